This is an optimization exercise on Yosys and OpenROAD, whose aim is small area, a short achievable clock period and few clock cycles, not a production implementation. Only simulation tests tie the RTL to the original design; equivalence was not proved. The runs stand in the order in which they began. Some may have run side by side, so a run need not build on the results above it, and the first need not be the original design. Some runs may be left out. An edit can pass the tests and still lose a function that they never use. Power and IR drop assume default switching activity.

### design/flow/design.v
module IF(clk,reset,intterupt,stall,flush,exception,
    PCSrcID,branchaddrID,jumpaddrID,instructionIF,
    PCIF,PCplus4IF,instructionID,imem_data,PC);
    input clk,reset,intterupt,stall,flush,exception;
    input [2:0] PCSrcID;
    input [31:0] branchaddrID,jumpaddrID;
    input [31:0] instructionID; 
    output [31:0] instructionIF;
    output [31:0] PCplus4IF,PCIF;
    input [31:0] imem_data; 
    output reg [31:0] PC;
    wire [31:0] PCnext;
    assign PCIF=flush? PC-32'd4:PC;
    assign PCplus4IF=(stall)?PC:PC+32'd4;
    assign PCnext=
        (PCSrcID==3)? 32'h80000004:
        (PCSrcID==4)? 32'h80000008:
        (stall)? PC:
        (PCSrcID==1)? branchaddrID:
        (PCSrcID==2)? jumpaddrID:
        (PCSrcID==0)? PCplus4IF:32'd0;
    always @(posedge clk or posedge reset) 
    begin
        if (reset) begin
            PC<=0;
        end
        else begin
            PC<=PCnext;
        end
    end
    wire [31:0] instructionPC;
    assign instructionPC=imem_data;
    assign instructionIF=flush? 32'b0: stall? instructionID: instructionPC;
endmodule
module IF_ID(clk,reset,intterupt,PCIF,PCplus4IF,instructionIF,PCID,PCplus4ID,instructionID);
    input clk,reset,intterupt;
    input [31:0] PCplus4IF,PCIF;
    input [31:0] instructionIF;
    output reg [31:0] PCplus4ID,PCID;
    output reg [31:0] instructionID;
    always @(posedge clk or posedge reset)
    begin
        if (reset)
        begin
            PCplus4ID<=0;
            PCID<=0;
            instructionID<=0;
        end
        else begin
            PCplus4ID<=PCplus4IF;
            PCID<=PCIF;
            instructionID<=instructionIF;
        end
    end
endmodule
module Control(OpCode,Funct,stall,intterupt,exception,
	BranchID,JumpID,JRID,RegWriteID,RegDstID,MemReadID,MemWriteID,MemtoRegID,ALUSrcID,ExtOpID,ALUOpID);
	input [5:0] OpCode;
	input [5:0] Funct;
	input stall,intterupt,exception;
	output BranchID,JumpID,RegWriteID,MemReadID,MemWriteID,ALUSrcID,ExtOpID,JRID;
	output [1:0] RegDstID,MemtoRegID;
	output [3:0] ALUOpID;
	assign ALUOpID[2:0] = 
		(OpCode == 6'h00)? 3'b010: 
		(OpCode == 6'h04)? 3'b001: 
		(OpCode == 6'h0c)? 3'b100: 
		(OpCode == 6'h0d)? 3'b011: 
		(OpCode == 6'h0f)? 3'b110: 
		(OpCode == 6'h0a || OpCode == 6'h0b)? 3'b101:3'b000; 
	assign ALUOpID[3] = OpCode[0];
	assign BranchID=
		(OpCode == 6'h04 || OpCode==6'h05 || OpCode==6'h06 || OpCode==6'h07)? 1:0;
	assign JumpID=
		(OpCode==6'h02 || OpCode==6'h03 || (OpCode==6'h00 & Funct==6'h08) || (OpCode==6'h00 & Funct==6'h09))?1:0; 
	assign JRID=
		(OpCode==6'h00 & (Funct==6'h08 | Funct==6'h09));
	assign RegWriteID=
		(intterupt | exception)? 1:
		(stall)? 0:
		(OpCode == 6'h2b || OpCode == 6'h04 || OpCode == 6'h05 || OpCode==6'h06 || OpCode==6'h07 ||
		 OpCode == 6'h02 || (OpCode == 6'h00 & Funct == 6'h08))? 0:1; 
	assign RegDstID=
		(intterupt | exception)? 2'b11:
		(OpCode == 6'h23 || OpCode == 6'h0f || OpCode == 6'h08 || OpCode == 6'h09 || OpCode == 6'h0c || OpCode == 6'h0b || OpCode == 6'h0a || OpCode==6'h0d)? 2'b00:
		(OpCode == 6'h03 || (OpCode==6'h00 & Funct==6'h09))? 2'b10:2'b01;
	assign MemReadID=
		(stall)? 0:
		(OpCode == 6'h23)? 1:0;
	assign MemWriteID=
		(stall | intterupt)? 0:
		(OpCode == 6'h2b)? 1:0;
	assign MemtoRegID=
		intterupt? 2'b11:
		(OpCode == 6'h23)? 2'b01:
		(exception || OpCode == 6'h03 || (OpCode == 6'h00 & Funct == 6'h09))? 2'b10:2'b00;
	assign ALUSrcID=
		(OpCode == 6'h23 || OpCode == 6'h2b || OpCode == 6'h0f || OpCode == 6'h08 || OpCode == 6'h09 || OpCode == 6'h0c || OpCode == 6'h0a || OpCode == 6'h0b || OpCode==6'h0d)? 1:0;
	assign ExtOpID=
		(OpCode == 6'h0c || OpCode==6'h0d)? 0:1;
endmodule
module Compare(forwardout1ID,forwardout2ID,OpCode,compare);
    input [31:0] forwardout1ID,forwardout2ID;
    input [5:0] OpCode;
    output compare;
    wire [31:0] diff;
    assign diff=forwardout1ID-forwardout2ID;
    assign compare=
        (OpCode==6'h4 & diff==0) | (OpCode==6'h5 & diff!=0) | (OpCode==6'h6 & $signed(forwardout1ID)<=0) | (OpCode==6'h7 & $signed(forwardout1ID)>0);
endmodule
module RegisterFile(reset,clk,RegWriteWB,readaddr1,readaddr2,regwriteaddrWB,regwritedataWB,
	readdata1,readdata2);
	input reset,clk;
	input RegWriteWB;
	input [4:0] readaddr1,readaddr2,regwriteaddrWB;
	input [31:0] regwritedataWB;
	output [31:0] readdata1,readdata2;
	reg [31:0] RF_data[31:1];
	assign readdata1 = (readaddr1 == 5'b00000)? 32'h00000000: RF_data[readaddr1];
	assign readdata2 = (readaddr2 == 5'b00000)? 32'h00000000: RF_data[readaddr2];
	integer i;
	always @(posedge reset or posedge clk)
		if (reset)
			for (i = 1; i < 32; i = i + 1)
				RF_data[i] <= 32'h00000000;
		else if (RegWriteWB && (regwriteaddrWB != 5'b00000))
			RF_data[regwriteaddrWB] <= regwritedataWB;
endmodule
module DataForward(clk,reset,intterupt,
    readdata1,readdata2,
    regwritedataWB,ALUoutMEM,
    regwriteaddrWB,regwriteaddrMEM,rsaddr,rtaddr,
    RegWriteWB,RegWriteMEM,
    forwardout1,forwardout2);
    input clk,reset,intterupt;
    input [31:0] readdata1,readdata2,regwritedataWB,ALUoutMEM;
    input [4:0] regwriteaddrWB,regwriteaddrMEM,rsaddr,rtaddr;
    input RegWriteWB,RegWriteMEM;
    output [31:0] forwardout1,forwardout2;
    wire [1:0] Forward1,Forward2; 
    assign Forward1=(RegWriteMEM & (regwriteaddrMEM!=0) & (regwriteaddrMEM==rsaddr))? 2'b01:
        (RegWriteWB & (regwriteaddrWB!=0) & (regwriteaddrWB==rsaddr))? 2'b10:2'b00;
    assign Forward2=(RegWriteMEM & (regwriteaddrMEM!=0) & (regwriteaddrMEM==rtaddr))? 2'b01:
        (RegWriteWB & (regwriteaddrWB!=0) & (regwriteaddrWB==rtaddr))? 2'b10:2'b00;
    assign forwardout1=(Forward1==2'b01)? ALUoutMEM:(Forward1==2'b10)? regwritedataWB:readdata1;
    assign forwardout2=(Forward2==2'b01)? ALUoutMEM:(Forward2==2'b10)? regwritedataWB:readdata2;
endmodule
module ID(clk,reset,intterupt,stall,exception,instructionID,PCplus4ID,PCID,regwriteaddrWB,regwritedataWB,RegWriteWB,RegWriteMEM,
    ALUoutMEM,regwriteaddrMEM,readdata1ID,readdata2ID,extenddataID,rdaddrID,rtaddrID,rsaddrID,branchaddrID,jumpaddrID,
    JumpID,JRID,PCSrcID,RegWriteID,ExtOpID,MemReadID,MemWriteID,ALUSrcID,MemtoRegID,BranchID,RegDstID,ALUOpID,FunctID,shamtID);
    input clk,reset,intterupt,stall;
    input [31:0] instructionID,PCplus4ID,PCID;
    input [4:0] regwriteaddrWB,regwriteaddrMEM;
    input [31:0] regwritedataWB,ALUoutMEM;
    input RegWriteWB,RegWriteMEM;
    output exception;
    output [31:0] readdata1ID;
    output [31:0] readdata2ID;
    output [31:0] extenddataID;
    output [31:0] branchaddrID,jumpaddrID;
    output [4:0] rdaddrID,rtaddrID,rsaddrID,shamtID;
    output RegWriteID,ExtOpID,MemReadID,MemWriteID,ALUSrcID,BranchID,JumpID,JRID;
    output [1:0] RegDstID,MemtoRegID;
    output [3:0] ALUOpID;
    output [5:0] FunctID;
    output [2:0] PCSrcID;
    assign exception=(instructionID[31:26]==6'h3f);
    Control Control(.OpCode(instructionID[31:26]),.Funct(instructionID[5:0]),.stall(stall),.intterupt(intterupt),.exception(exception),
		.BranchID(BranchID),.RegWriteID(RegWriteID),.RegDstID(RegDstID),.JumpID(JumpID),.JRID(JRID), 
		.MemReadID(MemReadID),.MemWriteID(MemWriteID),.MemtoRegID(MemtoRegID),
		.ALUSrcID(ALUSrcID),.ExtOpID(ExtOpID),.ALUOpID(ALUOpID));
    wire [31:0] regreaddata1,regreaddata2;
    RegisterFile RegisterFile(.reset(reset),.clk(clk),.RegWriteWB(RegWriteWB),
        .readaddr1(instructionID[25:21]),.readaddr2(instructionID[20:16]),.regwriteaddrWB(regwriteaddrWB),.regwritedataWB(regwritedataWB),
	    .readdata1(regreaddata1),.readdata2(regreaddata2));
    assign extenddataID={ExtOpID? {16{instructionID[15]}}:16'h0000, instructionID[15:0]};
    assign rdaddrID=instructionID[15:11];
    assign rtaddrID=instructionID[20:16];
    assign rsaddrID=instructionID[25:21];
    assign shamtID=instructionID[10:6];
    assign FunctID=instructionID[5:0];
    wire forwardWB_ID1,forwardWB_ID2;
    assign forwardWB_ID1=RegWriteWB & (regwriteaddrWB!=0) & (regwriteaddrWB==instructionID[25:21]);
    assign forwardWB_ID2=RegWriteWB & (regwriteaddrWB!=0) & (regwriteaddrWB==instructionID[20:16]);
    assign readdata1ID=forwardWB_ID1? regwritedataWB:regreaddata1;
    assign readdata2ID=forwardWB_ID2? regwritedataWB:regreaddata2; 
    wire compare;
    wire [31:0] forwardout1ID,forwardout2ID;
    Compare Compare(.forwardout1ID(forwardout1ID),.forwardout2ID(forwardout2ID),.OpCode(instructionID[31:26]),.compare(compare));
    assign PCSrcID=(intterupt)? 3'd3: (exception & PCID[31]==0)? 3'd4: (BranchID & compare)? 3'd1:(JumpID)?3'd2:3'd0;
    assign branchaddrID=PCplus4ID+{extenddataID[29:0],2'b00};
    DataForward DataForwardID(.clk(clk),.reset(reset),.intterupt(intterupt),
      .readdata1(readdata1ID),.readdata2(readdata2ID),.regwritedataWB(regwritedataWB),.ALUoutMEM(ALUoutMEM), 
      .regwriteaddrWB(regwriteaddrWB),.regwriteaddrMEM(regwriteaddrMEM),.rsaddr(rsaddrID),.rtaddr(rtaddrID),
      .RegWriteWB(RegWriteWB),.RegWriteMEM(RegWriteMEM), 
      .forwardout1(forwardout1ID),.forwardout2(forwardout2ID)); 
    assign jumpaddrID=JRID?forwardout1ID:{PCplus4ID[31:28],instructionID[25:0],2'b00};
endmodule
module StallFlush(clk,reset,intterupt,
    MemReadEX,rtaddrEX,rtaddrID,rsaddrID,PCSrcID,BranchID,JRID,regwriteaddrEX,
    MemReadMEM,regwriteaddrMEM,MemtoRegMEM,RegWriteEX,
    stall,flush);
    input clk,reset,intterupt;
    input MemReadEX,BranchID,JRID,MemReadMEM,RegWriteEX;
    input [4:0] regwriteaddrEX,rtaddrEX,rsaddrID,rtaddrID,regwriteaddrMEM;
    input [2:0] PCSrcID;
    input [1:0] MemtoRegMEM;
    output stall,flush;
    assign stall=(MemReadEX & (rtaddrEX!=0) & ((rtaddrEX==rsaddrID) | (rtaddrEX==rtaddrID))) 
    | (BranchID & RegWriteEX & (regwriteaddrEX!=0) & (regwriteaddrEX==rsaddrID | regwriteaddrEX==rtaddrID)) 
    | (BranchID & MemReadMEM & (regwriteaddrMEM!=0) & ((regwriteaddrMEM==rsaddrID) | (regwriteaddrMEM==rtaddrID))) 
    | (BranchID & (MemtoRegMEM==2'b10) & (rsaddrID==5'b11111 | rtaddrID==5'b11111)) 
    | (BranchID & (MemtoRegMEM==2'b11) & (rsaddrID==5'b11010 | rtaddrID==5'b11010)) 
    | (JRID & RegWriteEX & (regwriteaddrEX!=0) & (regwriteaddrEX==rsaddrID)) 
    | (JRID & MemReadMEM & (regwriteaddrMEM!=0) & (regwriteaddrMEM==rsaddrID)) 
    | (JRID & (MemtoRegMEM==2'b10) & rsaddrID==5'b11111) 
    | (JRID & (MemtoRegMEM==2'b11) & rsaddrID==5'b11010); 
    assign flush=(stall!=1) & (PCSrcID!=0);
endmodule
module ID_EX(clk,reset,intterupt,
    PCplus4ID,readdata1ID,readdata2ID,extenddataID,rdaddrID,rtaddrID,rsaddrID,
    RegWriteID,ExtOpID,MemReadID,MemWriteID,FunctID,shamtID,PCID,
    ALUSrcID,MemtoRegID,RegDstID,ALUOpID,
    PCplus4EX,readdata1EX,readdata2EX,extenddataEX,rdaddrEX,rtaddrEX,rsaddrEX,
    RegWriteEX,ExtOpEX,MemReadEX,MemWriteEX,FunctEX,shamtEX,PCEX,
    ALUSrcEX,MemtoRegEX,RegDstEX,ALUOpEX);
    input clk,reset,intterupt;
    input [31:0] PCplus4ID,readdata1ID,readdata2ID,extenddataID,PCID;
    input [4:0] rdaddrID,rtaddrID,rsaddrID,shamtID;
    input RegWriteID,ExtOpID,MemReadID,MemWriteID,ALUSrcID;
    input [1:0] RegDstID,MemtoRegID;
    input [3:0] ALUOpID;
    input [5:0] FunctID;
    output reg [31:0] PCplus4EX,readdata1EX,readdata2EX,extenddataEX,PCEX;
    output reg [4:0] rdaddrEX,rtaddrEX,rsaddrEX,shamtEX;
    output reg RegWriteEX,ExtOpEX,MemReadEX,MemWriteEX,ALUSrcEX;
    output reg [1:0] RegDstEX,MemtoRegEX;
    output reg [3:0] ALUOpEX;
    output reg [5:0] FunctEX;
    always @(posedge clk or posedge reset)
    begin
        if(reset) begin
            PCplus4EX<=0;
            PCEX<=0;
            readdata1EX<=0;
            readdata2EX<=0;
            extenddataEX<=0;
            rdaddrEX<=0;
            rtaddrEX<=0;
            rsaddrEX<=0;
            shamtEX<=0;
            RegWriteEX<=0;
            ExtOpEX<=0;
            MemReadEX<=0;
            MemWriteEX<=0;
            ALUSrcEX<=0;
            MemtoRegEX<=0;
            RegDstEX<=0;
            ALUOpEX<=0;
            FunctEX<=0;
        end
        else begin
            PCplus4EX<=PCplus4ID;
            PCEX<=PCID;
            readdata1EX<=readdata1ID;
            readdata2EX<=readdata2ID;
            extenddataEX<=extenddataID;
            rdaddrEX<=rdaddrID;
            rtaddrEX<=rtaddrID;
            rsaddrEX<=rsaddrID;
            shamtEX<=shamtID;
            RegWriteEX<=RegWriteID;
            ExtOpEX<=ExtOpID;
            MemReadEX<=MemReadID;
            MemWriteEX<=MemWriteID;
            ALUSrcEX<=ALUSrcID;
            MemtoRegEX<=MemtoRegID;
            RegDstEX<=RegDstID;
            ALUOpEX<=ALUOpID;
            FunctEX<=FunctID;
        end
    end
endmodule
module ALUControl(ALUOp, Funct, ALUCt, Sign);
	input [3:0] ALUOp;
	input [5:0] Funct;
	output reg [4:0] ALUCt;
	output Sign;
	parameter aluAND = 5'b00000;
	parameter aluOR  = 5'b00001;
	parameter aluADD = 5'b00010;
	parameter aluSUB = 5'b00110;
	parameter aluSLT = 5'b00111;
	parameter aluNOR = 5'b01100;
	parameter aluXOR = 5'b01101;
	parameter aluSLL = 5'b10000;
	parameter aluSRL = 5'b11000;
	parameter aluSRA = 5'b11001;
	parameter aluLU  = 5'b11010;
	assign Sign = (ALUOp[2:0] == 3'b010)? ~Funct[0]: ~ALUOp[3];
	reg [4:0] aluFunct;
	always @(*)
		case (Funct)
			6'b00_0000: aluFunct <= aluSLL;
			6'b00_0010: aluFunct <= aluSRL;
			6'b00_0011: aluFunct <= aluSRA;
			6'b10_0000: aluFunct <= aluADD;
			6'b10_0001: aluFunct <= aluADD;
			6'b10_0010: aluFunct <= aluSUB;
			6'b10_0011: aluFunct <= aluSUB;
			6'b10_0100: aluFunct <= aluAND;
			6'b10_0101: aluFunct <= aluOR;
			6'b10_0110: aluFunct <= aluXOR;
			6'b10_0111: aluFunct <= aluNOR;
			6'b10_1010: aluFunct <= aluSLT;
			6'b10_1011: aluFunct <= aluSLT;
			default: aluFunct <= aluADD;
		endcase
	always @(*)
		case (ALUOp[2:0])
			3'b000: ALUCt <= aluADD;
			3'b001: ALUCt <= aluSUB;
			3'b100: ALUCt <= aluAND;
			3'b011: ALUCt <= aluOR;
			3'b101: ALUCt <= aluSLT;
			3'b110: ALUCt <= aluLU;
			3'b010: ALUCt <= aluFunct;
			default: ALUCt <= aluADD;
		endcase
endmodule
module ALU(in1, in2, ALUCt, Sign, out, zero,shamt);
	input [31:0] in1, in2;
	input [4:0] ALUCt,shamt;
	input Sign;
	output reg [31:0] out;
	output zero;
	assign zero = (out == 0);
	wire ss;
	assign ss = {in1[31], in2[31]};
	wire lt_31;
	assign lt_31 = (in1[30:0] < in2[30:0]);
	wire lt_signed;
	assign lt_signed = (in1[31] ^ in2[31])? 
		((ss == 2'b01)? 0: 1): lt_31;
	always @(*)
		case (ALUCt)
			5'b00000: out <= in1 & in2;
			5'b00001: out <= in1 | in2;
			5'b00010: out <= in1 + in2;
			5'b00110: out <= in1 - in2;
			5'b00111: out <= {31'h00000000, Sign? lt_signed: (in1 < in2)};
			5'b01100: out <= ~(in1 | in2);
			5'b01101: out <= in1 ^ in2;
			5'b10000: out <= (in2 << shamt);
			5'b11000: out <= (in2 >> shamt);
			5'b11001: out <= ({{32{in2[31]}}, in2} >> shamt);
			5'b11010: out <= {in2[15:0],16'b0};
			default: out <= 32'h00000000;
		endcase
endmodule
module EX(clk,reset,intterupt,
    readdata1EX,readdata2EX,extenddataEX,rdaddrEX,rtaddrEX,rsaddrEX,shamtEX,
    regwritedataWB,ALUoutMEM,regwriteaddrWB,regwriteaddrMEM,RegWriteWB,RegWriteMEM,
    ALUSrcEX,ALUOpEX,RegDstEX,FunctEX,
    ALUequalEX,ALUoutEX,memwritedataEX,regwriteaddrEX);
    input clk,reset,intterupt;
    input [31:0] readdata1EX,readdata2EX,extenddataEX;
    input [31:0] regwritedataWB,ALUoutMEM;
    input [4:0] rdaddrEX,rtaddrEX,rsaddrEX;
    input [4:0] regwriteaddrMEM,regwriteaddrWB;
    input [4:0] shamtEX;
    input ALUSrcEX;
    input RegWriteMEM,RegWriteWB;
    input [1:0] RegDstEX;
    input [3:0] ALUOpEX;
    input [5:0] FunctEX;
    output ALUequalEX;
    output [31:0] ALUoutEX,memwritedataEX;
    output [4:0] regwriteaddrEX;
    wire [4:0] ALUCt;
    wire Sign;
    ALUControl ALUControl(.ALUOp(ALUOpEX),.Funct(FunctEX),.ALUCt(ALUCt),.Sign(Sign));
    wire [31:0] forwardout1EX,forwardout2EX;
    DataForward DataForwardEX(.clk(clk),.reset(reset),.intterupt(intterupt),
        .readdata1(readdata1EX),.readdata2(readdata2EX),.regwritedataWB(regwritedataWB),.ALUoutMEM(ALUoutMEM), 
        .regwriteaddrWB(regwriteaddrWB),.regwriteaddrMEM(regwriteaddrMEM),.rsaddr(rsaddrEX),.rtaddr(rtaddrEX),
        .RegWriteWB(RegWriteWB),.RegWriteMEM(RegWriteMEM), 
        .forwardout1(forwardout1EX),.forwardout2(forwardout2EX)); 
    wire [31:0] ALUin2;
    assign ALUin2=ALUSrcEX?extenddataEX:forwardout2EX;
    ALU ALU(.in1(forwardout1EX),.in2(ALUin2),.ALUCt(ALUCt),.Sign(Sign),.shamt(shamtEX),
        .out(ALUoutEX),.zero(ALUequalEX));
    assign memwritedataEX=forwardout2EX;
    assign regwriteaddrEX=(RegDstEX==2'b00)? rtaddrEX:(RegDstEX==2'b01)? rdaddrEX:(RegDstEX==2'b10)? 5'b11111:5'b11010;
endmodule
module EX_MEM(clk,reset,intterupt,
    ALUequalEX,MemWriteEX,MemReadEX,MemtoRegEX,RegWriteEX,
    ALUoutEX,memwritedataEX,regwriteaddrEX,PCplus4EX,PCEX,
    ALUequalMEM,MemWriteMEM,MemReadMEM,MemtoRegMEM,RegWriteMEM,
    ALUoutMEM,memwritedataMEM,regwriteaddrMEM,PCplus4MEM,PCMEM);
    input clk,reset,intterupt;
    input ALUequalEX,MemWriteEX,MemReadEX,RegWriteEX;
    input [1:0] MemtoRegEX; 
    input [31:0] ALUoutEX,memwritedataEX,PCplus4EX,PCEX;
    input [4:0] regwriteaddrEX;
    output reg ALUequalMEM,MemWriteMEM,MemReadMEM,RegWriteMEM;
    output reg [1:0] MemtoRegMEM;
    output reg [31:0] ALUoutMEM,memwritedataMEM,PCplus4MEM,PCMEM;
    output reg [4:0] regwriteaddrMEM;
    always @(posedge clk or posedge reset)
    begin
        if(reset) begin
            ALUequalMEM<=0;
            MemWriteMEM<=0;
            MemReadMEM<=0;
            MemtoRegMEM<=0;
            RegWriteMEM<=0;
            ALUoutMEM<=0;
            memwritedataMEM<=0;
            regwriteaddrMEM<=0;
            PCplus4MEM<=0;
            PCMEM<=0;
        end
        else begin
            ALUequalMEM<=ALUequalEX;
            MemWriteMEM<=MemWriteEX;
            MemReadMEM<=MemReadEX;
            MemtoRegMEM<=MemtoRegEX;
            RegWriteMEM<=RegWriteEX;
            ALUoutMEM<=ALUoutEX;
            memwritedataMEM<=memwritedataEX;
            regwriteaddrMEM<=regwriteaddrEX;
            PCplus4MEM<=PCplus4EX;
            PCMEM<=PCEX;
        end
    end
endmodule
module MEM(clk,reset,
    memaddrMEM,memwritedataMEM,
    ALUequalMEM,MemWriteMEM,MemReadMEM,
    memreaddataMEM,
    dmem_addr,dmem_wdata,dmem_we,dmem_re,dmem_rdata);
    input clk,reset;
    input [31:0] memaddrMEM,memwritedataMEM;
    input ALUequalMEM,MemWriteMEM,MemReadMEM;
    output [31:0] memreaddataMEM;
    output [31:0] dmem_addr,dmem_wdata;
    output dmem_we,dmem_re;
    input [31:0] dmem_rdata;
    assign dmem_addr=memaddrMEM;
    assign dmem_wdata=memwritedataMEM;
    assign dmem_we=MemWriteMEM;
    assign dmem_re=MemReadMEM;
    assign memreaddataMEM=MemReadMEM? dmem_rdata:32'h00000000;
endmodule
module MEM_WB(clk,reset,intterupt,
    ALUoutMEM,memreaddataMEM,regwriteaddrMEM,MemtoRegMEM,RegWriteMEM,PCplus4MEM,PCMEM,
    ALUoutWB,memreaddataWB,regwriteaddrWB,MemtoRegWB,RegWriteWB,PCplus4WB,PCWB);
    input clk,reset,intterupt;
    input [31:0] ALUoutMEM,memreaddataMEM,PCplus4MEM,PCMEM;
    input [4:0] regwriteaddrMEM;
    input [1:0] MemtoRegMEM;
    input RegWriteMEM;
    output reg [31:0] ALUoutWB,memreaddataWB,PCplus4WB,PCWB;
    output reg [4:0] regwriteaddrWB;
    output reg [1:0] MemtoRegWB;
    output reg RegWriteWB;
    always @(posedge clk or posedge reset)
    begin
        if(reset) begin
            ALUoutWB<=0;
            memreaddataWB<=0;
            regwriteaddrWB<=0;
            MemtoRegWB<=0;
            RegWriteWB<=0;
            PCplus4WB<=0;
            PCWB<=0;
        end
        else begin
            ALUoutWB<=ALUoutMEM;
            memreaddataWB<=memreaddataMEM;
            regwriteaddrWB<=regwriteaddrMEM;
            MemtoRegWB<=MemtoRegMEM;
            RegWriteWB<=RegWriteMEM;
            PCplus4WB<=PCplus4MEM;
            PCWB<=PCMEM;
        end
    end
endmodule
module WB(clk,reset,intterupt,
    memreaddataWB,ALUoutWB,PCplus4WB,PCWB,MemtoRegWB,regwritedataWB);
    input clk,reset,intterupt;
    input [31:0] memreaddataWB,ALUoutWB,PCplus4WB,PCWB;
    input [1:0] MemtoRegWB;
    output [31:0] regwritedataWB;
    assign regwritedataWB=(MemtoRegWB==2'b01)? memreaddataWB:(MemtoRegWB==2'b00)? ALUoutWB:(MemtoRegWB==2'b10)?PCplus4WB:PCWB;
endmodule
module CPU(reset, clk, imem_addr, imem_data, dmem_addr, dmem_wdata, dmem_we, dmem_re, dmem_rdata);
	input reset, clk; 
    output [31:0] imem_addr; 
    input [31:0] imem_data; 
    output [31:0] dmem_addr,dmem_wdata; 
    output dmem_we,dmem_re; 
    input [31:0] dmem_rdata; 
    wire stall,flush; 
    wire intterupt,exception;
    assign intterupt=1'b0; 
    wire [2:0] PCSrcID; 
    wire [31:0] jumpaddrID; 
    wire [31:0] branchaddrID; 
    wire [31:0] instructionIF,instructionID; 
    wire [31:0] PCplus4IF,PCIF; 
    IF IF(.clk(clk),.reset(reset),.intterupt(intterupt),.stall(stall),.flush(flush),.exception(exception),
        .PCSrcID(PCSrcID), 
        .branchaddrID(branchaddrID),.instructionID(instructionID),.jumpaddrID(jumpaddrID), 
        .imem_data(imem_data),.PC(imem_addr),
        .instructionIF(instructionIF),.PCplus4IF(PCplus4IF),.PCIF(PCIF)); 
    wire [31:0] PCplus4ID,PCID;
    IF_ID IF_ID(.clk(clk),.reset(reset),.intterupt(intterupt),
        .PCIF(PCIF),.PCplus4IF(PCplus4IF),.instructionIF(instructionIF), 
        .PCID(PCID),.PCplus4ID(PCplus4ID),.instructionID(instructionID)); 
    wire [4:0] regwriteaddrWB,regwriteaddrMEM; 
    wire [31:0] regwritedataWB,ALUoutMEM; 
    wire RegWriteWB,RegWriteMEM; 
    wire [31:0] readdata1ID;
    wire [31:0] readdata2ID; 
    wire [31:0] extenddataID; 
    wire [4:0] rdaddrID,rsaddrID,rtaddrID; 
    wire [4:0] shamtID;
    wire RegWriteID,ExtOpID,MemReadID,MemWriteID,ALUSrcID,BranchID,JumpID,JRID;
    wire [1:0] RegDstID,MemtoRegID;
    wire [3:0] ALUOpID;
    wire [5:0] FunctID; 
    ID ID(.clk(clk),.reset(reset),.intterupt(intterupt),.stall(stall),.exception(exception),
        .instructionID(instructionID),.PCplus4ID(PCplus4ID),.PCID(PCID),
        .regwriteaddrWB(regwriteaddrWB),.regwritedataWB(regwritedataWB),.RegWriteWB(RegWriteWB),
        .regwriteaddrMEM(regwriteaddrMEM),.ALUoutMEM(ALUoutMEM),.RegWriteMEM(RegWriteMEM), 
        .readdata1ID(readdata1ID),.readdata2ID(readdata2ID),.extenddataID(extenddataID),
        .rdaddrID(rdaddrID),.rtaddrID(rtaddrID),.rsaddrID(rsaddrID),.branchaddrID(branchaddrID),.jumpaddrID(jumpaddrID), 
        .RegWriteID(RegWriteID),.ExtOpID(ExtOpID),.MemReadID(MemReadID),.PCSrcID(PCSrcID),.shamtID(shamtID),
        .MemWriteID(MemWriteID),.ALUSrcID(ALUSrcID),.MemtoRegID(MemtoRegID),.JumpID(JumpID),.JRID(JRID),
        .BranchID(BranchID),.RegDstID(RegDstID),.ALUOpID(ALUOpID),.FunctID(FunctID)); 
    wire [31:0] PCplus4EX,PCEX;
    wire [31:0] readdata1EX;
    wire [31:0] readdata2EX; 
    wire [31:0] extenddataEX; 
    wire [4:0] rdaddrEX,rtaddrEX,rsaddrEX; 
    wire [4:0] shamtEX;
    wire RegWriteEX,ExtOpEX,MemReadEX,MemWriteEX,ALUSrcEX;
    wire [1:0] RegDstEX,MemtoRegEX;
    wire [3:0] ALUOpEX;
    wire [5:0] FunctEX; 
    wire [4:0] regwriteaddrEX;
    wire MemReadMEM;
    wire [1:0] MemtoRegMEM;
    StallFlush StallFlush(.clk(clk),.reset(reset),.intterupt(intterupt),
        .regwriteaddrEX(regwriteaddrEX),.BranchID(BranchID),.RegWriteEX(RegWriteEX),.JRID(JRID),
        .MemReadEX(MemReadEX),.rtaddrEX(rtaddrEX),.rtaddrID(rtaddrID),.rsaddrID(rsaddrID),.PCSrcID(PCSrcID),
        .MemReadMEM(MemReadMEM),.MemtoRegMEM(MemtoRegMEM),.regwriteaddrMEM(regwriteaddrMEM), 
        .stall(stall),.flush(flush)); 
    ID_EX ID_EX(.clk(clk),.reset(reset),.intterupt(intterupt),
        .readdata1ID(readdata1ID),.readdata2ID(readdata2ID),.extenddataID(extenddataID),.PCplus4ID(PCplus4ID),
        .rdaddrID(rdaddrID),.rtaddrID(rtaddrID),.rsaddrID(rsaddrID),.shamtID(shamtID),.PCID(PCID),
        .RegWriteID(RegWriteID),.ExtOpID(ExtOpID),.MemReadID(MemReadID),
        .MemWriteID(MemWriteID),.ALUSrcID(ALUSrcID),.MemtoRegID(MemtoRegID),
        .RegDstID(RegDstID),.ALUOpID(ALUOpID),.FunctID(FunctID),
        .readdata1EX(readdata1EX),.readdata2EX(readdata2EX),.extenddataEX(extenddataEX),.PCplus4EX(PCplus4EX),
        .rdaddrEX(rdaddrEX),.rtaddrEX(rtaddrEX),.rsaddrEX(rsaddrEX),.shamtEX(shamtEX),.PCEX(PCEX),
        .RegWriteEX(RegWriteEX),.ExtOpEX(ExtOpEX),.MemReadEX(MemReadEX),
        .MemWriteEX(MemWriteEX),.ALUSrcEX(ALUSrcEX),.MemtoRegEX(MemtoRegEX),
        .RegDstEX(RegDstEX),.ALUOpEX(ALUOpEX),.FunctEX(FunctEX));
    wire [31:0] ALUoutEX;
    wire [31:0] memwritedataEX;
    wire ALUequalEX;
    EX EX(.clk(clk),.reset(reset),.intterupt(intterupt),
        .readdata1EX(readdata1EX),.readdata2EX(readdata2EX),.extenddataEX(extenddataEX),
        .rdaddrEX(rdaddrEX),.rtaddrEX(rtaddrEX),.rsaddrEX(rsaddrEX),.shamtEX(shamtEX),
        .regwritedataWB(regwritedataWB),.ALUoutMEM(ALUoutMEM),.regwriteaddrWB(regwriteaddrWB),.regwriteaddrMEM(regwriteaddrMEM), 
        .RegWriteWB(RegWriteWB),.RegWriteMEM(RegWriteMEM),
        .ALUSrcEX(ALUSrcEX),.ALUOpEX(ALUOpEX),.RegDstEX(RegDstEX),.FunctEX(FunctEX), 
        .ALUequalEX(ALUequalEX), 
        .ALUoutEX(ALUoutEX),.memwritedataEX(memwritedataEX),.regwriteaddrEX(regwriteaddrEX)); 
    wire [31:0] memwritedataMEM;
    wire [31:0] PCplus4MEM,PCMEM;
    wire ALUequalMEM,MemWriteMEM; 
    EX_MEM EX_MEM(.clk(clk),.reset(reset),.intterupt(intterupt),
        .ALUequalEX(ALUequalEX),.MemWriteEX(MemWriteEX),.MemReadEX(MemReadEX),.MemtoRegEX(MemtoRegEX),.RegWriteEX(RegWriteEX),
        .ALUoutEX(ALUoutEX),.memwritedataEX(memwritedataEX),.regwriteaddrEX(regwriteaddrEX),.PCplus4EX(PCplus4EX),.PCEX(PCEX),
        .ALUequalMEM(ALUequalMEM),.MemWriteMEM(MemWriteMEM),.MemReadMEM(MemReadMEM),.MemtoRegMEM(MemtoRegMEM),.RegWriteMEM(RegWriteMEM),
        .ALUoutMEM(ALUoutMEM),.memwritedataMEM(memwritedataMEM),.regwriteaddrMEM(regwriteaddrMEM),.PCplus4MEM(PCplus4MEM),.PCMEM(PCMEM));
    wire [31:0] memreaddataMEM;
    MEM MEM(.clk(clk),.reset(reset),
        .memaddrMEM(ALUoutMEM),.memwritedataMEM(memwritedataMEM), 
        .ALUequalMEM(ALUequalMEM),.MemWriteMEM(MemWriteMEM),.MemReadMEM(MemReadMEM), 
        .memreaddataMEM(memreaddataMEM), 
        .dmem_addr(dmem_addr),.dmem_wdata(dmem_wdata),.dmem_we(dmem_we),.dmem_re(dmem_re),.dmem_rdata(dmem_rdata)); 
    wire [31:0] ALUoutWB;
    wire [31:0] memreaddataWB;
    wire [31:0] PCplus4WB,PCWB;
    wire [1:0] MemtoRegWB;
    MEM_WB MEM_WB(.clk(clk),.reset(reset),.intterupt(intterupt),
        .ALUoutMEM(ALUoutMEM),.memreaddataMEM(memreaddataMEM),.regwriteaddrMEM(regwriteaddrMEM),
        .MemtoRegMEM(MemtoRegMEM),.RegWriteMEM(RegWriteMEM),.PCplus4MEM(PCplus4MEM),.PCMEM(PCMEM),
        .ALUoutWB(ALUoutWB),.memreaddataWB(memreaddataWB),.regwriteaddrWB(regwriteaddrWB),
        .MemtoRegWB(MemtoRegWB),.RegWriteWB(RegWriteWB),.PCplus4WB(PCplus4WB),.PCWB(PCWB));
    WB WB(.clk(clk),.reset(reset),.intterupt(intterupt),
        .PCWB(PCWB),.PCplus4WB(PCplus4WB),.memreaddataWB(memreaddataWB),.ALUoutWB(ALUoutWB),.MemtoRegWB(MemtoRegWB), 
        .regwritedataWB(regwritedataWB)); 
endmodule
### design/flow/config.mk
export PLATFORM = sky130hd
export DESIGN_NAME = CPU
export DESIGN_NICKNAME = CPU
export VERILOG_FILES = /design/flow/design.v
export SDC_FILE = /design/flow/constraint.sdc
export NUM_CORES = 4
export LEC_CHECK = 0
export CAP_MARGIN = 20
export CORE_MARGIN = 2
export CORE_UTILIZATION = 30
export SLEW_MARGIN = 20
### design/flow/run.sh
#!/bin/bash
# synth_recipe.tcl (not shown) runs the flow's synth.tcl, then flattens the netlist and writes it again
# the make line also repeats each setting of config.mk as NAME=value (left out here)
make -C /OpenROAD-flow-scripts/flow DESIGN_CONFIG=/design/flow/config.mk WORK_HOME=/design/flow/orfs CLKGATE_MAP_FILE= SYNTH_SCRIPT=/design/flow/synth_recipe.tcl finish
### design/flow/constraint.sdc
create_clock -name core_clock -period 11.0 [get_ports {clk}]
set_input_delay 2.2000 -clock core_clock [delete_from_list [all_inputs] [get_ports {clk}]]
set_output_delay 2.2000 -clock core_clock [all_outputs]
set_load 0.01 [all_outputs]
==> impl_metrics.toml, run 1 <==
[routing]
vias = 81300
wl_per_cell_um = 37.8
routed_wl_um = 482000
drc = 0
dr.pass1.iters = 11
detail-route-antenna-nets = 0
vias_per_cell = 6.37
drt_iter0_drc = 13600

[logic_synthesis]
synth-seq-cells = 1553
async_flop_share = 1.00
synth_cells = 9099
syn_area_mm2 = 0.0822
synth_flop_cell = "dfrtp_1"
ys_warn_count = 9
synth.avg_cell_area_um2 = 9.03
synth_edf_count = 0
synth_cell_types = 93
yosysSeqAreaShare = 0.473
ys_top_cells_by_area = "dfrtp_1, o21ai_0, nand2_1"
yosysTopAreaCellShare = 0.473
yosys.area.top_type = "dfrtp_1"

[global_route]
grt_pass1_wl_um = 656000
antenna_found_initial = 35
grt_pass1_vias = 76600
grt_max_degree = 163
grtUsageTotal = 0.337
grt_remaining_overflow = 0

[power]
ir_drop_uv = 180
cellPowerDensity_mw_per_mm2 = 380
leakage_nw = 41.3
fin_total_pwr_mw = 36.4

[final_layout]
layout_commonest_cell = "dfrtp_1"
final_util = 0.351
fillers = 27500
nNetsFinal = 9253
layout.cells.non_filler = 12800
drive_gt1_frac = 0.110
area_growth_pct = 16.5
layout_common_cells = "dfrtp_1, nand2_1, o21ai_0"

[setup_path]
worstSetupEndpointType = "flip-flop"
critical_path.most_common_cell = "buf_4"
cp.buffers_inverters = 5
cp.arrival_ps = 10440
cp_top_family = "simple AND/OR/NAND/NOR gates"
rr_endpoint = "IF_ID.instructionID[22]"
r2r_slack_ps = 1340
path_cells = "buf_4 > and3b_2 > buf_4 > and3_1 > a2111oi_0 > nand3_1 > nor3_1 > buf_4 > o31ai_1 > ha_1 > nor4_1 > a22oi_1 > buf_4 > a221o_1 > a21boi_0 > o22ai_1 > a2111oi_0 > o2111ai_1 > or3b_2 > a32o_1 > or2_2 > nor3_4 > buf_4 > a22o_1"
critPathCapture = "IF_ID.instructionID[22]"
path_max_fanout = 24
startpoint_type = "flip-flop"
r2r_start = "IF_ID.instructionID[23]"
worst_path_max_delay_cell = "nor3_1"
cp.depth = 24
r2r_cells = 24
slowest_delay_ps = 1030
worstSetupStartpoint = "IF_ID.instructionID[23]"
required_ps = 11780
crit_type = "reg2reg"

[floorplan]
io_pins = 164
die_w_um = 527
chipHeight_um = 527
rows = 192
core-area_mm2 = 0.273
die-area_mm2 = 0.278
start_util = 0.301

[timing]
period_share = 0.878
period_minus_slack_ps = 9660
fin_tns_setup_ps = 0
slew_headroom = 0.103
slew_viol_final = 0
rsz0062_at_grt = "false"
fin_hold_ws_ps = 332
setup_viol = 0
fmax_ghz = 0.104
hold_viol = 0
fin_skew_ps = 82.6
tightest_slew_ps = 1350

[clock_tree]
ctsHoldBuffers = 0
cts_setup_buffers = 0
cts-buffers-inserted = 186
clk_latency_ps = 930
h-tree-depth = 4
cts.sinks = 1553
cts_root_buffer = "clkbuf_16"
clk_path_buf_depth = 4
post_cts_resized = 0
clkTransAtPathRegs_ps = 60
cts_tree = "yes"

[placed_design]
hpwlAfterDp_um = 337000
place.gp.congestion = 1.07
io_buffers = 163
place_inst = 12400

[hold_path]
min_path_type = "reg2reg"
min_path_cells = 0

[outcome]
status = "no timing/DRC/antenna violations"

[run]
drv_cap = 0
==> cell type report <==
| class | instances | area (µm²) | share of cell area |
|---|---|---|---|
| flip-flops and latches | 1553 | 38900 | 0.406 |
| diodes | 20 | 50.0 | 0.000523 |
| clock buffers | 244 | 5240 | 0.0547 |
| well taps | 3589 | 4490 | 0.0469 |
| repair buffers | 535 | 4740 | 0.0495 |
| inverters | 168 | 634 | 0.00662 |
| clock inverters | 87 | 1050 | 0.0109 |
| multi-input cells | 6580 | 40700 | 0.425 |
==> where the power goes <==
part | internal, mW | total, mW | leakage, nW | switching (mW)
Sequential | 8.02 | 11.0 | 20.1 | 2.97
Combinational | 5.68 | 18.9 | 18.1 | 13.2
Clock | 3.81 | 6.51 | 3.09 | 2.71
==> metrics by stage <==
step	area, µm²	setup WS (ps)
2_1_floorplan	82200	-12710
3_3_place_gp	89200	1630
3_5_place_dp	89300	1840
4_1_cts	95600	1760
5_1_grt	95700	1130
6_report	95800	1340
==> sequential cells by signal (all words and copies together), names as in the netlist, 4 cells and up <==
signal	cells
ID.RegisterFile.RF_data	992
ID_EX.FunctEX	5
ID_EX.rtaddrEX	5
IF_ID.instructionID	32
ID_EX.PCEX	30
EX_MEM.PCMEM	32
MEM_WB.memreaddataWB	32
MEM_WB.PCWB	32
ID_EX.readdata2EX	32
ID_EX.readdata1EX	32
EX_MEM.memwritedataMEM	32
MEM_WB.PCplus4WB	30
ID_EX.PCplus4EX	32
ID_EX.ALUOpEX	4
EX_MEM.PCplus4MEM	30
EX_MEM.ALUoutMEM	32
EX_MEM.regwriteaddrMEM	5
ID_EX.rsaddrEX	5
ID_EX.extenddataEX	12
MEM_WB.regwriteaddrWB	5
MEM_WB.ALUoutWB	32
IF_ID.PCplus4ID	32
IF_ID.PCID	30
IF.PC	32
==> worst reg2reg max path, cell delays in order, from the launching register on <==
cell	delay [ps]
dfrtp_2	490
buf_4	380
and3b_2	650
buf_4	400
and3_1	200
a2111oi_0	790
nand3_1	150
nor3_1	1030
buf_4	260
o31ai_1	190
ha_1	310
nor4_1	350
a22oi_1	130
buf_4	190
a221o_1	340
a21boi_0	260
o22ai_1	110
a2111oi_0	570
o2111ai_1	290
or3b_2	550
a32o_1	380
or2_2	630
nor3_4	370
buf_4	360
a22o_1	200
==> worst min-delay path by stage <==
stage	slack, ps	from	end
after detailed placement	330	ID_EX.PCEX[15]	EX_MEM.PCMEM[15]
after floorplan	330	ID_EX.MemWriteEX	EX_MEM.MemWriteMEM
after global placement	330	EX_MEM.PCMEM[14]	MEM_WB.PCWB[14]
final	330	EX_MEM.PCMEM[9]	MEM_WB.PCWB[9]
after CTS	340	EX_MEM.PCMEM[9]	MEM_WB.PCWB[9]
after global routing	350	EX_MEM.PCplus4MEM[4]	MEM_WB.PCplus4WB[4]
==> kinds of logic after synthesis <==
logic type	after synthesis	synth area share
adder cells (fa/ha/maj)	163	0.0251
buffers and inverters	966	0.0450
flip-flops	1553	0.473
AND/OR/NAND/NOR	2924	0.165
XOR/XNOR	183	0.0195
multiplexers	338	0.0442
AO/OA/AOI/OAI	2972	0.228
==> synth_stat cells (all sizes together) (20+ instances only) <==
cell / instances
o211ai: 53
o21a: 40
xor2: 79
mux2: 68
o22ai: 20
xnor2: 104
o31ai: 32
nand2b: 51
nor2: 350
nand2: 1446
a31oi: 47
o21ai: 1345
a221oi: 113
nand4: 174
nor2b: 32
clkbuf: 693
a21o: 24
a2111oi: 78
dfrtp: 1553
buf: 105
and3: 196
nand3: 304
a22o: 123
a211oi: 41
a21oi: 352
or3: 28
nor3: 98
or4: 28
nor4: 61
inv: 166
ha: 160
a22oi: 491
nand3b: 23
and2: 51
mux2i: 257
a222oi: 33
==> layer usage <==
layer,up-vias,routed length (µm),track usage
met1,40700,195000,0.448
met5,-,224,0.00208
met3,1645,57500,0.109
met2,6054,194000,0.470
met4,19,36200,0.204
li1,32900,-,-
Testbench counts, summed over its fixed seeds: cycles 103,966.
==> run 2: changes to the inputs <==
==> design/flow/design.v (replaced) <==
module CPU(reset, clk, imem_addr, imem_data, dmem_addr, dmem_wdata, dmem_we, dmem_re, dmem_rdata);
  input reset, clk;
  output [31:0] imem_addr;
  input [31:0] imem_data;
  output [31:0] dmem_addr, dmem_wdata;
  output dmem_we, dmem_re;
  input [31:0] dmem_rdata;
  localparam ALU_ADD = 4'd0, ALU_SUB = 4'd1, ALU_AND = 4'd2, ALU_OR = 4'd3,
             ALU_XOR = 4'd4, ALU_NOR = 4'd5, ALU_SLT = 4'd6, ALU_SLTU = 4'd7,
             ALU_SLL = 4'd8, ALU_SRL = 4'd9, ALU_SRA = 4'd10, ALU_LUI = 4'd11,
             ALU_LINK = 4'd12;
  reg [31:0] pc;
  reg [31:0] e_a, e_b, e_x;
  reg [15:0] e_imm;
  reg        e_fa, e_fb;
  reg [4:0]  e_dst;
  reg        e_ld, e_st, e_br, e_jr, e_pred;
  reg [1:0]  e_bop;
  reg [3:0]  e_alu;
  reg        e_isimm, e_sext;
  reg [31:0] m_res, m_sd;
  reg [4:0]  m_dst;
  reg        m_ld, m_st;
  reg [31:0] rf [0:31];
  reg [31:1] rv;
  wire [31:0] rvz = {rv, 1'b0};
  wire [31:0] ins = imem_data;
  wire [5:0] op = ins[31:26];
  wire [5:0] fn = ins[5:0];
  wire [4:0] rs = ins[25:21], rt = ins[20:16], rd = ins[15:11];
  wire rtype = (op == 6'h00);
  wire r_sh  = rtype & (fn == 6'h00 | fn == 6'h02 | fn == 6'h03);
  wire r_alu = rtype & (fn[5:4] == 2'b10);
  wire r_jr  = rtype & (fn == 6'h08);
  wire r_jalr = rtype & (fn == 6'h09);
  wire i_alu = (op[5:3] == 3'b001);
  wire i_lui = (op == 6'h0f);
  wire f_ld  = (op == 6'h23);
  wire f_st  = (op == 6'h2b);
  wire f_br  = (op[5:2] == 4'b0001);
  wire f_j   = (op[5:1] == 5'b00001);
  wire f_jal = (op == 6'h03);
  wire f_trap = (op == 6'h3f);
  wire uses_rs = ~(f_j | f_trap | i_lui | r_sh);
  wire uses_rt = rtype | f_st | (op[5:1] == 5'b00010);
  reg [4:0] f_dst;
  always @* begin
    if (r_sh | r_alu) f_dst = rd;
    else if (i_alu | f_ld) f_dst = rt;
    else if (f_jal | r_jalr) f_dst = 5'd31;
    else if (f_trap) f_dst = 5'd26;
    else f_dst = 5'd0;
  end
  reg [3:0] f_alu;
  always @* begin
    f_alu = ALU_ADD;
    if (rtype) begin
      case (fn)
        6'h00: f_alu = ALU_SLL;
        6'h02: f_alu = ALU_SRL;
        6'h03: f_alu = ALU_SRA;
        6'h22, 6'h23: f_alu = ALU_SUB;
        6'h24: f_alu = ALU_AND;
        6'h25: f_alu = ALU_OR;
        6'h26: f_alu = ALU_XOR;
        6'h27: f_alu = ALU_NOR;
        6'h2a: f_alu = ALU_SLT;
        6'h2b: f_alu = ALU_SLTU;
        6'h09: f_alu = ALU_LINK;
        default: f_alu = ALU_ADD;
      endcase
    end else begin
      case (op)
        6'h0a: f_alu = ALU_SLT;
        6'h0b: f_alu = ALU_SLTU;
        6'h0c: f_alu = ALU_AND;
        6'h0d: f_alu = ALU_OR;
        6'h0e: f_alu = ALU_XOR;
        6'h0f: f_alu = ALU_LUI;
        6'h03, 6'h3f: f_alu = ALU_LINK;
        default: f_alu = ALU_ADD;
      endcase
    end
  end
  wire [31:0] m_wdata = m_ld ? dmem_rdata : m_res;
  wire [31:0] rf_a = rvz[rs] ? rf[rs] : 32'd0;
  wire [31:0] rf_b = rvz[rt] ? rf[rt] : 32'd0;
  wire [31:0] f_a = (m_dst != 5'd0 && m_dst == rs) ? m_wdata : rf_a;
  wire [31:0] f_b = (m_dst != 5'd0 && m_dst == rt) ? m_wdata : rf_b;
  wire [31:0] pc4 = pc + 32'd4;
  wire [31:0] btarget = pc4 + {{14{ins[15]}}, ins[15:0], 2'b00};
  wire f_pred = f_br & ins[15];
  wire [31:0] a = e_fa ? m_res : e_a;
  wire [31:0] b = e_fb ? m_res : e_b;
  wire [31:0] immx = {e_sext ? {16{e_imm[15]}} : 16'd0, e_imm};
  wire [31:0] bi = e_isimm ? immx : b;
  wire [31:0] sum = a + bi;
  wire [31:0] dif = a - bi;
  wire lt_s = (a[31] ^ bi[31]) ? a[31] : dif[31];
  wire lt_u = (a < bi);
  reg [31:0] res;
  always @* begin
    case (e_alu)
      ALU_ADD:  res = sum;
      ALU_SUB:  res = dif;
      ALU_AND:  res = a & bi;
      ALU_OR:   res = a | bi;
      ALU_XOR:  res = a ^ bi;
      ALU_NOR:  res = ~(a | bi);
      ALU_SLT:  res = {31'd0, lt_s};
      ALU_SLTU: res = {31'd0, lt_u};
      ALU_SLL:  res = bi << e_imm[10:6];
      ALU_SRL:  res = bi >> e_imm[10:6];
      ALU_SRA:  res = $signed(bi) >>> e_imm[10:6];
      ALU_LUI:  res = {e_imm, 16'd0};
      default:  res = e_x;
    endcase
  end
  wire a_zero = (a == 32'd0);
  reg cond;
  always @* begin
    case (e_bop)
      2'd0: cond = (a == b);
      2'd1: cond = (a != b);
      2'd2: cond = a[31] | a_zero;
      default: cond = ~a[31] & ~a_zero;
    endcase
  end
  wire e_redirect = e_jr | (e_br & (cond != e_pred));
  wire [31:0] e_target = e_jr ? a : e_x;
  wire stall = e_ld & (e_dst != 5'd0) &
               ((uses_rs & (rs == e_dst)) | (uses_rt & (rt == e_dst)));
  wire kill = e_redirect | stall;
  reg [31:0] npc;
  always @* begin
    if (e_redirect) npc = e_target;
    else if (stall) npc = pc;
    else if (f_j) npc = {pc4[31:28], ins[25:0], 2'b00};
    else if (f_trap & ~pc[31]) npc = 32'h80000008;
    else if (f_pred) npc = btarget;
    else npc = pc4;
  end
  always @(posedge clk or posedge reset)
    if (reset) pc <= 32'd0;
    else pc <= npc;
  always @(posedge clk or posedge reset)
    if (reset) begin
      e_dst <= 5'd0; e_ld <= 1'b0; e_st <= 1'b0; e_br <= 1'b0; e_jr <= 1'b0;
    end else if (kill) begin
      e_dst <= 5'd0; e_ld <= 1'b0; e_st <= 1'b0; e_br <= 1'b0; e_jr <= 1'b0;
    end else begin
      e_dst <= f_dst; e_ld <= f_ld; e_st <= f_st; e_br <= f_br; e_jr <= r_jr | r_jalr;
    end
  always @(posedge clk) begin
    e_a <= f_a;
    e_b <= f_b;
    e_fa <= (e_dst != 5'd0) && (e_dst == rs);
    e_fb <= (e_dst != 5'd0) && (e_dst == rt);
    e_imm <= ins[15:0];
    e_x <= (f_br & ~ins[15]) ? btarget : pc4;
    e_pred <= f_pred;
    e_bop <= op[1:0];
    e_alu <= f_alu;
    e_isimm <= i_alu | f_ld | f_st;
    e_sext <= ~(op == 6'h0c | op == 6'h0d | op == 6'h0e);
  end
  always @(posedge clk or posedge reset)
    if (reset) begin
      m_dst <= 5'd0; m_ld <= 1'b0; m_st <= 1'b0;
    end else begin
      m_dst <= e_dst; m_ld <= e_ld; m_st <= e_st;
    end
  always @(posedge clk) begin
    m_res <= res;
    m_sd <= b;
  end
  assign dmem_addr = m_res;
  assign dmem_wdata = m_sd;
  assign dmem_we = m_st;
  assign dmem_re = m_ld;
  always @(posedge clk or posedge reset)
    if (reset) rv <= 31'd0;
    else if (m_dst != 5'd0) rv[m_dst] <= 1'b1;
  always @(posedge clk)
    if (m_dst != 5'd0) rf[m_dst] <= m_wdata;
  assign imem_addr = pc;
endmodule
==> run 2 against run 1 <==
Maximum frequency rose by 59%. Synthesized cell count fell by 46%. Die area fell by 15%. Routed wire length fell by 46%. Design area fell by 16%. Clock-buffer cell count fell by 52. Non-clock buffer count fell by 234. Total power fell by 60%. Sequential power fell by 43%. Critical endpoint is now m_res[31]. Highest routed layer unchanged.
==> impl_metrics.toml, run 2 <==
[setup_path]
cp_top_family = "compound AO/OA/AOI/OAI gates"
slowest_delay_ps = 670
worst_path_max_delay_cell = "mux2i_2"
worstSetupEndpointType = "flip-flop"
rr_endpoint = "m_res[31]"
path_cells = "buf_4 > inv_2 > buf_4 > mux2i_2 > ha_1 > inv_1 > a21oi_1 > o2111ai_1 > a311oi_2 > o21bai_2 > a21oi_2 > o2111a_1 > nor2b_1 > nor2_1 > o21bai_1 > fa_1 > o22ai_1 > a211oi_1 > a21oi_1 > nor2b_1 > nor3_1 > a21oi_1"
crit_type = "reg2reg"
r2r_cells = 22
cp.arrival_ps = 6790
r2r_start = "e_isimm"
cp.depth = 22
path_max_fanout = 35
critPathCapture = "m_res[31]"
worstSetupStartpoint = "e_isimm"
critical_path.most_common_cell = "a21oi_1"
r2r_slack_ps = 4920
startpoint_type = "flip-flop"
required_ps = 11720
cp.buffers_inverters = 4

[logic_synthesis]
yosysTopAreaCellShare = 0.440
synth_flop_cell = "edfxtp_1"
synth_xor_area_frac = 0.0187
ys_top_cells_by_area = "edfxtp_1, mux4_2, dfxtp_1"
synth_common_cells = "edfxtp_1, mux4_2, nor2_1"
synth_simple_gate_area_frac = 0.0578
yosysSeqAreaShare = 0.522
yosys.area.top_type = "edfxtp_1"
synth_cells = 4873
synth_compound_area_frac = 0.0887
synth_edf_count = 1024
ys_warn_count = 1
synth_cell_types = 103
syn_area_mm2 = 0.0699
async_flop_share = 0.0612
synth.avg_cell_area_um2 = 14.3
muxShareOfSynthArea = 0.257
synth_top_family_by_area = "multiplexers"
synthAdderAreaFrac = 0.0262
synth-seq-cells = 1290
synth_most_common_cell = "edfxtp_1"

[hold_path]
min_path_type = "reg2reg"
hp-start = "e_st"

[final_layout]
final_util = 0.345
largest-register = "rf"
drive_gt1_frac = 0.231
area_growth_pct = 14.5
finalInstanceArea_mm2 = 0.0800
layout_commonest_cell = "edfxtp_1"
largest_register_ffs = 1024
layout_common_cells = "edfxtp_1, mux4_2, nand2_1"
nNetsFinal = 5206

[power]
ir_drop_uv = 136
seq_power_share = 0.438
p_comb_frac = 0.234
p_int_mw = 9.79
pwr-share-clk = 0.328
switchingPower_mw = 4.58
p_sw_frac = 0.319
leakage_nw = 27.1
cellPowerDensity_mw_per_mm2 = 180
fin_total_pwr_mw = 14.4

[routing]
drc = 0
vias_per_cell = 5.98
detail-route-antenna-nets = 0
vias = 48800
routed_wl_um = 260000
drt_iter0_drc = 6884
dr.pass1.iters = 9
wl_per_cell_um = 31.8

[outcome]
status = "no timing/DRC/antenna violations"

[timing]
rsz0062_at_grt = "false"
setup_viol = 0
slew_headroom = 0.222
fin_hold_ws_ps = 394
tightest_slew_ps = 1160
fin_skew_ps = 45.3
hold_viol = 0
slew_viol_final = 0
period_share = 0.552
period_minus_slack_ps = 6080
fin_tns_setup_ps = 0
fmax_ghz = 0.165

[floorplan]
core-area_mm2 = 0.232
chipHeight_um = 487
rows = 177
die_w_um = 487
io_pins = 164
die-area_mm2 = 0.237
start_util = 0.301

[clock_tree]
h-tree-depth = 4
clk_latency_ps = 800
cts-buffers-inserted = 138
clkTransAtPathRegs_ps = 60
post_cts_resized = 0
clk_path_buf_depth = 3
cts.sinks = 1290
ctsHoldBuffers = 0
cts_setup_buffers = 0
cts_tree = "yes"
cts_root_buffer = "clkbuf_16"

[global_route]
grt_pass1_vias = 47400
grt_remaining_overflow = 0
antenna_found_initial = 10
grtUsageTotal = 0.215
grt_max_degree = 120
grt_pass1_wl_um = 364000

[run]
drv_cap = 0

[placed_design]
hpwlAfterDp_um = 169000
place.gp.congestion = 0.977
io_buffers = 163
placed_area_mm2 = 0.0754
==> run 2: cell types whose count changed after synthesis, moves of 245 or more <==
cell / before / now
a22oi_1: 491 / 27
clkbuf_1: 693 / 235
dfrtp_1: 1553 / 79
edfxtp_1: 0 / 1024
mux4_2: 13 / 672
nand2_1: 1446 / 263
nand3_1: 304 / 59
o21ai_0: 1332 / 216
==> run 2: per-layer routing <==
layer	global-route usage	vias to the layer above	share of wire
li1	-	19800	-
met1	0.273	25300	0.37
met2	0.333	3105	0.46
met3	0.0548	603	0.11
met4	0.119	6	0.064
met5	0.00327	-	0.00051
==> run 2: final cells by class <==
class / count / area, µm²
antenna: 3 / 7.51
clock inverter: 61 / 752
tap: 3043 / 3810
clock buffer: 192 / 3810
multi-input combinational: 3093 / 31700
timing repair buffer: 301 / 2740
fill: 22100 / 152000
inverter: 172 / 647
sequential: 1290 / 36500
==> run 2: logic make-up (layout without fill, tap and decap cells) <==
| family | Yosys count | after routing |
|---|---|---|
| multiplexers | 935 | 935 |
| flip-flops | 1290 | 1290 |
| other | 1 | 35 |
| AO/OA/AOI/OAI | 962 | 962 |
| XOR/XNOR | 149 | 149 |
| AND/OR/NAND/NOR | 871 | 871 |
| buffers and inverters | 521 | 726 |
| adder cells (fa/ha/maj) | 144 | 144 |
==> run 2: worst min-delay path by stage <==
stage	to	slack, ps	cells past startpoint
final	m_st	390	0
after global routing	m_st	390	0
after CTS	m_st	390	0
after detailed placement	m_st	350	0
after global placement	m_st	380	0
after floorplan	m_st	330	0
==> run 2: power by group through the flow <==
stage                     Combinational, mW  Sequential, mW  Clock (mW)
after detailed placement               3.29            6.36           0
after global placement                 3.26            6.35           0
after CTS                              3.31            6.26        4.78
after floorplan                        2.06            6.14           0
final                                  3.36            6.28        4.72
after global routing                   3.60            6.29        4.97
==> run 2: through the flow <==
stage / std cells / setup slack (ps)
after floorplan: 4904 / 6200
after global placement: 7898 / 4790
after detailed placement: 7898 / 4820
after CTS: 8151 / 5100
after global routing: 8154 / 4740
final: 8155 / 4920
Testbench counts for the RTL of run 2, summed over its fixed seeds: cycles 94,728.
==> run 3: changes to the inputs <==
==> design/flow/design.v (replaced) <==
module CPU(reset, clk, imem_addr, imem_data, dmem_addr, dmem_wdata, dmem_we, dmem_re, dmem_rdata);
  input reset, clk;
  output [31:0] imem_addr;
  input [31:0] imem_data;
  output [31:0] dmem_addr, dmem_wdata;
  output dmem_we, dmem_re;
  input [31:0] dmem_rdata;
  reg [31:0] pc;
  reg [31:0] e_a, e_b, e_x, e_i;
  reg        e_fa, e_fb;
  reg [4:0]  e_dst;
  reg        e_ld, e_st, e_br, e_jr, e_pred;
  reg [1:0]  e_bop;
  reg        e_bi;
  reg        e_sub, e_uns;
  reg [1:0]  e_lop;
  reg        e_left, e_arith;
  reg        e_rsum, e_rlog, e_rslt, e_rsh, e_rb;
  reg [31:0] m_res, m_sd;
  reg [4:0]  m_dst;
  reg        m_ld, m_st;
  reg [31:0] rf [1:31];
  reg [31:1] rv;
  wire [31:0] ins = imem_data;
  wire [5:0] op = ins[31:26];
  wire [5:0] fn = ins[5:0];
  wire [4:0] rs = ins[25:21], rt = ins[20:16], rd = ins[15:11];
  wire rtype  = (op == 6'h00);
  wire r_sh   = rtype & (fn == 6'h00 | fn == 6'h02 | fn == 6'h03);
  wire r_alu  = rtype & (fn[5:4] == 2'b10);
  wire r_jr   = rtype & (fn == 6'h08);
  wire r_jalr = rtype & (fn == 6'h09);
  wire i_alu  = (op[5:3] == 3'b001);
  wire i_lui  = (op == 6'h0f);
  wire i_zx   = (op == 6'h0c) | (op == 6'h0d) | (op == 6'h0e);
  wire f_ld   = (op == 6'h23);
  wire f_st   = (op == 6'h2b);
  wire f_br   = (op[5:2] == 4'b0001);
  wire f_j    = (op[5:1] == 5'b00001);
  wire f_jal  = (op == 6'h03);
  wire f_trap = (op == 6'h3f);
  wire f_jr   = r_jr | r_jalr;
  wire f_link = f_jal | r_jalr | f_trap;
  wire f_imm  = i_alu | f_ld | f_st;
  wire uses_rs = ~(f_j | f_trap | i_lui | r_sh);
  wire uses_rt = rtype | f_st | (op[5:1] == 5'b00010);
  reg [4:0] f_dst;
  always @* begin
    if (r_sh | r_alu) f_dst = rd;
    else if (i_alu | f_ld) f_dst = rt;
    else if (f_jal | r_jalr) f_dst = 5'd31;
    else if (f_trap) f_dst = 5'd26;
    else f_dst = 5'd0;
  end
  wire f_slt  = (rtype & (fn == 6'h2a | fn == 6'h2b)) | (op == 6'h0a) | (op == 6'h0b);
  wire f_uns  = rtype ? fn[0] : op[0];
  wire f_sub  = (rtype & (fn == 6'h22 | fn == 6'h23)) | f_slt;
  wire f_log  = (rtype & (fn[5:2] == 4'b1001)) | i_zx;
  wire [1:0] f_lop = rtype ? fn[1:0] : op[1:0];
  wire f_rb   = i_lui | f_link;
  wire f_rsum = ~(f_slt | f_log | r_sh | f_rb);
  wire [31:0] m_wdata = m_ld ? dmem_rdata : m_res;
  wire [31:0] rvz = {rv, 1'b0};
  wire [31:0] rf_a = rvz[rs] ? rf[rs] : 32'd0;
  wire [31:0] rf_b = rvz[rt] ? rf[rt] : 32'd0;
  wire mw_rs = (m_dst != 5'd0) && (m_dst == rs);
  wire mw_rt = (m_dst != 5'd0) && (m_dst == rt);
  wire ew_rs = (e_dst != 5'd0) && (e_dst == rs);
  wire ew_rt = (e_dst != 5'd0) && (e_dst == rt);
  wire [31:0] f_a = mw_rs ? m_wdata : rf_a;
  wire [31:0] f_b = mw_rt ? m_wdata : rf_b;
  wire [31:0] pc4 = pc + 32'd4;
  wire [6:0] lo = {1'b0, pc4[7:2]} + {1'b0, ins[5:0]};
  wire [31:0] btarget = {pc4[31:8], lo[5:0], pc4[1:0]};
  wire f_pred = f_br & (ins[15:6] == 10'h3ff) & lo[6];
  wire [31:0] immx = i_lui ? {ins[15:0], 16'd0} : {i_zx ? 16'd0 : {16{ins[15]}}, ins[15:0]};
  wire [31:0] f_i = (f_link ? pc4 : immx) ^ {32{f_sub}};
  wire [31:0] a  = e_fa ? m_res : e_a;
  wire [31:0] b  = e_fb ? m_res : e_b;
  wire [31:0] subm = {32{e_sub}};
  wire [31:0] bx = e_bi ? e_i : e_fb ? (m_res ^ subm) : (e_b ^ subm);
  wire [31:0] bi = bx;
  wire [32:0] sum = {1'b0, a} + {1'b0, bx} + {32'd0, e_sub};
  wire lt = e_uns ? ~sum[32] : ((a[31] == bx[31]) ? a[31] : sum[31]);
  reg [31:0] lres;
  always @* begin
    case (e_lop)
      2'd0: lres = a & bi;
      2'd1: lres = a | bi;
      2'd2: lres = a ^ bi;
      default: lres = ~(a | bi);
    endcase
  end
  reg [31:0] sin, shres;
  wire [31:0] srout;
  integer j;
  always @* for (j = 0; j < 32; j = j + 1) sin[j] = e_left ? b[31-j] : b[j];
  wire [63:0] sext = {{32{e_arith & b[31]}}, sin};
  assign srout = sext >> e_i[10:6];
  always @* for (j = 0; j < 32; j = j + 1) shres[j] = e_left ? srout[31-j] : srout[j];
  wire [31:0] res = ({32{e_rsum}} & sum[31:0]) | ({32{e_rlog}} & lres) |
                    ({32{e_rsh}} & shres) | ({32{e_rb}} & bi) | {31'd0, e_rslt & lt};
  wire a_zero = (a == 32'd0);
  reg cond;
  always @* begin
    case (e_bop)
      2'd0: cond = (a == b);
      2'd1: cond = (a != b);
      2'd2: cond = a[31] | a_zero;
      default: cond = ~a[31] & ~a_zero;
    endcase
  end
  wire e_redirect = e_jr | (e_br & (cond != e_pred));
  wire [31:0] e_btarget = e_x + {e_i[29:0], 2'b00};
  wire [31:0] e_target = e_jr ? a : e_pred ? e_x : e_btarget;
  wire stall = e_ld & (e_dst != 5'd0) &
               ((uses_rs & (rs == e_dst)) | (uses_rt & (rt == e_dst)));
  wire kill = e_redirect | stall;
  wire f_jrnow = f_jr & mw_rs & ~ew_rs;
  wire [31:0] jtarget = m_wdata;
  reg [31:0] fpc;
  always @* begin
    if (f_jrnow) fpc = jtarget;
    else if (f_j) fpc = {pc4[31:28], ins[25:0], 2'b00};
    else if (f_trap & ~pc[31]) fpc = 32'h80000008;
    else if (f_pred) fpc = btarget;
    else fpc = pc4;
  end
  wire [31:0] npc = e_redirect ? e_target : stall ? pc : fpc;
  always @(posedge clk or posedge reset)
    if (reset) pc <= 32'd0;
    else pc <= npc;
  always @(posedge clk or posedge reset)
    if (reset) begin
      e_dst <= 5'd0; e_ld <= 1'b0; e_st <= 1'b0; e_br <= 1'b0; e_jr <= 1'b0;
    end else if (kill) begin
      e_dst <= 5'd0; e_ld <= 1'b0; e_st <= 1'b0; e_br <= 1'b0; e_jr <= 1'b0;
    end else begin
      e_dst <= f_dst; e_ld <= f_ld; e_st <= f_st; e_br <= f_br; e_jr <= f_jr & ~f_jrnow;
    end
  always @(posedge clk) begin
    e_a <= f_a;
    e_b <= f_b;
    e_x <= pc4;
    e_fa <= ew_rs;
    e_fb <= ew_rt;
    e_pred <= f_pred;
    e_bop <= op[1:0];
    e_bi <= f_imm | f_link;
    e_i <= f_i;
    e_sub <= f_sub;
    e_uns <= f_uns;
    e_lop <= f_lop;
    e_left <= ~fn[1];
    e_arith <= fn[0];
    e_rsum <= f_rsum;
    e_rlog <= f_log;
    e_rslt <= f_slt;
    e_rsh <= r_sh;
    e_rb <= f_rb;
  end
  always @(posedge clk or posedge reset)
    if (reset) begin
      m_dst <= 5'd0; m_ld <= 1'b0; m_st <= 1'b0;
    end else begin
      m_dst <= e_dst; m_ld <= e_ld; m_st <= e_st;
    end
  always @(posedge clk) begin
    m_res <= res;
    m_sd <= b;
  end
  assign dmem_addr = m_res;
  assign dmem_wdata = m_sd;
  assign dmem_we = m_st;
  assign dmem_re = m_ld;
  assign imem_addr = pc;
  always @(posedge clk or posedge reset)
    if (reset) rv <= 31'd0;
    else if (m_dst != 5'd0) rv[m_dst] <= 1'b1;
  always @(posedge clk)
    if (m_dst != 5'd0) rf[m_dst] <= m_wdata;
endmodule
==> design/flow/flow/run.sh (new file) <==
#!/bin/bash
# The standard layout, with plain buffers (not delay cells) on the ports,
# timing repair aimed below the clock period (worst paths only), and larger
# clock-tree sink clusters. make's output goes to make.log; each ORFS step
# writes its own log under orfs/logs.
set -euo pipefail
bash standard.sh \
  "BUFFER_PORTS_ARGS=-buffer_cell sky130_fd_sc_hd__buf_2" \
  SETUP_SLACK_MARGIN=7.3 \
  TNS_END_PERCENT=5 \
  finish > make.log 2>&1
==> design/flow/standard.sh (new file) <==
#!/bin/bash
# synth_recipe.tcl (not shown) runs the flow's synth.tcl, then flattens the netlist and writes it again
# the make line also repeats each setting of config.mk as NAME=value (left out here)
make -C /OpenROAD-flow-scripts/flow DESIGN_CONFIG=/design/flow/config.mk WORK_HOME=/design/flow/orfs CLKGATE_MAP_FILE= SYNTH_SCRIPT=/design/flow/synth_recipe.tcl "${@:-finish}"
--- a/design/flow/config.mk
+++ b/design/flow/config.mk
@@ -8,4 +8,6 @@
 export CAP_MARGIN = 20
 export CORE_MARGIN = 2
-export CORE_UTILIZATION = 30
+export CORE_UTILIZATION = 40
+export CTS_CLUSTER_DIAMETER = 60
+export CTS_CLUSTER_SIZE = 20
 export SLEW_MARGIN = 20
removed: design/flow/run.sh
==> run 3 against run 2 <==
Still clean. Setup slack better by 1800 ps. Design area down 2.1%. Register-to-register slack better by 1800 ps. Area after synthesis down 1.8%. Non-clock buffer count up 89. Clock power down 13%. Critical path depth down 11. Critical endpoint is now pc[25]. Largest power group unchanged. Highest routed layer unchanged.
==> impl_metrics.toml, run 3 <==
[final_layout]
diodes = 0
finalInstanceArea_mm2 = 0.0783
drive_gt1_frac = 0.295
nNetsFinal = 5166
layout_common_cells = "edfxtp_1, mux4_2, nand2_1"
area_growth_pct = 14.1
largest_register_ffs = 992
final_util = 0.461
largest-register = "rf"
layout_commonest_cell = "edfxtp_1"

[power]
leakage_nw = 27.1
p_sw_frac = 0.332
p_int_mw = 9.01
pwr-share-clk = 0.304
p_comb_frac = 0.239
switchingPower_mw = 4.47
seq_power_share = 0.457
cellPowerDensity_mw_per_mm2 = 172
ir_drop_uv = 138

[placed_design]
hpwlAfterDp_um = 155000
placed_area_mm2 = 0.0721
io_buffers = 163
place.gp.congestion = 0.992
pre_cts_slack_ps = 4150

[logic_synthesis]
synth_cells = 4847
synth_top_family_by_area = "multiplexers"
ys_top_cells_by_area = "edfxtp_1, mux4_2, dfxtp_1"
ys_warn_count = 1
muxShareOfSynthArea = 0.260
yosysSeqAreaShare = 0.524
synth_simple_gate_area_frac = 0.0524
synthAdderAreaFrac = 0.0216
synth.avg_cell_area_um2 = 14.2
synth_most_common_cell = "edfxtp_1"
synth_edf_count = 992
synth_compound_area_frac = 0.0872
synth_flop_cell = "edfxtp_1"
async_flop_share = 0.0618
synth_common_cells = "edfxtp_1, mux4_2, nand2_1"
synth_cell_types = 91
yosys.area.top_type = "edfxtp_1"
synth_xor_area_frac = 0.0230
synth-seq-cells = 1279
syn_area_mm2 = 0.0686
yosysTopAreaCellShare = 0.434

[routing]
drt_iter0_drc = 6709
routed_wl_um = 256000
dr.pass1.iters = 7
wl_per_cell_um = 35.1
vias_per_cell = 6.65
vias = 48500
drc = 0
detail-route-antenna-nets = 0

[floorplan]
rows = 151
io_pins = 164
chipHeight_um = 418
die_w_um = 418
die-area_mm2 = 0.175
core-area_mm2 = 0.170
start_util = 0.404

[timing]
rsz0062_at_grt = "true"
tightest_slew_ps = 1290
setup_viol = 0
period_minus_slack_ps = 4250
finalWorstSetupSlack_ps = 6750
hold_viol = 0
fmax_ghz = 0.235
slew_headroom = 0.114
fin_tns_setup_ps = 0
fin_hold_ws_ps = 341
slew_viol_final = 0
fin_skew_ps = 70.0
period_share = 0.387

[global_route]
antenna_found_initial = 5
grt_pass1_wl_um = 354000
grt_pass1_vias = 46400
grt_max_degree = 85
grt_remaining_overflow = 0
grtUsageTotal = 0.286

[setup_path]
worst_path_max_delay_cell = "or4_4"
required_ps = 11660
r2r_start = "e_fb"
rr_endpoint = "m_res[25]"
cp.arrival_ps = 4920
path_cells = "buf_8 > nor2_4 > nand3_2 > or4_4 > nor3b_4 > or3b_4 > and2_4 > a221o_1 > mux2_4 > mux2i_1 > mux2i_1"
r2r_cells = 14
cp.buffers_inverters = 1
cp_top_family = "simple AND/OR/NAND/NOR gates"
slowest_delay_ps = 560
worstSetupEndpointType = "flip-flop"
startpoint_type = "input port"
critical_path.most_common_cell = "mux2i_1"
r2r_slack_ps = 6770
crit_type = "in2reg"
path_max_fanout = 5

[clock_tree]
cts.sinks = 1279
clk_latency_ps = 810
cts_root_buffer = "clkbuf_16"
cts_tree = "yes"
clkTransAtPathRegs_ps = 80
clk_path_buf_depth = 3
cts-buffers-inserted = 105
h-tree-depth = 3

[run]
drv_cap = 0

[hold_path]
hp-start = "e_st"
hold_end = "m_st"
min_path_type = "reg2reg"
min_path_cells = 0

[outcome]
status = "no timing/DRC/antenna violations"
run 3: cell count changes after synthesis, sizes merged, moves of 24 or more:
| cell | before | now |
|---|---|---|
| a21o | 45 | 19 |
| edfxtp | 1024 | 992 |
| o211ai | 45 | 21 |
| mux2 | 44 | 80 |
| mux2i | 219 | 272 |
| ha | 140 | 112 |
| xnor2 | 98 | 135 |
| inv | 170 | 195 |
| mux4 | 672 | 630 |
run 3: power by group through the flow:
| stage | sequential, mW | clock [mW] | combinational [mW] |
|---|---|---|---|
| after floorplan | 6.04 | 0 | 1.96 |
| after global placement | 6.22 | 0 | 2.98 |
| after detailed placement | 6.23 | 0 | 3.01 |
| after CTS | 6.12 | 4.15 | 3.14 |
| after global routing | 6.15 | 4.32 | 3.45 |
| final | 6.16 | 4.10 | 3.22 |
run 3: metrics by stage:
| step | power, mW | std cells |
|---|---|---|
| 2_1_floorplan | 8.01 | 4847 |
| 3_3_place_gp | 9.21 | 6996 |
| 3_5_place_dp | 9.24 | 6997 |
| 4_1_cts | 13.4 | 7268 |
| 5_1_grt | 13.9 | 7294 |
| 6_report | 13.5 | 7294 |
run 3: worst max-delay path by stage:
stage                        startpoint  endpoint  slack, ps  cells after the start
after floorplan           imem_data[29]    pc[25]       6200                     13
after global placement    imem_data[16]   e_b[10]       4120                      8
after detailed placement  imem_data[16]    e_b[4]       4150                      8
after CTS                 imem_data[30]    pc[25]       6850                     11
after global routing      imem_data[31]    pc[25]       6680                     11
final                     imem_data[31]    pc[25]       6750                     11
run 3: routing by layer:
layer  wire length [µm]  vias to the layer above  track usage
li1                   -                    19600            -
met2             119000                     3170        0.456
met1              92200                    25000        0.362
met5                 26                        -            0
met3              25200                      734       0.0519
met4              19600                        4        0.182
run 3: kinds of logic (layout without fill, tap and decap cells):
family,count (synthesis),count (layout)
flops,1279,1279
mux,982,982
compound gates,936,936
simple gates,796,798
buf+inv,558,785
xor+xnor,180,180
fa+ha+maj,116,116
run 3: layout make-up:
| cell class | instances | area, µm² |
|---|---|---|
| clock buffer | 119 | 2690 |
| clock inverter | 80 | 1060 |
| fill | 14600 | 91600 |
| inverter | 196 | 738 |
| multi-input combinational | 3012 | 31500 |
| sequential | 1279 | 36000 |
| tap | 2218 | 2780 |
| timing repair buffer | 390 | 3540 |
run 3: repair_timing:
| item | 4_1_cts | 5_1_grt |
|---|---|---|
| setup buffers | 55 | 21 |
| gates resized for setup | 231 | 70 |
| pin swaps | 35 | 14 |
| endpoints found under the hold margin | 0 | 0 |
| setup endpoints to repair | 249 | 244 |
| gates cloned | 17 | 4 |
| hold buffers | 0 | 0 |
Testbench counts for the RTL of run 3, summed over its fixed seeds: cycles 94,493.
==> run 4: changes to the inputs <==
--- a/design/flow/design.v
+++ b/design/flow/design.v
@@ -12,10 +12,10 @@
   reg        e_ld, e_st, e_br, e_jr, e_pred;
   reg [1:0]  e_bop;
-  reg        e_bi;
+  reg        e_bi, e_const;
   reg        e_sub, e_uns;
   reg [1:0]  e_lop;
   reg        e_left, e_arith;
   reg        e_rsum, e_rlog, e_rslt, e_rsh, e_rb;
-  reg [31:0] m_res, m_sd;
+  reg [31:0] m_res, m_sd, m_addr;
   reg [4:0]  m_dst;
   reg        m_ld, m_st;
@@ -75,5 +75,5 @@
   wire f_pred = f_br & (ins[15:6] == 10'h3ff) & lo[6];
   wire [31:0] immx = i_lui ? {ins[15:0], 16'd0} : {i_zx ? 16'd0 : {16{ins[15]}}, ins[15:0]};
-  wire [31:0] f_i = (f_link ? pc4 : immx) ^ {32{f_sub}};
+  wire [31:0] f_i = f_link ? pc4 : (immx ^ {32{op[5:1] == 5'b00101}});
   wire [31:0] a  = e_fa ? m_res : e_a;
   wire [31:0] b  = e_fb ? m_res : e_b;
@@ -117,15 +117,18 @@
                ((uses_rs & (rs == e_dst)) | (uses_rt & (rt == e_dst)));
   wire kill = e_redirect | stall;
-  wire f_jrnow = f_jr & mw_rs & ~ew_rs;
-  wire [31:0] jtarget = m_wdata;
-  reg [31:0] fpc;
-  always @* begin
-    if (f_jrnow) fpc = jtarget;
-    else if (f_j) fpc = {pc4[31:28], ins[25:0], 2'b00};
-    else if (f_trap & ~pc[31]) fpc = 32'h80000008;
-    else if (f_pred) fpc = btarget;
-    else fpc = pc4;
-  end
-  wire [31:0] npc = e_redirect ? e_target : stall ? pc : fpc;
+  wire f_jrnow = f_jr & (ew_rs ? e_const : mw_rs);
+  wire [31:0] jtarget = ew_rs ? e_i : m_wdata;
+  wire f_go   = ~e_redirect & ~stall;
+  wire f_tv   = f_trap & ~pc[31];
+  wire s_stay = ~e_redirect & stall;
+  wire s_jr   = f_go & f_jrnow;
+  wire s_j    = f_go & f_j;
+  wire s_trap = f_go & f_tv;
+  wire s_pred = f_go & f_pred;
+  wire s_seq  = f_go & ~(f_jrnow | f_j | f_tv | f_pred);
+  wire [31:0] npc = ({32{e_redirect}} & e_target) | ({32{s_stay}} & pc) |
+                    ({32{s_jr}} & jtarget) | ({32{s_j}} & {pc4[31:28], ins[25:0], 2'b00}) |
+                    ({32{s_trap}} & 32'h80000008) | ({32{s_pred}} & btarget) |
+                    ({32{s_seq}} & pc4);
   always @(posedge clk or posedge reset)
     if (reset) pc <= 32'd0;
@@ -148,4 +151,5 @@
     e_bop <= op[1:0];
     e_bi <= f_imm | f_link;
+    e_const <= (rs == 5'd0) & ((op == 6'h0d) | (op == 6'h09) | (op == 6'h08)) | i_lui;
     e_i <= f_i;
     e_sub <= f_sub;
@@ -170,5 +174,7 @@
     m_sd <= b;
   end
-  assign dmem_addr = m_res;
+  always @(posedge clk)
+    if (e_ld | e_st) m_addr <= res;
+  assign dmem_addr = m_addr;
   assign dmem_wdata = m_sd;
   assign dmem_we = m_st;
==> run 4 against run 3 <==
First-iteration DRC count up 17%. Design area up 1.2%. Synthesized cell count up 0.50%. Largest power group unchanged. Highest routed layer unchanged. Largest cell class unchanged. Hold slack better by 130 ps. Maximum frequency down 2.4%. Routed wire length up 0.15%. Core utilization up 0.11 points. Via count down 0.88%.
==> impl_metrics.toml, run 4 <==
[timing]
fmax_ghz = 0.229
setup_viol = 0
hold_viol = 0
tightest_slew_ps = 1170
fin_skew_ps = 55.2
fin_tns_setup_ps = 0
finalWorstSetupSlack_ps = 6640
rsz0062_at_grt = "true"
slew_headroom = 0.201
period_share = 0.396
period_minus_slack_ps = 4360
slew_viol_final = 0

[routing]
vias = 48100
routed_wl_um = 256000
drt_iter0_drc = 7817
drc = 0
vias_per_cell = 6.46
wl_per_cell_um = 34.4
detail-route-antenna-nets = 0
dr.pass1.iters = 7

[global_route]
antenna_found_initial = 14
grtUsageTotal = 0.289
grt_pass1_wl_um = 357000
grt_remaining_overflow = 0
grt_pass1_vias = 46400
grt_max_degree = 133

[logic_synthesis]
ys_warn_count = 1
synth_most_common_cell = "edfxtp_1"
synth_common_cells = "edfxtp_1, mux4_2, nand2_1"
synth.avg_cell_area_um2 = 14.2
synth_flop_cell = "edfxtp_1"
synth_cell_types = 83
yosysTopAreaCellShare = 0.446
syn_area_mm2 = 0.0690
synth_edf_count = 1024
synth_cells = 4871
synth-seq-cells = 1312
async_flop_share = 0.0602
yosys.area.top_type = "edfxtp_1"
ys_top_cells_by_area = "edfxtp_1, mux4_2, dfxtp_1"
yosysSeqAreaShare = 0.535

[setup_path]
crit_type = "reg2reg"
path_cells = "buf_12 > buf_4 > mux2i_2 > inv_1 > ha_1 > inv_1 > o21bai_1 > a22o_1 > a311o_1 > a221o_1 > a311oi_2 > o21ai_1 > a21oi_2 > xnor2_1 > a221o_1"
startpoint_type = "flip-flop"
cp.arrival_ps = 4880
required_ps = 11520
worstSetupEndpointType = "flip-flop"
r2r_slack_ps = 6640
worst_path_max_delay_cell = "mux2i_2"
path_max_fanout = 12
slowest_delay_ps = 450

[power]
ir_drop_uv = 137
cellPowerDensity_mw_per_mm2 = 172
leakage_nw = 27.9

[floorplan]
io_pins = 164
rows = 152
die-area_mm2 = 0.176
core-area_mm2 = 0.172
start_util = 0.402
die_w_um = 419
chipHeight_um = 419

[clock_tree]
cts-buffers-inserted = 111
cts_root_buffer = "clkbuf_16"
clk_latency_ps = 780
clk_path_buf_depth = 3
ctsHoldBuffers = 0
cts_tree = "yes"
cts.sinks = 1312
clkTransAtPathRegs_ps = 70
h-tree-depth = 3

[placed_design]
place.gp.congestion = 0.972
place_inst = 7117
pre_cts_slack_ps = 4570
hpwlAfterDp_um = 154000
io_buffers = 163

[final_layout]
nNetsFinal = 5207
layout_common_cells = "edfxtp_1, mux4_2, nand2_1"
layout_commonest_cell = "edfxtp_1"
drive_gt1_frac = 0.282
largest-register = "rf"
area_growth_pct = 14.9
layout.cells.non_filler = 7443
largest_register_ffs = 992

[hold_path]
min_path_type = "reg2reg"

[run]
drv_cap = 0

[outcome]
status = "no timing/DRC/antenna violations"
==> run 4: cell count changes after synthesis, sizes merged, moves of 10 or more <==
cell	before	now
nand2	275	340
mux2	80	45
edfxtp	992	1024
xor2	45	77
o21ai	274	253
a221oi	39	19
o221ai	22	5
a221o	29	14
buf	127	113
xnor2	135	121
nand2b	21	34
inv	195	205
mux4	630	620
==> run 4: final cells by class <==
cell class	count	area, µm²
antenna	12	30.0
fill	15000	92300
multi-input combinational	3012	31100
tap	2310	2890
clock inverter	78	1030
clock buffer	131	2960
timing repair buffer	382	3580
inverter	206	779
sequential	1312	36900
==> run 4: worst max-delay path: cells and delay by family, from the launching register on <==
family,cells,cell delay (ps)
buf+inv,4,740
xor+xnor,1,80
compound gates,8,2010
fa+ha+maj,1,370
flops,1,420
mux,1,450
==> run 4: path summary, 6_finish.rpt <==
kind                           from  cells past startpoint          to
min in group asynchronous     reset                      2       rv[7]
max                            e_fa                     15  m_addr[28]
max reg2reg                    e_fa                     15  m_addr[28]
max in group asynchronous     reset                      3        m_ld
min                        e_dst[3]                      0    m_dst[3]
min reg2reg                e_dst[3]                      0    m_dst[3]
==> run 4: routing by layer <==
layer | up-vias | part of all wire | GRT usage
met1 | 24700 | 0.37 | 0.364
met4 | 6 | 0.071 | 0.179
met5 | - | 0.00014 | 0
met3 | 713 | 0.10 | 0.0684
li1 | 19500 | - | -
met2 | 3118 | 0.46 | 0.450
==> run 4: kinds of logic (layout without fill, tap and decap cells) <==
kind of cell,after synthesis,in the layout,synth area share
other cells,0,12,0
flops,1312,1312,0.535
fa+ha+maj,116,116,0.0215
simple gates,875,878,0.0564
mux,945,948,0.251
xor+xnor,198,198,0.0251
buf+inv,553,797,0.0319
compound gates,872,872,0.0792
==> run 4: power breakdown <==
part           switching (mW)  internal, mW
combinational            1.96          1.14
sequential              0.370          5.86
clock                    2.10          2.24
==> run 4: stage by stage <==
stage                     total power, mW  hold slack, ps  utilization  cell area (µm²)
after floorplan                      8.04             346            -            69500
after global placement               9.16             455        0.423            72600
after detailed placement             9.19             444        0.423            72600
after CTS                            13.6             471        0.460            79000
after global routing                 14.1             484        0.462            79200
final                                13.7             469        0.462            79300
==> run 4: timing repair <==
action | 4_1_cts | 5_1_grt
resized for setup | 245 | 28
gates cloned | 31 | 0
endpoints found under the setup margin | 213 | 226
buffers inserted | 64 | 9
pin swaps | 37 | 13
Testbench counts for the RTL of run 4, summed over its fixed seeds: cycles 92,959.
==> run 5: changes to the inputs <==
--- a/design/flow/design.v
+++ b/design/flow/design.v
@@ -62,6 +62,14 @@
   wire [31:0] m_wdata = m_ld ? dmem_rdata : m_res;
   wire [31:0] rvz = {rv, 1'b0};
-  wire [31:0] rf_a = rvz[rs] ? rf[rs] : 32'd0;
-  wire [31:0] rf_b = rvz[rt] ? rf[rt] : 32'd0;
+  reg [31:0] rf_a, rf_b;
+  integer k;
+  always @* begin
+    rf_a = 32'd0;
+    rf_b = 32'd0;
+    for (k = 1; k < 32; k = k + 1) begin
+      rf_a = rf_a | ({32{rvz[k] & (rs == k)}} & rf[k]);
+      rf_b = rf_b | ({32{rvz[k] & (rt == k)}} & rf[k]);
+    end
+  end
   wire mw_rs = (m_dst != 5'd0) && (m_dst == rs);
   wire mw_rt = (m_dst != 5'd0) && (m_dst == rt);
--- a/design/flow/config.mk
+++ b/design/flow/config.mk
@@ -7,4 +7,6 @@
 export LEC_CHECK = 0
 export CAP_MARGIN = 20
+export CELL_PAD_IN_SITES_DETAIL_PLACEMENT = 2
+export CELL_PAD_IN_SITES_GLOBAL_PLACEMENT = 2
 export CORE_MARGIN = 2
 export CORE_UTILIZATION = 40
==> run 5 against run 4 <==
Global-route usage up 16 points. Synthesized cell count up 10%. Still clean. Critical path type is now in2reg. Setup slack worse by 190 ps. Largest cell class unchanged.
==> impl_metrics.toml, run 5 <==
[power]
cellPowerDensity_mw_per_mm2 = 169
ir_drop_uv = 179
leakage_nw = 27.1

[logic_synthesis]
yosysTopAreaCellShare = 0.478
yosys.area.top_type = "edfxtp_1"
async_flop_share = 0.0602
ys_top_cells_by_area = "edfxtp_1, dfxtp_1, a22oi_1"
synth-seq-cells = 1312
synth_compound_area_frac = 0.201
muxShareOfSynthArea = 0.0515
syn_area_mm2 = 0.0643
synth.avg_cell_area_um2 = 12.0
synth_cells = 5371
synth_most_common_cell = "edfxtp_1"
synthAdderAreaFrac = 0.0230
synth_common_cells = "edfxtp_1, a22oi_1, clkbuf_1"
synth_xor_area_frac = 0.0268
yosysSeqAreaShare = 0.574
synth_flop_cell = "edfxtp_1"
synth_top_family_by_area = "compound AO/OA/AOI/OAI gates"
synth_simple_gate_area_frac = 0.0877
synth_edf_count = 1024
synth_cell_types = 92
ys_warn_count = 1

[clock_tree]
h-tree-depth = 4
cts.sinks = 1312
clk_latency_ps = 840
clkTransAtPathRegs_ps = 70
ctsHoldBuffers = 0
clk_path_buf_depth = 3
cts_root_buffer = "clkbuf_16"
cts-buffers-inserted = 130
cts_tree = "yes"

[timing]
period_share = 0.413
slew_headroom = 0.183
fin_tns_setup_ps = 0
setup_viol = 0
fin_skew_ps = 65.1
hold_viol = 0
slew_viol_final = 0
fmax_ghz = 0.220
tightest_slew_ps = 1230
rsz0062_at_grt = "true"
period_minus_slack_ps = 4540

[floorplan]
die_w_um = 405
core-area_mm2 = 0.160
chipHeight_um = 405
io_pins = 164
die-area_mm2 = 0.164
rows = 147
start_util = 0.402

[placed_design]
place.gp.congestion = 0.942
place_inst = 7431
hpwlAfterDp_um = 232000
io_buffers = 163

[setup_path]
cp.arrival_ps = 5270
r2r_slack_ps = 6580
path_max_fanout = 24
required_ps = 11730
worstSetupEndpointType = "flip-flop"
crit_type = "in2reg"
startpoint_type = "input port"
r2r_cells = 17

[outcome]
status = "no timing/DRC/antenna violations"

[global_route]
grt_pass1_vias = 57500
grtUsageMet3 = 0.123
grt_remaining_overflow = 0
global_route.peak_usage_layer = "met2"
grt_max_degree = 65
grtUsageTotal = 0.452
grt_util_met1 = 0.543
grt_pass1_wl_um = 505000
antenna_found_initial = 21
use_met2 = 0.693

[routing]
detail-route-antenna-nets = 0
routed_wl_um = 384000
vias_per_cell = 7.45
drc = 0
drt_iter0_drc = 9968
dr.pass1.iters = 8
wl_per_cell_um = 49.0
vias = 58300

[hold_path]
min_path_cells = 0
min_path_type = "reg2reg"

[final_layout]
layout_common_cells = "edfxtp_1, a22oi_1, a221oi_1"
layout_commonest_cell = "edfxtp_1"
drive_gt1_frac = 0.209
largest_register_ffs = 992
layout.cells.non_filler = 7832
nNetsFinal = 5732
largest-register = "rf"
fillers = 15600
area_growth_pct = 17.9

[run]
drv_cap = 0
-- run 5: cell type report --
| class | instances | area, µm² | area share |
|---|---|---|---|
| Sequential cell | 1312 | 37000 | 0.487 |
| Multi-Input combinational cell | 3472 | 27000 | 0.356 |
| Timing Repair Buffer | 476 | 4150 | 0.0548 |
| Clock buffer | 151 | 3470 | 0.0457 |
| Tap cell | 2160 | 2700 | 0.0356 |
| Clock inverter | 84 | 902 | 0.0119 |
| Inverter | 158 | 607 | 0.00800 |
| Antenna cell | 19 | 47.5 | 0.000627 |
-- run 5: kinds of logic (layout without fill, tap and decap cells) --
logic type,Yosys count,after routing
simple gates,1166,1168
flops,1312,1312
mux,268,268
buf+inv,590,869
fa+ha+maj,116,116
other cells,0,19
compound gates,1722,1723
xor+xnor,197,197
-- run 5: worst paths after layout --
kind,end,from
min in group asynchronous,rv[25],reset
min,m_st,e_st
max reg2reg,m_addr[25],e_fb
max,e_b[24],imem_data[20]
max in group asynchronous,e_jr,reset
min reg2reg,m_st,e_st
-- run 5: repair_timing --
item | 4_1_cts | 5_1_grt
setup buffers | 41 | 88
cloned | 9 | 9
hold endpoints to repair | 0 | 0
pin swaps | 28 | 51
endpoints found under the setup margin | 259 | 259
resized for setup | 202 | 287
-- run 5: report_power, final --
part / internal (mW) / leakage, nW / total, mW / switching (mW)
Clock: 2.46 / 2.11 / 4.75 / 2.29
Combinational: 0.715 / 12.6 / 2.13 / 1.41
Sequential: 5.66 / 12.4 / 5.98 / 0.324
-- run 5: per-stage QoR --
step | setup WS [ps] | utilization | hold WS [ps] | total power, mW | instance area [µm²]
CTS | 6570 | 0.460 | 406 | 12.8 | 73700
global route | 6520 | 0.473 | 417 | 13.2 | 75800
floorplan | 6460 | - | 346 | 7.13 | 64500
global placement | 4880 | 0.423 | 380 | 8.00 | 67800
finish | 6460 | 0.474 | 394 | 12.9 | 75900
detailed placement | 4790 | 0.424 | 390 | 8.05 | 67900
-- run 5: layer usage --
metal,share of wire,vias to the layer above
met3,0.12,1593
met4,0.093,4
met1,0.35,29900
met5,0.000070,-
li1,-,21800
met2,0.44,5106
-- run 5: worst max-delay path, stage by stage --
cell and delay (ps):
clkbuf_4 240, nor3b_1 580, and3_2 620, buf_4 760, a22o_1 270, a221oi_1 60, nand4_1 200, nor3_4 110
a21oi_1 190
Testbench counts for the RTL of run 5, summed over its fixed seeds: cycles 92,959.
==> run 6: changes to the inputs <==
--- a/design/flow/design.v
+++ b/design/flow/design.v
@@ -17,5 +17,5 @@
   reg        e_left, e_arith;
   reg        e_rsum, e_rlog, e_rslt, e_rsh, e_rb;
-  reg [31:0] m_res, m_sd, m_addr;
+  reg [31:0] m_res, m_sd;
   reg [4:0]  m_dst;
   reg        m_ld, m_st;
@@ -62,14 +62,6 @@
   wire [31:0] m_wdata = m_ld ? dmem_rdata : m_res;
   wire [31:0] rvz = {rv, 1'b0};
-  reg [31:0] rf_a, rf_b;
-  integer k;
-  always @* begin
-    rf_a = 32'd0;
-    rf_b = 32'd0;
-    for (k = 1; k < 32; k = k + 1) begin
-      rf_a = rf_a | ({32{rvz[k] & (rs == k)}} & rf[k]);
-      rf_b = rf_b | ({32{rvz[k] & (rt == k)}} & rf[k]);
-    end
-  end
+  wire [31:0] rf_a = rvz[rs] ? rf[rs] : 32'd0;
+  wire [31:0] rf_b = rvz[rt] ? rf[rt] : 32'd0;
   wire mw_rs = (m_dst != 5'd0) && (m_dst == rs);
   wire mw_rt = (m_dst != 5'd0) && (m_dst == rt);
@@ -182,7 +174,5 @@
     m_sd <= b;
   end
-  always @(posedge clk)
-    if (e_ld | e_st) m_addr <= res;
-  assign dmem_addr = m_addr;
+  assign dmem_addr = m_res;
   assign dmem_wdata = m_sd;
   assign dmem_we = m_st;
--- a/design/flow/config.mk
+++ b/design/flow/config.mk
@@ -7,6 +7,4 @@
 export LEC_CHECK = 0
 export CAP_MARGIN = 20
-export CELL_PAD_IN_SITES_DETAIL_PLACEMENT = 2
-export CELL_PAD_IN_SITES_GLOBAL_PLACEMENT = 2
 export CORE_MARGIN = 2
 export CORE_UTILIZATION = 40
==> run 6 against run 5 <==
Die area grew 5.9%. First-iteration DRC count decreased by 32%. Hold slack lost 30 ps. Global-route usage down 16 points. Combinational power rose by 45%. Still clean. Clock skew is 5.6 ps lower. Register-to-register slack improved by 410 ps. Sequential share of layout area shrank 2.7 points. Non-clock buffer count down 86. Clock power down 11%. Routed wire length down 33%.
==> impl_metrics.toml, run 6 <==
[timing]
fin_skew_ps = 59.5
period_minus_slack_ps = 4120
period_share = 0.374
tightest_slew_ps = 1220
fmax_ghz = 0.243
fin_tns_setup_ps = 0
rsz0062_at_grt = "true"
setup_viol = 0
hold_viol = 0
slew_viol_final = 0
slew_headroom = 0.171

[setup_path]
cp.arrival_ps = 4700
crit_type = "in2reg"
r2r_start = "e_fb"
startpoint_type = "input port"
r2r_slack_ps = 6990
rr_endpoint = "m_res[19]"
required_ps = 11590
path_max_fanout = 49
r2r_cells = 14
worstSetupEndpointType = "flip-flop"

[clock_tree]
ctsHoldBuffers = 0
clk_latency_ps = 790
cts-buffers-inserted = 108
clkTransAtPathRegs_ps = 70
cts_root_buffer = "clkbuf_16"
clk_path_buf_depth = 3
cts.sinks = 1280
h-tree-depth = 3
cts_tree = "yes"

[floorplan]
die-area_mm2 = 0.174
io_pins = 164
core-area_mm2 = 0.169
rows = 151
start_util = 0.402
die_w_um = 417
chipHeight_um = 417

[hold_path]
hold_end = "m_st"
hp-start = "e_st"
min_path_type = "reg2reg"
min_path_cells = 0

[placed_design]
place.gp.congestion = 0.992
place_inst = 6954
io_buffers = 163
placed_area_mm2 = 0.0718
hpwlAfterDp_um = 157000

[logic_synthesis]
synth_xor_area_frac = 0.0257
yosys.area.top_type = "edfxtp_1"
synth-seq-cells = 1280
synth_cell_types = 85
synth_cells = 4797
synth_compound_area_frac = 0.0814
ys_top_cells_by_area = "edfxtp_1, mux4_2, dfxtp_1"
synth_flop_cell = "edfxtp_1"
synthAdderAreaFrac = 0.0217
syn_area_mm2 = 0.0681
synth_simple_gate_area_frac = 0.0537
yosysTopAreaCellShare = 0.437
synth_top_family_by_area = "multiplexers"
ys_warn_count = 1
async_flop_share = 0.0617
synth.avg_cell_area_um2 = 14.2
synth_most_common_cell = "edfxtp_1"
synth_common_cells = "edfxtp_1, mux4_2, nand2_1"
muxShareOfSynthArea = 0.259
yosysSeqAreaShare = 0.528
synth_edf_count = 992

[routing]
dr.pass1.iters = 9
wl_per_cell_um = 35.3
vias = 48000
drc = 0
routed_wl_um = 257000
vias_per_cell = 6.59
drt_iter0_drc = 6772
detail-route-antenna-nets = 0

[final_layout]
layout.cells.non_filler = 7276
area_growth_pct = 14.9
layout_common_cells = "edfxtp_1, mux4_2, nand2_1"
largest_register_ffs = 992
layout_commonest_cell = "edfxtp_1"
finalInstanceArea_mm2 = 0.0783
nNetsFinal = 5139
drive_gt1_frac = 0.294
largest-register = "rf"

[global_route]
antenna_found_initial = 15
grtUsageTotal = 0.292
grt_pass1_wl_um = 360000
grt_pass1_vias = 46500
grt_remaining_overflow = 0
grt_max_degree = 140

[power]
leakage_nw = 27.6
ir_drop_uv = 144
cellPowerDensity_mw_per_mm2 = 172

[outcome]
status = "no timing/DRC/antenna violations"

[run]
drv_cap = 0
## run 6: how the worst max path moves through the flow
stage / from / end / slack [ps] / cells past startpoint
detailed placement: imem_data[21] / e_a[7] / 4810 / 7
CTS: e_fb / m_res[26] / 6990 / 18
floorplan: imem_data[1] / pc[4] / 6470 / 13
global placement: imem_data[24] / pc[24] / 4860 / 11
global route: imem_data[0] / pc[4] / 6880 / 16
finish: imem_data[18] / e_b[22] / 6880 / 6
## run 6: where the power goes
part           leakage [nW]  total (mW)  internal, mW  switching (mW)
sequential             11.8        6.16          5.71           0.446
combinational          13.9        3.09          1.14            1.95
clock                  1.89        4.23          2.13            2.10
## run 6: stage by stage
step	util	worst slack [ps]	power, mW	hold slack, ps
6_report	0.462	6880	13.5	363
5_1_grt	0.462	6880	13.9	372
3_5_place_dp	0.424	4810	9.07	357
4_1_cts	0.460	6990	13.4	364
2_1_floorplan	-	6470	7.83	331
3_3_place_gp	0.424	4860	9.05	366
## run 6: layout make-up
class,count,area (µm²)
clock buffer,115,2790
sequential,1280,36000
inverter,210,817
antenna,7,17.5
clock inverter,89,1140
multi-input combinational,2967,31200
timing repair buffer,390,3490
tap,2218,2780
fill,14700,91000
## run 6: logic make-up (layout without fill, tap and decap cells)
group	Yosys count	after routing
XOR/XNOR	199	199
multiplexers	970	970
adder cells (fa/ha/maj)	116	116
AND/OR/NAND/NOR	812	812
buffers and inverters	550	804
AO/OA/AOI/OAI	870	870
flip-flops	1280	1280
other	0	7
## run 6: metal layers
metal | global-route usage | routed length, µm | vias up
met1 | 0.376 | 95200 | 24700
met5 | 0 | 45 | -
li1 | - | - | 19400
met4 | 0.173 | 18000 | 6
met3 | 0.0592 | 25300 | 715
met2 | 0.459 | 118000 | 3159
## run 6: worst max-delay path, cell delays in order
cell and delay (ps):
buf_6 290, buf_4 680, mux4_2 410, mux4_2 470, mux2i_1 410, o22ai_1 120
## run 6: what timing repair did
item / in CTS / in global routing
setup buffers: 72 / 19
gates cloned: 19 / 1
resized for setup: 241 / 64
pin swaps: 47 / 40
setup endpoints to repair: 246 / 242
Testbench counts for the RTL of run 6, summed over its fixed seeds: cycles 92,959.
==> run 7: changes to the inputs <==
--- a/design/flow/design.v
+++ b/design/flow/design.v
@@ -62,6 +62,14 @@
   wire [31:0] m_wdata = m_ld ? dmem_rdata : m_res;
   wire [31:0] rvz = {rv, 1'b0};
-  wire [31:0] rf_a = rvz[rs] ? rf[rs] : 32'd0;
-  wire [31:0] rf_b = rvz[rt] ? rf[rt] : 32'd0;
+  reg [31:0] rf_a, rf_b;
+  integer k;
+  always @* begin
+    rf_a = 32'd0;
+    rf_b = 32'd0;
+    for (k = 1; k < 32; k = k + 1) begin
+      rf_a = rf_a | ({32{rvz[k] & (rs == k)}} & rf[k]);
+      rf_b = rf_b | ({32{rvz[k] & (rt == k)}} & rf[k]);
+    end
+  end
   wire mw_rs = (m_dst != 5'd0) && (m_dst == rs);
   wire mw_rt = (m_dst != 5'd0) && (m_dst == rt);
--- a/design/flow/config.mk
+++ b/design/flow/config.mk
@@ -7,4 +7,6 @@
 export LEC_CHECK = 0
 export CAP_MARGIN = 20
+export CELL_PAD_IN_SITES_DETAIL_PLACEMENT = 2
+export CELL_PAD_IN_SITES_GLOBAL_PLACEMENT = 2
 export CORE_MARGIN = 2
 export CORE_UTILIZATION = 40
==> run 7 against run 6 <==
Still clean. Total power decreased by 2.9%. Hold slack lost 14 ps. Area after synthesis shrank 6.7%. Via count increased by 24%. Register-to-register slack got worse by 70 ps. Cell count up 8.0%. Sequential power is 4.2% lower. Non-clock buffer count rose by 165. Design area shrank 1.5%. Critical endpoint is now e_b[24].
==> impl_metrics.toml, run 7 <==
[clock_tree]
h-tree-depth = 4
ctsHoldBuffers = 0
clk_latency_ps = 860
cts_tree = "yes"
clkTransAtPathRegs_ps = 70
cts_root_buffer = "clkbuf_16"
cts-buffers-inserted = 130
cts.sinks = 1280
clk_path_buf_depth = 3

[setup_path]
crit_type = "in2reg"
worstSetupEndpointType = "flip-flop"
path_max_fanout = 18
startpoint_type = "input port"
required_ps = 11660
cp.arrival_ps = 4790

[floorplan]
start_util = 0.402
io_pins = 164
core-area_mm2 = 0.158
die-area_mm2 = 0.162
chipHeight_um = 403
die_w_um = 403
rows = 146

[logic_synthesis]
synth_most_common_cell = "edfxtp_1"
ys_top_cells_by_area = "edfxtp_1, dfxtp_1, a22oi_1"
synth_cells = 5417
ys_warn_count = 1
synth.avg_cell_area_um2 = 11.7
async_flop_share = 0.0617
yosysTopAreaCellShare = 0.468
synth_simple_gate_area_frac = 0.0913
synth_common_cells = "edfxtp_1, a22oi_1, clkbuf_1"
synth_flop_cell = "edfxtp_1"
synth_xor_area_frac = 0.0280
synth_edf_count = 992
muxShareOfSynthArea = 0.0492
synth_cell_types = 85
synthAdderAreaFrac = 0.0233
yosys.area.top_type = "edfxtp_1"
yosysSeqAreaShare = 0.565
synth_top_family_by_area = "compound AO/OA/AOI/OAI gates"
synth_compound_area_frac = 0.206
syn_area_mm2 = 0.0636
synth-seq-cells = 1280

[placed_design]
pre_cts_slack_ps = 5140
place.gp.congestion = 0.928
io_buffers = 163
place_inst = 7404
hpwlAfterDp_um = 236000
placed_area_mm2 = 0.0672

[final_layout]
nNetsFinal = 5853
area_growth_pct = 21.3
layout_common_cells = "edfxtp_1, a22oi_1, nand2_1"
final_util = 0.487
layout.cells.non_filler = 7860
drive_gt1_frac = 0.231
seq_area_mm2 = 0.0360
layout_commonest_cell = "edfxtp_1"
multiInputGateArea_mm2 = 0.0278
finalInstanceArea_mm2 = 0.0771
fillers = 15400
largest_register_ffs = 992
largest-register = "rf"

[timing]
slew_viol_final = 0
period_minus_slack_ps = 4130
period_share = 0.375
hold_viol = 0
fmax_ghz = 0.242
fin_hold_ws_ps = 349
finalWorstSetupSlack_ps = 6870
rsz0062_at_grt = "true"
fin_tns_setup_ps = 0
slew_headroom = 0.198
tightest_slew_ps = 1200
fin_skew_ps = 78.7
setup_viol = 0

[global_route]
grt_pass1_wl_um = 509000
grt_max_degree = 79
grt_pass1_vias = 58300
grt_remaining_overflow = 0
grtUsageTotal = 0.458
antenna_found_initial = 32

[routing]
vias_per_cell = 7.60
detail-route-antenna-nets = 0
dr.pass1.iters = 9
routed_wl_um = 391000
vias = 59700
drc = 0
drt_iter0_drc = 11000
wl_per_cell_um = 49.7

[power]
cellPowerDensity_mw_per_mm2 = 170
ir_drop_uv = 176
fin_total_pwr_mw = 13.1
leakage_nw = 27.3

[run]
drv_cap = 0

[outcome]
status = "no timing/DRC/antenna violations"

[hold_path]
min_path_type = "reg2reg"
[run 7: final timing paths]
kind	startpoint	to	slack (ps)	cells after the start
worst max-delay path	imem_data[16]	e_b[24]	6870	11
worst min register to register	e_st	m_st	350	0
worst min-delay path	e_st	m_st	350	0
min in group asynchronous	reset	rv[24]	1480	2
worst max register to register	m_res[15]	m_res[0]	6920	14
max in group asynchronous	reset	m_ld	8270	3
[run 7: logic make-up after synthesis]
| group | Yosys count |
|---|---|
| AOI/OAI and AO/OA | 1756 |
| xor gates and xnor gates | 203 |
| adders and majority gates | 116 |
| buffers and inverters | 609 |
| DFF | 1280 |
| muxes | 253 |
| and+or+nand+nor | 1200 |
[run 7: metal layers]
metal | vias to the layer above | track usage | share of wire | routed length [µm]
met1 | 30300 | 0.549 | 0.34 | 134000
met4 | 26 | 0.346 | 0.097 | 38100
met5 | - | 0 | 0.00057 | 221
met2 | 5586 | 0.699 | 0.43 | 170000
met3 | 1784 | 0.131 | 0.13 | 49400
li1 | 22100 | - | - | -
[run 7: cell type report]
type / count / area share
Sequential cell: 1280 / 0.467
Multi-Input combinational cell: 3533 / 0.361
Inverter: 171 / 0.00857
Tap cell: 2072 / 0.0336
Clock buffer: 146 / 0.0440
Timing Repair Buffer: 555 / 0.0708
Clock inverter: 93 / 0.0147
Antenna cell: 10 / 0.000325
[run 7: power by group]
group | leakage [nW] | total (mW) | switching [mW] | internal, mW
logic | 13.5 | 2.36 | 1.56 | 0.795
clock network | 2.18 | 4.82 | 2.31 | 2.51
registers | 11.6 | 5.90 | 0.359 | 5.55
[run 7: critical path, cell delays in order]
cell,delay (ps)
buf_12,120
buf_4,140
nor3b_2,190
and3_2,240
buf_8,220
buf_12,260
a22o_1,250
a221oi_1,370
nand4_1,240
nor3_4,340
a21oi_1,120
[run 7: repair_timing]
item,CTS,global route
pin swaps,72,92
buffers inserted,56,123
cloned,14,13
setup endpoints to repair,256,251
resized for setup,367,333
Testbench counts for the RTL of run 7, summed over its fixed seeds: cycles 92,959.
==> run 8: changes to the inputs <==
--- a/design/flow/design.v
+++ b/design/flow/design.v
@@ -62,14 +62,6 @@
   wire [31:0] m_wdata = m_ld ? dmem_rdata : m_res;
   wire [31:0] rvz = {rv, 1'b0};
-  reg [31:0] rf_a, rf_b;
-  integer k;
-  always @* begin
-    rf_a = 32'd0;
-    rf_b = 32'd0;
-    for (k = 1; k < 32; k = k + 1) begin
-      rf_a = rf_a | ({32{rvz[k] & (rs == k)}} & rf[k]);
-      rf_b = rf_b | ({32{rvz[k] & (rt == k)}} & rf[k]);
-    end
-  end
+  wire [31:0] rf_a = rvz[rs] ? rf[rs] : 32'd0;
+  wire [31:0] rf_b = rvz[rt] ? rf[rt] : 32'd0;
   wire mw_rs = (m_dst != 5'd0) && (m_dst == rs);
   wire mw_rt = (m_dst != 5'd0) && (m_dst == rt);
--- a/design/flow/config.mk
+++ b/design/flow/config.mk
@@ -7,8 +7,6 @@
 export LEC_CHECK = 0
 export CAP_MARGIN = 20
-export CELL_PAD_IN_SITES_DETAIL_PLACEMENT = 2
-export CELL_PAD_IN_SITES_GLOBAL_PLACEMENT = 2
 export CORE_MARGIN = 2
-export CORE_UTILIZATION = 40
+export CORE_UTILIZATION = 50
 export CTS_CLUSTER_DIAMETER = 60
 export CTS_CLUSTER_SIZE = 20
==> run 8 against run 7 <==
Sequential share of layout area down 0.92 points. Clock power down 11%. Total power up 3.3%. First-iteration DRC count down 38%. Non-clock buffer count down 118. Design area up 2.0%. Hold slack better by 31 ps. Die area down 14%. Synthesized cell count down 11%. Clock skew down 40 ps. Maximum frequency up 0.29%.
==> impl_metrics.toml, run 8 <==
[hold_path]
hp-start = "e_ld"
hold_end = "m_ld"
min_path_cells = 0
min_path_type = "reg2reg"

[floorplan]
rows = 135
die-area_mm2 = 0.139
io_pins = 164
start_util = 0.504
core-area_mm2 = 0.135
die_w_um = 373
chipHeight_um = 373

[timing]
slew_viol_final = 0
fmax_ghz = 0.243
fin_skew_ps = 38.8
slew_headroom = 0.189
setup_viol = 0
tightest_slew_ps = 1190
fin_tns_setup_ps = 0
period_minus_slack_ps = 4120
hold_viol = 0
rsz0062_at_grt = "true"
period_share = 0.374

[power]
ir_drop_uv = 150
leakage_nw = 28.1
cellPowerDensity_mw_per_mm2 = 172

[clock_tree]
clk_latency_ps = 780
clkTransAtPathRegs_ps = 70
cts_root_buffer = "clkbuf_16"
clk_path_buf_depth = 3
cts-buffers-inserted = 111
cts.sinks = 1280
cts_tree = "yes"
ctsHoldBuffers = 0
h-tree-depth = 3

[routing]
routed_wl_um = 259000
drt_iter0_drc = 6786
detail-route-antenna-nets = 0
vias_per_cell = 7.00
dr.pass1.iters = 9
vias = 48200
drc = 0
wl_per_cell_um = 37.5

[setup_path]
startpoint_type = "input port"
r2r_cells = 12
r2r_start = "m_res[5]"
required_ps = 11640
r2r_slack_ps = 6930
path_max_fanout = 48
worstSetupStartpoint = "imem_data[17]"
cp.arrival_ps = 4760
crit_type = "in2reg"
worstSetupEndpointType = "flip-flop"
rr_endpoint = "pc[7]"

[global_route]
grtUsageTotal = 0.368
grt_max_degree = 85
grt_pass1_wl_um = 359000
grt_pass1_vias = 46500
antenna_found_initial = 17
grt_remaining_overflow = 0

[logic_synthesis]
synth-seq-cells = 1280
synth_simple_gate_area_frac = 0.0537
synth.avg_cell_area_um2 = 14.2
synth_top_family_by_area = "multiplexers"
yosysSeqAreaShare = 0.528
syn_area_mm2 = 0.0681
synth_common_cells = "edfxtp_1, mux4_2, nand2_1"
synth_edf_count = 992
synth_flop_cell = "edfxtp_1"
synthAdderAreaFrac = 0.0217
synth_cell_types = 85
yosys.area.top_type = "edfxtp_1"
ys_warn_count = 1
synth_most_common_cell = "edfxtp_1"
muxShareOfSynthArea = 0.259
synth_xor_area_frac = 0.0257
ys_top_cells_by_area = "edfxtp_1, mux4_2, dfxtp_1"
yosysTopAreaCellShare = 0.437
async_flop_share = 0.0617
synth_compound_area_frac = 0.0814
synth_cells = 4797

[final_layout]
nNetsFinal = 5189
finalInstanceArea_mm2 = 0.0786
final_util = 0.581
drive_gt1_frac = 0.302
layout_common_cells = "edfxtp_1, mux4_2, nand2_1"
layout_commonest_cell = "edfxtp_1"
largest_register_ffs = 992
area_growth_pct = 15.4
largest-register = "rf"

[placed_design]
placed_area_mm2 = 0.0712
hpwlAfterDp_um = 155000
place.gp.congestion = 1.01
io_buffers = 163

[outcome]
status = "no timing/DRC/antenna violations"

[run]
drv_cap = 0
run 8: area by class of cell:
| type | instances | area, µm² |
|---|---|---|
| Tap cell | 1781 | 2230 |
| Fill cell | 10600 | 56700 |
| Clock inverter | 89 | 1110 |
| Sequential cell | 1280 | 36000 |
| Timing Repair Buffer | 437 | 4350 |
| Antenna cell | 4 | 10.0 |
| Inverter | 210 | 822 |
| Multi-Input combinational cell | 2967 | 31300 |
| Clock buffer | 121 | 2870 |
run 8: metrics by stage:
| step | hold slack, ps | setup WS (ps) | power [mW] | cells |
|---|---|---|---|---|
| 4_1_cts | 384 | 6980 | 13.4 | 6834 |
| 2_1_floorplan | 331 | 6470 | 7.83 | 4797 |
| 3_5_place_dp | 364 | 4060 | 9.01 | 6524 |
| 3_3_place_gp | 364 | 4090 | 8.99 | 6523 |
| 5_1_grt | 381 | 6870 | 13.9 | 6885 |
| 6_report | 380 | 6880 | 13.5 | 6889 |
run 8: timing repair:
action | 4_1_cts | 5_1_grt
pin swaps | 40 | 37
setup buffers | 68 | 50
setup endpoints to repair | 231 | 234
endpoints found under the hold margin | 0 | 0
resized for setup | 261 | 81
cloned | 32 | 1
run 8: how the worst max path moves through the flow:
stage | depth (start not counted) | endpoint | slack [ps]
final | 6 | e_b[27] | 6880
after global routing | 14 | pc[3] | 6870
after CTS | 19 | m_res[26] | 6980
after detailed placement | 8 | e_a[21] | 4060
after global placement | 8 | e_a[23] | 4090
after floorplan | 13 | pc[4] | 6470
run 8: kinds of logic after synthesis:
logic type               after synthesis
XOR/XNOR                             199
flip-flops                          1280
AND/OR/NAND/NOR                      812
adder cells (fa/ha/maj)              116
AO/OA/AOI/OAI                        870
multiplexers                         970
buffers and inverters                550
run 8: worst max-delay path: stages:
cell,delay (ps)
clkbuf_16,270
buf_4,690
mux4_2,420
mux4_2,500
mux2i_1,380
o22ai_1,120
run 8: layer usage:
| layer | vias up | wire length (µm) | global-route usage |
|---|---|---|---|
| met2 | 3057 | 118000 | 0.567 |
| met3 | 773 | 26000 | 0.0824 |
| li1 | 19500 | - | - |
| met4 | 30 | 19700 | 0.236 |
| met1 | 24900 | 94800 | 0.475 |
| met5 | - | 211 | 0 |
run 8: where the power goes:
part | total (mW) | internal (mW) | switching, mW
combinational | 3.08 | 1.16 | 1.92
sequential | 6.12 | 5.71 | 0.413
clock | 4.31 | 2.18 | 2.13
total | 13.5 | 9.05 | 4.47
Testbench counts for the RTL of run 8, summed over its fixed seeds: cycles 92,959.
==> run 9: changes to the inputs <==
--- a/design/flow/design.v
+++ b/design/flow/design.v
@@ -62,6 +62,14 @@
   wire [31:0] m_wdata = m_ld ? dmem_rdata : m_res;
   wire [31:0] rvz = {rv, 1'b0};
-  wire [31:0] rf_a = rvz[rs] ? rf[rs] : 32'd0;
-  wire [31:0] rf_b = rvz[rt] ? rf[rt] : 32'd0;
+  reg [31:0] rf_a, rf_b;
+  integer k;
+  always @* begin
+    rf_a = 32'd0;
+    rf_b = 32'd0;
+    for (k = 1; k < 32; k = k + 1) begin
+      rf_a = rf_a | ({32{rvz[k] & (rs == k)}} & rf[k]);
+      rf_b = rf_b | ({32{rvz[k] & (rt == k)}} & rf[k]);
+    end
+  end
   wire mw_rs = (m_dst != 5'd0) && (m_dst == rs);
   wire mw_rt = (m_dst != 5'd0) && (m_dst == rt);
@@ -73,5 +81,6 @@
   wire [6:0] lo = {1'b0, pc4[7:2]} + {1'b0, ins[5:0]};
   wire [31:0] btarget = {pc4[31:8], lo[5:0], pc4[1:0]};
-  wire f_pred = f_br & (ins[15:6] == 10'h3ff) & lo[6];
+  wire f_pred = f_br & (ins[15:6] == 10'h3ff) & lo[6] |
+                (op == 6'h05) & (ins[15:6] == 10'h000) & ~lo[6];
   wire [31:0] immx = i_lui ? {ins[15:0], 16'd0} : {i_zx ? 16'd0 : {16{ins[15]}}, ins[15:0]};
   wire [31:0] f_i = f_link ? pc4 : (immx ^ {32{op[5:1] == 5'b00101}});
--- a/design/flow/config.mk
+++ b/design/flow/config.mk
@@ -7,6 +7,8 @@
 export LEC_CHECK = 0
 export CAP_MARGIN = 20
+export CELL_PAD_IN_SITES_DETAIL_PLACEMENT = 2
+export CELL_PAD_IN_SITES_GLOBAL_PLACEMENT = 2
 export CORE_MARGIN = 2
-export CORE_UTILIZATION = 50
+export CORE_UTILIZATION = 40
 export CTS_CLUSTER_DIAMETER = 60
 export CTS_CLUSTER_SIZE = 20
==> run 9 against run 8 <==
Core utilization shrank 10 points. Critical path depth rose by 3. Sequential cell count unchanged. Via count rose by 23%. First-iteration DRC count is 59% higher. Design area decreased by 4.2%. Clock power grew 13%. Setup slack got worse by 240 ps. Synthesized cell count increased by 12%. Cell count grew 13%. Combinational power down 26%. Critical path type unchanged.
==> impl_metrics.toml, run 9 <==
[routing]
detail-route-antenna-nets = 0
drc = 0
drt_iter0_drc = 10800
dr.pass1.iters = 13
vias = 59200
vias_per_cell = 7.64
wl_per_cell_um = 49.5
routed_wl_um = 384000

[logic_synthesis]
synth_cell_types = 92
yosysSeqAreaShare = 0.567
yosysTopAreaCellShare = 0.470
ys_top_cells_by_area = "edfxtp_1, dfxtp_1, a221oi_1"
synth.avg_cell_area_um2 = 11.8
syn_area_mm2 = 0.0634
synth-seq-cells = 1280
synth_most_common_cell = "edfxtp_1"
yosys.area.top_type = "edfxtp_1"
async_flop_share = 0.0617
synth_flop_cell = "edfxtp_1"
synth_edf_count = 992
synth_cells = 5354
ys_warn_count = 1
synth_common_cells = "edfxtp_1, clkbuf_1, nand2_1"

[setup_path]
startpoint_type = "input port"
required_ps = 11730
cp.arrival_ps = 5090
worstSetupEndpointType = "flip-flop"
crit_type = "in2reg"
path_max_fanout = 19

[placed_design]
place.gp.congestion = 0.950
io_buffers = 163
placed_area_mm2 = 0.0670
hpwlAfterDp_um = 233000

[outcome]
status = "no timing/DRC/antenna violations"

[final_layout]
drive_gt1_frac = 0.223
area_growth_pct = 18.8
finalInstanceArea_mm2 = 0.0754
largest-register = "rf"
final_util = 0.477
largest_register_ffs = 992
nNetsFinal = 5745
layout_common_cells = "edfxtp_1, nand2_1, a221oi_1, a22o_1, a22oi_1"
layout_commonest_cell = "edfxtp_1"

[floorplan]
io_pins = 164
die_w_um = 402
start_util = 0.401
die-area_mm2 = 0.162
rows = 146
chipHeight_um = 402
core-area_mm2 = 0.158

[timing]
slew_headroom = 0.167
slew_viol_final = 0
fin_hold_ws_ps = 361
hold_viol = 0
fmax_ghz = 0.230
fin_tns_setup_ps = 0
fin_skew_ps = 51.3
rsz0062_at_grt = "true"
tightest_slew_ps = 1250
period_share = 0.396
setup_viol = 0
period_minus_slack_ps = 4360

[clock_tree]
h-tree-depth = 4
cts_tree = "yes"
cts-buffers-inserted = 130
clk_latency_ps = 820
cts.sinks = 1280
clk_path_buf_depth = 3
clkTransAtPathRegs_ps = 80
cts_root_buffer = "clkbuf_16"

[power]
ir_drop_uv = 172
p_sw_frac = 0.319
fin_total_pwr_mw = 13.0
pwr-share-clk = 0.373
seq_power_share = 0.452
leakage_nw = 26.8
cellPowerDensity_mw_per_mm2 = 172
p_int_mw = 8.85
switchingPower_mw = 4.15
p_comb_frac = 0.175

[global_route]
grt_pass1_wl_um = 508000
grt_pass1_vias = 58000
grt_remaining_overflow = 0
grtUsageTotal = 0.457
grt_max_degree = 65
antenna_found_initial = 29

[hold_path]
min_path_type = "reg2reg"

[run]
drv_cap = 0
[run 9: metrics by stage]
stage               setup WS (ps)  std cells
floorplan                    6620       5354
global placement             5180       7330
detailed placement           5180       7330
CTS                          6820       7651
global route                 6740       7740
finish                       6640       7755
[run 9: final cells by class]
class	count	area (µm²)
fillers	15500	82700
clock buffers	138	3320
diodes	16	40.0
repair buffers	507	4230
multi-input cells	3476	27200
well taps	2072	2590
flip-flops and latches	1280	36000
inverters	168	669
clock inverters	98	1250
[run 9: kinds of logic (layout without fill, tap and decap cells)]
family | after synthesis | after routing | share of synthesized area
compound gates | 1697 | 1698 | 0.202
flops | 1280 | 1280 | 0.567
simple gates | 1176 | 1182 | 0.0901
buf+inv | 605 | 911 | 0.0369
mux | 270 | 270 | 0.0519
xor+xnor | 210 | 210 | 0.0290
fa+ha+maj | 116 | 116 | 0.0234
other cells | 0 | 16 | 0
[run 9: power groups by stage]
stage | clock (mW) | combinational [mW] | sequential (mW)
2_1_floorplan | 0 | 1.25 | 5.81
4_1_cts | 4.86 | 2.13 | 5.85
5_1_grt | 5.03 | 2.41 | 5.89
6_report | 4.85 | 2.27 | 5.88
3_5_place_dp | 0 | 2.05 | 5.95
3_3_place_gp | 0 | 2.00 | 5.95
[run 9: final timing paths]
kind | endpoint | depth (start not counted) | slack (ps) | from
worst max-delay path | e_b[3] | 9 | 6640 | imem_data[17]
worst min-delay path | m_st | 0 | 360 | e_st
worst max register to register | m_res[0] | 22 | 6880 | e_fb
worst min register to register | m_st | 0 | 360 | e_st
max in group asynchronous | m_dst[0] | 3 | 8340 | reset
min in group asynchronous | pc[15] | 2 | 1350 | reset
[run 9: critical path: stages]
cell and delay [ps]:
buf_2 250, and2_1 380, and3_2 1000, buf_4 520, a22o_1 200, a221oi_1 50
nand4_1 140, nor3_1 70, a21oi_1 170
[run 9: metal layers]
metal	vias to the layer above	part of all wire	routed length (µm)	GRT usage
li1	21800	-	-	-
met1	30000	0.34	132000	0.541
met2	5541	0.43	166000	0.696
met3	1876	0.13	48200	0.145
met4	22	0.098	37500	0.344
met5	-	0.00047	179	0
[run 9: timing repair]
item	CTS	global route
cloned	10	9
hold buffers	0	0
setup endpoints to repair	236	254
pin swaps	53	51
buffers inserted	75	78
resized for setup	298	193
Testbench counts for the RTL of run 9, summed over its fixed seeds: cycles 91,835.
==> run 10: changes to the inputs <==
--- a/design/flow/config.mk
+++ b/design/flow/config.mk
@@ -7,8 +7,8 @@
 export LEC_CHECK = 0
 export CAP_MARGIN = 20
-export CELL_PAD_IN_SITES_DETAIL_PLACEMENT = 2
-export CELL_PAD_IN_SITES_GLOBAL_PLACEMENT = 2
+export CELL_PAD_IN_SITES_DETAIL_PLACEMENT = 1
+export CELL_PAD_IN_SITES_GLOBAL_PLACEMENT = 1
 export CORE_MARGIN = 2
-export CORE_UTILIZATION = 40
+export CORE_UTILIZATION = 45
 export CTS_CLUSTER_DIAMETER = 60
 export CTS_CLUSTER_SIZE = 20
==> run 10 against run 9 <==
Critical path type unchanged. Sequential cell count unchanged. Sequential share of layout area increased by 0.78 points. Clock-buffer cell count decreased by 13. Still clean on timing, DRC and antenna. Routed wire length decreased by 8.6%. Highest routed layer unchanged. Sequential power about the same. Largest power group unchanged. Largest cell class unchanged. Maximum frequency increased by 1.1%.
==> impl_metrics.toml, run 10 <==
[floorplan]
core-area_mm2 = 0.140
die_w_um = 379
io_pins = 164
start_util = 0.454
rows = 137
die-area_mm2 = 0.144
chipHeight_um = 379

[timing]
period_share = 0.392
slew_viol_final = 0
fin_skew_ps = 39.0
fin_tns_setup_ps = 0
period_minus_slack_ps = 4310
hold_viol = 0
tightest_slew_ps = 1160
setup_viol = 0
slew_headroom = 0.225
rsz0062_at_grt = "true"
fmax_ghz = 0.232

[logic_synthesis]
muxShareOfSynthArea = 0.0518
synth_most_common_cell = "edfxtp_1"
synth_cells = 5354
synth.avg_cell_area_um2 = 11.8
synth_compound_area_frac = 0.202
synth_xor_area_frac = 0.0290
async_flop_share = 0.0617
synthAdderAreaFrac = 0.0234
yosys.area.top_type = "edfxtp_1"
synth_simple_gate_area_frac = 0.0901
syn_area_mm2 = 0.0634
synth_top_family_by_area = "compound AO/OA/AOI/OAI gates"
ys_warn_count = 1
synth_edf_count = 992
yosysSeqAreaShare = 0.567
ys_top_cells_by_area = "edfxtp_1, dfxtp_1, a221oi_1"
synth_flop_cell = "edfxtp_1"
synth-seq-cells = 1280
yosysTopAreaCellShare = 0.470
synth_cell_types = 92
synth_common_cells = "edfxtp_1, clkbuf_1, nand2_1"

[clock_tree]
cts_root_buffer = "clkbuf_16"
cts.sinks = 1280
cts_tree = "yes"
ctsHoldBuffers = 0
clk_latency_ps = 790
h-tree-depth = 3
clk_path_buf_depth = 3
clkTransAtPathRegs_ps = 80
cts-buffers-inserted = 117

[global_route]
antenna_found_initial = 14
grt_max_degree = 65
grt_remaining_overflow = 0
grt_pass1_wl_um = 469000
grt_pass1_vias = 55000
grtUsageTotal = 0.478

[final_layout]
layout_common_cells = "edfxtp_1, nand2_1, a221oi_1"
area_growth_pct = 16.8
layout.cells.non_filler = 7484
nNetsFinal = 5684
largest_register_ffs = 992
drive_gt1_frac = 0.211
layout_commonest_cell = "edfxtp_1"
largest-register = "rf"

[setup_path]
crit_type = "in2reg"
worstSetupEndpointType = "flip-flop"
startpoint_type = "input port"
cp.arrival_ps = 4950
path_max_fanout = 21
required_ps = 11640
r2r_cells = 25

[placed_design]
place_inst = 7125
hpwlAfterDp_um = 215000
place.gp.congestion = 0.989
io_buffers = 163

[routing]
wl_per_cell_um = 46.9
vias_per_cell = 7.69
drt_iter0_drc = 10300
drc = 0
dr.pass1.iters = 8
routed_wl_um = 351000
vias = 57500
detail-route-antenna-nets = 0

[outcome]
status = "no timing/DRC/antenna violations"

[power]
cellPowerDensity_mw_per_mm2 = 169
ir_drop_uv = 157
leakage_nw = 26.4

[hold_path]
min_path_cells = 0
min_path_type = "reg2reg"

[run]
drv_cap = 0
[run 10: cell counts after synthesis]
No cell type changed its count.
[run 10: layout make-up]
type / count / area [µm²]
Sequential cell: 1280 / 36000
Tap cell: 1876 / 2350
Clock inverter: 95 / 1130
Timing Repair Buffer: 462 / 3930
Antenna cell: 5 / 12.5
Clock buffer: 125 / 3000
Inverter: 168 / 641
Fill cell: 14100 / 65600
Multi-Input combinational cell: 3473 / 27100
[run 10: logic make-up after synthesis]
group / after synthesis
compound gates: 1697
mux: 270
simple gates: 1176
fa+ha+maj: 116
buf+inv: 605
xor+xnor: 210
flops: 1280
[run 10: routing by layer]
metal | track usage | up-vias | share of wire
met3 | 0.146 | 1785 | 0.13
met1 | 0.573 | 28700 | 0.34
met5 | 0.00789 | - | 0.00081
met2 | 0.710 | 5403 | 0.42
met4 | 0.386 | 22 | 0.10
li1 | - | 21700 | -
[run 10: through the flow]
step | setup slack, ps | instance area (µm²) | power, mW | hold slack, ps | utilization
2_1_floorplan | 6620 | 63700 | 7.06 | 331 | -
3_3_place_gp | 4760 | 66600 | 7.94 | 339 | 0.477
3_5_place_dp | 4980 | 66600 | 7.96 | 342 | 0.477
4_1_cts | 6920 | 73500 | 12.4 | 367 | 0.526
5_1_grt | 6800 | 74100 | 12.8 | 376 | 0.531
6_report | 6690 | 74100 | 12.5 | 362 | 0.531
[run 10: power by group]
group	total, mW	internal [mW]	switching (mW)	leakage (nW)
logic	2.19	0.759	1.43	12.7
clock network	4.43	2.19	2.25	1.98
registers	5.87	5.53	0.338	11.7
total	12.5	8.48	4.02	26.4
[run 10: critical path: stages]
cell      delay, ps
buf_2           270
nor2b_2         460
and4_4          560
buf_4           610
a221oi_1        230
nand4_1         180
nor3_4           90
a21oi_1         310
[run 10: timing repair]
item	in CTS	in global routing
endpoints found under the hold margin	0	0
gates cloned	15	0
resized for setup	375	106
setup endpoints to repair	247	218
setup buffers	92	27
pin swaps	78	45
[run 10: worst paths after layout]
check / startpoint / to / slack, ps
worst max-delay path: imem_data[17] / e_b[13] / 6690
worst min-delay path: e_st / m_st / 360
worst max register to register: e_fb / m_res[0] / 6900
worst min register to register: e_st / m_st / 360
max in group asynchronous: reset / m_dst[0] / 8310
min in group asynchronous: reset / m_ld / 1460
==> run 11: changes to the inputs <==
--- a/design/flow/config.mk
+++ b/design/flow/config.mk
@@ -6,5 +6,5 @@
 export NUM_CORES = 4
 export LEC_CHECK = 0
-export CAP_MARGIN = 20
+export CAP_MARGIN = 10
 export CELL_PAD_IN_SITES_DETAIL_PLACEMENT = 1
 export CELL_PAD_IN_SITES_GLOBAL_PLACEMENT = 1
@@ -13,3 +13,3 @@
 export CTS_CLUSTER_DIAMETER = 60
 export CTS_CLUSTER_SIZE = 20
-export SLEW_MARGIN = 20
+export SLEW_MARGIN = 10
==> run 11 against run 10 <==
Die area unchanged. Area after synthesis unchanged. Clock skew decreased by 2.4 ps. Still clean on timing, DRC and antenna. Hold slack got worse by 9.1 ps. Critical path depth increased by 3.
==> impl_metrics.toml, run 11 <==
[logic_synthesis]
ys_warn_count = 1
synth_flop_cell = "edfxtp_1"
yosysTopAreaCellShare = 0.470
synth_edf_count = 992
async_flop_share = 0.0617
synth_cells = 5354
synth-seq-cells = 1280
synth_most_common_cell = "edfxtp_1"
synth.avg_cell_area_um2 = 11.8
synth_common_cells = "edfxtp_1, clkbuf_1, nand2_1"
syn_area_mm2 = 0.0634
yosysSeqAreaShare = 0.567
ys_top_cells_by_area = "edfxtp_1, dfxtp_1, a221oi_1"
yosys.area.top_type = "edfxtp_1"
synth_cell_types = 92

[routing]
drt_iter0_drc = 11300
drc = 0
wl_per_cell_um = 46.9
routed_wl_um = 352000
dr.pass1.iters = 11
vias_per_cell = 7.68
vias = 57600
detail-route-antenna-nets = 0

[floorplan]
chipHeight_um = 379
die-area_mm2 = 0.144
rows = 137
start_util = 0.454
die_w_um = 379
core-area_mm2 = 0.140
io_pins = 164

[timing]
finalWorstSetupSlack_ps = 6730
setup_viol = 0
period_minus_slack_ps = 4270
rsz0062_at_grt = "true"
fin_skew_ps = 36.6
period_share = 0.388
hold_viol = 0
fin_tns_setup_ps = 0
slew_viol_final = 0
tightest_slew_ps = 1160
fmax_ghz = 0.234
slew_headroom = 0.230

[clock_tree]
cts_root_buffer = "clkbuf_16"
clk_path_buf_depth = 3
cts_tree = "yes"
h-tree-depth = 3
clk_latency_ps = 800
ctsHoldBuffers = 0
clkTransAtPathRegs_ps = 80
cts-buffers-inserted = 116
cts.sinks = 1280

[placed_design]
hpwlAfterDp_um = 214000
io_buffers = 163
placed_area_mm2 = 0.0666
place.gp.congestion = 0.989
pre_cts_slack_ps = 4970

[power]
cellPowerDensity_mw_per_mm2 = 169
leakage_nw = 26.5
ir_drop_uv = 158
fin_total_pwr_mw = 12.6

[final_layout]
seq_area_mm2 = 0.0360
drive_gt1_frac = 0.210
layout_common_cells = "edfxtp_1, nand2_1, a221oi_1, a22o_1, a22oi_1"
layout_commonest_cell = "edfxtp_1"
largest_register_ffs = 992
nNetsFinal = 5689
largest-register = "rf"
multiInputGateArea_mm2 = 0.0270
fillers = 14100
area_growth_pct = 17.1
finalInstanceArea_mm2 = 0.0743

[run]
drv_cap = 0

[setup_path]
startpoint_type = "input port"
worstSetupEndpointType = "flip-flop"
crit_type = "in2reg"
path_max_fanout = 19
cp.arrival_ps = 4970
required_ps = 11710

[global_route]
grt_max_degree = 65
antenna_found_initial = 16
grt_pass1_vias = 54900
grt_pass1_wl_um = 470000
grt_remaining_overflow = 0
grtUsageTotal = 0.480

[outcome]
status = "no timing/DRC/antenna violations"

[hold_path]
min_path_type = "reg2reg"
## run 11: changes by cell type in the layout (fill, tap and decap cells not counted), sizes merged
cell / previous run / this run
bufinv: 3 / 5
clkbuf: 127 / 126
nor2: 247 / 246
buf: 449 / 455
clkinv: 44 / 38
diode: 5 / 16
inv: 205 / 213
clkinvlp: 11 / 9
## run 11: power by group
group	internal, mW	switching (mW)
clock network	2.23	2.26
logic	0.760	1.44
registers	5.53	0.338
total	8.52	4.04
## run 11: worst max-delay path, cell delays in order
cell	delay [ps]
buf_4	170
nor2_1	460
and3_2	280
buf_4	500
buf_4	510
a22o_1	210
a221oi_1	50
nand4_1	140
nor3_1	60
buf_4	180
a21oi_1	150
## run 11: cell families after synthesis
group / after synthesis / synth area share
buffers and inverters: 605 / 0.0369
adder cells (fa/ha/maj): 116 / 0.0234
AND/OR/NAND/NOR: 1176 / 0.0901
XOR/XNOR: 210 / 0.0290
flip-flops: 1280 / 0.567
multiplexers: 270 / 0.0519
AO/OA/AOI/OAI: 1697 / 0.202
## run 11: what timing repair did
| action | CTS | global route |
|---|---|---|
| cloned | 15 | 1 |
| endpoints found under the setup margin | 251 | 225 |
| setup buffers | 97 | 28 |
| pin swaps | 67 | 44 |
| resized for setup | 354 | 115 |
| endpoints found under the hold margin | 0 | 0 |
## run 11: stage by stage
step / util / instances / hold WS, ps
3_5_place_dp: 0.477 / 7124 / 340
3_3_place_gp: 0.477 / 7124 / 339
6_report: 0.532 / 7501 / 353
4_1_cts: 0.526 / 7456 / 355
2_1_floorplan: - / 5354 / 331
5_1_grt: 0.531 / 7486 / 373
## run 11: final cells by class
type,instances,share of cell area
tap,1876,0.0316
sequential,1280,0.485
multi-input combinational,3472,0.364
antenna,16,0.000539
clock inverter,97,0.0164
clock buffer,123,0.0400
timing repair buffer,469,0.0548
inverter,168,0.00863
## run 11: path summary, 6_finish.rpt
check | from | end | slack [ps] | depth (start not counted)
max in group asynchronous | reset | m_dst[0] | 8260 | 3
hold / removal | e_st | m_st | 350 | 0
setup reg to reg | e_fb | m_res[30] | 6780 | 13
hold reg to reg | e_st | m_st | 350 | 0
setup / recovery | imem_data[23] | e_a[22] | 6730 | 11
min in group asynchronous | reset | pc[18] | 1470 | 2
## run 11: per-layer routing
metal  global-route usage  up-vias  wire, µm
met3                0.147     1840     46700
met5              0.00823        -       115
met4                0.396       10     36600
li1                     -    21700         -
met1                0.571    28600    120000
met2                0.713     5496    149000
==> run 12: changes to the inputs <==
--- a/design/flow/config.mk
+++ b/design/flow/config.mk
@@ -6,5 +6,5 @@
 export NUM_CORES = 4
 export LEC_CHECK = 0
-export CAP_MARGIN = 10
+export CAP_MARGIN = 20
 export CELL_PAD_IN_SITES_DETAIL_PLACEMENT = 1
 export CELL_PAD_IN_SITES_GLOBAL_PLACEMENT = 1
@@ -12,4 +12,4 @@
 export CORE_UTILIZATION = 45
 export CTS_CLUSTER_DIAMETER = 60
-export CTS_CLUSTER_SIZE = 20
-export SLEW_MARGIN = 10
+export CTS_CLUSTER_SIZE = 30
+export SLEW_MARGIN = 20
==> run 12 against run 11 <==
Largest power group unchanged. Setup slack worse by 4.6 ps. Total power up 0.36%. Die area unchanged. Register-to-register slack better by 120 ps. Sequential share of layout area down 0.58 points. Sequential power about the same. Routed wire length up 1.1%. Clock power up 1%. Still clean. Global-route usage down 0.15 points.
==> impl_metrics.toml, run 12 <==
[routing]
wl_per_cell_um = 47.1
drc = 0
vias_per_cell = 7.75
routed_wl_um = 356000
detail-route-antenna-nets = 0
drt_iter0_drc = 10900
vias = 58500
dr.pass1.iters = 13

[clock_tree]
cts.sinks = 1280
ctsHoldBuffers = 0
clk_latency_ps = 780
cts-buffers-inserted = 116
clk_path_buf_depth = 3
h-tree-depth = 3
cts_tree = "yes"
cts_root_buffer = "clkbuf_16"
clkTransAtPathRegs_ps = 80

[timing]
hold_viol = 0
fmax_ghz = 0.234
tightest_slew_ps = 1200
setup_viol = 0
slew_viol_final = 0
rsz0062_at_grt = "true"
period_share = 0.388
fin_skew_ps = 36.2
slew_headroom = 0.202
fin_tns_setup_ps = 0
period_minus_slack_ps = 4270

[floorplan]
io_pins = 164
chipHeight_um = 379
start_util = 0.454
die_w_um = 379
die-area_mm2 = 0.144
rows = 137
core-area_mm2 = 0.140

[setup_path]
worstSetupEndpointType = "flip-flop"
startpoint_type = "input port"
cp.arrival_ps = 4900
slowest_delay_ps = 590
worst_path_max_delay_cell = "buf_4"
required_ps = 11630
cp.buffers_inverters = 2
path_max_fanout = 21
cp_top_family = "simple AND/OR/NAND/NOR gates"
path_cells = "buf_2 > nor2b_2 > and4_4 > buf_4 > a221oi_1 > nand4_1 > nor3_4 > a21oi_1"
crit_type = "in2reg"

[global_route]
antenna_found_initial = 16
grt_pass1_wl_um = 469000
grt_remaining_overflow = 0
grtUsageTotal = 0.478
grt_pass1_vias = 55000
grt_max_degree = 65

[final_layout]
fillers = 14000
nNetsFinal = 5733
largest_register_ffs = 992
layout_common_cells = "edfxtp_1, nand2_1, a22o_1"
largest-register = "rf"
multiInputGateArea_mm2 = 0.0272
finalInstanceArea_mm2 = 0.0752
area_growth_pct = 18.5
layout_commonest_cell = "edfxtp_1"
drive_gt1_frac = 0.223
seq_area_mm2 = 0.0360

[logic_synthesis]
ys_top_cells_by_area = "edfxtp_1, dfxtp_1, a221oi_1"
synth_cells = 5354
synth_cell_types = 92
yosysSeqAreaShare = 0.567
synth_most_common_cell = "edfxtp_1"
synth_common_cells = "edfxtp_1, clkbuf_1, nand2_1"
ys_warn_count = 1
yosysTopAreaCellShare = 0.470
syn_area_mm2 = 0.0634
synth-seq-cells = 1280
async_flop_share = 0.0617
yosys.area.top_type = "edfxtp_1"
synth.avg_cell_area_um2 = 11.8
synth_edf_count = 992
synth_flop_cell = "edfxtp_1"

[run]
drv_cap = 0

[power]
leakage_nw = 26.9
ir_drop_uv = 168
cellPowerDensity_mw_per_mm2 = 168

[placed_design]
io_buffers = 163
placed_area_mm2 = 0.0666
hpwlAfterDp_um = 215000
place.gp.congestion = 0.989

[hold_path]
min_path_type = "reg2reg"

[outcome]
status = "no timing/DRC/antenna violations"
run 12: cell types whose count changed in the layout (fill, tap and decap cells not counted), sizes merged:
cell,before,now
buf,455,493
bufinv,5,4
clkbuf,126,130
diode,16,19
inv,213,215
nor2,246,247
run 12: final timing paths:
check	startpoint	end	slack [ps]	cells after the start
worst max-delay path	imem_data[17]	e_b[13]	6730	8
worst min-delay path	e_st	m_st	360	0
worst max register to register	e_fb	m_res[0]	6900	25
worst min register to register	e_st	m_st	360	0
max in group asynchronous	reset	m_dst[0]	8270	3
min in group asynchronous	reset	m_ld	1480	2
run 12: power breakdown:
part / switching (mW) / internal, mW
clock: 2.32 / 2.22
combinational: 1.43 / 0.763
sequential: 0.339 / 5.53
total: 4.09 / 8.52
run 12: layout make-up:
cell class / instances / share of cell area
inverters: 168 / 0.00852
clock buffers: 122 / 0.0392
clock inverters: 98 / 0.0172
flip-flops and latches: 1280 / 0.479
multi-input cells: 3473 / 0.361
diodes: 19 / 0.000633
repair buffers: 512 / 0.0630
well taps: 1876 / 0.0312
run 12: cells by family after synthesis:
group                    count (synthesis)  share of synthesized area
buffers and inverters                  605                     0.0369
XOR/XNOR                               210                     0.0290
adder cells (fa/ha/maj)                116                     0.0234
flip-flops                            1280                      0.567
multiplexers                           270                     0.0519
AND/OR/NAND/NOR                       1176                     0.0901
AO/OA/AOI/OAI                         1697                      0.202
run 12: per-layer routing:
layer | vias up | wire length [µm] | share of wire | track usage
met5 | - | 308 | 0.00087 | 0.00926
met4 | 20 | 36100 | 0.10 | 0.383
met3 | 1826 | 47500 | 0.13 | 0.140
met2 | 5777 | 151000 | 0.43 | 0.715
met1 | 29100 | 121000 | 0.34 | 0.574
li1 | 21800 | - | - | -
run 12: worst reg2reg max path: stages, from the launching register on:
cell and delay [ps]:
dfxtp_4 410, buf_16 120, mux2_4 320, xnor2_2 140, o21ai_2 170, inv_2 80
buf_6 120, buf_4 120, buf_4 120, buf_4 120, buf_6 110, buf_4 120
buf_4 130, buf_4 120, buf_4 120, buf_4 120, buf_4 120, buf_4 120
buf_4 130, buf_6 110, ha_4 160, mux2i_2 160, a21oi_2 80, a221oi_2 300
o221a_2 270, nand3_2 70
run 12: timing repair:
action | in CTS | in global routing
setup buffers | 88 | 72
gates resized for setup | 386 | 176
pin swaps | 76 | 68
setup endpoints to repair | 245 | 222
cloned | 15 | 9
run 12: per-stage QoR:
stage / hold WS, ps / setup slack [ps] / power (mW) / cells / util
after floorplan: 331 / 6620 / 7.06 / 5354 / -
after global placement: 339 / 4760 / 7.94 / 7124 / 0.477
after detailed placement: 342 / 4980 / 7.96 / 7125 / 0.477
after CTS: 367 / 6920 / 12.5 / 7448 / 0.527
after global routing: 376 / 6790 / 12.9 / 7531 / 0.538
final: 363 / 6730 / 12.6 / 7548 / 0.538
==> run 13: changes to the inputs <==
--- a/design/flow/config.mk
+++ b/design/flow/config.mk
@@ -6,5 +6,5 @@
 export NUM_CORES = 4
 export LEC_CHECK = 0
-export CAP_MARGIN = 20
+export CAP_MARGIN = 10
 export CELL_PAD_IN_SITES_DETAIL_PLACEMENT = 1
 export CELL_PAD_IN_SITES_GLOBAL_PLACEMENT = 1
@@ -13,3 +13,3 @@
 export CTS_CLUSTER_DIAMETER = 60
 export CTS_CLUSTER_SIZE = 30
-export SLEW_MARGIN = 20
+export SLEW_MARGIN = 10
==> run 13 against run 12 <==
Design area grew 0.23%. Sequential share of layout area shrank 0.11 points. Critical endpoint is now m_res[30]. Global-route usage grew 0.11 points. Still clean. Critical path depth grew 5. Routed wire length grew 0.56%. Register-to-register slack lost 120 ps.
==> impl_metrics.toml, run 13 <==
[power]
leakage_nw = 27.0
cellPowerDensity_mw_per_mm2 = 168
ir_drop_uv = 175

[global_route]
grtUsageTotal = 0.479
grt_pass1_vias = 54900
grt_pass1_wl_um = 469000
grt_max_degree = 65
grt_remaining_overflow = 0
antenna_found_initial = 21

[final_layout]
drive_gt1_frac = 0.221
finalInstanceArea_mm2 = 0.0753
layout.cells.non_filler = 7552
nNetsFinal = 5739
layout_commonest_cell = "edfxtp_1"
largest_register_ffs = 992
final_util = 0.539
area_growth_pct = 18.8
seq_area_mm2 = 0.0360
multiInputGateArea_mm2 = 0.0272
fillers = 14000
largest-register = "rf"
layout_common_cells = "edfxtp_1, nand2_1, a22o_1"

[hold_path]
min_path_type = "reg2reg"

[clock_tree]
cts.sinks = 1280
cts_tree = "yes"
clkTransAtPathRegs_ps = 80
cts-buffers-inserted = 116
cts_root_buffer = "clkbuf_16"
ctsHoldBuffers = 0
clk_path_buf_depth = 3
clk_latency_ps = 800
h-tree-depth = 3

[timing]
fin_tns_setup_ps = 0
period_minus_slack_ps = 4220
fin_skew_ps = 36.0
rsz0062_at_grt = "true"
hold_viol = 0
slew_viol_final = 0
period_share = 0.384
slew_headroom = 0.203
tightest_slew_ps = 1200
fmax_ghz = 0.237
setup_viol = 0

[logic_synthesis]
yosys.area.top_type = "edfxtp_1"
ys_top_cells_by_area = "edfxtp_1, dfxtp_1, a221oi_1"
yosysSeqAreaShare = 0.567
synth_cells = 5354
synth_cell_types = 92
ys_warn_count = 1
synth_most_common_cell = "edfxtp_1"
synth_flop_cell = "edfxtp_1"
synth-seq-cells = 1280
synth_edf_count = 992
async_flop_share = 0.0617
synth.avg_cell_area_um2 = 11.8
syn_area_mm2 = 0.0634
synth_common_cells = "edfxtp_1, clkbuf_1, nand2_1"
yosysTopAreaCellShare = 0.470

[setup_path]
crit_type = "reg2reg"
path_cells = "buf_4 > buf_4 > buf_12 > mux2i_4 > xnor2_1 > o21ai_0 > ha_1 > mux2i_1 > a21oi_1 > a222oi_1 > o21ai_0 > a21oi_1 > o311ai_0"
cp.arrival_ps = 4830
cp_top_family = "compound AO/OA/AOI/OAI gates"
worst_path_max_delay_cell = "a222oi_1"
cp.buffers_inverters = 3
path_max_fanout = 7
required_ps = 11610
worstSetupEndpointType = "flip-flop"
slowest_delay_ps = 760
startpoint_type = "flip-flop"

[placed_design]
io_buffers = 163
place.gp.congestion = 0.989
place_inst = 7124
hpwlAfterDp_um = 214000
placed_area_mm2 = 0.0666

[run]
drv_cap = 0

[routing]
routed_wl_um = 358000
dr.pass1.iters = 14
wl_per_cell_um = 47.4
vias = 58400
vias_per_cell = 7.73
detail-route-antenna-nets = 0
drc = 0
drt_iter0_drc = 11200

[floorplan]
die_w_um = 379
io_pins = 164
die-area_mm2 = 0.144
rows = 137
core-area_mm2 = 0.140
chipHeight_um = 379
start_util = 0.454

[outcome]
status = "no timing/DRC/antenna violations"
-- run 13: cell counts after synthesis --
Identical to the previous run, type by type.
-- run 13: final timing paths --
path	startpoint	endpoint	slack, ps	cells past startpoint
worst max-delay path	e_fb	m_res[30]	6780	13
worst min-delay path	e_st	m_st	350	0
worst max register to register	e_fb	m_res[30]	6780	13
worst min register to register	e_st	m_st	350	0
max in group asynchronous	reset	m_dst[0]	8270	3
min in group asynchronous	reset	m_ld	1470	2
-- run 13: layout make-up --
| type | instances | area share |
|---|---|---|
| Clock inverter | 101 | 0.0173 |
| Tap cell | 1876 | 0.0312 |
| Sequential cell | 1280 | 0.478 |
| Multi-Input combinational cell | 3473 | 0.360 |
| Inverter | 168 | 0.00850 |
| Antenna cell | 15 | 0.000498 |
| Timing Repair Buffer | 518 | 0.0651 |
| Clock buffer | 121 | 0.0393 |
-- run 13: through the flow --
step                      power [mW]  worst slack, ps  hold slack (ps)
after detailed placement        7.96             4970              340
after floorplan                 7.06             6620              331
after global placement          7.94             4760              339
after global routing            12.9             6780              372
final                           12.6             6780              354
after CTS                       12.5             6910              355
-- run 13: logic make-up after synthesis --
kind of cell,Yosys count,share of synthesized area
adders and majority gates,116,0.0234
and+or+nand+nor,1176,0.0901
DFF,1280,0.567
muxes,270,0.0519
xor gates and xnor gates,210,0.0290
AOI/OAI and AO/OA,1697,0.202
buffers and inverters,605,0.0369
-- run 13: power breakdown --
group	leakage, nW	switching (mW)	total (mW)	internal, mW
registers	11.7	0.340	5.87	5.53
logic	13.2	1.45	2.22	0.771
clock network	2.06	2.32	4.55	2.24
-- run 13: metal layers --
metal / wire length (µm) / track usage
met3: 48100 / 0.150
met4: 37000 / 0.392
met2: 151000 / 0.713
met5: 224 / 0.00789
met1: 121000 / 0.569
-- run 13: worst register-to-register path, stage by stage (launching register included) --
cell and delay, ps:
dfxtp_4 410, buf_4 130, buf_4 110, buf_12 120, mux2i_4 470, xnor2_1 100, o21ai_0 480, ha_1 420
mux2i_1 180, a21oi_1 90, a222oi_1 760, o21ai_0 190, a21oi_1 380, o311ai_0 220
-- run 13: repair_timing --
| item | 4_1_cts | 5_1_grt |
|---|---|---|
| gates cloned | 15 | 9 |
| pin swaps | 69 | 55 |
| setup endpoints to repair | 251 | 222 |
| resized for setup | 356 | 216 |
| setup buffers | 97 | 70 |

==> port drivers added, routing unchanged <==
How much do the figures lean on ideal ports? The routed layouts below were timed once more, with nothing changed but the port constraints. Step 1: set_driving_cell puts a clkbuf_16 on clk and a buf_2 on each other input, an assumption about the parent block. Step 2, shift: input delay + t, output delay - t, t = (earliest + latest rising clock arrival at the registers) / 2. This alone moves slack from input paths to output paths. Slacks: ideal / step 1 / step 2; pairs: ideal / step 1.
run	t (ns)	slack for setup (ns)	worst setup path after step 2	clock arrival spread, ns	cell pins on the clock port's net
run 1	0.964	1.343 / 1.343 / 1.343	register to register	0.084 / 0.084	1
run 2	0.869	4.923 / 4.923 / 4.858	input to register	0.049 / 0.049	1
run 3	0.856	6.745 / 6.684 / 5.828	input to register	0.078 / 0.078	1
run 4	0.842	6.642 / 6.640 / 5.798	input to register	0.055 / 0.056	1
run 5	0.903	6.456 / 6.255 / 5.351	input to register	0.073 / 0.073	1
run 6	0.856	6.884 / 6.807 / 5.951	input to register	0.064 / 0.064	1
run 7	0.908	6.871 / 6.829 / 5.993	input to register	0.085 / 0.085	1
run 8	0.842	6.884 / 6.787 / 5.945	input to register	0.044 / 0.044	1
run 9	0.895	6.644 / 6.713 / 5.818	input to register	0.051 / 0.051	1
run 10	0.864	6.689 / 6.751 / 5.887	input to register	0.050 / 0.050	1
run 11	0.857	6.735 / 6.781 / 5.934	input to register	0.044 / 0.044	1
run 12	0.851	6.730 / 6.792 / 5.941	input to register	0.041 / 0.041	1
run 13	0.857	6.780 / 6.780 / 5.984	input to register	0.044 / 0.044	1
After both steps every run listed still meets setup and hold. For run 5, which loses most, drivers alone change the setup slack by -0.201 ns; drivers and shift together by -1.105 ns.
